Source: an optimization exercise on an open RTL-to-GDS flow (aim: small area). Production flows keep margins and buffers that such runs may drop. At most, simulation tests tie the RTL to the original design; equivalence was not proved. The runs stand in the order in which they began. Some may have run side by side, so a run need not build on the results above it, and the first need not be the original design. Not every run is shown, and edits may drop behaviour that the tests do not exercise. Only the layout flow was run in run 3; the RTL was not checked for function there. Power figures rest on the tool's default switching activity, not on a simulated workload.

--- flow/design.v ---
`timescale 1ns / 1ps
module controller #(
    parameter ADDR_W = 7,
    parameter BANK_ADDR_W = ADDR_W - 4
) ( 
    input  wire        clk,
    input  wire        rst_n,
    input  wire [ADDR_W-1:0] addr,
    input  wire        ce_n,
    input  wire        we_n,
    input  wire [15:0] bank_active_status,
    output reg  [15:0] bank_sel,
    output reg  [BANK_ADDR_W-1:0] bank_addr,
    output reg         precharge_en,
    output reg         row_decode_en,
    output reg         col_decode_en,
    output reg         sense_amp_en,
    output reg         write_driver_en,
    output reg  [15:0] request_wakeup,
    output reg  [15:0] access_done
);
    parameter IDLE       = 3'b000;
    parameter WAIT_PMU   = 3'b001;
    parameter PRECHARGE  = 3'b010;
    parameter DECODE     = 3'b011;
    parameter ACCESS     = 3'b100;
    parameter FINISH     = 3'b101;
    parameter T_PRECHARGE_CYCLES = 2;
    parameter T_DECODE_CYCLES    = 1;
    parameter T_ACCESS_CYCLES    = 3;
    reg [2:0]  current_state;
    reg [2:0]  next_state;
    reg [ADDR_W-1:0] captured_addr;
    reg        captured_we_n;
    reg [1:0]  timer_counter; 
    wire       timer_done;
    always @* begin
        case (current_state)
            IDLE: begin
                if (!ce_n)
                    next_state = WAIT_PMU;
                else
                    next_state = IDLE;
            end
            WAIT_PMU: begin
                if (bank_active_status[captured_addr[ADDR_W-1:BANK_ADDR_W]])
                    next_state = PRECHARGE;
                else
                    next_state = WAIT_PMU;
            end
            PRECHARGE: begin
                if (timer_done)
                    next_state = DECODE;
                else
                    next_state = PRECHARGE;
            end
            DECODE: begin
                if (timer_done)
                    next_state = ACCESS;
                else
                    next_state = DECODE;
            end
            ACCESS: begin
                if (timer_done)
                    next_state = FINISH;
                else
                    next_state = ACCESS;
            end
            FINISH: begin
                next_state = IDLE;
            end
            default: begin
                next_state = IDLE;
            end
        endcase
    end
    assign timer_done = (current_state == PRECHARGE && timer_counter >= T_PRECHARGE_CYCLES) ||
                        (current_state == DECODE    && timer_counter >= T_DECODE_CYCLES)    ||
                        (current_state == ACCESS    && timer_counter >= T_ACCESS_CYCLES);
    always @(posedge clk or negedge rst_n) begin
        if (!rst_n) begin
            current_state <= IDLE;
            timer_counter <= 0;
            captured_addr <= 0;
            captured_we_n <= 1'b1;
        end else begin
            current_state <= next_state;
            if (current_state == IDLE && next_state == WAIT_PMU) begin
                captured_addr <= addr;
                captured_we_n <= we_n;
            end
            if (next_state != current_state) begin
                timer_counter <= 1; 
            end else if (!timer_done) begin
                timer_counter <= timer_counter + 1;
            end
        end
    end
    always @* begin
        bank_sel        = 16'b0;
        bank_addr       = '0;
        precharge_en    = 1'b0;
        row_decode_en   = 1'b0;
        col_decode_en   = 1'b0;
        sense_amp_en    = 1'b0;
        write_driver_en = 1'b0;
        request_wakeup  = 16'b0;
        access_done     = 16'b0;
        case (current_state)
            WAIT_PMU: begin
                bank_sel       = 1'b1 << captured_addr[ADDR_W-1:BANK_ADDR_W];
                bank_addr      = captured_addr[BANK_ADDR_W-1:0];
                request_wakeup = 1'b1 << captured_addr[ADDR_W-1:BANK_ADDR_W];
            end
            PRECHARGE: begin
                bank_sel     = 1'b1 << captured_addr[ADDR_W-1:BANK_ADDR_W];
                bank_addr    = captured_addr[BANK_ADDR_W-1:0];
                precharge_en = 1'b1;
            end
            DECODE: begin
                bank_sel        = 1'b1 << captured_addr[ADDR_W-1:BANK_ADDR_W];
                bank_addr       = captured_addr[BANK_ADDR_W-1:0];
                row_decode_en   = 1'b1;
                col_decode_en   = 1'b1;
            end
            ACCESS: begin
                bank_sel        = 1'b1 << captured_addr[ADDR_W-1:BANK_ADDR_W];
                bank_addr       = captured_addr[BANK_ADDR_W-1:0];
                row_decode_en   = 1'b1;
                col_decode_en   = 1'b1;
                if (captured_we_n) begin 
                    sense_amp_en = 1'b1;
                end else begin 
                    write_driver_en = 1'b1;
                end
            end
            FINISH: begin
                bank_sel    = 1'b1 << captured_addr[ADDR_W-1:BANK_ADDR_W];
                bank_addr   = captured_addr[BANK_ADDR_W-1:0];
                access_done = 1'b1 << captured_addr[ADDR_W-1:BANK_ADDR_W];
            end
        endcase
    end
endmodule
`timescale 1ns / 1ps
module power_management_unit (    
    input  wire        clk,
    input  wire        rst_n, 
    input  wire [15:0] request_wakeup,
    input  wire [15:0] access_done, 
    output wire [15:0] power_gate_en,
    output wire [15:0] rbb_en,
    output wire [15:0] bank_active_status
);
    parameter DEEP_SLEEP = 2'b00;
    parameter STANDBY    = 2'b01;
    parameter ACTIVE     = 2'b10;
    parameter T_WAKEUP_CYCLES      = 50;
    parameter T_IDLE_CYCLES        = 150;
    parameter T_DEEP_SLEEP_CYCLES  = 1000;
    reg [1:0]  current_state [15:0];
    reg [1:0]  next_state [15:0];
    reg [$clog2(T_WAKEUP_CYCLES)-1:0]      wakeup_timer [15:0];
    reg [$clog2(T_IDLE_CYCLES)-1:0]        idle_timer [15:0];
    reg [$clog2(T_DEEP_SLEEP_CYCLES)-1:0]  deep_sleep_timer [15:0];
    genvar i;
    generate
        for (i = 0; i < 16; i = i + 1) begin : bank_fsm
            wire wakeup_timer_done;
            wire idle_timer_done;
            wire deep_sleep_timer_done;
            always @* begin
                case (current_state[i])
                    DEEP_SLEEP: begin
                        if (request_wakeup[i])
                            next_state[i] = STANDBY;
                        else
                            next_state[i] = DEEP_SLEEP;
                    end
                    STANDBY: begin
                        if (wakeup_timer_done)
                            next_state[i] = ACTIVE;
                        else if (deep_sleep_timer_done)
                            next_state[i] = DEEP_SLEEP;
                        else
                            next_state[i] = STANDBY;
                    end
                    ACTIVE: begin
                        if (idle_timer_done && !request_wakeup[i])
                            next_state[i] = STANDBY;
                        else
                            next_state[i] = ACTIVE;
                    end
                    default: begin
                        next_state[i] = DEEP_SLEEP;
                    end
                endcase
            end
            always @(posedge clk or negedge rst_n) begin
                if (!rst_n) begin
                    current_state[i]    <= DEEP_SLEEP;
                    wakeup_timer[i]     <= 0;
                    idle_timer[i]       <= 0;
                    deep_sleep_timer[i] <= 0;
                end else begin                  
                    current_state[i] <= next_state[i];                  
                    if (current_state[i] == DEEP_SLEEP && next_state[i] == STANDBY) begin
                        wakeup_timer[i] <= 1;
                    end else if (current_state[i] == STANDBY && wakeup_timer[i] > 0 && !wakeup_timer_done) begin
                        wakeup_timer[i] <= wakeup_timer[i] + 1;
                    end else begin
                        wakeup_timer[i] <= 0;
                    end                   
                    if (request_wakeup[i] && current_state[i] == ACTIVE) begin
                        idle_timer[i] <= 0; 
                    end else if (access_done[i] && current_state[i] == ACTIVE) begin
                        idle_timer[i] <= 1; 
                    end else if (current_state[i] == ACTIVE && idle_timer[i] > 0 && !idle_timer_done) begin
                        idle_timer[i] <= idle_timer[i] + 1; 
                    end else begin
                        idle_timer[i] <= 0; 
                    end                    
                    if (current_state[i] == ACTIVE && next_state[i] == STANDBY) begin
                        deep_sleep_timer[i] <= 1;
                    end else if (current_state[i] == STANDBY && deep_sleep_timer[i] > 0 && !deep_sleep_timer_done) begin
                        deep_sleep_timer[i] <= deep_sleep_timer[i] + 1;
                    end else begin
                        deep_sleep_timer[i] <= 0; 
                    end
                end
            end
            assign bank_active_status[i] = (current_state[i] == ACTIVE);
            assign power_gate_en[i]      = (current_state[i] != DEEP_SLEEP);
            assign rbb_en[i]             = (current_state[i] == STANDBY);
            assign wakeup_timer_done     = (wakeup_timer[i] >= T_WAKEUP_CYCLES);
            assign idle_timer_done       = (idle_timer[i]   >= T_IDLE_CYCLES);
            assign deep_sleep_timer_done = (deep_sleep_timer[i] >= T_DEEP_SLEEP_CYCLES);
        end
    endgenerate
endmodule
`timescale 1ns / 1ps
module memory_bank_2 #(
    parameter ROW_BITS = 1,
    parameter COL_BITS = 2
) (
    input  logic       clk,
    input  logic       rst_n,
    input  logic [ROW_BITS+COL_BITS-1:0] bank_addr,
    input  logic [31:0] din,
    input  logic       precharge_en,
    input  logic       row_decode_en,
    input  logic       col_decode_en,
    input  logic       sense_amp_en,
    input  logic       write_driver_en,
    input  logic       power_gate_en,
    input  logic       rbb_en,
    output logic [31:0] bank_dout
);
    localparam WORDS = 1 << (ROW_BITS + COL_BITS);
    wire [ROW_BITS-1:0] row_addr = bank_addr[ROW_BITS+COL_BITS-1:COL_BITS];
    wire [COL_BITS-1:0] col_addr = bank_addr[COL_BITS-1:0];
    logic [31:0] memory_array [WORDS-1:0];
    always @(posedge clk or negedge rst_n) begin
        if (!rst_n) begin
            for (int w = 0; w < WORDS; w++) begin
                memory_array[w] <= 32'b0;
            end
        end else if (write_driver_en) begin
            memory_array[{row_addr, col_addr}] <= din;
        end
    end
    always @* begin
        if (sense_amp_en) begin
            bank_dout = memory_array[{row_addr, col_addr}];
        end else begin
            bank_dout = 32'b0;
        end
    end
endmodule
`timescale 1ns / 1ps
module sram_top #(
    parameter ROW_BITS = 1,
    parameter COL_BITS = 2,
    parameter ADDR_W   = 4 + ROW_BITS + COL_BITS
) (
    input  logic        clk,
    input  logic        rst_n,
    input  logic [ADDR_W-1:0] addr,
    input  logic [31:0] din,
    input  logic        ce_n,
    input  logic        we_n,
    output logic [31:0] dout
);
    wire [ROW_BITS+COL_BITS-1:0] bank_addr;
    wire        precharge_en;
    wire        row_decode_en;
    wire        col_decode_en;
    wire        sense_amp_en;
    wire        write_driver_en;
    wire [15:0] request_wakeup;
    wire [15:0] access_done;
    wire [15:0] bank_active_status;
    wire [15:0] power_gate_en;
    wire [15:0] rbb_en;
    wire [15:0] bank_sel;
    wire [31:0] all_banks_dout [15:0];
    controller #(.ADDR_W(ADDR_W)) u_controller (
        .clk(clk),
        .rst_n(rst_n),
        .addr(addr),
        .ce_n(ce_n),
        .we_n(we_n),
        .bank_active_status(bank_active_status),
        .bank_sel(bank_sel),
        .bank_addr(bank_addr),
        .precharge_en(precharge_en),
        .row_decode_en(row_decode_en),
        .col_decode_en(col_decode_en),
        .sense_amp_en(sense_amp_en),
        .write_driver_en(write_driver_en),
        .request_wakeup(request_wakeup),
        .access_done(access_done)
    );
    power_management_unit u_pmu (
        .clk(clk),
        .rst_n(rst_n),
        .request_wakeup(request_wakeup),
        .access_done(access_done),
        .power_gate_en(power_gate_en),
        .rbb_en(rbb_en),
        .bank_active_status(bank_active_status)
    );
   generate
        for (genvar i = 0; i < 16; i++) begin : BANK_GEN
            wire bank_precharge_en   = precharge_en    & bank_sel[i];
            wire bank_row_decode_en  = row_decode_en   & bank_sel[i];
            wire bank_col_decode_en  = col_decode_en   & bank_sel[i];
            wire bank_sense_amp_en   = sense_amp_en    & bank_sel[i];
            wire bank_write_driver_en= write_driver_en & bank_sel[i];
            memory_bank_2 #(.ROW_BITS(ROW_BITS), .COL_BITS(COL_BITS)) u_bank (
                .clk(clk),
                .rst_n(rst_n),
                .bank_addr(bank_addr), 
                .din(din),
                .precharge_en(bank_precharge_en),
                .row_decode_en(bank_row_decode_en),
                .col_decode_en(bank_col_decode_en),
                .sense_amp_en(bank_sense_amp_en),
                .write_driver_en(bank_write_driver_en),
                .power_gate_en(power_gate_en[i]),
                .rbb_en(rbb_en[i]),
                .bank_dout(all_banks_dout[i])
            );
        end
    endgenerate
    always_comb begin
        dout = 32'b0;
        case (bank_sel)
            16'h0001: dout = all_banks_dout[0];
            16'h0002: dout = all_banks_dout[1];
            16'h0004: dout = all_banks_dout[2];
            16'h0008: dout = all_banks_dout[3];
            16'h0010: dout = all_banks_dout[4];
            16'h0020: dout = all_banks_dout[5];
            16'h0040: dout = all_banks_dout[6];
            16'h0080: dout = all_banks_dout[7];
            16'h0100: dout = all_banks_dout[8];
            16'h0200: dout = all_banks_dout[9];
            16'h0400: dout = all_banks_dout[10];
            16'h0800: dout = all_banks_dout[11];
            16'h1000: dout = all_banks_dout[12];
            16'h2000: dout = all_banks_dout[13];
            16'h4000: dout = all_banks_dout[14];
            16'h8000: dout = all_banks_dout[15];
            default:  dout = 32'b0;
        endcase
    end
endmodule
--- flow/run.sh ---
#!/bin/bash
# synth_recipe.tcl (not shown) runs the flow's synth.tcl, then flattens the netlist and writes it again
# the make line also repeats each setting of config.mk as NAME=value (left out here)
make -C /OpenROAD-flow-scripts/flow DESIGN_CONFIG=/design/flow/config.mk WORK_HOME=/design/flow/orfs CLKGATE_MAP_FILE= SYNTH_SCRIPT=/design/flow/synth_recipe.tcl finish
--- flow/config.mk ---
export PLATFORM = sky130hd
export DESIGN_NAME = sram_top
export DESIGN_NICKNAME = sram_top
export VERILOG_FILES = /design/flow/design.v
export SDC_FILE = /design/flow/constraint.sdc
export NUM_CORES = 4
export LEC_CHECK = 0
export CAP_MARGIN = 20
export CORE_MARGIN = 2
export CORE_UTILIZATION = 45
export PLACE_DENSITY = 0.6
export SETUP_SLACK_MARGIN = 0.3
export SLEW_MARGIN = 20
--- flow/constraint.sdc ---
create_clock -name core_clock -period 10.0 [get_ports {clk}]
set_input_delay 2.0000 -clock core_clock [delete_from_list [all_inputs] [get_ports {clk}]]
set_output_delay 2.0000 -clock core_clock [all_outputs]
set_load 0.01 [all_outputs]
==> summary.md, run 1 <==
### Floorplanning
* 0.452 — Initial Utilization
* 249 — std cell rows
* 684 um — die span in x
* 684 um — Die Ht
* 468000 sq um — area enclosed by the die boundary
* 460000 sq um — core area
* 75 — number of placed I/O pins

### Synthesis
* sky130_fd_sc_hd__dfrtp_1, sky130_fd_sc_hd__mux2_2, sky130_fd_sc_hd__o21ai_0, sky130_fd_sc_hd__clkbuf_1, sky130_fd_sc_hd__nor2_1 — ranking of synthesized cells by instance count
* sky130_fd_sc_hd__dfrtp_1 — most repeated cell in the gate-level netlist after synthesis
* 0.544 — register area share after synthesis
* 4525 — Synth Register Bits
* 12.4 sq um — post-synthesis average cell area
* 1.00 — async set-or-reset flop fraction in the synthesized netlist
* 0 — count of flip-flops with a built-in enable after synthesis
* 0.544 — share of the synthesized area in the top cell type
* sky130_fd_sc_hd__dfrtp_1, sky130_fd_sc_hd__mux2_2, sky130_fd_sc_hd__o21ai_0 — ranking of synthesized cells by area
* sky130_fd_sc_hd__dfrtp_1 — Yosys top cell by area
* 10 — number of warnings issued by yosys
* 208000 sq um — netlist area before placement
* 17000 — nets in the synthesized netlist
* 84 — number of distinct library cell variants in the gate-level netlist after synthesis
* sky130_fd_sc_hd__dfrtp_1 — top flip-flop cell by instance count after synthesis
* 16800 — Post-Syn Instances

### STA
* 0.973 — final clock period utilization by the worst path
* 0.0381 — headroom to the max-slew limit
* 88.8 ps — Clock Skews
* 0 — final number of setup-violating endpoints
* 0 — count of final max-slew check failures
* 1440 ps — Worst Max-Slew Pin Slew
* 0 — Final Hold Violating Endpoints
* 0 ps — setup_tns
* 9730 ps — final critical path time including I/O delays and setup
* 103 MHz — Peak Freq
* no — RSZ-0062 raised after global routing

### Critical path
* or3_1 > nand2_4 > buf_12 > buf_4 > a21oi_1 > a31oi_1 > nor4_1 > nand4_1 > or3_1 > clkdlybuf4s50_1 — crit path cell chain
* 7730 ps — data arrival time of the worst path
* BANK_GEN[13].u_bank.memory_array[2][19] — capturing point of the worst reg2reg path
* 42 — Max Fanout on Critical Path
* 4160 ps — reg-to-reg setup timing slack
* u_controller.captured_addr[1] — critical register-to-register path startpoint
* output port — Worst setup EP type
* reg2out — Crit Path Class
* 8000 ps — critical path required time
* flop — sort of element at the start of the critical path
* sky130_fd_sc_hd__or3_1 — most frequent cell on the critical path
* sky130_fd_sc_hd__nor4_1 — Slowest cell on crit path
* 8 — worst r2r path cells
* 860 ps — delay of the slowest cell on the worst path

### Routing
* 847 mm — WL final
* 0 — number of DRC violations after detailed routing
* 37.0 um — routed wire length per instance
* 19300 — number of DRC violations after detailed-routing iteration 0
* 326 mm — Post-Route M1 WL
* 152000 — total via count in the routed design
* met5 — DR top layer
* 8 — number of search-and-repair iterations in the first detailed-routing pass
* 350 mm — detailed-routed wire length on met2
* 6.63 — via/cell ratio
* 102 mm — wire length on met3
* 0 — remaining antenna violation count after routing

### Worst hold path
* 1 — number of cells on the worst hold path
* BANK_GEN[5].u_bank.memory_array[2][5] — startpoint of the tightest hold check path
* reg2reg — worst min path class
* BANK_GEN[5].u_bank.memory_array[2][5] — end point of the most critical hold path

### Cells and area
* 0.340 — fraction of final layout cells with drive strength greater than 1
* 16500 — Final nets
* 40400 — number of fill cells in the layout
* 11.7% — area added between synthesis and finish
* 113000 sq um — storage element area
* 0.505 — Final Util
* 89200 sq um — total area of multi-input combinational cells

### Power and ir drop
* 0.167 mV — worst IR drop on VDD
* 107 nW — leakage power
* 168 nW/um^2 — pwr dens
* 39.1 mW — Pwr Total

### Placement
* 74 — I/O Buffers
* 0.917 — GPL Wtd Cong
* 502 mm — half-perimeter wire length after placement

### Clock tree
* 60 ps — clock transition time at the flip-flop clock pins of the worst setup and hold paths
* 0 — Gates resized, CTS repair
* 0 — count of hold buffers inserted by post-cts repair
* 480 — cts bufs inserted
* 1100 ps — clock latency at the later pin of the worst-skew pair
* 5 — H-tree Lvls
* 0 — Post-CTS Setup Repair Bufs
* yes — clock tree from TritonCTS
* 4 — buffer depth of the longest clock path
* sky130_fd_sc_hd__clkbuf_16 — clock root buffer master
* 4525 — sink count of the clock tree

### Global route
* 0 — sum of overflow across all layers after global routing
* 172 — pin count of the biggest net entering global routing
* 106 — initial antenna violation count
* 1180 mm — global-route wire length before repair
* 145000 — vias in the first global route
* 0.353 — total global-route track usage

### Outcome
* no timing/DRC/antenna violations — status

### Flow run
* 0 — Max-cap violations

## through the flow
step / hold WS, ps / setup slack [ps] / instance area [sq um] / std cells
CTS: 480 / 710 / 232000 / 22800
global route: 493 / 509 / 232000 / 22900
global placement: 458 / 468 / 216000 / 22000
detailed placement: 466 / 1860 / 217000 / 22000
floorplan: 448 / 5120 / 208000 / 16800
finish: 478 / 267 / 233000 / 22900
## flip-flops by register name (all words and copies together), names as in the netlist
name,cells
u_pmu.current_state,32
BANK_GEN.u_bank.memory_array,4096
u_pmu.idle_timer,128
u_controller.captured_addr,7
u_pmu.wakeup_timer,96
u_controller.current_state,3
u_controller.timer_counter,2
u_pmu.deep_sleep_timer,160
u_controller.captured_we_n,1
## worst max-delay path, delay by kind of cell (launching register included)
| family | cells | cell delay [ps] |
|---|---|---|
| simple gates | 5 | 3870 |
| buf+inv | 3 | 1200 |
| flops | 1 | 740 |
| compound gates | 2 | 700 |
## layer usage
metal	GRT usage	up-vias
li1	-	60100
met1	0.464	80000
met2	0.501	9298
met3	0.111	2673
met4	0.233	84
met5	0.00316	-
## worst max-delay path by stage
stage / slack (ps) / from / endpoint
final: 270 / u_controller.current_state[1] / dout[6]
after global routing: 510 / u_controller.current_state[1] / dout[6]
after CTS: 710 / u_controller.current_state[1] / dout[6]
after detailed placement: 1860 / u_controller.current_state[1] / dout[6]
after global placement: 470 / u_controller.captured_addr[2] / dout[25]
after floorplan: 5120 / u_controller.captured_addr[1] / dout[21]
## cell usage in the layout, fill, tap and decap left out, types with 103 or more instances in the layout
cell type	n
sky130_fd_sc_hd__clkbuf_1	131
sky130_fd_sc_hd__a211oi_1	130
sky130_fd_sc_hd__a221oi_1	304
sky130_fd_sc_hd__mux2_2	4070
sky130_fd_sc_hd__nor2_4	128
sky130_fd_sc_hd__clkbuf_16	483
sky130_fd_sc_hd__ha_1	131
sky130_fd_sc_hd__xor2_1	171
sky130_fd_sc_hd__nand2_1	598
sky130_fd_sc_hd__mux2i_1	411
sky130_fd_sc_hd__nor2_1	577
sky130_fd_sc_hd__a21oi_1	525
sky130_fd_sc_hd__inv_1	215
sky130_fd_sc_hd__o221ai_1	130
sky130_fd_sc_hd__a22oi_1	201
sky130_fd_sc_hd__dfrtp_1	4521
sky130_fd_sc_hd__a31oi_1	112
sky130_fd_sc_hd__o21ai_0	1064
sky130_fd_sc_hd__clkbuf_8	118
sky130_fd_sc_hd__nand2b_1	133
sky130_fd_sc_hd__buf_4	445
sky130_fd_sc_hd__nand3_1	297
sky130_fd_sc_hd__xnor2_1	103
## cell families (layout without fill, tap and decap cells)
family,Yosys count,in the layout,synth area share
multiplexers,4599,4599,0.247
flip-flops,4525,4525,0.544
AO/OA/AOI/OAI,3243,3243,0.103
AND/OR/NAND/NOR,2252,2252,0.0507
buffers and inverters,1780,1669,0.0357
XOR/XNOR,274,274,0.0115
adder cells (fa/ha/maj),131,131,0.00787
other,0,84,0
## power breakdown
| part | switching (mW) | internal, mW |
|---|---|---|
| Sequential | 0.109 | 18.5 |
| Clock | 7.92 | 10.2 |
| Combinational | 1.95 | 0.480 |
## layout make-up
| type | instances | share of cell area |
|---|---|---|
| multi-input combinational | 10500 | 0.383 |
| clock inverter | 130 | 0.00651 |
| tap | 6149 | 0.0331 |
| antenna | 84 | 0.000904 |
| sequential | 4525 | 0.487 |
| inverter | 218 | 0.00362 |
| timing repair buffer | 589 | 0.0244 |
| clock buffer | 732 | 0.0611 |
==> inputs of run 2 (changes only) <==
==> flow/design.v (replaced) <==
`timescale 1ns / 1ps
module controller (
    input  wire        clk,
    input  wire        rst_n,
    input  wire [6:0]  addr,
    input  wire        ce_n,
    input  wire        we_n,
    input  wire [15:0] bank_active_status,
    output wire [6:0]  cap_addr,      
    output wire        seek,          
    output wire        show,          
    output wire        wload,         
    output wire [15:0] request_wakeup,
    output wire [15:0] access_done
);
    localparam IDLE = 4'd0, WAIT = 4'd1, PRE1 = 4'd2, PRE2 = 4'd3, DEC = 4'd4,
               ACC1 = 4'd5, ACC2 = 4'd6, ACC3 = 4'd7, FIN = 4'd8;
    reg [3:0] st;
    reg [6:0] ca;
    reg       cwe_n;
    wire [15:0] bdec = 16'd1 << ca[6:3];
    always @(posedge clk or negedge rst_n) begin
        if (!rst_n)
            st <= IDLE;
        else case (st)
            IDLE:    st <= ce_n ? IDLE : WAIT;
            WAIT:    st <= bank_active_status[ca[6:3]] ? PRE1 : WAIT;
            FIN:     st <= IDLE;
            default: st <= (st > FIN) ? IDLE : st + 4'd1;
        endcase
    end
    always @(posedge clk) begin
        if (st == IDLE && !ce_n) begin
            ca    <= addr;
            cwe_n <= we_n;
        end
    end
    assign cap_addr       = ca;
    assign seek           = (st >= WAIT) && (st <= DEC);
    assign show           = (st >= ACC1) && (st <= ACC3) && cwe_n;
    assign wload          = (st == ACC3) && !cwe_n;
    assign request_wakeup = (st == WAIT) ? bdec : 16'd0;
    assign access_done    = (st == FIN)  ? bdec : 16'd0;
endmodule
`timescale 1ns / 1ps
module power_management_unit (
    input  wire        clk,
    input  wire        rst_n,
    input  wire [15:0] request_wakeup,
    input  wire [15:0] access_done,
    output wire [15:0] bank_active_status
);
    localparam [9:0] TERM = 10'h3ff;
    localparam [9:0] K_WAKE = 10'h12f;   
    localparam [9:0] K_IDLE = 10'h0ca;   
    localparam [9:0] K_DEEP = 10'h3f7;   
    genvar i;
    generate
        for (i = 0; i < 16; i = i + 1) begin : bank_fsm
            reg       act, sb, mode;
            reg [9:0] cnt;
            wire req  = request_wakeup[i];
            wire done = access_done[i];
            wire term = (cnt == TERM);
            wire ld_wake = !act && !sb && req;
            wire ld_deep = act && !req && mode && term;
            wire ld_idle = act && !req && !(mode && term) && done;
            always @(posedge clk or negedge rst_n) begin
                if (!rst_n) begin
                    act  <= 1'b0;
                    sb   <= 1'b0;
                    mode <= 1'b0;
                end else if (act) begin
                    if (req)
                        mode <= 1'b0;
                    else if (mode && term) begin
                        act <= 1'b0;
                        sb  <= 1'b1;
                    end else if (done)
                        mode <= 1'b1;
                end else if (sb) begin
                    if (term) begin
                        sb   <= 1'b0;
                        act  <= !mode;
                        mode <= 1'b0;
                    end
                end else if (req) begin
                    sb   <= 1'b1;
                    mode <= 1'b0;
                end
            end
            always @(posedge clk) begin
                if (ld_wake)
                    cnt <= K_WAKE;
                else if (ld_deep)
                    cnt <= K_DEEP;
                else if (ld_idle)
                    cnt <= K_IDLE;
                else
                    cnt <= {cnt[8:0], cnt[9] ^ cnt[6]};
            end
            assign bank_active_status[i] = act;
        end
    endgenerate
endmodule
`timescale 1ns / 1ps
module memory_bank_2 (
    input  wire        clk,
    input  wire        rst_n,
    input  wire [6:0]  raddr,
    input  wire        seek,
    input  wire        show,
    input  wire [6:0]  waddr,
    input  wire [31:0] din,
    input  wire        wload,
    output wire [31:0] dout
);
    reg  [6:0]  phase;
    reg  [31:0] wbuf;
    reg  [6:0]  wa;
    reg         pend;
    reg  [31:0] rreg;
    reg         rval;
    wire [31:0] d [0:127];
    wire        v [0:127];
    always @(posedge clk)
        phase <= phase + 7'd1;
    wire [6:0] wpos  = wa + phase;
    wire       wfire = pend && (wpos[2:0] == 3'd7);
    always @(posedge clk) begin
        if (wload) begin
            wbuf <= din;
            wa   <= waddr;
        end
    end
    always @(posedge clk or negedge rst_n) begin
        if (!rst_n)
            pend <= 1'b0;
        else
            pend <= wload | (pend & !wfire);
    end
    genvar p;
    generate
        for (p = 0; p < 128; p = p + 1) begin : slot
            reg [31:0] q;
            reg        qv;
            if (p % 8 == 0) begin : wtap
                wire wen = wfire && (wpos[6:3] == ((p / 8 + 15) % 16));
                always @(posedge clk)
                    q <= wen ? wbuf : d[(p + 127) % 128];
                always @(posedge clk or negedge rst_n)
                    if (!rst_n) qv <= 1'b0;
                    else        qv <= wen | v[(p + 127) % 128];
            end else begin : plain
                always @(posedge clk)
                    q <= d[p - 1];
                always @(posedge clk or negedge rst_n)
                    if (!rst_n) qv <= 1'b0;
                    else        qv <= v[p - 1];
            end
            assign d[p] = q;
            assign v[p] = qv;
        end
    endgenerate
    wire [6:0] rpos = raddr + phase;
    wire       fwd  = pend && (wa == raddr);
    wire       rhit = (rpos[1:0] == 2'd0);
    reg [31:0] tap_d;
    reg        tap_v;
    integer k;
    always @* begin
        tap_d = 32'd0;
        tap_v = 1'b0;
        for (k = 0; k < 32; k = k + 1) begin
            tap_d = tap_d | (d[4 * k] & {32{rpos[6:2] == k}});
            tap_v = tap_v | (v[4 * k] & (rpos[6:2] == k));
        end
    end
    always @(posedge clk) begin
        if (seek && (fwd || rhit)) begin
            rreg <= fwd ? wbuf : tap_d;
            rval <= fwd | tap_v;
        end
    end
    assign dout = rreg & {32{show & rval}};
endmodule
`timescale 1ns / 1ps
module sram_top #(
    parameter ROW_BITS = 1,
    parameter COL_BITS = 2,
    parameter ADDR_W   = 4 + ROW_BITS + COL_BITS
) (
    input  logic        clk,
    input  logic        rst_n,
    input  logic [ADDR_W-1:0] addr,
    input  logic [31:0] din,
    input  logic        ce_n,
    input  logic        we_n,
    output logic [31:0] dout
);
    wire [6:0]  cap_addr;
    wire        seek, show, wload;
    wire [15:0] request_wakeup;
    wire [15:0] access_done;
    wire [15:0] bank_active_status;
    controller u_controller (
        .clk(clk),
        .rst_n(rst_n),
        .addr(addr),
        .ce_n(ce_n),
        .we_n(we_n),
        .bank_active_status(bank_active_status),
        .cap_addr(cap_addr),
        .seek(seek),
        .show(show),
        .wload(wload),
        .request_wakeup(request_wakeup),
        .access_done(access_done)
    );
    power_management_unit u_pmu (
        .clk(clk),
        .rst_n(rst_n),
        .request_wakeup(request_wakeup),
        .access_done(access_done),
        .bank_active_status(bank_active_status)
    );
    memory_bank_2 u_mem (
        .clk(clk),
        .rst_n(rst_n),
        .raddr(cap_addr),
        .seek(seek),
        .show(show),
        .waddr(cap_addr),
        .din(din),
        .wload(wload),
        .dout(dout)
    );
endmodule
==> run 2 against run 1 <==
  * First-iteration DRC count shrank 72%
  * Sequential share of layout area rose by 22 points
  * Synthesized area is 47% lower
  * Synthesized cell count decreased by 57%
  * Wire length shrank 65%
  * Clock skew shrank 15 ps
  * Clock-buffer cell count decreased by 133
  * Fmax increased by 68%
  * Sequential cell count shrank 1
  * Non-clock buffer count down 410
  * Global-route usage is 12 points lower
==> summary.md, run 2 <==
### Outcome
* no timing/DRC/antenna violations — status

### STA
* 0.578 — final clock period utilization by the worst path, -0.395
* 0 — final number of setup-violating endpoints, unchanged
* 173 MHz — Peak Freq, +68%
* 5780 ps — final critical path time including I/O delays and setup, -3950 ps
* 0.153 — headroom to the max-slew limit, +0.115
* 0 — count of final max-slew check failures, unchanged
* 1270 ps — Worst Max-Slew Pin Slew, -173 ps
* 0 — Final Hold Violating Endpoints, unchanged
* no — RSZ-0062 raised after global routing
* 73.4 ps — Clock Skews, -15.4 ps
* 4220 ps — Worst Setup Slack, final, +3950 ps
* 266 ps — tightest hold margin, -213 ps
* 0 ps — setup_tns, unchanged

### Synthesis
* sky130_fd_sc_hd__dfxtp_1 — top flip-flop cell by instance count after synthesis
* sky130_fd_sc_hd__dfxtp_1 — most repeated cell in the gate-level netlist after synthesis
* 80 — count of flip-flops with a built-in enable after synthesis, +80
* sky130_fd_sc_hd__dfxtp_1, sky130_fd_sc_hd__mux2_2, sky130_fd_sc_hd__dfrtp_1 — ranking of synthesized cells by area
* 111000 sq um — netlist area before placement, -47%
* 3 — number of warnings issued by yosys, -7
* 4524 — Synth Register Bits, -0.022%
* sky130_fd_sc_hd__dfxtp_1, sky130_fd_sc_hd__mux2_2, sky130_fd_sc_hd__nand2_1, sky130_fd_sc_hd__a22oi_1, sky130_fd_sc_hd__dfrtp_1 — ranking of synthesized cells by instance count
* 0.0400 — async set-or-reset flop fraction in the synthesized netlist, -0.960
* 0.768 — share of the synthesized area in the top cell type, +0.224
* 7206 — nets in the synthesized netlist, -58%
* 7144 — Post-Syn Instances, -57%
* 91 — number of distinct library cell variants in the gate-level netlist after synthesis, +8.3%
* 15.6 sq um — post-synthesis average cell area, +26%
* sky130_fd_sc_hd__dfxtp_1 — Yosys top cell by area
* 0.830 — register area share after synthesis, +0.286

### Routing
* 26.8 um — routed wire length per instance, -27%
* 0 — number of DRC violations after detailed routing, unchanged
* 0 — remaining antenna violation count after routing, unchanged
* 297 mm — WL final, -65%
* 5410 — number of DRC violations after detailed-routing iteration 0, -72%
* 7 — number of search-and-repair iterations in the first detailed-routing pass, -1
* 56900 — total via count in the routed design, -63%
* 5.13 — via/cell ratio, -23%

### Floorplanning
* 75 — number of placed I/O pins, unchanged
* 182 — std cell rows, -27%
* 0.452 — Initial Utilization, about the same
* 501 um — die span in x, -27%
* 251000 sq um — area enclosed by the die boundary, -46%
* 501 um — Die Ht, -27%
* 246000 sq um — core area, -47%

### Clock tree
* yes — clock tree from TritonCTS
* 0 — count of hold buffers inserted by post-cts repair, unchanged
* 1000 ps — clock latency at the later pin of the worst-skew pair, -100 ps
* 4524 — sink count of the clock tree, -0.022%
* 60 ps — clock transition time at the flip-flop clock pins of the worst setup and hold paths, about the same
* sky130_fd_sc_hd__clkbuf_16 — clock root buffer master
* 0 — Post-CTS Setup Repair Bufs, unchanged
* 0 — Gates resized, CTS repair, unchanged
* 420 — cts bufs inserted, -13%
* 4 — buffer depth of the longest clock path, unchanged
* 5 — H-tree Lvls, unchanged

### Critical path
* 4220 ps — reg-to-reg setup timing slack, +60 ps
* 6590 ps — data arrival time of the worst path, -1140 ps
* flop — Worst setup EP type
* flop — sort of element at the start of the critical path
* 14 — worst r2r path cells, +6
* reg2reg — Crit Path Class
* 33 — Max Fanout on Critical Path, -21%
* 10810 ps — critical path required time, +2810 ps

### Cells and area
* sky130_fd_sc_hd__dfxtp_1, sky130_fd_sc_hd__mux2_2, sky130_fd_sc_hd__clkbuf_16, sky130_fd_sc_hd__nand2_1, sky130_fd_sc_hd__a22oi_1 — commonest non-fill, non-tap cells in the layout
* 4096 — number of flip-flops under the largest register name, unchanged
* 0.180 — fraction of final layout cells with drive strength greater than 1, -0.160
* 130000 sq um — final instance area, -44%
* 7573 — Final nets, -54%
* u_mem.slot.q — Top reg by flops
* u_mem.slot.q (4096), u_pmu.bank_fsm.cnt (160), u_mem.slot.qv (128) — largest registers ranked by flip-flop count
* sky130_fd_sc_hd__dfxtp_1 — most common library cell in the layout ignoring fill and taps
* 17.0% — area added between synthesis and finish

### Placement
* 74 — I/O Buffers, unchanged
* 0.865 — GPL Wtd Cong, -5.7%
* 179 mm — half-perimeter wire length after placement, -64%
* 4330 ps — minimum setup slack after placement, +2470 ps
* 116000 sq um — area post-placement, -46%

### Global route
* 0.233 — total global-route track usage, -0.121
* 31 — initial antenna violation count, -71%
* 0 — sum of overflow across all layers after global routing, unchanged
* 55900 — vias in the first global route, -62%
* 121 — pin count of the biggest net entering global routing, -30%
* 413 mm — global-route wire length before repair, -65%

### Worst hold path
* 0 — number of cells on the worst hold path, -1
* reg2reg — worst min path class

### Flow run
* 0 — Max-cap violations, unchanged

==> run 2: worst max-delay path, cell delays in order, from the launching register on <==
cell and delay (ps):
sky130_fd_sc_hd__dfxtp_1 440, sky130_fd_sc_hd__ha_1 280, sky130_fd_sc_hd__inv_1 70, sky130_fd_sc_hd__fa_1 650, sky130_fd_sc_hd__and2b_4 420, sky130_fd_sc_hd__o22ai_4 130, sky130_fd_sc_hd__xnor2_4 150, sky130_fd_sc_hd__buf_4 640
sky130_fd_sc_hd__nand3_2 630, sky130_fd_sc_hd__nor3_4 990, sky130_fd_sc_hd__buf_4 610, sky130_fd_sc_hd__a221oi_1 180, sky130_fd_sc_hd__nand3_1 120, sky130_fd_sc_hd__a2111oi_0 70, sky130_fd_sc_hd__a21oi_1 210
==> run 2: through the flow <==
step                      instances   util
after detailed placement      10300  0.472
after global routing          11100  0.529
after global placement        10300  0.472
final                         11100  0.529
after floorplan                7144      -
after CTS                     11100  0.529
==> run 2: metal layers <==
metal | up-vias | global-route usage | routed length, um
met4 | 8 | 0.0814 | 9490
met1 | 28700 | 0.330 | 134000
li1 | 25200 | - | -
met3 | 591 | 0.0486 | 22200
met2 | 2340 | 0.352 | 131000
met5 | - | 0 | 50
==> run 2: path summary, 6_finish.rpt <==
check	from	endpoint
worst max-delay path	u_mem.phase[0]	u_mem.rreg[0]
worst min-delay path	u_mem.slot[37].q[31]	u_mem.slot[38].q[31]
worst max register to register	u_mem.phase[0]	u_mem.rreg[0]
worst min register to register	u_mem.slot[37].q[31]	u_mem.slot[38].q[31]
max in group asynchronous	rst_n	u_mem.slot[84].qv
min in group asynchronous	rst_n	u_pmu.bank_fsm[8].act
==> run 2: cell type report <==
class	count	area (sq um)
timing repair buffer	179	1570
tap	3220	4030
sequential	4524	92300
antenna	14	35.0
clock inverter	153	1700
inverter	48	180
clock buffer	599	12200
multi-input combinational	2338	18100
fill	19700	116000
==> run 2: cell families (layout without fill, tap and decap cells) <==
family	count (synthesis)	after routing	synth area share
xor+xnor	41	41	0.00364
other cells	0	14	0
mux	543	543	0.0554
compound gates	850	850	0.0566
flops	4524	4524	0.830
simple gates	885	885	0.0409
fa+ha+maj	19	19	0.00227
buf+inv	282	979	0.0112
Power of run 2 is not shown: the default activity estimate is doubtful for this run.
==> inputs of run 3 (changes only) <==
--- a/flow/design.v
+++ b/flow/design.v
@@ -50,47 +50,50 @@
     input  wire [15:0] access_done,
     output wire [15:0] bank_active_status
 );
-    localparam [9:0] TERM = 10'h3ff;
-    localparam [9:0] K_WAKE = 10'h12f;   
-    localparam [9:0] K_IDLE = 10'h0ca;   
-    localparam [9:0] K_DEEP = 10'h3f7;   
+    localparam [9:0] TERM   = 10'h13f;
+    localparam [9:0] K_WAKE = 10'h136;   
+    localparam [9:0] K_IDLE = 10'h334;   
+    localparam [9:0] K_DEEP = 10'h335;   
+    reg         wk;
+    wire [15:0] ld_wake;
+    always @(posedge clk or negedge rst_n) begin
+        if (!rst_n)
+            wk <= 1'b0;
+        else
+            wk <= (|ld_wake) | (wk & (|request_wakeup));
+    end
     genvar i;
     generate
         for (i = 0; i < 16; i = i + 1) begin : bank_fsm
-            reg       act, sb, mode;
+            reg       act, m;
             reg [9:0] cnt;
             wire req  = request_wakeup[i];
             wire done = access_done[i];
             wire term = (cnt == TERM);
-            wire ld_wake = !act && !sb && req;
-            wire ld_deep = act && !req && mode && term;
-            wire ld_idle = act && !req && !(mode && term) && done;
+            assign ld_wake[i] = !act && !m && req;
+            wire ld_deep = act && !req && m && term;
+            wire ld_idle = act && !req && !(m && term) && done;
             always @(posedge clk or negedge rst_n) begin
                 if (!rst_n) begin
-                    act  <= 1'b0;
-                    sb   <= 1'b0;
-                    mode <= 1'b0;
+                    act <= 1'b0;
+                    m   <= 1'b0;
                 end else if (act) begin
                     if (req)
-                        mode <= 1'b0;
-                    else if (mode && term) begin
+                        m <= 1'b0;
+                    else if (m && term)
                         act <= 1'b0;
-                        sb  <= 1'b1;
-                    end else if (done)
-                        mode <= 1'b1;
-                end else if (sb) begin
+                    else if (done)
+                        m <= 1'b1;
+                end else if (m) begin
                     if (term) begin
-                        sb   <= 1'b0;
-                        act  <= !mode;
-                        mode <= 1'b0;
+                        act <= req && wk;
+                        m   <= 1'b0;
                     end
-                end else if (req) begin
-                    sb   <= 1'b1;
-                    mode <= 1'b0;
-                end
+                end else if (req)
+                    m <= 1'b1;
             end
             always @(posedge clk) begin
-                if (ld_wake)
+                if (ld_wake[i])
                     cnt <= K_WAKE;
                 else if (ld_deep)
                     cnt <= K_DEEP;
@@ -120,18 +123,24 @@
     reg  [6:0]  wa;
     reg         pend;
     reg  [31:0] rreg;
-    reg         rval;
+    reg  [3:0]  clrcnt;
     wire [31:0] d [0:127];
-    wire        v [0:127];
     always @(posedge clk)
         phase <= phase + 7'd1;
-    wire [6:0] wpos  = wa + phase;
-    wire       wfire = pend && (wpos[2:0] == 3'd7);
+    wire clr = !(&clrcnt);
+    always @(posedge clk or negedge rst_n) begin
+        if (!rst_n)
+            clrcnt <= 4'd0;
+        else if (clr)
+            clrcnt <= clrcnt + 4'd1;
+    end
+    wire [6:0]  wpos  = wa + phase;
+    wire        wfire = pend && (wpos[2:0] == 3'd7);
     always @(posedge clk) begin
-        if (wload) begin
-            wbuf <= din;
+        if (wload || clr)
+            wbuf <= din & {32{!clr}};
+        if (wload)
             wa   <= waddr;
-        end
     end
     always @(posedge clk or negedge rst_n) begin
         if (!rst_n)
@@ -143,46 +152,32 @@
     generate
         for (p = 0; p < 128; p = p + 1) begin : slot
             reg [31:0] q;
-            reg        qv;
             if (p % 8 == 0) begin : wtap
-                wire wen = wfire && (wpos[6:3] == ((p / 8 + 15) % 16));
+                wire wen = clr || (wfire && (wpos[6:3] == ((p / 8 + 15) % 16)));
                 always @(posedge clk)
                     q <= wen ? wbuf : d[(p + 127) % 128];
-                always @(posedge clk or negedge rst_n)
-                    if (!rst_n) qv <= 1'b0;
-                    else        qv <= wen | v[(p + 127) % 128];
             end else begin : plain
                 always @(posedge clk)
                     q <= d[p - 1];
-                always @(posedge clk or negedge rst_n)
-                    if (!rst_n) qv <= 1'b0;
-                    else        qv <= v[p - 1];
             end
             assign d[p] = q;
-            assign v[p] = qv;
         end
     endgenerate
     wire [6:0] rpos = raddr + phase;
     wire       fwd  = pend && (wa == raddr);
     wire       rhit = (rpos[1:0] == 2'd0);
     reg [31:0] tap_d;
-    reg        tap_v;
     integer k;
     always @* begin
         tap_d = 32'd0;
-        tap_v = 1'b0;
-        for (k = 0; k < 32; k = k + 1) begin
+        for (k = 0; k < 32; k = k + 1)
             tap_d = tap_d | (d[4 * k] & {32{rpos[6:2] == k}});
-            tap_v = tap_v | (v[4 * k] & (rpos[6:2] == k));
-        end
     end
     always @(posedge clk) begin
-        if (seek && (fwd || rhit)) begin
+        if (seek && (fwd || rhit))
             rreg <= fwd ? wbuf : tap_d;
-            rval <= fwd | tap_v;
-        end
-    end
-    assign dout = rreg & {32{show & rval}};
+    end
+    assign dout = rreg & {32{show}};
 endmodule
 `timescale 1ns / 1ps
 module sram_top #(
--- a/flow/config.mk
+++ b/flow/config.mk
@@ -8,6 +8,7 @@
 export CAP_MARGIN = 20
 export CORE_MARGIN = 2
 export CORE_UTILIZATION = 45
+export CTS_BUF_LIST = sky130_fd_sc_hd__clkbuf_4 sky130_fd_sc_hd__clkbuf_8
 export PLACE_DENSITY = 0.6
 export SETUP_SLACK_MARGIN = 0.3
 export SLEW_MARGIN = 20
==> run 3 against run 2 <==
  * Register-to-register slack better by 100 ps
  * Worst setup slack improved by 41 ps
  * Clock-buffer cell count rose by 409
  * Largest cell class unchanged
==> summary.md, run 3 <==
### Cells and area
* 4096 — number of flip-flops under the largest register name, unchanged
* sky130_fd_sc_hd__dfxtp_1 — most common library cell in the layout ignoring fill and taps
* 0.240 — fraction of final layout cells with drive strength greater than 1, +0.0604
* 17.3% — area added between synthesis and finish
* 19500 — number of fill cells in the layout, -1.1%
* 7690 — Final nets, +1.5%
* sky130_fd_sc_hd__dfxtp_1, sky130_fd_sc_hd__clkbuf_8, sky130_fd_sc_hd__mux2_2, sky130_fd_sc_hd__nand2_1, sky130_fd_sc_hd__clkbuf_4 — commonest non-fill, non-tap cells in the layout
* u_mem.slot.q — Top reg by flops
* u_mem.slot.q (4096), u_pmu.bank_fsm.cnt (160) — largest registers ranked by flip-flop count

### Global route
* 0 — sum of overflow across all layers after global routing, unchanged
* 57500 — vias in the first global route, +2.8%
* 80 — pin count of the biggest net entering global routing, -34%
* 0.245 — total global-route track usage, +0.0120
* 422 mm — global-route wire length before repair, +2.3%
* 31 — initial antenna violation count, unchanged

### Floorplanning
* 240000 sq um — core area, -2.4%
* 494 um — Die Ht, -1.3%
* 244000 sq um — area enclosed by the die boundary, -2.6%
* 0.451 — Initial Utilization, -0.00130
* 75 — number of placed I/O pins, unchanged
* 180 — std cell rows, -1.1%
* 494 um — die span in x, -1.3%

### Synthesis
* 0.00958 — async set-or-reset flop fraction in the synthesized netlist, -0.0304
* sky130_fd_sc_hd__dfxtp_1, sky130_fd_sc_hd__mux2_2, sky130_fd_sc_hd__nand2_1, sky130_fd_sc_hd__clkbuf_1, sky130_fd_sc_hd__a22oi_1 — ranking of synthesized cells by instance count
* sky130_fd_sc_hd__dfxtp_1 — most repeated cell in the gate-level netlist after synthesis
* 79 — count of flip-flops with a built-in enable after synthesis, -1.3%
* sky130_fd_sc_hd__dfxtp_1 — Yosys top cell by area
* 7044 — Post-Syn Instances, -1.4%
* 3 — number of warnings issued by yosys, unchanged
* 7107 — nets in the synthesized netlist, -1.4%
* sky130_fd_sc_hd__dfxtp_1, sky130_fd_sc_hd__mux2_2, sky130_fd_sc_hd__edfxtp_1 — ranking of synthesized cells by area
* 0.789 — share of the synthesized area in the top cell type, +0.0210
* 0.820 — register area share after synthesis, -0.00972
* sky130_fd_sc_hd__dfxtp_1 — top flip-flop cell by instance count after synthesis
* 15.4 sq um — post-synthesis average cell area, -1.3%
* 4384 — Synth Register Bits, -3.1%
* 86 — number of distinct library cell variants in the gate-level netlist after synthesis, -5.5%
* 108000 sq um — netlist area before placement, -2.7%

### STA
* 0.574 — final clock period utilization by the worst path, -0.00412
* 174 MHz — Peak Freq, +0.72%
* 0 — count of final max-slew check failures, unchanged
* 5740 ps — final critical path time including I/O delays and setup, -41.2 ps
* 0 — Final Hold Violating Endpoints, unchanged
* 0.106 — headroom to the max-slew limit, -0.0470
* 1340 ps — Worst Max-Slew Pin Slew, +65.6 ps
* 84.3 ps — Clock Skews, +10.9 ps
* 0 — final number of setup-violating endpoints, unchanged
* no — RSZ-0062 raised after global routing
* 0 ps — setup_tns, unchanged

### Routing
* 27.1 um — routed wire length per instance, +0.86%
* 0 — remaining antenna violation count after routing, unchanged
* 0 — number of DRC violations after detailed routing, unchanged
* 305 mm — WL final, +2.8%
* 57800 — total via count in the routed design, +1.7%
* 9 — number of search-and-repair iterations in the first detailed-routing pass, +2
* 6055 — number of DRC violations after detailed-routing iteration 0, +12%
* 5.12 — via/cell ratio, -0.23%

### Placement
* 188 mm — half-perimeter wire length after placement, +4.9%
* 74 — I/O Buffers, unchanged
* 0.880 — GPL Wtd Cong, +1.7%

### Clock tree
* 1120 ps — clock latency at the later pin of the worst-skew pair, +120 ps
* yes — clock tree from TritonCTS
* 6 — H-tree Lvls, +1
* 0 — Post-CTS Setup Repair Bufs, unchanged
* 4384 — sink count of the clock tree, -3.1%
* sky130_fd_sc_hd__clkbuf_8 — clock root buffer master
* 4 — buffer depth of the longest clock path, unchanged
* 60 ps — clock transition time at the flip-flop clock pins of the worst setup and hold paths, about the same
* 0 — count of hold buffers inserted by post-cts repair, unchanged
* 0 — Gates resized, CTS repair, unchanged
* 641 — cts bufs inserted, +53%

### Outcome
* no timing/DRC/antenna violations — status

### Critical path
* output port — Worst setup EP type
* sky130_fd_sc_hd__buf_4 — Slowest cell on crit path
* 28 — Max Fanout on Critical Path, -15%
* inv_1 > ha_1 > nand2b_1 > and3_2 > buf_4 > and2_1 > clkdlybuf4s50_1 — crit path cell chain
* 8000 ps — critical path required time, -2810 ps
* 11 — worst r2r path cells, -3
* 590 ps — delay of the slowest cell on the worst path, -400 ps
* 3740 ps — data arrival time of the worst path, -2850 ps
* reg2out — Crit Path Class
* flop — sort of element at the start of the critical path

### Worst hold path
* reg2reg — worst min path class
* 0 — number of cells on the worst hold path, unchanged

### Flow run
* 0 — Max-cap violations, unchanged

## run 3: cell types whose count changed after synthesis, sizes merged, moves of 22 or more
| cell | delta |
|---|---|
| a22oi | -87 |
| a21o | -23 |
| or2 | +37 |
| dfrtp | -139 |
| clkbuf | +84 |
| o21ai | -54 |
| and2 | +32 |
| mux2i | +46 |
| nand2 | -41 |
| a32o | +22 |
| nand4 | -26 |
| a221oi | +35 |
| buf | -49 |
| nor2 | -23 |
## run 3: layout make-up
cell class / instances / area [sq um] / area share
Antenna cell: 13 / 32.5 / 0.000256
Clock buffer: 1008 / 12500 / 0.0981
Clock inverter: 98 / 888 / 0.00700
Inverter: 31 / 116 / 0.000917
Multi-Input combinational cell: 2360 / 18900 / 0.149
Sequential cell: 4384 / 88800 / 0.699
Tap cell: 3185 / 3990 / 0.0314
Timing Repair Buffer: 209 / 1820 / 0.0143
## run 3: cells by family after synthesis
group | Yosys count | share of synthesized area
XOR/XNOR | 45 | 0.00392
buffers and inverters | 300 | 0.0114
multiplexers | 591 | 0.0617
AND/OR/NAND/NOR | 899 | 0.0429
adder cells (fa/ha/maj) | 20 | 0.00245
flip-flops | 4384 | 0.820
AO/OA/AOI/OAI | 805 | 0.0573
## run 3: final timing paths
| kind | from | endpoint | slack (ps) |
|---|---|---|---|
| setup / recovery | u_controller.st[1] | dout[28] | 4260 |
| hold / removal | u_mem.slot[38].q[12] | u_mem.slot[39].q[12] | 260 |
| setup reg to reg | u_controller.ca[3] | u_mem.rreg[10] | 4320 |
| hold reg to reg | u_mem.slot[38].q[12] | u_mem.slot[39].q[12] | 260 |
| max in group asynchronous | rst_n | u_mem.pend | 8590 |
| min in group asynchronous | rst_n | u_pmu.bank_fsm[3].act | 960 |
## run 3: worst max-delay path, delay by kind of cell, from the launching register on
kind	cells	cell delay (ps)
simple gates	3	730
flops	1	390
fa+ha+maj	1	220
buf+inv	3	1240
## run 3: layer usage
layer / vias to the layer above / GRT usage / wire length (um)
li1: 25600 / - / -
met1: 28900 / 0.336 / 135000
met2: 2660 / 0.366 / 133000
met3: 698 / 0.0628 / 25000
met4: 12 / 0.103 / 12600
met5: - / 0 / 93
## run 3: stage by stage
stage	instances	hold slack, ps	setup WS [ps]	util	instance area, sq um
6_report	11300	262	4260	0.529	127000
5_1_grt	11300	278	4030	0.529	127000
4_1_cts	11300	267	4090	0.529	127000
3_5_place_dp	10200	312	4550	0.474	114000
3_3_place_gp	10200	309	4770	0.473	114000
2_1_floorplan	7044	310	5560	-	108000
Power of run 3 is not shown: the default activity estimate is doubtful for this run.
==> inputs of run 4 (changes only) <==
--- a/flow/design.v
+++ b/flow/design.v
@@ -7,6 +7,7 @@
     input  wire        we_n,
     input  wire [15:0] bank_active_status,
     output wire [6:0]  cap_addr,      
+    output wire [6:0]  req_addr,      
     output wire        seek,          
     output wire        show,          
     output wire        wload,         
@@ -36,7 +37,8 @@
         end
     end
     assign cap_addr       = ca;
-    assign seek           = (st >= WAIT) && (st <= DEC);
+    assign req_addr       = (st == IDLE) ? addr : ca;
+    assign seek           = ((st == IDLE) && !ce_n) || ((st >= WAIT) && (st <= DEC));
     assign show           = (st >= ACC1) && (st <= ACC3) && cwe_n;
     assign wload          = (st == ACC3) && !cwe_n;
     assign request_wakeup = (st == WAIT) ? bdec : 16'd0;
@@ -165,13 +167,16 @@
     endgenerate
     wire [6:0] rpos = raddr + phase;
     wire       fwd  = pend && (wa == raddr);
-    wire       rhit = (rpos[1:0] == 2'd0);
     reg [31:0] tap_d;
+    reg        rhit;
     integer k;
     always @* begin
         tap_d = 32'd0;
-        for (k = 0; k < 32; k = k + 1)
-            tap_d = tap_d | (d[4 * k] & {32{rpos[6:2] == k}});
+        rhit  = 1'b0;
+        for (k = 0; k < 26; k = k + 1) begin
+            tap_d = tap_d | (d[5 * k] & {32{rpos == 5 * k}});
+            rhit  = rhit | (rpos == 5 * k);
+        end
     end
     always @(posedge clk) begin
         if (seek && (fwd || rhit))
@@ -193,7 +198,7 @@
     input  logic        we_n,
     output logic [31:0] dout
 );
-    wire [6:0]  cap_addr;
+    wire [6:0]  cap_addr, req_addr;
     wire        seek, show, wload;
     wire [15:0] request_wakeup;
     wire [15:0] access_done;
@@ -206,6 +211,7 @@
         .we_n(we_n),
         .bank_active_status(bank_active_status),
         .cap_addr(cap_addr),
+        .req_addr(req_addr),
         .seek(seek),
         .show(show),
         .wload(wload),
@@ -222,7 +228,7 @@
     memory_bank_2 u_mem (
         .clk(clk),
         .rst_n(rst_n),
-        .raddr(cap_addr),
+        .raddr(req_addr),
         .seek(seek),
         .show(show),
         .waddr(cap_addr),
==> flow/flow/run.sh (new file) <==
#!/bin/bash
# Layout flow: the standard flow, with the combinational logic mapped by an
# area-oriented ABC script (flow/area.abc) instead of ORFS's speed script.
# Registers, their names and cell types are those of the standard synthesis.
set -euo pipefail
cd "$(dirname "$0")/.."
W=$PWD
sed 's|log_cmd abc {\*}\$abc_args|log_cmd abc {*}[lreplace $abc_args 1 1 '"$W"'/flow/area.abc]|' \
    "$FLOW_HOME/scripts/synth.tcl" > "$W/flow_synth.tcl"
grep -q "flow/area.abc" "$W/flow_synth.tcl"
sed "s|source \$::env(SCRIPTS_DIR)/synth.tcl|source $W/flow_synth.tcl|" \
    "$W/synth_recipe.tcl" > "$W/flow_synth_recipe.tcl"
grep -q "flow_synth.tcl" "$W/flow_synth_recipe.tcl"
bash "$W/standard.sh" SYNTH_SCRIPT="$W/flow_synth_recipe.tcl" finish > "$W/flow_standard.log" 2>&1
==> flow/flow/area.abc (new file) <==
strash
dc2
dch -f
amap -m
topo
==> flow/standard.sh (new file) <==
#!/bin/bash
# synth_recipe.tcl (not shown) runs the flow's synth.tcl, then flattens the netlist and writes it again
# the make line also repeats each setting of config.mk as NAME=value (left out here)
make -C /OpenROAD-flow-scripts/flow DESIGN_CONFIG=/design/flow/config.mk WORK_HOME=/design/flow/orfs CLKGATE_MAP_FILE= SYNTH_SCRIPT=/design/flow/synth_recipe.tcl "${@:-finish}"
--- a/flow/config.mk
+++ b/flow/config.mk
@@ -8,7 +8,6 @@
 export CAP_MARGIN = 20
 export CORE_MARGIN = 2
 export CORE_UTILIZATION = 45
-export CTS_BUF_LIST = sky130_fd_sc_hd__clkbuf_4 sky130_fd_sc_hd__clkbuf_8
 export PLACE_DENSITY = 0.6
 export SETUP_SLACK_MARGIN = 0.3
 export SLEW_MARGIN = 20
removed: flow/run.sh
==> run 4 against run 3 <==
  * Still clean on timing, DRC and antenna
  * Final cell count shrank 4.6%
  * Global-route usage shrank 4.5 points
  * Sequential cell count is the same
  * Worst hold slack lost 2.9 ps
  * Non-clock buffer count shrank 67
  * Design area shrank 4.2%
  * Register-to-register slack lost 1700 ps
  * Clock-buffer cell count shrank 408
  * Synthesized area shrank 5.2%
  * Sequential share of layout area grew 3.1 points
==> summary.md, run 4 <==
### Synthesis
* sky130_fd_sc_hd__dfxtp_1, sky130_fd_sc_hd__edfxtp_1, sky130_fd_sc_hd__a21oi_1 — ranking of synthesized cells by area
* 6960 — nets in the synthesized netlist, -2.1%
* 52 — number of distinct library cell variants in the gate-level netlist after synthesis, -40%
* 14.9 sq um — post-synthesis average cell area, -3.1%
* 0.00958 — async set-or-reset flop fraction in the synthesized netlist, unchanged
* 0 — multiplexer share of the synthesized area, -0.0617
* sky130_fd_sc_hd__dfxtp_1 — most repeated cell in the gate-level netlist after synthesis
* 4384 — Synth Register Bits, unchanged
* 0 — xor and xnor area share after synthesis, -0.00392
* 0.865 — register area share after synthesis, +0.0449
* 6895 — Post-Syn Instances, -2.1%
* 0.00283 — adder-cell area share of the yosys netlist, +0.000378
* sky130_fd_sc_hd__dfxtp_1 — Yosys top cell by area
* compound AO/OA/AOI/OAI gates — dominant combinational cell family by area after synthesis
* 3 — number of warnings issued by yosys, unchanged
* 103000 sq um — netlist area before placement, -5.2%
* 0.0706 — Synth Area in Compound Gates, +0.0133
* 0.0551 — area share of and/or/nand/nor cells after synthesis, +0.0122
* sky130_fd_sc_hd__dfxtp_1, sky130_fd_sc_hd__nor2_1, sky130_fd_sc_hd__a21oi_1, sky130_fd_sc_hd__nand2_1, sky130_fd_sc_hd__clkinv_1 — ranking of synthesized cells by instance count
* sky130_fd_sc_hd__dfxtp_1 — top flip-flop cell by instance count after synthesis
* 0.832 — share of the synthesized area in the top cell type, +0.0432
* 79 — count of flip-flops with a built-in enable after synthesis, unchanged

### Cells and area
* u_mem.slot.q — Top reg by flops
* sky130_fd_sc_hd__dfxtp_1 — most common library cell in the layout ignoring fill and taps
* 4096 — number of flip-flops under the largest register name, unchanged
* 122000 sq um — final instance area, -4.2%
* 7508 — Final nets, -2.4%
* 88800 sq um — storage element area, unchanged
* 0.535 — Final Util, +0.00617
* 13600 sq um — total area of multi-input combinational cells, -28%
* u_mem.slot.q (4096), u_pmu.bank_fsm.cnt (160) — largest registers ranked by flip-flop count
* sky130_fd_sc_hd__dfxtp_1, sky130_fd_sc_hd__nor2_1, sky130_fd_sc_hd__a21oi_1, sky130_fd_sc_hd__clkbuf_16, sky130_fd_sc_hd__nand2_1 — commonest non-fill, non-tap cells in the layout
* 0.0971 — fraction of final layout cells with drive strength greater than 1, -0.143
* 18200 — number of fill cells in the layout, -6.3%
* 10800 — non-filler instance count after layout, -4.6%
* 18.5% — area added between synthesis and finish

### Global route
* 0 — sum of overflow across all layers after global routing, unchanged
* 339 mm — global-route wire length before repair, -20%
* 51800 — vias in the first global route, -10%
* 0.199 — total global-route track usage, -0.0453
* 11 — initial antenna violation count, -65%
* 55 — pin count of the biggest net entering global routing, -31%

### Clock tree
* yes — clock tree from TritonCTS
* sky130_fd_sc_hd__clkbuf_16 — clock root buffer master
* 0 — Post-CTS Setup Repair Bufs, unchanged
* 4384 — sink count of the clock tree, unchanged
* 60 ps — clock transition time at the flip-flop clock pins of the worst setup and hold paths, about the same
* 5 — H-tree Lvls, -1
* 404 — cts bufs inserted, -37%
* 4 — buffer depth of the longest clock path, unchanged
* 980 ps — clock latency at the later pin of the worst-skew pair, -140 ps
* 0 — Gates resized, CTS repair, unchanged
* 0 — count of hold buffers inserted by post-cts repair, unchanged

### Placement
* 135 mm — half-perimeter wire length after placement, -28%
* 2150 ps — minimum setup slack after placement, -2400 ps
* 0.843 — GPL Wtd Cong, -4.1%
* 74 — I/O Buffers, unchanged
* 10000 — number of instances in the placed design, -1.2%
* 108000 sq um — area post-placement, -4.9%

### STA
* 0 — count of final max-slew check failures, unchanged
* 136 MHz — Peak Freq, -22%
* 0 ps — setup_tns, unchanged
* 0 — final number of setup-violating endpoints, unchanged
* 0 — Final Hold Violating Endpoints, unchanged
* 73.4 ps — Clock Skews, -11.0 ps
* 0.735 — final clock period utilization by the worst path, +0.161
* 1050 ps — Worst Max-Slew Pin Slew, -287 ps
* 0.301 — headroom to the max-slew limit, +0.194
* 2650 ps — Worst Setup Slack, final, -1610 ps
* 7350 ps — final critical path time including I/O delays and setup, +1610 ps
* no — RSZ-0062 raised after global routing

### Routing
* 8 — number of search-and-repair iterations in the first detailed-routing pass, -1
* 0 — number of DRC violations after detailed routing, unchanged
* 4.90 — via/cell ratio, -4.4%
* 52800 — total via count in the routed design, -8.8%
* 235 mm — WL final, -23%
* 5072 — number of DRC violations after detailed-routing iteration 0, -16%
* 21.8 um — routed wire length per instance, -19%
* 0 — remaining antenna violation count after routing, unchanged

### Floorplanning
* 481 um — die span in x, -2.6%
* 0.452 — Initial Utilization, +0.000693
* 175 — std cell rows, -2.8%
* 232000 sq um — area enclosed by the die boundary, -5.1%
* 481 um — Die Ht, -2.6%
* 75 — number of placed I/O pins, unchanged
* 227000 sq um — core area, -5.3%

### Critical path
* flop — sort of element at the start of the critical path
* flop — Worst setup EP type
* 7890 ps — data arrival time of the worst path, +4150 ps
* reg2reg — Crit Path Class
* 10540 ps — critical path required time, +2540 ps
* 32 — Max Fanout on Critical Path, +14%

### Worst hold path
* reg2reg — worst min path class

### Flow run
* 0 — Max-cap violations, unchanged

### Power and ir drop
* 47.5 nW — leakage power
* 292 nW/um^2 — pwr dens
* 0.198 mV — worst IR drop on VDD

### Outcome
* no timing/DRC/antenna violations — status

run 4: changes by cell type after synthesis, sizes merged, moves of 100 or more:
cell    delta
nor2b    +102
o21ai    +100
a22oi    -102
clkinv   +170
a21oi    +319
clkbuf   -195
nor2     +514
mux2     -526
run 4: cells by family after synthesis:
kind of cell	after synthesis
buffers and inverters	170
AOI/OAI and AO/OA	1095
and+or+nand+nor	1224
DFF	4384
adders and majority gates	22
run 4: final cells by class:
type                            count  area share
Timing Repair Buffer              142      0.0104
Multi-Input combinational cell   2341       0.112
Sequential cell                  4384       0.730
Clock buffer                      600      0.0996
Antenna cell                        7    0.000144
Inverter                          170     0.00532
Tap cell                         3009      0.0310
Clock inverter                    117      0.0118
run 4: power breakdown:
group	switching [mW]	internal, mW
registers	0.376	18.3
clock network	6.27	9.09
logic	1.07	0.446
total	7.71	27.8
run 4: worst max-delay path, stage by stage, from the launching register on:
cell and delay, ps:
sky130_fd_sc_hd__dfrtp_1 420, sky130_fd_sc_hd__clkinv_1 100, sky130_fd_sc_hd__ha_1 170, sky130_fd_sc_hd__nor2b_1 190, sky130_fd_sc_hd__clkinv_1 120, sky130_fd_sc_hd__nor2_1 370, sky130_fd_sc_hd__clkinv_1 350, sky130_fd_sc_hd__o22ai_1 370
sky130_fd_sc_hd__clkinv_1 180, sky130_fd_sc_hd__ha_1 350, sky130_fd_sc_hd__a21o_1 120, sky130_fd_sc_hd__a31oi_1 50, sky130_fd_sc_hd__nor2_1 140, sky130_fd_sc_hd__nor2_1 60, sky130_fd_sc_hd__nor2_1 90, sky130_fd_sc_hd__nor2_1 60
sky130_fd_sc_hd__o21ai_0 770, sky130_fd_sc_hd__clkinv_1 320, sky130_fd_sc_hd__nand3_1 280, sky130_fd_sc_hd__nor3_2 70, sky130_fd_sc_hd__buf_4 260, sky130_fd_sc_hd__buf_4 370, sky130_fd_sc_hd__nor4_1 340, sky130_fd_sc_hd__nand3_1 120
sky130_fd_sc_hd__nor4b_1 740, sky130_fd_sc_hd__a31oi_4 20, sky130_fd_sc_hd__buf_4 460
run 4: layer usage:
layer	vias to the layer above	routed length [um]	GRT usage
met5	-	14	0
met4	2	7380	0.0696
met3	568	16300	0.0411
met2	1894	98200	0.288
met1	25800	113000	0.295
li1	24500	-	-
run 4: stage by stage:
stage / hold slack (ps) / total power, mW
finish: 259 / 35.5
global placement: 310 / 20.5
floorplan: 310 / 19.7
global route: 275 / 36.7
detailed placement: 312 / 20.5
CTS: 262 / 35.8
run 4: worst paths after layout:
check | cells past startpoint | startpoint | slack, ps | endpoint
min | 0 | u_mem.slot[67].q[23] | 260 | u_mem.slot[68].q[23]
max in group asynchronous | 1 | rst_n | 8420 | u_pmu.bank_fsm[5].m
min reg2reg | 0 | u_mem.slot[67].q[23] | 260 | u_mem.slot[68].q[23]
max | 26 | u_controller.st[0] | 2650 | u_mem.rreg[18]
min in group asynchronous | 1 | rst_n | 1090 | u_pmu.bank_fsm[9].m
max reg2reg | 26 | u_controller.st[0] | 2650 | u_mem.rreg[18]
==> inputs of run 5 (changes only) <==
--- a/flow/flow/run.sh
+++ b/flow/flow/run.sh
@@ -2,6 +2,8 @@
 # Layout flow: the standard flow, with the combinational logic mapped by an
 # area-oriented ABC script (flow/area.abc) instead of ORFS's speed script.
 # Registers, their names and cell types are those of the standard synthesis.
+# Clock tree synthesis runs with the arguments in flow/cts_args.txt (no dummy
+# load cells).
 set -euo pipefail
 cd "$(dirname "$0")/.."
 W=$PWD
@@ -11,4 +13,4 @@
 sed "s|source \$::env(SCRIPTS_DIR)/synth.tcl|source $W/flow_synth.tcl|" \
     "$W/synth_recipe.tcl" > "$W/flow_synth_recipe.tcl"
 grep -q "flow_synth.tcl" "$W/flow_synth_recipe.tcl"
-bash "$W/standard.sh" SYNTH_SCRIPT="$W/flow_synth_recipe.tcl" finish > "$W/flow_standard.log" 2>&1
+bash "$W/standard.sh" SYNTH_SCRIPT="$W/flow_synth_recipe.tcl" CTS_ARGS="$(cat "$W/flow/cts_args.txt")" finish > "$W/flow_standard.log" 2>&1
==> flow/flow/cts_args.txt (new file) <==
-sink_clustering_enable -repair_clock_nets -dont_use_dummy_load
==> run 5 against run 4 <==
  * Critical endpoint unchanged
  * Highest routed layer is now met4
  * Clock-buffer cell count shrank 196
  * Worst setup slack got worse by 13 ps
  * Worst hold slack better by 1.4 ps
  * Still clean on timing, DRC and antenna
  * First-iteration DRC count fell by 5.6%
  * Fmax is 0.17% lower
  * Synthesized cell count did not move
  * Clock power shrank 18%
  * Register-to-register slack about the same
  * Non-clock buffer count unchanged
==> summary.md, run 5 <==
### Outcome
* no timing/DRC/antenna violations — status

### Global route
* 337 mm — global-route wire length before repair, -0.87%
* 0 — sum of overflow across all layers after global routing, unchanged
* 9 — initial antenna violation count, -2
* 51400 — vias in the first global route, -0.63%
* 0.198 — total global-route track usage, -0.00134
* 55 — pin count of the biggest net entering global routing, unchanged

### Cells and area
* 15.2% — area added between synthesis and finish
* 18600 — number of fill cells in the layout, +1.8%
* 7508 — Final nets, unchanged
* 0.0703 — fraction of final layout cells with drive strength greater than 1, -0.0268
* 88800 sq um — storage element area, unchanged
* u_mem.slot.q (4096), u_pmu.bank_fsm.cnt (160) — largest registers ranked by flip-flop count
* 4096 — number of flip-flops under the largest register name, unchanged
* sky130_fd_sc_hd__dfxtp_1, sky130_fd_sc_hd__nor2_1, sky130_fd_sc_hd__a21oi_1, sky130_fd_sc_hd__clkbuf_16, sky130_fd_sc_hd__nand2_1 — commonest non-fill, non-tap cells in the layout
* 13600 sq um — total area of multi-input combinational cells, unchanged
* sky130_fd_sc_hd__dfxtp_1 — most common library cell in the layout ignoring fill and taps
* u_mem.slot.q — Top reg by flops

### Clock tree
* 990 ps — clock latency at the later pin of the worst-skew pair, about the same
* 60 ps — clock transition time at the flip-flop clock pins of the worst setup and hold paths, about the same
* 4 — buffer depth of the longest clock path, unchanged
* yes — clock tree from TritonCTS
* sky130_fd_sc_hd__clkbuf_16 — clock root buffer master
* 404 — cts bufs inserted, unchanged
* 0 — Gates resized, CTS repair, unchanged
* 5 — H-tree Lvls, unchanged
* 4384 — sink count of the clock tree, unchanged
* 0 — count of hold buffers inserted by post-cts repair, unchanged
* 0 — Post-CTS Setup Repair Bufs, unchanged

### Synthesis
* sky130_fd_sc_hd__dfxtp_1 — top flip-flop cell by instance count after synthesis
* sky130_fd_sc_hd__dfxtp_1 — Yosys top cell by area
* 14.9 sq um — post-synthesis average cell area, unchanged
* 0.865 — register area share after synthesis, unchanged
* 52 — number of distinct library cell variants in the gate-level netlist after synthesis, unchanged
* 6960 — nets in the synthesized netlist, unchanged
* 79 — count of flip-flops with a built-in enable after synthesis, unchanged
* sky130_fd_sc_hd__dfxtp_1 — most repeated cell in the gate-level netlist after synthesis
* 103000 sq um — netlist area before placement, unchanged
* 0.00958 — async set-or-reset flop fraction in the synthesized netlist, unchanged
* 3 — number of warnings issued by yosys, unchanged
* 4384 — Synth Register Bits, unchanged
* 6895 — Post-Syn Instances, unchanged
* sky130_fd_sc_hd__dfxtp_1, sky130_fd_sc_hd__edfxtp_1, sky130_fd_sc_hd__a21oi_1 — ranking of synthesized cells by area
* 0.832 — share of the synthesized area in the top cell type, unchanged
* sky130_fd_sc_hd__dfxtp_1, sky130_fd_sc_hd__nor2_1, sky130_fd_sc_hd__a21oi_1, sky130_fd_sc_hd__nand2_1, sky130_fd_sc_hd__clkinv_1 — ranking of synthesized cells by instance count

### Routing
* 0 — number of DRC violations after detailed routing, unchanged
* 233 mm — WL final, -0.83%
* 52100 — total via count in the routed design, -1.2%
* 8 — number of search-and-repair iterations in the first detailed-routing pass, unchanged
* 4788 — number of DRC violations after detailed-routing iteration 0, -5.6%
* 0 — remaining antenna violation count after routing, unchanged
* 22.3 um — routed wire length per instance, +2.2%
* 4.99 — via/cell ratio, +1.8%

### Flow run
* 0 — Max-cap violations, unchanged

### STA
* 136 MHz — Peak Freq, -0.17%
* 0 — count of final max-slew check failures, unchanged
* 0.272 — headroom to the max-slew limit, -0.0283
* 1090 ps — Worst Max-Slew Pin Slew, +42.5 ps
* no — RSZ-0062 raised after global routing
* 7360 ps — final critical path time including I/O delays and setup, +12.6 ps
* 0.736 — final clock period utilization by the worst path, +0.00126
* 0 ps — setup_tns, unchanged
* 0 — Final Hold Violating Endpoints, unchanged
* 105 ps — Clock Skews, +31.6 ps
* 2640 ps — Worst Setup Slack, final, -12.6 ps
* 0 — final number of setup-violating endpoints, unchanged

### Floorplanning
* 481 um — Die Ht, unchanged
* 75 — number of placed I/O pins, unchanged
* 227000 sq um — core area, unchanged
* 0.452 — Initial Utilization, unchanged
* 175 — std cell rows, unchanged
* 481 um — die span in x, unchanged
* 232000 sq um — area enclosed by the die boundary, unchanged

### Placement
* 135 mm — half-perimeter wire length after placement, unchanged
* 0.843 — GPL Wtd Cong, unchanged
* 2150 ps — minimum setup slack after placement, unchanged
* 74 — I/O Buffers, unchanged

### Critical path
* flop — sort of element at the start of the critical path
* 10530 ps — critical path required time, about the same
* reg2reg — Crit Path Class
* 7890 ps — data arrival time of the worst path, about the same
* 32 — Max Fanout on Critical Path, unchanged
* flop — Worst setup EP type

### Power and ir drop
* 279 nW/um^2 — pwr dens, -4.7%
* 45.8 nW — leakage power, -3.6%
* 0.195 mV — worst IR drop on VDD, -1.6%

### Worst hold path
* reg2reg — worst min path class

-- run 5: routing by layer --
layer | track usage | part of all wire | vias up
met4 | 0.0679 | 0.029 | 0
met3 | 0.0413 | 0.071 | 529
met5 | 0 | 0 | -
met1 | 0.292 | 0.48 | 25600
met2 | 0.288 | 0.42 | 1817
li1 | - | - | 24200
-- run 5: path summary, 6_finish.rpt --
path / cells after the start / to / from / slack [ps]
worst max-delay path: 25 / u_mem.rreg[18] / u_controller.st[0] / 2640
worst max register to register: 25 / u_mem.rreg[18] / u_controller.st[0] / 2640
max in group asynchronous: 1 / u_pmu.bank_fsm[5].m / rst_n / 8420
worst min register to register: 0 / u_mem.slot[68].q[23] / u_mem.slot[67].q[23] / 260
worst min-delay path: 0 / u_mem.slot[68].q[23] / u_mem.slot[67].q[23] / 260
min in group asynchronous: 1 / u_pmu.bank_fsm[7].m / rst_n / 1120
-- run 5: final cells by class --
cell class,instances,area share
multi-input cells,2341,0.115
well taps,3009,0.0319
inverters,170,0.00548
flip-flops and latches,4384,0.751
diodes,5,0.000106
repair buffers,142,0.0107
clock buffers,404,0.0856
-- run 5: logic make-up after synthesis --
family / Yosys count / share of synthesized area
DFF: 4384 / 0.865
adders and majority gates: 22 / 0.00283
buffers and inverters: 170 / 0.00622
AOI/OAI and AO/OA: 1095 / 0.0706
and+or+nand+nor: 1224 / 0.0551
-- run 5: worst max-delay path, stage by stage, from the launching register on --
cell and delay [ps]:
sky130_fd_sc_hd__dfrtp_1 420, sky130_fd_sc_hd__clkinv_1 100, sky130_fd_sc_hd__ha_1 170, sky130_fd_sc_hd__nor2b_1 200, sky130_fd_sc_hd__clkinv_1 120, sky130_fd_sc_hd__nor2_1 370
sky130_fd_sc_hd__clkinv_1 360, sky130_fd_sc_hd__o22ai_1 470, sky130_fd_sc_hd__clkinv_1 140, sky130_fd_sc_hd__ha_1 290, sky130_fd_sc_hd__nand2_1 40, sky130_fd_sc_hd__o21ai_0 290
sky130_fd_sc_hd__a21oi_1 140, sky130_fd_sc_hd__o21bai_1 190, sky130_fd_sc_hd__nor2_1 70, sky130_fd_sc_hd__a21oi_1 580, sky130_fd_sc_hd__clkinv_1 330, sky130_fd_sc_hd__nand3_1 300
sky130_fd_sc_hd__nor3_2 70, sky130_fd_sc_hd__buf_4 250, sky130_fd_sc_hd__buf_4 370, sky130_fd_sc_hd__nor4_1 320, sky130_fd_sc_hd__nand3_1 130, sky130_fd_sc_hd__nor4b_1 720
sky130_fd_sc_hd__a31oi_4 20, sky130_fd_sc_hd__buf_4 440
-- run 5: power by group --
part	total, mW	switching, mW	internal [mW]
registers	18.7	0.374	18.3
clock network	12.7	5.67	7.06
logic	1.51	1.07	0.446
total	32.9	7.11	25.8
-- run 5: stage by stage --
stage / util / instance area (sq um) / cells / total power, mW / hold WS (ps)
finish: 0.520 / 118000 / 10500 / 32.9 / 261
global route: 0.520 / 118000 / 10500 / 34.0 / 267
CTS: 0.520 / 118000 / 10400 / 33.2 / 256
detailed placement: 0.476 / 108000 / 10000 / 20.5 / 312
global placement: 0.476 / 108000 / 10000 / 20.5 / 310
floorplan: - / 103000 / 6895 / 19.7 / 310
==> inputs of run 6 (changes only) <==
==> flow/flow/cts_args.txt (replaced) <==
-sink_clustering_enable -repair_clock_nets -dont_use_dummy_load -sink_clustering_size 24 -sink_clustering_max_diameter 80
==> run 6 against run 5 <==
  * Still clean
  * First-iteration DRC count rose by 9.7%
  * Clock power shrank 33%
  * Sequential share of layout area is 3.3 points higher
  * Synthesized area did not move
  * Global-route usage fell by 0.49 points
  * Fmax down 0.41%
  * Register-to-register slack worse by 30 ps
  * Design area is 4.2% lower
  * Total power fell by 13%
  * Die area unchanged
  * Via count is 2.6% lower
  * Clock skew fell by 29 ps
  * Largest power group unchanged
==> summary.md, run 6 <==
### Outcome
* no timing/DRC/antenna violations — status

### Power and ir drop
* 0.191 mV — worst IR drop on VDD, -2.1%
* 0.053 — logic gate share of total power, +0.007
* 0.298 — clock network fraction of design power, -0.089
* 0.222 — switching power as a share of total power, +0.00626
* 6.38 mW — power dissipated by switching net loads, -10%
* 0.649 — Reg power frac, +0.082
* 254 nW/um^2 — pwr dens, -8.9%
* 43.3 nW — leakage power, -5.4%
* 22.3 mW — internal power, -13%

### Synthesis
* 3 — number of warnings issued by yosys, unchanged
* sky130_fd_sc_hd__dfxtp_1, sky130_fd_sc_hd__edfxtp_1, sky130_fd_sc_hd__a21oi_1 — ranking of synthesized cells by area
* sky130_fd_sc_hd__dfxtp_1 — Yosys top cell by area
* 79 — count of flip-flops with a built-in enable after synthesis, unchanged
* 6895 — Post-Syn Instances, unchanged
* 52 — number of distinct library cell variants in the gate-level netlist after synthesis, unchanged
* 0.00958 — async set-or-reset flop fraction in the synthesized netlist, unchanged
* 103000 sq um — netlist area before placement, unchanged
* 0.832 — share of the synthesized area in the top cell type, unchanged
* sky130_fd_sc_hd__dfxtp_1 — most repeated cell in the gate-level netlist after synthesis
* 6960 — nets in the synthesized netlist, unchanged
* sky130_fd_sc_hd__dfxtp_1 — top flip-flop cell by instance count after synthesis
* 14.9 sq um — post-synthesis average cell area, unchanged
* 0.865 — register area share after synthesis, unchanged
* 4384 — Synth Register Bits, unchanged
* sky130_fd_sc_hd__dfxtp_1, sky130_fd_sc_hd__nor2_1, sky130_fd_sc_hd__a21oi_1, sky130_fd_sc_hd__nand2_1, sky130_fd_sc_hd__clkinv_1 — ranking of synthesized cells by instance count

### Routing
* 0 — remaining antenna violation count after routing, unchanged
* 22.2 um — routed wire length per instance, -0.18%
* 50800 — total via count in the routed design, -2.6%
* 228 mm — WL final, -2.1%
* 4.95 — via/cell ratio, -0.72%
* 0 — number of DRC violations after detailed routing, unchanged
* 5252 — number of DRC violations after detailed-routing iteration 0, +9.7%
* 9 — number of search-and-repair iterations in the first detailed-routing pass, +1

### Clock tree
* 0 — Post-CTS Setup Repair Bufs, unchanged
* 203 — cts bufs inserted, -50%
* 0 — count of hold buffers inserted by post-cts repair, unchanged
* sky130_fd_sc_hd__clkbuf_16 — clock root buffer master
* 3 — buffer depth of the longest clock path, -1
* 90 ps — clock transition time at the flip-flop clock pins of the worst setup and hold paths, +30 ps
* 4384 — sink count of the clock tree, unchanged
* yes — clock tree from TritonCTS
* 4 — H-tree Lvls, -1
* 0 — Gates resized, CTS repair, unchanged
* 870 ps — clock latency at the later pin of the worst-skew pair, -120 ps

### Floorplanning
* 232000 sq um — area enclosed by the die boundary, unchanged
* 75 — number of placed I/O pins, unchanged
* 175 — std cell rows, unchanged
* 481 um — Die Ht, unchanged
* 0.452 — Initial Utilization, unchanged
* 227000 sq um — core area, unchanged
* 481 um — die span in x, unchanged

### Placement
* 0.843 — GPL Wtd Cong, unchanged
* 108000 sq um — area post-placement, unchanged
* 135 mm — half-perimeter wire length after placement, unchanged
* 10000 — number of instances in the placed design, unchanged
* 74 — I/O Buffers, unchanged

### Critical path
* u_controller.st[0] — critical register-to-register path startpoint
* 2610 ps — reg-to-reg setup timing slack, -30 ps
* 26 — worst r2r path cells, +4.0%
* 7820 ps — data arrival time of the worst path, -70 ps
* 32 — Max Fanout on Critical Path, unchanged
* reg2reg — Crit Path Class
* flop — sort of element at the start of the critical path
* 10420 ps — critical path required time, -110 ps
* u_mem.rreg[15] — capturing point of the worst reg2reg path
* flop — Worst setup EP type

### STA
* 0 — final number of setup-violating endpoints, unchanged
* 75.8 ps — Clock Skews, -29.2 ps
* 0 — Final Hold Violating Endpoints, unchanged
* 0 — count of final max-slew check failures, unchanged
* 258 ps — tightest hold margin, -3.02 ps
* 1060 ps — Worst Max-Slew Pin Slew, -28.9 ps
* 0 ps — setup_tns, unchanged
* no — RSZ-0062 raised after global routing
* 135 MHz — Peak Freq, -0.41%
* 0.739 — final clock period utilization by the worst path, +0.00304
* 0.284 — headroom to the max-slew limit, +0.0118
* 7390 ps — final critical path time including I/O delays and setup, +30.4 ps

### Cells and area
* 10.3% — area added between synthesis and finish
* 10300 — non-filler instance count after layout, -1.9%
* 113000 sq um — final instance area, -4.2%
* 0.0445 — fraction of final layout cells with drive strength greater than 1, -0.0258
* 7307 — Final nets, -2.7%
* sky130_fd_sc_hd__dfxtp_1 — most common library cell in the layout ignoring fill and taps
* sky130_fd_sc_hd__dfxtp_1, sky130_fd_sc_hd__nor2_1, sky130_fd_sc_hd__a21oi_1, sky130_fd_sc_hd__clkbuf_16, sky130_fd_sc_hd__nand2_1 — commonest non-fill, non-tap cells in the layout
* 4096 — number of flip-flops under the largest register name, unchanged
* u_mem.slot.q (4096), u_pmu.bank_fsm.cnt (160) — largest registers ranked by flip-flop count
* 0.498 — Final Util, -0.0221
* u_mem.slot.q — Top reg by flops

### Worst hold path
* reg2reg — worst min path class
* 0 — number of cells on the worst hold path, unchanged
* u_mem.slot[38].q[23] — startpoint of the tightest hold check path
* u_mem.slot[39].q[23] — end point of the most critical hold path

### Flow run
* 0 — Max-cap violations, unchanged

### Global route
* 8 — initial antenna violation count, -1
* 327 mm — global-route wire length before repair, -2.8%
* 48800 — vias in the first global route, -5.0%
* 55 — pin count of the biggest net entering global routing, unchanged
* 0 — sum of overflow across all layers after global routing, unchanged
* 0.193 — total global-route track usage, -0.00494

run 6: cell counts after synthesis:
Identical to the previous run, type by type.
run 6: worst max-delay path by stage:
| stage | from | end | cells after the start |
|---|---|---|---|
| floorplan | addr[0] | u_mem.rreg[0] | 16 |
| global placement | addr[0] | u_mem.rreg[15] | 22 |
| detailed placement | addr[0] | u_mem.rreg[15] | 22 |
| CTS | u_controller.st[0] | u_mem.rreg[15] | 21 |
| global route | u_controller.st[0] | u_mem.rreg[15] | 25 |
| finish | u_controller.st[0] | u_mem.rreg[15] | 26 |
run 6: power by group through the flow:
stage / clock [mW] / sequential (mW) / combinational, mW
6_report: 8.55 / 18.6 / 1.51
5_1_grt: 9.36 / 18.7 / 1.62
4_1_cts: 8.74 / 18.6 / 1.49
3_5_place_dp: 0 / 19.0 / 1.49
3_3_place_gp: 0 / 19.0 / 1.42
2_1_floorplan: 0 / 18.9 / 0.813
run 6: kinds of logic (layout without fill, tap and decap cells):
family / count (synthesis) / in the layout / synth area share
buf+inv: 170 / 515 / 0.00622
compound gates: 1095 / 1095 / 0.0706
other cells: 0 / 10 / 0
fa+ha+maj: 22 / 22 / 0.00283
flops: 4384 / 4384 / 0.865
simple gates: 1224 / 1224 / 0.0551
run 6: worst max-delay path, stage by stage, from the launching register on:
cell	delay (ps)
sky130_fd_sc_hd__dfrtp_1	430
sky130_fd_sc_hd__clkinv_1	100
sky130_fd_sc_hd__ha_1	160
sky130_fd_sc_hd__nor2b_1	190
sky130_fd_sc_hd__clkinv_1	120
sky130_fd_sc_hd__nor2_1	380
sky130_fd_sc_hd__clkinv_1	360
sky130_fd_sc_hd__o22ai_1	370
sky130_fd_sc_hd__clkinv_1	180
sky130_fd_sc_hd__ha_1	350
sky130_fd_sc_hd__a21o_1	120
sky130_fd_sc_hd__a31oi_1	50
sky130_fd_sc_hd__nor2_1	130
sky130_fd_sc_hd__nor2_1	60
sky130_fd_sc_hd__nor2_1	90
sky130_fd_sc_hd__nor2_1	60
sky130_fd_sc_hd__o21ai_0	830
sky130_fd_sc_hd__clkinv_1	330
sky130_fd_sc_hd__nand3_1	290
sky130_fd_sc_hd__nor3_2	70
sky130_fd_sc_hd__buf_4	260
sky130_fd_sc_hd__buf_4	370
sky130_fd_sc_hd__nor4_1	310
sky130_fd_sc_hd__nand3_1	120
sky130_fd_sc_hd__nor4b_1	700
sky130_fd_sc_hd__a31oi_4	20
sky130_fd_sc_hd__buf_4	460
run 6: area by class of cell:
type | instances | area [sq um]
fill | 19100 | 114000
sequential | 4384 | 88800
multi-input combinational | 2341 | 13600
clock buffer | 203 | 5080
tap | 3009 | 3760
timing repair buffer | 142 | 1270
inverter | 170 | 647
antenna | 10 | 25.0
run 6: metrics by stage:
step / setup slack [ps] / total power [mW]
after floorplan: 1380 / 19.7
after global placement: 2260 / 20.5
after detailed placement: 2150 / 20.5
after CTS: 2840 / 28.9
after global routing: 2330 / 29.7
final: 2610 / 28.7
run 6: metal layers:
metal	vias up	routed length (um)	track usage
li1	23700	-	-
met1	25000	112000	0.293
met2	1628	95700	0.281
met3	415	14600	0.0352
met4	0	5840	0.0538
met5	-	0	0
==> inputs of run 7 (changes only) <==
--- a/flow/flow/run.sh
+++ b/flow/flow/run.sh
@@ -3,7 +3,7 @@
 # area-oriented ABC script (flow/area.abc) instead of ORFS's speed script.
 # Registers, their names and cell types are those of the standard synthesis.
 # Clock tree synthesis runs with the arguments in flow/cts_args.txt (no dummy
-# load cells).
+# load cells). Ports are buffered with sky130_fd_sc_hd__buf_1.
 set -euo pipefail
 cd "$(dirname "$0")/.."
 W=$PWD
@@ -13,4 +13,5 @@
 sed "s|source \$::env(SCRIPTS_DIR)/synth.tcl|source $W/flow_synth.tcl|" \
     "$W/synth_recipe.tcl" > "$W/flow_synth_recipe.tcl"
 grep -q "flow_synth.tcl" "$W/flow_synth_recipe.tcl"
-bash "$W/standard.sh" SYNTH_SCRIPT="$W/flow_synth_recipe.tcl" CTS_ARGS="$(cat "$W/flow/cts_args.txt")" finish > "$W/flow_standard.log" 2>&1
+bash "$W/standard.sh" SYNTH_SCRIPT="$W/flow_synth_recipe.tcl" CTS_ARGS="$(cat "$W/flow/cts_args.txt")" \
+    BUFFER_PORTS_ARGS="-buffer_cell sky130_fd_sc_hd__buf_1" finish > "$W/flow_standard.log" 2>&1
==> flow/flow/cts_args.txt (replaced) <==
-sink_clustering_enable -repair_clock_nets -dont_use_dummy_load -buf_list sky130_fd_sc_hd__clkbuf_4 -sink_clustering_size 10 -sink_clustering_max_diameter 40
==> run 7 against run 6 <==
  * Final cell count grew 3.4%
  * Synthesized area did not move
  * Still clean
  * Worst setup slack got worse by 17 ps
  * First-iteration DRC count is 11% lower
  * Critical path type unchanged
  * Highest routed layer is now met5
  * Clock power down about 10%
  * Non-clock buffer count decreased by 1
  * Sequential power about the same
  * Global-route usage increased by 0.61 points
==> summary.md, run 7 <==
### Outcome
* no timing/DRC/antenna violations — status

### Cells and area
* 10600 — non-filler instance count after layout, +3.4%
* 0.492 — Final Util, -0.00633
* 8.87% — area added between synthesis and finish
* u_mem.slot.q — Top reg by flops
* sky130_fd_sc_hd__dfxtp_1 — most common library cell in the layout ignoring fill and taps
* 7651 — Final nets, +4.7%
* 19400 — number of fill cells in the layout, +1.5%
* u_mem.slot.q (4096), u_pmu.bank_fsm.cnt (160) — largest registers ranked by flip-flop count
* sky130_fd_sc_hd__dfxtp_1, sky130_fd_sc_hd__nor2_1, sky130_fd_sc_hd__clkbuf_4, sky130_fd_sc_hd__a21oi_1, sky130_fd_sc_hd__nand2_1 — commonest non-fill, non-tap cells in the layout
* 0.0878 — fraction of final layout cells with drive strength greater than 1, +0.0433
* 88800 sq um — storage element area, unchanged
* 13600 sq um — total area of multi-input combinational cells, about the same
* 4096 — number of flip-flops under the largest register name, unchanged

### Global route
* 0.291 — global-route met2 utilization, +0.0101
* 0.199 — total global-route track usage, +0.00606
* 52200 — vias in the first global route, +6.8%
* 0.0433 — global routing met3 resource utilization, +0.00807
* 51 — pin count of the biggest net entering global routing, -7.3%
* 12 — initial antenna violation count, +4
* met2 — most congested layer reported by global routing
* 0 — sum of overflow across all layers after global routing, unchanged
* 338 mm — global-route wire length before repair, +3.3%
* 0.289 — GRT met1 Usage, -0.00380

### Synthesis
* 6960 — nets in the synthesized netlist, unchanged
* 79 — count of flip-flops with a built-in enable after synthesis, unchanged
* 4384 — Synth Register Bits, unchanged
* 52 — number of distinct library cell variants in the gate-level netlist after synthesis, unchanged
* 0.865 — register area share after synthesis, unchanged
* 3 — number of warnings issued by yosys, unchanged
* 0.832 — share of the synthesized area in the top cell type, unchanged
* sky130_fd_sc_hd__dfxtp_1 — Yosys top cell by area
* sky130_fd_sc_hd__dfxtp_1 — top flip-flop cell by instance count after synthesis
* 0.00958 — async set-or-reset flop fraction in the synthesized netlist, unchanged
* sky130_fd_sc_hd__dfxtp_1, sky130_fd_sc_hd__edfxtp_1, sky130_fd_sc_hd__a21oi_1 — ranking of synthesized cells by area
* 14.9 sq um — post-synthesis average cell area, unchanged
* 6895 — Post-Syn Instances, unchanged
* 103000 sq um — netlist area before placement, unchanged
* sky130_fd_sc_hd__dfxtp_1 — most repeated cell in the gate-level netlist after synthesis
* sky130_fd_sc_hd__dfxtp_1, sky130_fd_sc_hd__nor2_1, sky130_fd_sc_hd__a21oi_1, sky130_fd_sc_hd__nand2_1, sky130_fd_sc_hd__clkinv_1 — ranking of synthesized cells by instance count

### STA
* 1080 ps — Worst Max-Slew Pin Slew, +15.2 ps
* no — RSZ-0062 raised after global routing
* 0 — final number of setup-violating endpoints, unchanged
* 135 MHz — Peak Freq, -0.23%
* 0 ps — setup_tns, unchanged
* 0 — count of final max-slew check failures, unchanged
* 130 ps — Clock Skews, +54.2 ps
* 7410 ps — final critical path time including I/O delays and setup, +17.2 ps
* 0.741 — final clock period utilization by the worst path, +0.00172
* 0.277 — headroom to the max-slew limit, -0.00711
* 0 — Final Hold Violating Endpoints, unchanged
* 2590 ps — Worst Setup Slack, final, -17.2 ps

### Power and ir drop
* 43.1 nW — leakage power, -0.41%
* 0.181 mV — worst IR drop on VDD, -5.1%
* 27.8 mW — Pwr Total, -3.3%
* 249 nW/um^2 — pwr dens, -2.0%

### Flow run
* 0 — Max-cap violations, unchanged

### Critical path
* reg2reg — Crit Path Class
* 32 — Max Fanout on Critical Path, unchanged
* 10910 ps — critical path required time, +490 ps
* flop — sort of element at the start of the critical path
* flop — Worst setup EP type
* 8320 ps — data arrival time of the worst path, +500 ps

### Routing
* 0 — remaining antenna violation count after routing, unchanged
* 7 — number of search-and-repair iterations in the first detailed-routing pass, -2
* 4681 — number of DRC violations after detailed-routing iteration 0, -11%
* 4.96 — via/cell ratio, +0.26%
* 0 — number of DRC violations after detailed routing, unchanged
* 52700 — total via count in the routed design, +3.7%
* 233 mm — WL final, +2.3%
* 22.0 um — routed wire length per instance, -1.1%

### Placement
* 134 mm — half-perimeter wire length after placement, -0.66%
* 74 — I/O Buffers, unchanged
* 2300 ps — minimum setup slack after placement, +148 ps
* 0.817 — GPL Wtd Cong, -3.1%
* 10000 — number of instances in the placed design, unchanged

### Floorplanning
* 175 — std cell rows, unchanged
* 0.452 — Initial Utilization, unchanged
* 227000 sq um — core area, unchanged
* 481 um — Die Ht, unchanged
* 75 — number of placed I/O pins, unchanged
* 232000 sq um — area enclosed by the die boundary, unchanged
* 481 um — die span in x, unchanged

### Clock tree
* sky130_fd_sc_hd__clkbuf_4 — clock root buffer master
* yes — clock tree from TritonCTS
* 548 — cts bufs inserted, +170%
* 1350 ps — clock latency at the later pin of the worst-skew pair, +480 ps
* 4 — buffer depth of the longest clock path, +1
* 0 — count of hold buffers inserted by post-cts repair, unchanged
* 0 — Gates resized, CTS repair, unchanged
* 6 — H-tree Lvls, +2
* 100 ps — clock transition time at the flip-flop clock pins of the worst setup and hold paths, about the same
* 4384 — sink count of the clock tree, unchanged
* 0 — Post-CTS Setup Repair Bufs, unchanged

### Worst hold path
* reg2reg — worst min path class

run 7: cell counts after synthesis:
No cell type changed its count.
run 7: routing by layer:
layer  share of wire  wire (um)  vias to the layer above
met1            0.47     110000                    25600
met4           0.034       7820                        2
li1                -          -                    24600
met2            0.42      99000                     1901
met3           0.070      16200                      532
met5        0.000051         12                        -
run 7: final cells by class:
| class | instances | share of cell area |
|---|---|---|
| repair buffers | 141 | 0.00700 |
| clock buffers | 548 | 0.0368 |
| well taps | 3009 | 0.0337 |
| flip-flops and latches | 4384 | 0.795 |
| multi-input cells | 2341 | 0.122 |
| diodes | 17 | 0.000381 |
| inverters | 170 | 0.00579 |
run 7: path summary, 6_finish.rpt:
kind	startpoint	to	slack (ps)	cells past startpoint
worst max-delay path	u_controller.st[0]	u_mem.rreg[10]	2590	24
worst min-delay path	u_mem.slot[67].q[1]	u_mem.slot[68].q[1]	210	0
worst max register to register	u_controller.st[0]	u_mem.rreg[10]	2590	24
worst min register to register	u_mem.slot[67].q[1]	u_mem.slot[68].q[1]	210	0
max in group asynchronous	rst_n	u_controller.st[0]	8770	2
min in group asynchronous	rst_n	u_pmu.bank_fsm[12].m	740	2
run 7: through the flow:
step	area, sq um	hold slack (ps)
final	112000	206
after floorplan	103000	310
after CTS	112000	207
after global placement	108000	310
after detailed placement	108000	312
after global routing	112000	201
run 7: power breakdown:
| group | total (mW) | internal (mW) | switching (mW) |
|---|---|---|---|
| clock network | 7.66 | 2.54 | 5.12 |
| registers | 18.6 | 18.3 | 0.367 |
| logic | 1.47 | 0.413 | 1.06 |
run 7: cell families after synthesis:
family | Yosys count | share of synthesized area
buffers and inverters | 170 | 0.00622
adders and majority gates | 22 | 0.00283
and+or+nand+nor | 1224 | 0.0551
DFF | 4384 | 0.865
AOI/OAI and AO/OA | 1095 | 0.0706
run 7: worst max-delay path, cell delays in order, from the launching register on:
cell and delay [ps]:
sky130_fd_sc_hd__dfrtp_1 420, sky130_fd_sc_hd__clkinv_1 90, sky130_fd_sc_hd__ha_1 170, sky130_fd_sc_hd__nor2b_1 200, sky130_fd_sc_hd__clkinv_1 130, sky130_fd_sc_hd__nor2_1 350, sky130_fd_sc_hd__clkinv_1 320, sky130_fd_sc_hd__o22ai_1 450
sky130_fd_sc_hd__clkinv_1 130, sky130_fd_sc_hd__ha_1 300, sky130_fd_sc_hd__nand2_1 50, sky130_fd_sc_hd__o21ai_0 300, sky130_fd_sc_hd__a21oi_1 130, sky130_fd_sc_hd__o21bai_1 190, sky130_fd_sc_hd__nor2_1 60, sky130_fd_sc_hd__a21oi_1 410
sky130_fd_sc_hd__nand3_1 380, sky130_fd_sc_hd__nor2_4 720, sky130_fd_sc_hd__buf_4 670, sky130_fd_sc_hd__nor3_1 90, sky130_fd_sc_hd__nand2_1 110, sky130_fd_sc_hd__nor3_1 40, sky130_fd_sc_hd__nor4b_1 220, sky130_fd_sc_hd__a31oi_4 190
sky130_fd_sc_hd__buf_4 800
==> inputs of run 8 (changes only) <==
--- a/flow/config.mk
+++ b/flow/config.mk
@@ -5,9 +5,9 @@
 export SDC_FILE = /design/flow/constraint.sdc
 export NUM_CORES = 4
 export LEC_CHECK = 0
-export CAP_MARGIN = 20
+export CAP_MARGIN = 0
 export CORE_MARGIN = 2
 export CORE_UTILIZATION = 45
 export PLACE_DENSITY = 0.6
 export SETUP_SLACK_MARGIN = 0.3
-export SLEW_MARGIN = 20
+export SLEW_MARGIN = 0
==> run 8 against run 7 <==
  * Global-route usage is essentially flat
  * Register-to-register slack got worse by 150 ps
  * Design area barely moved
  * Combinational power about the same
  * Sequential share of layout area about the same
==> summary.md, run 8 <==
### Outcome
* no timing/DRC/antenna violations — status

### Synthesis
* 0.0706 — Synth Area in Compound Gates, unchanged
* sky130_fd_sc_hd__dfxtp_1, sky130_fd_sc_hd__nor2_1, sky130_fd_sc_hd__a21oi_1, sky130_fd_sc_hd__nand2_1, sky130_fd_sc_hd__clkinv_1 — ranking of synthesized cells by instance count
* 0.832 — share of the synthesized area in the top cell type, unchanged
* sky130_fd_sc_hd__dfxtp_1 — most repeated cell in the gate-level netlist after synthesis
* 0 — multiplexer share of the synthesized area, unchanged
* 79 — count of flip-flops with a built-in enable after synthesis, unchanged
* 0 — xor and xnor area share after synthesis, unchanged
* 0.865 — register area share after synthesis, unchanged
* 0.00283 — adder-cell area share of the yosys netlist, unchanged
* 0.0551 — area share of and/or/nand/nor cells after synthesis, unchanged
* 3 — number of warnings issued by yosys, unchanged
* sky130_fd_sc_hd__dfxtp_1 — Yosys top cell by area
* 52 — number of distinct library cell variants in the gate-level netlist after synthesis, unchanged
* sky130_fd_sc_hd__dfxtp_1, sky130_fd_sc_hd__edfxtp_1, sky130_fd_sc_hd__a21oi_1 — ranking of synthesized cells by area
* 14.9 sq um — post-synthesis average cell area, unchanged
* 4384 — Synth Register Bits, unchanged
* 6960 — nets in the synthesized netlist, unchanged
* 0.00958 — async set-or-reset flop fraction in the synthesized netlist, unchanged
* 103000 sq um — netlist area before placement, unchanged
* compound AO/OA/AOI/OAI gates — dominant combinational cell family by area after synthesis
* sky130_fd_sc_hd__dfxtp_1 — top flip-flop cell by instance count after synthesis
* 6895 — Post-Syn Instances, unchanged

### Floorplanning
* 227000 sq um — core area, unchanged
* 481 um — die span in x, unchanged
* 481 um — Die Ht, unchanged
* 175 — std cell rows, unchanged
* 0.452 — Initial Utilization, unchanged
* 232000 sq um — area enclosed by the die boundary, unchanged
* 75 — number of placed I/O pins, unchanged

### Cells and area
* 0.0872 — fraction of final layout cells with drive strength greater than 1, -0.000613
* 7647 — Final nets, -0.052%
* 19400 — number of fill cells in the layout, +0.22%
* sky130_fd_sc_hd__dfxtp_1 — most common library cell in the layout ignoring fill and taps
* 88800 sq um — storage element area, unchanged
* u_mem.slot.q (4096), u_pmu.bank_fsm.cnt (160) — largest registers ranked by flip-flop count
* 0.492 — Final Util, about the same
* sky130_fd_sc_hd__dfxtp_1, sky130_fd_sc_hd__nor2_1, sky130_fd_sc_hd__clkbuf_4, sky130_fd_sc_hd__a21oi_1, sky130_fd_sc_hd__nand2_1 — commonest non-fill, non-tap cells in the layout
* 8.83% — area added between synthesis and finish, about the same
* 4096 — number of flip-flops under the largest register name, unchanged
* u_mem.slot.q — Top reg by flops
* 112000 sq um — final instance area, about the same
* 13600 sq um — total area of multi-input combinational cells, about the same

### Critical path
* u_mem.rreg[28] — capturing point of the worst reg2reg path
* 960 ps — delay of the slowest cell on the worst path, +160 ps
* 21 — worst r2r path cells, -13%
* u_controller.st[0] — Worst Setup SP
* 8460 ps — data arrival time of the worst path, +140 ps
* 2440 ps — reg-to-reg setup timing slack, -150 ps
* 32 — Max Fanout on Critical Path, unchanged
* flop — sort of element at the start of the critical path
* u_controller.st[0] — critical register-to-register path startpoint
* sky130_fd_sc_hd__o21ai_0 — Slowest cell on crit path
* flop — Worst setup EP type
* clkinv_1 > ha_1 > nor2b_1 > clkinv_1 > nor2_1 > clkinv_1 > o22ai_1 > clkinv_1 > ha_1 > nand2_1 > o21ai_0 > o21ai_0 > nand4_1 > nor2_4 > buf_4 > nor3_1 > nand2_1 > nor3_1 > nor4b_1 > a31oi_4 > buf_4 — crit path cell chain
* sky130_fd_sc_hd__clkinv_1 — most frequent cell on the critical path
* simple AND/OR/NAND/NOR gates — cell class contributing the biggest share of worst-path delay
* 6 — buffer and inverter count on the worst path, unchanged
* reg2reg — Crit Path Class
* 10900 ps — critical path required time, about the same

### Power and ir drop
* 6.54 mW — power dissipated by switching net loads, -0.18%
* 43.1 nW — leakage power, about the same
* 21.2 mW — internal power, about the same
* 0.236 — switching power as a share of total power, about the same
* 0.179 mV — worst IR drop on VDD, -1.2%
* 249 nW/um^2 — pwr dens, about the same
* 0.672 — Reg power frac, about the same
* 0.275 — clock network fraction of design power, about the same
* 27.8 mW — Pwr Total, -0.11%
* 0.053 — logic gate share of total power, about the same

### Clock tree
* 0 — count of hold buffers inserted by post-cts repair, unchanged
* 6 — H-tree Lvls, unchanged
* 544 — cts bufs inserted, -0.73%
* yes — clock tree from TritonCTS
* sky130_fd_sc_hd__clkbuf_4 — clock root buffer master
* 4 — buffer depth of the longest clock path, unchanged
* 0 — Gates resized, CTS repair, unchanged
* 0 — Post-CTS Setup Repair Bufs, unchanged
* 100 ps — clock transition time at the flip-flop clock pins of the worst setup and hold paths, about the same
* 1360 ps — clock latency at the later pin of the worst-skew pair, about the same
* 4384 — sink count of the clock tree, unchanged

### Global route
* 0.288 — GRT met1 Usage, -0.00104
* 0 — sum of overflow across all layers after global routing, unchanged
* 51 — pin count of the biggest net entering global routing, unchanged
* 52300 — vias in the first global route, +0.35%
* 339 mm — global-route wire length before repair, +0.23%
* met2 — most congested layer reported by global routing
* 0.291 — global-route met2 utilization, -0.000675
* 12 — initial antenna violation count, unchanged
* 0.0447 — global routing met3 resource utilization, +0.00136
* 0.199 — total global-route track usage, about the same

### STA
* 120 ps — Clock Skews, -10.2 ps
* 0 — count of final max-slew check failures, unchanged
* 7560 ps — final critical path time including I/O delays and setup, +149 ps
* 242 ps — tightest hold margin, +35.9 ps
* 0 — Final Hold Violating Endpoints, unchanged
* 132 MHz — Peak Freq, -2.0%
* 0.756 — final clock period utilization by the worst path, +0.0149
* 0.157 — headroom to the max-slew limit, -0.120
* 1260 ps — Worst Max-Slew Pin Slew, +178 ps
* 0 — final number of setup-violating endpoints, unchanged
* 0 ps — setup_tns, unchanged
* no — RSZ-0062 raised after global routing

### Routing
* 0 — remaining antenna violation count after routing, unchanged
* 52700 — total via count in the routed design, -0.021%
* 233 mm — WL final, -0.17%
* 4.97 — via/cell ratio, about the same
* 9 — number of search-and-repair iterations in the first detailed-routing pass, +2
* 0 — number of DRC violations after detailed routing, unchanged
* 4693 — number of DRC violations after detailed-routing iteration 0, +0.26%
* 21.9 um — routed wire length per instance, -0.11%

### Worst hold path
* reg2reg — worst min path class
* u_mem.slot[74].q[0] — end point of the most critical hold path
* 0 — number of cells on the worst hold path, unchanged
* u_mem.slot[73].q[0] — startpoint of the tightest hold check path

### Flow run
* 0 — Max-cap violations, unchanged

### Placement
* 0.817 — GPL Wtd Cong, unchanged
* 108000 sq um — area post-placement, about the same
* 74 — I/O Buffers, unchanged
* 134 mm — half-perimeter wire length after placement, about the same

[run 8: cell counts after synthesis]
Identical to the previous run, type by type.
[run 8: cell families after synthesis]
kind of cell,Yosys count
buffers and inverters,170
and+or+nand+nor,1224
AOI/OAI and AO/OA,1095
DFF,4384
adders and majority gates,22
[run 8: worst max-delay path by stage]
stage                                 to  cells past startpoint
final                     u_mem.rreg[28]                     21
after global routing      u_mem.rreg[12]                     21
after CTS                 u_mem.rreg[12]                     21
after detailed placement  u_mem.rreg[15]                     16
after global placement    u_mem.rreg[23]                     19
after floorplan            u_mem.rreg[0]                     16
[run 8: area by class of cell]
type,instances,share of cell area
multi-input combinational,2341,0.122
antenna,14,0.000314
timing repair buffer,141,0.00700
tap,3009,0.0337
inverter,170,0.00579
clock buffer,544,0.0366
sequential,4384,0.795
[run 8: power groups by stage]
stage	Combinational, mW	Clock, mW	Sequential [mW]
floorplan	0.813	0	18.9
global placement	1.39	0	19.0
detailed placement	1.44	0	19.0
CTS	1.45	7.91	18.6
global route	1.58	8.61	18.7
finish	1.46	7.64	18.6
[run 8: through the flow]
step           setup slack, ps  std cells
3_3_place_gp              2480      10000
3_5_place_dp              2300      10000
5_1_grt                   2140      10600
2_1_floorplan             1380       6895
6_report                  2440      10600
4_1_cts                   2720      10600
[run 8: layer usage]
layer / vias to the layer above / wire length [um]
met5: - / 0
met4: 0 / 8010
met3: 538 / 16300
met2: 1886 / 98600
met1: 25600 / 110000
li1: 24600 / -
==> inputs of run 9 (changes only) <==
--- a/flow/design.v
+++ b/flow/design.v
@@ -157,7 +157,7 @@
             if (p % 8 == 0) begin : wtap
                 wire wen = clr || (wfire && (wpos[6:3] == ((p / 8 + 15) % 16)));
                 always @(posedge clk)
-                    q <= wen ? wbuf : d[(p + 127) % 128];
+                    q <= wen ? ((p / 8) % 2 ? ~wbuf : wbuf) : ~d[(p + 127) % 128];
             end else begin : plain
                 always @(posedge clk)
                     q <= d[p - 1];
@@ -174,7 +174,7 @@
         tap_d = 32'd0;
         rhit  = 1'b0;
         for (k = 0; k < 26; k = k + 1) begin
-            tap_d = tap_d | (d[5 * k] & {32{rpos == 5 * k}});
+            tap_d = tap_d | ((((5 * k) / 8) % 2 ? ~d[5 * k] : d[5 * k]) & {32{rpos == 5 * k}});
             rhit  = rhit | (rpos == 5 * k);
         end
     end
--- a/flow/config.mk
+++ b/flow/config.mk
@@ -5,9 +5,10 @@
 export SDC_FILE = /design/flow/constraint.sdc
 export NUM_CORES = 4
 export LEC_CHECK = 0
-export CAP_MARGIN = 0
+export CAP_MARGIN = 20
 export CORE_MARGIN = 2
 export CORE_UTILIZATION = 45
+export GPL_TIMING_DRIVEN = 0
 export PLACE_DENSITY = 0.6
 export SETUP_SLACK_MARGIN = 0.3
-export SLEW_MARGIN = 0
+export SLEW_MARGIN = 20
==> run 9 against run 8 <==
  * Still clean on timing, DRC and antenna
  * Fmax is 16% higher
  * Sequential share of layout area is 1.4 points lower
  * Sequential cell count stayed put
  * Total power is 0.40% higher
  * Die area is 0.84% lower
  * Register-to-register slack better by 1000 ps
  * Global-route usage is 2.7 points higher
  * Critical path type unchanged
  * Critical endpoint is now u_mem.rreg[8]
  * Largest cell class unchanged
==> summary.md, run 9 <==
### Synthesis
* 6721 — nets in the synthesized netlist, -3.4%
* 102000 sq um — netlist area before placement, -0.84%
* sky130_fd_sc_hd__dfxtp_1 — most repeated cell in the gate-level netlist after synthesis
* sky130_fd_sc_hd__dfxtp_1, sky130_fd_sc_hd__o22ai_1, sky130_fd_sc_hd__edfxtp_1 — ranking of synthesized cells by area
* compound AO/OA/AOI/OAI gates — dominant combinational cell family by area after synthesis
* 0 — xor and xnor area share after synthesis, unchanged
* 0.0465 — area share of and/or/nand/nor cells after synthesis, -0.00861
* 49 — number of distinct library cell variants in the gate-level netlist after synthesis, -5.8%
* sky130_fd_sc_hd__dfxtp_1 — Yosys top cell by area
* 15.3 sq um — post-synthesis average cell area, +2.7%
* 0.839 — share of the synthesized area in the top cell type, +0.00707
* 6656 — Post-Syn Instances, -3.5%
* sky130_fd_sc_hd__dfxtp_1 — top flip-flop cell by instance count after synthesis
* 3 — number of warnings issued by yosys, unchanged
* 0.873 — register area share after synthesis, +0.00735
* 79 — count of flip-flops with a built-in enable after synthesis, unchanged
* 0 — multiplexer share of the synthesized area, unchanged
* 0.0714 — Synth Area in Compound Gates, +0.000809
* 0.00285 — adder-cell area share of the yosys netlist, +0.0000240
* 4384 — Synth Register Bits, unchanged
* sky130_fd_sc_hd__dfxtp_1, sky130_fd_sc_hd__o22ai_1, sky130_fd_sc_hd__nor2_1, sky130_fd_sc_hd__clkinv_1, sky130_fd_sc_hd__nand2_1 — ranking of synthesized cells by instance count
* 0.00958 — async set-or-reset flop fraction in the synthesized netlist, unchanged

### STA
* 0.653 — final clock period utilization by the worst path, -0.103
* 0 — final number of setup-violating endpoints, unchanged
* 0 — count of final max-slew check failures, unchanged
* 153 MHz — Peak Freq, +16%
* 0 — Final Hold Violating Endpoints, unchanged
* 1090 ps — Worst Max-Slew Pin Slew, -170 ps
* 3470 ps — Worst Setup Slack, final, +1030 ps
* 142 ps — Clock Skews, +21.9 ps
* 236 ps — tightest hold margin, -5.76 ps
* no — RSZ-0062 raised after global routing
* 0.268 — headroom to the max-slew limit, +0.111
* 6530 ps — final critical path time including I/O delays and setup, -1030 ps

### Routing
* 5.15 — via/cell ratio, +3.7%
* 0 — remaining antenna violation count after routing, unchanged
* 263 mm — WL final, +13%
* 6 — number of search-and-repair iterations in the first detailed-routing pass, -3
* 0 — number of DRC violations after detailed routing, unchanged
* 4373 — number of DRC violations after detailed-routing iteration 0, -6.8%
* 25.2 um — routed wire length per instance, +15%
* 53700 — total via count in the routed design, +2.0%

### Placement
* 9881 — number of instances in the placed design, -1.6%
* 164 mm — half-perimeter wire length after placement, +22%
* 2970 ps — minimum setup slack after placement, +666 ps
* 74 — I/O Buffers, unchanged
* 0.781 — GPL Wtd Cong, -4.5%

### Critical path
* sky130_fd_sc_hd__o21ai_0 — Slowest cell on crit path
* 22 — worst r2r path cells, +4.8%
* 7580 ps — data arrival time of the worst path, -880 ps
* clkinv_1 > ha_1 > clkinv_1 > nor2_1 > nand2_1 > clkinv_1 > o22ai_1 > clkinv_1 > ha_1 > nand3_1 > nand3b_1 > o21ai_0 > or2_0 > or3_4 > buf_16 > o22ai_1 > a211oi_1 > o211ai_1 > a211oi_1 > o2111ai_1 > a2111oi_0 > a22oi_1 — crit path cell chain
* 3470 ps — reg-to-reg setup timing slack, +1030 ps
* 5 — buffer and inverter count on the worst path, -1
* sky130_fd_sc_hd__clkinv_1 — most frequent cell on the critical path
* reg2reg — Crit Path Class
* flop — Worst setup EP type
* flop — sort of element at the start of the critical path
* compound AO/OA/AOI/OAI gates — cell class contributing the biggest share of worst-path delay
* 18 — Max Fanout on Critical Path, -44%
* u_controller.st[0] — critical register-to-register path startpoint
* 860 ps — delay of the slowest cell on the worst path, -100 ps
* 11040 ps — critical path required time, +140 ps
* u_mem.rreg[8] — capturing point of the worst reg2reg path

### Floorplanning
* 75 — number of placed I/O pins, unchanged
* 479 um — Die Ht, -0.42%
* 479 um — die span in x, -0.42%
* 225000 sq um — core area, -1.1%
* 230000 sq um — area enclosed by the die boundary, -0.84%
* 174 — std cell rows, -0.57%
* 0.453 — Initial Utilization, +0.000950

### Power and ir drop
* 43.4 nW — leakage power, +0.59%
* 0.142 mV — worst IR drop on VDD, -21%
* 245 nW/um^2 — pwr dens, -1.4%
* 27.9 mW — Pwr Total, +0.40%

### Cells and area
* u_mem.slot.q — Top reg by flops
* 11.7% — area added between synthesis and finish
* u_mem.slot.q (4096), u_pmu.bank_fsm.cnt (160) — largest registers ranked by flip-flop count
* sky130_fd_sc_hd__dfxtp_1, sky130_fd_sc_hd__o22ai_1, sky130_fd_sc_hd__clkbuf_4, sky130_fd_sc_hd__nor2_1, sky130_fd_sc_hd__nand2_1 — commonest non-fill, non-tap cells in the layout
* sky130_fd_sc_hd__dfxtp_1 — most common library cell in the layout ignoring fill and taps
* 18900 — number of fill cells in the layout, -2.7%
* 0.506 — Final Util, +0.0141
* 7498 — Final nets, -1.9%
* 4096 — number of flip-flops under the largest register name, unchanged
* 10400 — non-filler instance count after layout, -1.6%
* 0.104 — fraction of final layout cells with drive strength greater than 1, +0.0164

### Clock tree
* 0 — Post-CTS Setup Repair Bufs, unchanged
* 541 — cts bufs inserted, -0.55%
* 0 — count of hold buffers inserted by post-cts repair, unchanged
* yes — clock tree from TritonCTS
* 4 — buffer depth of the longest clock path, unchanged
* 0 — Gates resized, CTS repair, unchanged
* 100 ps — clock transition time at the flip-flop clock pins of the worst setup and hold paths, about the same
* 4384 — sink count of the clock tree, unchanged
* sky130_fd_sc_hd__clkbuf_4 — clock root buffer master
* 1380 ps — clock latency at the later pin of the worst-skew pair, +20 ps
* 6 — H-tree Lvls, unchanged

### Global route
* 54200 — vias in the first global route, +3.6%
* 372 mm — global-route wire length before repair, +10%
* 45 — pin count of the biggest net entering global routing, -12%
* 0.226 — total global-route track usage, +0.0269
* 14 — initial antenna violation count, +2
* 0 — sum of overflow across all layers after global routing, unchanged

### Outcome
* no timing/DRC/antenna violations — status

### Worst hold path
* u_mem.slot[28].q[9] — end point of the most critical hold path
* reg2reg — worst min path class
* 0 — number of cells on the worst hold path, unchanged
* u_mem.slot[27].q[9] — startpoint of the tightest hold check path

### Flow run
* 0 — Max-cap violations, unchanged

[run 9: cell count changes in the layout (fill, tap and decap cells not counted), sizes merged, moves of 20 or more]
cell and change:
o2111ai +24, o21ai -20, nand2 -22, buf +94
o22ai +564, nand3 -24, a222oi -94, a22o -95
nor2 -231, or3 +20, a21oi -379
[run 9: cells by family (layout without fill, tap and decap cells)]
logic type      after synthesis  count (layout)
flops                      4384            4384
compound gates             1100            1100
simple gates                970             970
buf+inv                     180             955
fa+ha+maj                    22              22
other cells                   0              12
[run 9: worst register-to-register path, delay by kind of cell, from the launching register on]
kind | cells | cell delay, ps
AOI/OAI and AO/OA | 9 | 2870
and+or+nand+nor | 6 | 1450
buffers and inverters | 5 | 960
adders and majority gates | 2 | 520
DFF | 1 | 400
[run 9: cell type report]
| type | count | area [sq um] | share of cell area |
|---|---|---|---|
| Inverter | 180 | 802 | 0.00706 |
| Antenna cell | 12 | 30.0 | 0.000264 |
| Tap cell | 2992 | 3740 | 0.0329 |
| Timing Repair Buffer | 234 | 3610 | 0.0318 |
| Clock buffer | 541 | 4060 | 0.0357 |
| Multi-Input combinational cell | 2092 | 12600 | 0.111 |
| Sequential cell | 4384 | 88800 | 0.781 |
[run 9: power by group]
group,leakage [nW],switching (mW),total [mW],internal [mW]
registers,35.7,0.308,18.5,18.2
logic,5.15,1.16,1.72,0.564
clock network,2.49,5.15,7.66,2.51
total,43.4,6.62,27.9,21.2
[run 9: metrics by stage]
stage                     cell area (sq um)  TNS [ps]
after floorplan                      102000         0
after global placement               106000  -4801670
after detailed placement             110000         0
after CTS                            114000         0
after global routing                 114000         0
final                                114000         0
[run 9: worst max path at each step]
stage                                end  cells after the start          startpoint
after floorplan            u_mem.rreg[0]                     18             addr[0]
after global placement    u_mem.rreg[28]                     13             addr[6]
after detailed placement   u_mem.rreg[8]                     23             addr[0]
after CTS                  u_mem.rreg[8]                     27  u_controller.st[0]
after global routing       u_mem.rreg[8]                     22  u_controller.st[0]
final                      u_mem.rreg[8]                     22  u_controller.st[0]
[run 9: per-layer routing]
layer  routed length, um  part of all wire  track usage  up-vias
met4                9210             0.035       0.0869        2
li1                    -                 -            -    24300
met2              112000              0.43        0.331     2011
met5                  13          0.000049            0        -
met3               18100             0.069       0.0459      543
met1              124000              0.47        0.329    26800
==> inputs of run 10 (changes only) <==
--- a/flow/config.mk
+++ b/flow/config.mk
@@ -8,7 +8,6 @@
 export CAP_MARGIN = 20
 export CORE_MARGIN = 2
 export CORE_UTILIZATION = 45
-export GPL_TIMING_DRIVEN = 0
 export PLACE_DENSITY = 0.6
 export SETUP_SLACK_MARGIN = 0.3
 export SLEW_MARGIN = 20
==> run 10 against run 9 <==
  * Still clean
  * Design area down 2.5%
  * Combinational power down 12%
  * Sequential share of layout area up 2.0 points
  * Final cell count down 0.67%
  * Wire length up 0.31%
  * Global-route usage about the same
==> summary.md, run 10 <==
### Routing
* 0 — number of DRC violations after detailed routing, unchanged
* 5.22 — via/cell ratio, +1.5%
* 0 — remaining antenna violation count after routing, unchanged
* 4853 — number of DRC violations after detailed-routing iteration 0, +11%
* 54100 — total via count in the routed design, +0.80%
* 264 mm — WL final, +0.31%
* 25.5 um — routed wire length per instance, +0.98%
* 6 — number of search-and-repair iterations in the first detailed-routing pass, unchanged

### Worst hold path
* u_mem.slot[93].q[22] — startpoint of the tightest hold check path
* 0 — number of cells on the worst hold path, unchanged
* reg2reg — worst min path class

### Critical path
* 3000 ps — reg-to-reg setup timing slack, -460 ps
* u_controller.st[0] — Worst Setup SP
* 19 — Max Fanout on Critical Path, +1
* 11000 ps — critical path required time, -40 ps
* 940 ps — delay of the slowest cell on the worst path, +80 ps
* flop — sort of element at the start of the critical path
* reg2reg — Crit Path Class
* clkinv_1 > ha_1 > clkinv_1 > nor2_1 > nand2_1 > clkinv_1 > o22ai_1 > clkinv_1 > ha_1 > nand3_1 > nand3b_1 > a21oi_1 > o21bai_1 > nor2_1 > a21oi_1 > clkinv_1 > or3_1 > nor2_4 > nor4b_1 > nand4_1 > nor4_1 > nand3_1 > o32a_2 > buf_4 — crit path cell chain
* compound AO/OA/AOI/OAI gates — cell class contributing the biggest share of worst-path delay
* 24 — worst r2r path cells, +9.1%
* 24 — Crit path depth, +9.1%
* u_controller.st[0] — critical register-to-register path startpoint
* 6 — buffer and inverter count on the worst path, +1
* flop — Worst setup EP type
* sky130_fd_sc_hd__clkinv_1 — most frequent cell on the critical path
* 7990 ps — data arrival time of the worst path, +410 ps
* sky130_fd_sc_hd__o32a_2 — Slowest cell on crit path

### Clock tree
* 90 ps — clock transition time at the flip-flop clock pins of the worst setup and hold paths, about the same
* 4 — buffer depth of the longest clock path, unchanged
* 1410 ps — clock latency at the later pin of the worst-skew pair, +30 ps
* 4384 — sink count of the clock tree, unchanged
* 541 — cts bufs inserted, unchanged
* yes — clock tree from TritonCTS
* 0 — Gates resized, CTS repair, unchanged
* 6 — H-tree Lvls, unchanged
* 0 — count of hold buffers inserted by post-cts repair, unchanged
* 0 — Post-CTS Setup Repair Bufs, unchanged
* sky130_fd_sc_hd__clkbuf_4 — clock root buffer master

### Global route
* 45 — pin count of the biggest net entering global routing, unchanged
* 372 mm — global-route wire length before repair, about the same
* 26 — initial antenna violation count, +12
* 0 — sum of overflow across all layers after global routing, unchanged
* 0.226 — total global-route track usage, +0.000407
* 53200 — vias in the first global route, -1.8%

### Cells and area
* 8.94% — area added between synthesis and finish
* u_mem.slot.q (4096), u_pmu.bank_fsm.cnt (160) — largest registers ranked by flip-flop count
* 4096 — number of flip-flops under the largest register name, unchanged
* sky130_fd_sc_hd__dfxtp_1, sky130_fd_sc_hd__o22ai_1, sky130_fd_sc_hd__clkbuf_4, sky130_fd_sc_hd__nor2_1, sky130_fd_sc_hd__nand2_1 — commonest non-fill, non-tap cells in the layout
* 7424 — Final nets, -0.99%
* 111000 sq um — final instance area, -2.5%
* sky130_fd_sc_hd__dfxtp_1 — most common library cell in the layout ignoring fill and taps
* u_mem.slot.q — Top reg by flops
* 0.0943 — fraction of final layout cells with drive strength greater than 1, -0.00929

### Floorplanning
* 225000 sq um — core area, unchanged
* 174 — std cell rows, unchanged
* 75 — number of placed I/O pins, unchanged
* 230000 sq um — area enclosed by the die boundary, unchanged
* 479 um — Die Ht, unchanged
* 0.453 — Initial Utilization, unchanged
* 479 um — die span in x, unchanged

### STA
* no — RSZ-0062 raised after global routing
* 0 — count of final max-slew check failures, unchanged
* 0.170 — headroom to the max-slew limit, -0.0988
* 0.700 — final clock period utilization by the worst path, +0.0461
* 1250 ps — Worst Max-Slew Pin Slew, +160 ps
* 7000 ps — final critical path time including I/O delays and setup, +461 ps
* 0 ps — setup_tns, unchanged
* 0 — final number of setup-violating endpoints, unchanged
* 0 — Final Hold Violating Endpoints, unchanged
* 258 ps — tightest hold margin, +21.7 ps
* 151 ps — Clock Skews, +9.38 ps
* 143 MHz — Peak Freq, -6.6%

### Power and ir drop
* 27.7 mW — Pwr Total, -0.53%
* 21.1 mW — internal power, -0.61%
* 42.2 nW — leakage power, -2.7%
* 6.60 mW — power dissipated by switching net loads, -0.27%
* 0.238 — switching power as a share of total power, +0.000614
* 0.190 mV — worst IR drop on VDD, +34%
* 0.276 — clock network fraction of design power, about the same
* 0.669 — Reg power frac, +0.006
* 0.055 — logic gate share of total power, -0.007
* 250 nW/um^2 — pwr dens, +2.0%

### Synthesis
* 102000 sq um — netlist area before placement, unchanged
* 3 — number of warnings issued by yosys, unchanged
* sky130_fd_sc_hd__dfxtp_1 — top flip-flop cell by instance count after synthesis
* 0.839 — share of the synthesized area in the top cell type, unchanged
* 49 — number of distinct library cell variants in the gate-level netlist after synthesis, unchanged
* 0.00958 — async set-or-reset flop fraction in the synthesized netlist, unchanged
* sky130_fd_sc_hd__dfxtp_1 — Yosys top cell by area
* 79 — count of flip-flops with a built-in enable after synthesis, unchanged
* 0.873 — register area share after synthesis, unchanged
* 4384 — Synth Register Bits, unchanged
* sky130_fd_sc_hd__dfxtp_1 — most repeated cell in the gate-level netlist after synthesis
* 6656 — Post-Syn Instances, unchanged
* 6721 — nets in the synthesized netlist, unchanged
* sky130_fd_sc_hd__dfxtp_1, sky130_fd_sc_hd__o22ai_1, sky130_fd_sc_hd__nor2_1, sky130_fd_sc_hd__clkinv_1, sky130_fd_sc_hd__nand2_1 — ranking of synthesized cells by instance count
* 15.3 sq um — post-synthesis average cell area, unchanged
* sky130_fd_sc_hd__dfxtp_1, sky130_fd_sc_hd__o22ai_1, sky130_fd_sc_hd__edfxtp_1 — ranking of synthesized cells by area

### Placement
* 0.824 — GPL Wtd Cong, +5.6%
* 107000 sq um — area post-placement, -2.6%
* 74 — I/O Buffers, unchanged
* 144 mm — half-perimeter wire length after placement, -12%

### Outcome
* no timing/DRC/antenna violations — status

### Flow run
* 0 — Max-cap violations, unchanged

-- run 10: final timing paths --
check | end
setup / recovery | u_mem.rreg[25]
hold / removal | u_mem.slot[94].q[22]
setup reg to reg | u_mem.rreg[25]
hold reg to reg | u_mem.slot[94].q[22]
max in group asynchronous | u_pmu.bank_fsm[6].m
min in group asynchronous | u_controller.st[1]
-- run 10: layout make-up --
cell class,instances,area [sq um]
clock buffers,541,4060
inverters,180,677
well taps,2992,3740
repair buffers,160,925
diodes,16,40.0
multi-input cells,2092,12600
flip-flops and latches,4384,88800
fillers,19300,114000
-- run 10: power groups by stage --
| stage | Clock, mW | Combinational [mW] | Sequential (mW) |
|---|---|---|---|
| floorplan | 0 | 0.822 | 18.7 |
| CTS | 7.87 | 1.50 | 18.5 |
| detailed placement | 0 | 1.50 | 18.9 |
| global route | 8.60 | 1.62 | 18.6 |
| finish | 7.65 | 1.52 | 18.5 |
| global placement | 0 | 1.44 | 18.9 |
-- run 10: cell families (layout without fill, tap and decap cells) --
kind of cell	Yosys count	count (layout)	share of synthesized area
buffers and inverters	180	881	0.00664
adders and majority gates	22	22	0.00285
AOI/OAI and AO/OA	1100	1100	0.0714
and+or+nand+nor	970	970	0.0465
DFF	4384	4384	0.873
other	0	16	0
-- run 10: per-layer routing --
| metal | vias up | global-route usage | wire (um) |
|---|---|---|---|
| met1 | 26800 | 0.325 | 120000 |
| met2 | 2597 | 0.330 | 112000 |
| met3 | 612 | 0.0549 | 22300 |
| met5 | - | 0.00311 | 142 |
| li1 | 24200 | - | - |
| met4 | 9 | 0.0877 | 9150 |
-- run 10: metrics by stage --
| step | worst slack (ps) | util | instances |
|---|---|---|---|
| 6_report | 3000 | 0.493 | 10400 |
| 5_1_grt | 2820 | 0.493 | 10400 |
| 4_1_cts | 3210 | 0.493 | 10300 |
| 3_5_place_dp | 2640 | 0.475 | 9808 |
| 3_3_place_gp | 2650 | 0.475 | 9808 |
| 2_1_floorplan | 2740 | - | 6656 |
==> inputs of run 11 (changes only) <==
--- a/flow/config.mk
+++ b/flow/config.mk
@@ -7,7 +7,7 @@
 export LEC_CHECK = 0
 export CAP_MARGIN = 20
 export CORE_MARGIN = 2
-export CORE_UTILIZATION = 45
-export PLACE_DENSITY = 0.6
+export CORE_UTILIZATION = 65
+export PLACE_DENSITY = 0.75
 export SETUP_SLACK_MARGIN = 0.3
 export SLEW_MARGIN = 20
==> run 11 against run 10 <==
  * Synthesized cell count did not move
  * Wire length fell by 6.9%
  * Clock power fell by 2%
  * Utilization rose by 21 points
  * Sequential share of layout area rose by 0.97 points
  * Highest routed layer is now met4
  * Non-clock buffer count fell by 14
  * Combinational power fell by 3%
  * Register-to-register slack got worse by 120 ps
  * Via count rose by 0.13%
  * Worst setup slack got worse by 120 ps
  * Still clean on timing, DRC and antenna
  * Clock skew rose by 11 ps
  * Synthesized area did not move
==> summary.md, run 11 <==
### Outcome
* no timing/DRC/antenna violations — status

### Power and ir drop
* 0.250 mV — worst IR drop on VDD, +31%
* 42.1 nW — leakage power, -0.23%
* 251 nW/um^2 — pwr dens, +0.38%

### Synthesis
* 0.0465 — area share of and/or/nand/nor cells after synthesis, unchanged
* sky130_fd_sc_hd__dfxtp_1 — most repeated cell in the gate-level netlist after synthesis
* 102000 sq um — netlist area before placement, unchanged
* 0.00958 — async set-or-reset flop fraction in the synthesized netlist, unchanged
* 0.00285 — adder-cell area share of the yosys netlist, unchanged
* sky130_fd_sc_hd__dfxtp_1 — top flip-flop cell by instance count after synthesis
* 3 — number of warnings issued by yosys, unchanged
* sky130_fd_sc_hd__dfxtp_1 — Yosys top cell by area
* 0.839 — share of the synthesized area in the top cell type, unchanged
* 4384 — Synth Register Bits, unchanged
* 49 — number of distinct library cell variants in the gate-level netlist after synthesis, unchanged
* 0 — xor and xnor area share after synthesis, unchanged
* compound AO/OA/AOI/OAI gates — dominant combinational cell family by area after synthesis
* sky130_fd_sc_hd__dfxtp_1, sky130_fd_sc_hd__o22ai_1, sky130_fd_sc_hd__edfxtp_1 — ranking of synthesized cells by area
* 6656 — Post-Syn Instances, unchanged
* 0 — multiplexer share of the synthesized area, unchanged
* 15.3 sq um — post-synthesis average cell area, unchanged
* 0.0714 — Synth Area in Compound Gates, unchanged
* 6721 — nets in the synthesized netlist, unchanged
* 0.873 — register area share after synthesis, unchanged
* sky130_fd_sc_hd__dfxtp_1, sky130_fd_sc_hd__o22ai_1, sky130_fd_sc_hd__nor2_1, sky130_fd_sc_hd__clkinv_1, sky130_fd_sc_hd__nand2_1 — ranking of synthesized cells by instance count
* 79 — count of flip-flops with a built-in enable after synthesis, unchanged

### STA
* 0 — Final Hold Violating Endpoints, unchanged
* 0 — final number of setup-violating endpoints, unchanged
* 0 — count of final max-slew check failures, unchanged
* 162 ps — Clock Skews, +10.7 ps
* 2880 ps — Worst Setup Slack, final, -121 ps
* 0.712 — final clock period utilization by the worst path, +0.0121
* 0 ps — setup_tns, unchanged
* no — RSZ-0062 raised after global routing
* 7120 ps — final critical path time including I/O delays and setup, +121 ps
* 0.139 — headroom to the max-slew limit, -0.0307
* 241 ps — tightest hold margin, -17.1 ps
* 1290 ps — Worst Max-Slew Pin Slew, +46.1 ps
* 141 MHz — Peak Freq, -1.7%

### Routing
* 246 mm — WL final, -6.9%
* 0 — number of DRC violations after detailed routing, unchanged
* 0 — remaining antenna violation count after routing, unchanged
* 54200 — total via count in the routed design, +0.13%
* 26.1 um — routed wire length per instance, +2.6%
* 5.77 — via/cell ratio, +10%
* 7 — number of search-and-repair iterations in the first detailed-routing pass, +1
* 5968 — number of DRC violations after detailed-routing iteration 0, +23%

### Clock tree
* 100 ps — clock transition time at the flip-flop clock pins of the worst setup and hold paths, about the same
* 4 — buffer depth of the longest clock path, unchanged
* 0 — count of hold buffers inserted by post-cts repair, unchanged
* 531 — cts bufs inserted, -1.8%
* 6 — H-tree Lvls, unchanged
* 1400 ps — clock latency at the later pin of the worst-skew pair, about the same
* sky130_fd_sc_hd__clkbuf_4 — clock root buffer master
* 4384 — sink count of the clock tree, unchanged
* 0 — Post-CTS Setup Repair Bufs, unchanged
* 0 — Gates resized, CTS repair, unchanged
* yes — clock tree from TritonCTS

### Floorplanning
* 400 um — Die Ht, -17%
* 0.653 — Initial Utilization, +0.200
* 400 um — die span in x, -17%
* 160000 sq um — area enclosed by the die boundary, -31%
* 145 — std cell rows, -17%
* 156000 sq um — core area, -31%
* 75 — number of placed I/O pins, unchanged

### Cells and area
* u_mem.slot.q — Top reg by flops
* sky130_fd_sc_hd__dfxtp_1, sky130_fd_sc_hd__o22ai_1, sky130_fd_sc_hd__clkbuf_4, sky130_fd_sc_hd__nor2_1, sky130_fd_sc_hd__nand2_1 — commonest non-fill, non-tap cells in the layout
* 4096 — number of flip-flops under the largest register name, unchanged
* 109000 sq um — final instance area, -1.2%
* 7.63% — area added between synthesis and finish
* 0.0915 — fraction of final layout cells with drive strength greater than 1, -0.00283
* 7400 — Final nets, -0.32%
* 0.703 — Final Util, +0.209
* u_mem.slot.q (4096), u_pmu.bank_fsm.cnt (160) — largest registers ranked by flip-flop count
* sky130_fd_sc_hd__dfxtp_1 — most common library cell in the layout ignoring fill and taps

### Global route
* 349 mm — global-route wire length before repair, -6.2%
* 0 — sum of overflow across all layers after global routing, unchanged
* 45 — pin count of the biggest net entering global routing, unchanged
* 53300 — vias in the first global route, +0.073%
* 0.306 — total global-route track usage, +0.0799
* 9 — initial antenna violation count, -65%

### Critical path
* flop — sort of element at the start of the critical path
* flop — Worst setup EP type
* 10970 ps — critical path required time, -30 ps
* reg2reg — Crit Path Class
* 22 — worst r2r path cells, -8.3%
* u_controller.st[0] — critical register-to-register path startpoint
* u_mem.rreg[1] — capturing point of the worst reg2reg path
* 20 — Max Fanout on Critical Path, +1
* 2880 ps — reg-to-reg setup timing slack, -120 ps
* 8080 ps — data arrival time of the worst path, +90 ps
* u_controller.st[0] — Worst Setup SP

### Worst hold path
* reg2reg — worst min path class
* u_mem.slot[37].q[1] — end point of the most critical hold path
* 0 — number of cells on the worst hold path, unchanged
* u_mem.slot[36].q[1] — startpoint of the tightest hold check path

### Placement
* 136 mm — half-perimeter wire length after placement, -5.5%
* 2710 ps — minimum setup slack after placement, +65.3 ps
* 105000 sq um — area post-placement, -1.2%
* 0.861 — GPL Wtd Cong, +4.5%
* 74 — I/O Buffers, unchanged

### Flow run
* 0 — Max-cap violations, unchanged

run 11: cell counts after synthesis:
No cell type changed its count.
run 11: where the power goes:
group          switching [mW]  internal [mW]
Combinational            1.05          0.430
Clock                    5.01           2.47
Sequential              0.353           18.2
Total                    6.42           21.1
run 11: worst max path at each step:
| stage | to | slack (ps) | cells past startpoint |
|---|---|---|---|
| after detailed placement | u_mem.rreg[18] | 2710 | 17 |
| after CTS | u_mem.rreg[1] | 3290 | 22 |
| after floorplan | u_mem.rreg[0] | 2740 | 18 |
| final | u_mem.rreg[1] | 2880 | 22 |
| after global routing | u_mem.rreg[1] | 2710 | 22 |
| after global placement | u_mem.rreg[11] | 2740 | 17 |
run 11: critical path, cell delays in order (launching register included):
cell	delay, ps
sky130_fd_sc_hd__dfrtp_1	390
sky130_fd_sc_hd__clkinv_1	140
sky130_fd_sc_hd__ha_1	220
sky130_fd_sc_hd__clkinv_1	50
sky130_fd_sc_hd__nor2_1	60
sky130_fd_sc_hd__nand2_1	320
sky130_fd_sc_hd__clkinv_1	260
sky130_fd_sc_hd__o22ai_1	400
sky130_fd_sc_hd__clkinv_1	130
sky130_fd_sc_hd__ha_1	300
sky130_fd_sc_hd__nand3_1	70
sky130_fd_sc_hd__nand3b_1	130
sky130_fd_sc_hd__a21oi_1	80
sky130_fd_sc_hd__o21bai_1	180
sky130_fd_sc_hd__nor2_1	60
sky130_fd_sc_hd__a21oi_1	440
sky130_fd_sc_hd__clkinv_1	240
sky130_fd_sc_hd__or3_1	530
sky130_fd_sc_hd__nor2_4	910
sky130_fd_sc_hd__nor4_1	120
sky130_fd_sc_hd__nand3_1	150
sky130_fd_sc_hd__o32a_2	990
sky130_fd_sc_hd__buf_4	510
run 11: metal layers:
| metal | GRT usage | up-vias | wire length, um |
|---|---|---|---|
| li1 | - | 24100 | - |
| met1 | 0.435 | 26400 | 106000 |
| met2 | 0.449 | 2991 | 106000 |
| met3 | 0.0777 | 695 | 23800 |
| met4 | 0.131 | 0 | 9960 |
| met5 | 0 | - | 0 |
run 11: cell type report:
class	count	area, sq um
antenna	13	32.5
clock buffer	531	3990
fill	9944	46400
inverter	180	676
multi-input combinational	2092	12600
sequential	4384	88800
tap	2058	2570
timing repair buffer	146	852
run 11: kinds of logic (layout without fill, tap and decap cells):
group,after synthesis,count (layout)
other,0,13
buffers and inverters,180,857
adder cells (fa/ha/maj),22,22
AO/OA/AOI/OAI,1100,1100
flip-flops,4384,4384
AND/OR/NAND/NOR,970,970
run 11: metrics by stage:
step | cells | total power [mW]
final | 9404 | 27.5
after global routing | 9402 | 28.4
after detailed placement | 8860 | 20.3
after floorplan | 6656 | 19.6
after global placement | 8858 | 20.3
after CTS | 9391 | 27.5
==> inputs of run 12 (changes only) <==
==> flow/flow/cts_args.txt (replaced) <==
-sink_clustering_enable -repair_clock_nets -dont_use_dummy_load -buf_list sky130_fd_sc_hd__clkbuf_4 -sink_clustering_size 11 -sink_clustering_max_diameter 40
==> run 12 against run 11 <==
  * Via count is 0.51% lower
  * Critical endpoint is now u_mem.rreg[28]
  * Wire length down 0.26%
  * Clock skew rose by 45 ps
  * Final cell count fell by 0.80%
  * Highest routed layer is now met5
  * Sequential cell count stayed put
  * Still clean on timing, DRC and antenna
==> summary.md, run 12 <==
### Synthesis
* 79 — count of flip-flops with a built-in enable after synthesis, unchanged
* 6656 — Post-Syn Instances, unchanged
* 49 — number of distinct library cell variants in the gate-level netlist after synthesis, unchanged
* sky130_fd_sc_hd__dfxtp_1, sky130_fd_sc_hd__o22ai_1, sky130_fd_sc_hd__nor2_1, sky130_fd_sc_hd__clkinv_1, sky130_fd_sc_hd__nand2_1 — ranking of synthesized cells by instance count
* 0.873 — register area share after synthesis, unchanged
* 0.839 — share of the synthesized area in the top cell type, unchanged
* 4384 — Synth Register Bits, unchanged
* 3 — number of warnings issued by yosys, unchanged
* sky130_fd_sc_hd__dfxtp_1 — most repeated cell in the gate-level netlist after synthesis
* 102000 sq um — netlist area before placement, unchanged
* sky130_fd_sc_hd__dfxtp_1 — Yosys top cell by area
* sky130_fd_sc_hd__dfxtp_1, sky130_fd_sc_hd__o22ai_1, sky130_fd_sc_hd__edfxtp_1 — ranking of synthesized cells by area
* sky130_fd_sc_hd__dfxtp_1 — top flip-flop cell by instance count after synthesis
* 6721 — nets in the synthesized netlist, unchanged
* 15.3 sq um — post-synthesis average cell area, unchanged
* 0.00958 — async set-or-reset flop fraction in the synthesized netlist, unchanged

### Critical path
* 20 — Max Fanout on Critical Path, unchanged
* reg2reg — Crit Path Class
* 880 ps — delay of the slowest cell on the worst path, -110 ps
* u_controller.st[0] — Worst Setup SP
* 3200 ps — reg-to-reg setup timing slack, +320 ps
* sky130_fd_sc_hd__clkinv_1 — most frequent cell on the critical path
* u_controller.st[0] — critical register-to-register path startpoint
* 7930 ps — data arrival time of the worst path, -150 ps
* 28 — worst r2r path cells, +27%
* flop — Worst setup EP type
* flop — sort of element at the start of the critical path
* u_mem.rreg[28] — end point of the critical path
* sky130_fd_sc_hd__or3_2 — Slowest cell on crit path
* 11130 ps — critical path required time, +160 ps
* u_mem.rreg[28] — capturing point of the worst reg2reg path

### Floorplanning
* 145 — std cell rows, unchanged
* 0.653 — Initial Utilization, unchanged
* 400 um — Die Ht, unchanged
* 160000 sq um — area enclosed by the die boundary, unchanged
* 75 — number of placed I/O pins, unchanged
* 400 um — die span in x, unchanged
* 156000 sq um — core area, unchanged

### Routing
* 11 — number of search-and-repair iterations in the first detailed-routing pass, +4
* 26.3 um — routed wire length per instance, +0.54%
* 53900 — total via count in the routed design, -0.51%
* 245 mm — WL final, -0.26%
* 0 — remaining antenna violation count after routing, unchanged
* 0 — number of DRC violations after detailed routing, unchanged
* 5539 — number of DRC violations after detailed-routing iteration 0, -7.2%
* 5.78 — via/cell ratio, +0.29%

### Power and ir drop
* 0.260 — clock network fraction of design power, -0.012
* 0.055 — logic gate share of total power, about the same
* 0.685 — Reg power frac, +0.011
* 6.33 mW — power dissipated by switching net loads, -1.3%
* 248 nW/um^2 — pwr dens, -1.1%
* 20.7 mW — internal power, -1.6%
* 0.234 — switching power as a share of total power, +0.000521
* 41.8 nW — leakage power, -0.76%
* 0.245 mV — worst IR drop on VDD, -2.1%

### STA
* 0 — Final Hold Violating Endpoints, unchanged
* 1270 ps — Worst Max-Slew Pin Slew, -20.4 ps
* 3200 ps — Worst Setup Slack, final, +318 ps
* 0.680 — final clock period utilization by the worst path, -0.0318
* 0 — count of final max-slew check failures, unchanged
* 6800 ps — final critical path time including I/O delays and setup, -318 ps
* 0 — final number of setup-violating endpoints, unchanged
* 206 ps — Clock Skews, +44.8 ps
* 0.152 — headroom to the max-slew limit, +0.0136
* 147 MHz — Peak Freq, +4.7%
* 0 ps — setup_tns, unchanged
* no — RSZ-0062 raised after global routing

### Clock tree
* 4384 — sink count of the clock tree, unchanged
* 4 — buffer depth of the longest clock path, unchanged
* 460 — cts bufs inserted, -13%
* 0 — Gates resized, CTS repair, unchanged
* 1480 ps — clock latency at the later pin of the worst-skew pair, +80 ps
* 5 — H-tree Lvls, -1
* 0 — count of hold buffers inserted by post-cts repair, unchanged
* yes — clock tree from TritonCTS
* 120 ps — clock transition time at the flip-flop clock pins of the worst setup and hold paths, +20 ps
* 0 — Post-CTS Setup Repair Bufs, unchanged
* sky130_fd_sc_hd__clkbuf_4 — clock root buffer master

### Cells and area
* 0.699 — Final Util, -0.00341
* u_mem.slot.q — Top reg by flops
* 7329 — Final nets, -0.96%
* u_mem.slot.q (4096), u_pmu.bank_fsm.cnt (160) — largest registers ranked by flip-flop count
* sky130_fd_sc_hd__dfxtp_1 — most common library cell in the layout ignoring fill and taps
* 7.11% — area added between synthesis and finish
* 4096 — number of flip-flops under the largest register name, unchanged
* sky130_fd_sc_hd__dfxtp_1, sky130_fd_sc_hd__o22ai_1, sky130_fd_sc_hd__clkbuf_4, sky130_fd_sc_hd__nor2_1, sky130_fd_sc_hd__nand2_1 — commonest non-fill, non-tap cells in the layout
* 0.0826 — fraction of final layout cells with drive strength greater than 1, -0.00888

### Placement
* 136 mm — half-perimeter wire length after placement, unchanged
* 0.861 — GPL Wtd Cong, unchanged
* 74 — I/O Buffers, unchanged
* 2710 ps — minimum setup slack after placement, unchanged

### Flow run
* 0 — Max-cap violations, unchanged

### Global route
* 0 — sum of overflow across all layers after global routing, unchanged
* 348 mm — global-route wire length before repair, -0.41%
* 6 — initial antenna violation count, -3
* 45 — pin count of the biggest net entering global routing, unchanged
* 0.305 — total global-route track usage, -0.000877
* 52800 — vias in the first global route, -0.98%

### Worst hold path
* reg2reg — worst min path class
* u_mem.slot[1].q[12] — startpoint of the tightest hold check path

### Outcome
* no timing/DRC/antenna violations — status

-- run 12: cells by family (layout without fill, tap and decap cells) --
group                    Yosys count  after routing  synth area share
adder cells (fa/ha/maj)           22             22           0.00285
other                              0              9                 0
AO/OA/AOI/OAI                   1100           1100            0.0714
AND/OR/NAND/NOR                  970            970            0.0465
flip-flops                      4384           4384             0.873
buffers and inverters            180            786           0.00664
-- run 12: area by class of cell --
type,instances,area (sq um)
inverter,180,676
multi-input combinational,2092,12600
tap,2058,2570
fill,10000,46900
antenna,9,22.5
clock buffer,460,3450
sequential,4384,88800
timing repair buffer,146,852
-- run 12: worst min path at each step --
stage / endpoint / slack, ps / cells after the start
2_1_floorplan: u_mem.slot[100].q[0] / 310 / 0
3_3_place_gp: u_mem.slot[57].q[1] / 310 / 0
3_5_place_dp: u_mem.slot[119].q[16] / 310 / 0
4_1_cts: u_mem.slot[75].q[30] / 220 / 0
5_1_grt: u_mem.slot[103].q[22] / 250 / 0
6_report: u_mem.slot[2].q[12] / 240 / 0
-- run 12: critical path, delay by kind of cell, from the launching register on --
kind / cells / cell delay (ps)
and+or+nand+nor: 10 / 2230
DFF: 1 / 410
AOI/OAI and AO/OA: 7 / 1780
buffers and inverters: 8 / 1410
adders and majority gates: 3 / 720
-- run 12: power by group through the flow --
stage | combinational (mW) | sequential [mW] | clock [mW]
floorplan | 0.822 | 18.7 | 0
global placement | 1.36 | 18.9 | 0
detailed placement | 1.42 | 18.9 | 0
CTS | 1.43 | 18.5 | 7.10
global route | 1.57 | 18.6 | 7.82
finish | 1.49 | 18.5 | 7.04
-- run 12: through the flow --
stage	instances	power, mW	instance area (sq um)	hold slack [ps]
3_3_place_gp	8858	20.3	105000	310
4_1_cts	9320	27.1	109000	221
2_1_floorplan	6656	19.6	102000	310
6_report	9329	27.1	109000	237
3_5_place_dp	8860	20.3	105000	312
5_1_grt	9323	28.0	109000	251
-- run 12: metal layers --
| metal | wire length, um | global-route usage | vias up |
|---|---|---|---|
| met5 | 12 | 0.00121 | - |
| met4 | 11000 | 0.134 | 2 |
| met3 | 23900 | 0.0802 | 778 |
| met2 | 105000 | 0.446 | 2910 |
| met1 | 106000 | 0.433 | 26300 |
| li1 | - | - | 23900 |
==> inputs of run 13 (changes only) <==
--- a/flow/design.v
+++ b/flow/design.v
@@ -10,6 +10,7 @@
     output wire [6:0]  req_addr,      
     output wire        seek,          
     output wire        show,          
+    output wire        first,         
     output wire        wload,         
     output wire [15:0] request_wakeup,
     output wire [15:0] access_done
@@ -38,7 +39,8 @@
     end
     assign cap_addr       = ca;
     assign req_addr       = (st == IDLE) ? addr : ca;
-    assign seek           = ((st == IDLE) && !ce_n) || ((st >= WAIT) && (st <= DEC));
+    assign seek           = ((st == IDLE) && !ce_n) || ((st >= WAIT) && (st <= ACC1));
+    assign first          = (st == ACC1);
     assign show           = (st >= ACC1) && (st <= ACC3) && cwe_n;
     assign wload          = (st == ACC3) && !cwe_n;
     assign request_wakeup = (st == WAIT) ? bdec : 16'd0;
@@ -115,9 +117,11 @@
     input  wire [6:0]  raddr,
     input  wire        seek,
     input  wire        show,
+    input  wire        first,
     input  wire [6:0]  waddr,
     input  wire [31:0] din,
     input  wire        wload,
+    input  wire        any_active,
     output wire [31:0] dout
 );
     reg  [6:0]  phase;
@@ -125,16 +129,16 @@
     reg  [6:0]  wa;
     reg         pend;
     reg  [31:0] rreg;
-    reg  [3:0]  clrcnt;
+    reg         woke;
     wire [31:0] d [0:127];
     always @(posedge clk)
         phase <= phase + 7'd1;
-    wire clr = !(&clrcnt);
-    always @(posedge clk or negedge rst_n) begin
-        if (!rst_n)
-            clrcnt <= 4'd0;
-        else if (clr)
-            clrcnt <= clrcnt + 4'd1;
+    wire clr = !woke;
+    always @(posedge clk or negedge rst_n) begin
+        if (!rst_n)
+            woke <= 1'b0;
+        else if (any_active)
+            woke <= 1'b1;
     end
     wire [6:0]  wpos  = wa + phase;
     wire        wfire = pend && (wpos[2:0] == 3'd7);
@@ -173,16 +177,18 @@
     always @* begin
         tap_d = 32'd0;
         rhit  = 1'b0;
-        for (k = 0; k < 26; k = k + 1) begin
-            tap_d = tap_d | ((((5 * k) / 8) % 2 ? ~d[5 * k] : d[5 * k]) & {32{rpos == 5 * k}});
-            rhit  = rhit | (rpos == 5 * k);
-        end
-    end
+        for (k = 0; k < 22; k = k + 1) begin
+            tap_d = tap_d | ((((6 * k) / 8) % 2 ? ~d[6 * k] : d[6 * k]) & {32{rpos == 6 * k}});
+            rhit  = rhit | (rpos == 6 * k);
+        end
+    end
+    wire [31:0] live = fwd ? wbuf : tap_d;
+    wire        lhit = fwd || rhit;
     always @(posedge clk) begin
-        if (seek && (fwd || rhit))
-            rreg <= fwd ? wbuf : tap_d;
-    end
-    assign dout = rreg & {32{show}};
+        if (seek && lhit)
+            rreg <= live;
+    end
+    assign dout = ((first && lhit) ? live : rreg) & {32{show}};
 endmodule
 `timescale 1ns / 1ps
 module sram_top #(
@@ -199,7 +205,7 @@
     output logic [31:0] dout
 );
     wire [6:0]  cap_addr, req_addr;
-    wire        seek, show, wload;
+    wire        seek, show, first, wload;
     wire [15:0] request_wakeup;
     wire [15:0] access_done;
     wire [15:0] bank_active_status;
@@ -214,6 +220,7 @@
         .req_addr(req_addr),
         .seek(seek),
         .show(show),
+        .first(first),
         .wload(wload),
         .request_wakeup(request_wakeup),
         .access_done(access_done)
@@ -231,9 +238,11 @@
         .raddr(req_addr),
         .seek(seek),
         .show(show),
+        .first(first),
         .waddr(cap_addr),
         .din(din),
         .wload(wload),
+        .any_active(|bank_active_status),
         .dout(dout)
     );
 endmodule
==> flow/flow/cts_args.txt (replaced) <==
-sink_clustering_enable -repair_clock_nets -dont_use_dummy_load -buf_list sky130_fd_sc_hd__clkbuf_4 -sink_clustering_size 10 -sink_clustering_max_diameter 40
--- a/flow/config.mk
+++ b/flow/config.mk
@@ -9,5 +9,5 @@
 export CORE_MARGIN = 2
 export CORE_UTILIZATION = 65
 export PLACE_DENSITY = 0.75
-export SETUP_SLACK_MARGIN = 0.3
+export SETUP_SLACK_MARGIN = 0.1
 export SLEW_MARGIN = 20
==> run 13 against run 12 <==
  * Non-clock buffer count rose by 25
  * Die area decreased by 0.70%
  * Worst setup slack worse by 2800 ps
  * Sequential share of layout area fell by 0.17 points
  * Clock skew decreased by 100 ps
  * Synthesized cell count is 2.5% lower
  * Clock-buffer cell count grew 72
  * Global-route usage down 0.11 points
  * Critical path depth shrank 1
  * Sequential power increased by 29%
  * Largest power group unchanged
==> summary.md, run 13 <==
### Outcome
* no timing/DRC/antenna violations — status

### Global route
* 52700 — vias in the first global route, -0.072%
* 345 mm — global-route wire length before repair, -0.73%
* 0 — sum of overflow across all layers after global routing, unchanged
* 41 — pin count of the biggest net entering global routing, -8.9%
* 5 — initial antenna violation count, -1
* 0.304 — total global-route track usage, -0.00111

### Synthesis
* sky130_fd_sc_hd__dfxtp_1, sky130_fd_sc_hd__o22ai_1, sky130_fd_sc_hd__edfxtp_1 — ranking of synthesized cells by area
* 51 — number of distinct library cell variants in the gate-level netlist after synthesis, +4.1%
* 0.845 — share of the synthesized area in the top cell type, +0.00600
* 3 — number of warnings issued by yosys, unchanged
* 4381 — Synth Register Bits, -0.068%
* 0.00890 — async set-or-reset flop fraction in the synthesized netlist, -0.000678
* sky130_fd_sc_hd__dfxtp_1 — Yosys top cell by area
* 6491 — Post-Syn Instances, -2.5%
* 79 — count of flip-flops with a built-in enable after synthesis, unchanged
* 6554 — nets in the synthesized netlist, -2.5%
* sky130_fd_sc_hd__dfxtp_1 — top flip-flop cell by instance count after synthesis
* 101000 sq um — netlist area before placement, -0.71%
* 15.6 sq um — post-synthesis average cell area, +1.8%
* 0.878 — register area share after synthesis, +0.00549
* sky130_fd_sc_hd__dfxtp_1 — most repeated cell in the gate-level netlist after synthesis
* sky130_fd_sc_hd__dfxtp_1, sky130_fd_sc_hd__o22ai_1, sky130_fd_sc_hd__nor2_1, sky130_fd_sc_hd__clkinv_1, sky130_fd_sc_hd__nand2_1 — ranking of synthesized cells by instance count

### STA
* yes — RSZ-0062 raised after global routing
* 410 ps — Worst Setup Slack, final, -2790 ps
* 104 MHz — Peak Freq, -29%
* 0.262 — headroom to the max-slew limit, +0.110
* 0 — final number of setup-violating endpoints, unchanged
* 0 ps — setup_tns, unchanged
* 104 ps — Clock Skews, -103 ps
* 9590 ps — final critical path time including I/O delays and setup, +2790 ps
* 1110 ps — Worst Max-Slew Pin Slew, -164 ps
* 0.959 — final clock period utilization by the worst path, +0.279
* 0 — Final Hold Violating Endpoints, unchanged
* 0 — count of final max-slew check failures, unchanged

### Critical path
* u_controller.st[0] — critical register-to-register path startpoint
* reg2out — Crit Path Class
* flop — sort of element at the start of the critical path
* 7590 ps — data arrival time of the worst path, -340 ps
* sky130_fd_sc_hd__a2111oi_0 — Slowest cell on crit path
* 12 — Max Fanout on Critical Path, -40%
* 660 ps — delay of the slowest cell on the worst path, -220 ps
* 26 — worst r2r path cells, -7.1%
* 3800 ps — reg-to-reg setup timing slack, +600 ps
* 8000 ps — critical path required time, -3130 ps
* output port — Worst setup EP type
* sky130_fd_sc_hd__clkinv_1 — most frequent cell on the critical path
* u_mem.rreg[13] — capturing point of the worst reg2reg path

### Routing
* 0 — remaining antenna violation count after routing, unchanged
* 5.73 — via/cell ratio, -0.99%
* 243 mm — WL final, -0.97%
* 26.3 um — routed wire length per instance, about the same
* 52900 — total via count in the routed design, -1.9%
* 5493 — number of DRC violations after detailed-routing iteration 0, -0.83%
* 0 — number of DRC violations after detailed routing, unchanged
* 7 — number of search-and-repair iterations in the first detailed-routing pass, -4

### Clock tree
* yes — clock tree from TritonCTS
* 4 — buffer depth of the longest clock path, unchanged
* 100 ps — clock transition time at the flip-flop clock pins of the worst setup and hold paths, -20 ps
* 0 — count of hold buffers inserted by post-cts repair, unchanged
* 1320 ps — clock latency at the later pin of the worst-skew pair, -160 ps
* 6 — H-tree Lvls, +1
* 532 — cts bufs inserted, +16%
* sky130_fd_sc_hd__clkbuf_4 — clock root buffer master
* 4381 — sink count of the clock tree, -0.068%

### Power and ir drop
* 316 nW/um^2 — pwr dens, +27%
* 0.206 mV — worst IR drop on VDD, -16%
* 34.4 mW — Pwr Total, +27%
* 42.6 nW — leakage power, +2.0%

### Flow run
* 0 — Max-cap violations, unchanged

### Cells and area
* 8.01% — area added between synthesis and finish
* 4096 — number of flip-flops under the largest register name, unchanged
* u_mem.slot.q (4096), u_pmu.bank_fsm.cnt (160) — largest registers ranked by flip-flop count
* 7259 — Final nets, -0.96%
* sky130_fd_sc_hd__dfxtp_1 — most common library cell in the layout ignoring fill and taps
* u_mem.slot.q — Top reg by flops
* 0.0976 — fraction of final layout cells with drive strength greater than 1, +0.0150
* sky130_fd_sc_hd__dfxtp_1, sky130_fd_sc_hd__o22ai_1, sky130_fd_sc_hd__clkbuf_4, sky130_fd_sc_hd__nor2_1, sky130_fd_sc_hd__clkinv_1 — commonest non-fill, non-tap cells in the layout
* 9998 — number of fill cells in the layout, -0.24%
* 109000 sq um — final instance area, +0.13%
* 0.707 — Final Util, +0.00821

### Floorplanning
* 154000 sq um — core area, -1.0%
* 398 um — Die Ht, -0.35%
* 398 um — die span in x, -0.35%
* 159000 sq um — area enclosed by the die boundary, -0.70%
* 144 — std cell rows, -0.69%
* 75 — number of placed I/O pins, unchanged
* 0.655 — Initial Utilization, +0.00216

### Worst hold path
* reg2reg — worst min path class
* u_mem.slot[64].q[22] — startpoint of the tightest hold check path
* u_mem.slot[65].q[22] — end point of the most critical hold path
* 0 — number of cells on the worst hold path, unchanged

### Placement
* 105000 sq um — area post-placement, -0.51%
* 74 — I/O Buffers, unchanged
* 135 mm — half-perimeter wire length after placement, -0.64%
* 0.842 — GPL Wtd Cong, -2.2%
* 321 ps — minimum setup slack after placement, -2390 ps

==> run 13: layer usage <==
| layer | track usage | vias up | share of wire |
|---|---|---|---|
| li1 | - | 23600 | - |
| met1 | 0.429 | 26000 | 0.43 |
| met2 | 0.457 | 2697 | 0.44 |
| met3 | 0.0726 | 654 | 0.088 |
| met4 | 0.124 | 0 | 0.042 |
| met5 | 0 | - | 0 |
==> run 13: critical path: cells and delay by family, from the launching register on <==
kind / cells / cell delay [ps]
AOI/OAI and AO/OA: 10 / 2790
adders and majority gates: 2 / 470
buffers and inverters: 8 / 1550
DFF: 1 / 430
and+or+nand+nor: 7 / 1010
==> run 13: repair_timing <==
item,in CTS,in global routing
pin swaps,1,2
resized for setup,11,21
buffers inserted,0,5
endpoints found under the setup margin,32,32
==> run 13: cell families after synthesis <==
group | after synthesis | share of synthesized area
flops | 4381 | 0.878
buf+inv | 176 | 0.00654
compound gates | 1052 | 0.0709
fa+ha+maj | 20 | 0.00263
simple gates | 862 | 0.0419
==> run 13: power breakdown <==
group          switching [mW]  internal (mW)  leakage [nW]
sequential               1.79           22.0          36.2
combinational            2.22          0.957          3.94
clock                    5.03           2.47          2.45
==> run 13: how the worst max path moves through the flow <==
stage / start / to / slack (ps) / cells past startpoint
after floorplan: addr[2] / dout[0] / 200 / 15
after global placement: addr[0] / dout[31] / 550 / 24
after detailed placement: addr[0] / dout[31] / 320 / 24
after CTS: u_controller.st[0] / dout[30] / 100 / 24
after global routing: u_controller.st[0] / dout[24] / 40 / 31
final: u_controller.st[0] / dout[30] / 410 / 27
==> run 13: layout make-up <==
type	count	area (sq um)	area share
Inverter	176	674	0.00618
Sequential cell	4381	88700	0.813
Tap cell	2044	2560	0.0234
Timing Repair Buffer	171	1140	0.0104
Clock buffer	532	3990	0.0366
Multi-Input combinational cell	1934	12000	0.110
Antenna cell	4	10.0	0.0000917
==> run 13: per-stage QoR <==
stage,instances,hold slack [ps]
final,9242,281
after detailed placement,8701,312
after global placement,8700,309
after CTS,9233,276
after global routing,9242,271
after floorplan,6491,310
==> inputs of run 14 (changes only) <==
--- a/flow/config.mk
+++ b/flow/config.mk
@@ -9,5 +9,5 @@
 export CORE_MARGIN = 2
 export CORE_UTILIZATION = 65
 export PLACE_DENSITY = 0.75
-export SETUP_SLACK_MARGIN = 0.1
+export SETUP_SLACK_MARGIN = 0.3
 export SLEW_MARGIN = 20
==> run 14 against run 13 <==
  * Critical endpoint unchanged
  * First-iteration DRC count is 17% higher
  * Highest routed layer is now met5
  * Critical path type unchanged
  * Clock power hardly changed
  * Wire length is 0.88% higher
  * Clock skew is 18 ps lower
==> summary.md, run 14 <==
### Floorplanning
* 75 — number of placed I/O pins, unchanged
* 0.655 — Initial Utilization, unchanged
* 144 — std cell rows, unchanged
* 398 um — die span in x, unchanged
* 398 um — Die Ht, unchanged
* 159000 sq um — area enclosed by the die boundary, unchanged
* 154000 sq um — core area, unchanged

### Worst hold path
* reg2reg — worst min path class

### Routing
* 26.4 um — routed wire length per instance, +0.58%
* 0 — remaining antenna violation count after routing, unchanged
* 5.73 — via/cell ratio, about the same
* 6402 — number of DRC violations after detailed-routing iteration 0, +17%
* 8 — number of search-and-repair iterations in the first detailed-routing pass, +1
* 53100 — total via count in the routed design, +0.37%
* 0 — number of DRC violations after detailed routing, unchanged
* 245 mm — WL final, +0.88%

### Cells and area
* sky130_fd_sc_hd__dfxtp_1, sky130_fd_sc_hd__o22ai_1, sky130_fd_sc_hd__clkbuf_4, sky130_fd_sc_hd__nor2_1, sky130_fd_sc_hd__clkinv_1 — commonest non-fill, non-tap cells in the layout
* 0.101 — fraction of final layout cells with drive strength greater than 1, +0.00336
* u_mem.slot.q (4096), u_pmu.bank_fsm.cnt (160) — largest registers ranked by flip-flop count
* 4096 — number of flip-flops under the largest register name, unchanged
* sky130_fd_sc_hd__dfxtp_1 — most common library cell in the layout ignoring fill and taps
* 109000 sq um — final instance area, +0.15%
* 9269 — non-filler instance count after layout, +0.29%
* 7277 — Final nets, +0.25%
* 0.708 — Final Util, +0.00104
* u_mem.slot.q — Top reg by flops
* 9840 — number of fill cells in the layout, -1.6%
* 8.17% — area added between synthesis and finish

### Clock tree
* 0 — count of hold buffers inserted by post-cts repair, unchanged
* 6 — H-tree Lvls, unchanged
* 4381 — sink count of the clock tree, unchanged
* yes — clock tree from TritonCTS
* sky130_fd_sc_hd__clkbuf_4 — clock root buffer master
* 4 — buffer depth of the longest clock path, unchanged
* 100 ps — clock transition time at the flip-flop clock pins of the worst setup and hold paths, about the same
* 1330 ps — clock latency at the later pin of the worst-skew pair, about the same
* 532 — cts bufs inserted, unchanged

### STA
* 106 MHz — Peak Freq, +1.4%
* 0.252 — headroom to the max-slew limit, -0.0103
* 1120 ps — Worst Max-Slew Pin Slew, +15.5 ps
* 9460 ps — final critical path time including I/O delays and setup, -128 ps
* 0 — count of final max-slew check failures, unchanged
* 0 ps — setup_tns, unchanged
* 86.1 ps — Clock Skews, -17.5 ps
* no — RSZ-0062 raised after global routing
* 0.946 — final clock period utilization by the worst path, -0.0128
* 0 — Final Hold Violating Endpoints, unchanged
* 0 — final number of setup-violating endpoints, unchanged

### Critical path
* sky130_fd_sc_hd__clkinv_1 — most frequent cell on the critical path
* 580 ps — delay of the slowest cell on the worst path, -80 ps
* reg2out — Crit Path Class
* 8000 ps — critical path required time, about the same
* output port — Worst setup EP type
* 7460 ps — data arrival time of the worst path, -130 ps
* flop — sort of element at the start of the critical path
* 14 — Max Fanout on Critical Path, +2
* sky130_fd_sc_hd__a22oi_1 — Slowest cell on crit path

### Synthesis
* 51 — number of distinct library cell variants in the gate-level netlist after synthesis, unchanged
* sky130_fd_sc_hd__dfxtp_1 — Yosys top cell by area
* 79 — count of flip-flops with a built-in enable after synthesis, unchanged
* 6554 — nets in the synthesized netlist, unchanged
* 0.00890 — async set-or-reset flop fraction in the synthesized netlist, unchanged
* 15.6 sq um — post-synthesis average cell area, unchanged
* sky130_fd_sc_hd__dfxtp_1, sky130_fd_sc_hd__o22ai_1, sky130_fd_sc_hd__nor2_1, sky130_fd_sc_hd__clkinv_1, sky130_fd_sc_hd__nand2_1 — ranking of synthesized cells by instance count
* 0.878 — register area share after synthesis, unchanged
* sky130_fd_sc_hd__dfxtp_1 — most repeated cell in the gate-level netlist after synthesis
* 6491 — Post-Syn Instances, unchanged
* 0.845 — share of the synthesized area in the top cell type, unchanged
* 4381 — Synth Register Bits, unchanged
* sky130_fd_sc_hd__dfxtp_1 — top flip-flop cell by instance count after synthesis
* 101000 sq um — netlist area before placement, unchanged
* 3 — number of warnings issued by yosys, unchanged
* sky130_fd_sc_hd__dfxtp_1, sky130_fd_sc_hd__o22ai_1, sky130_fd_sc_hd__edfxtp_1 — ranking of synthesized cells by area

### Placement
* 8711 — number of instances in the placed design, +0.11%
* 0.856 — GPL Wtd Cong, +1.6%
* 74 — I/O Buffers, unchanged
* 139 mm — half-perimeter wire length after placement, +3.1%
* 105000 sq um — area post-placement, about the same

### Global route
* 40 — pin count of the biggest net entering global routing, -2.4%
* 13 — initial antenna violation count, +8
* 0.306 — total global-route track usage, +0.00127
* 52300 — vias in the first global route, -0.83%
* 0 — sum of overflow across all layers after global routing, unchanged
* 345 mm — global-route wire length before repair, -0.17%

### Power and ir drop
* 316 nW/um^2 — pwr dens, about the same
* 42.7 nW — leakage power, +0.19%
* 34.5 mW — Pwr Total, +0.17%
* 0.180 mV — worst IR drop on VDD, -13%

### Flow run
* 0 — Max-cap violations, unchanged

### Outcome
* no timing/DRC/antenna violations — status

==> run 14: cell count changes in the layout (fill, tap and decap cells not counted), moves of 3 or more <==
cell,change
sky130_fd_sc_hd__buf_4,+22
sky130_fd_sc_hd__diode_2,+9
sky130_fd_sc_hd__a2111oi_0,-4
sky130_fd_sc_hd__a2111oi_1,+3
sky130_fd_sc_hd__buf_12,-3
sky130_fd_sc_hd__buf_6,-3
==> run 14: repair_timing <==
item | in CTS | in global routing
pin swaps | 2 | 2
gates resized for setup | 13 | 24
gates cloned | 0 | 1
endpoints found under the setup margin | 32 | 28
buffers inserted | 5 | 6
==> run 14: final timing paths <==
path,from,end,slack [ps],depth (start not counted)
min,u_mem.slot[51].q[13],u_mem.slot[52].q[13],270,0
min reg2reg,u_mem.slot[51].q[13],u_mem.slot[52].q[13],270,0
max,u_controller.st[0],dout[30],540,25
max reg2reg,u_controller.st[0],u_mem.rreg[5],3990,26
min in group asynchronous,rst_n,u_pmu.bank_fsm[5].act,790,1
max in group asynchronous,rst_n,u_pmu.bank_fsm[7].act,8570,1
==> run 14: final cells by class <==
| cell class | instances | area (sq um) | area share |
|---|---|---|---|
| Timing Repair Buffer | 188 | 1240 | 0.0113 |
| Antenna cell | 13 | 32.5 | 0.000298 |
| Sequential cell | 4381 | 88700 | 0.812 |
| Inverter | 176 | 686 | 0.00628 |
| Clock buffer | 532 | 3990 | 0.0366 |
| Tap cell | 2044 | 2560 | 0.0234 |
| Multi-Input combinational cell | 1935 | 12100 | 0.110 |
==> run 14: routing by layer <==
metal  share of wire  vias up  track usage
li1                -    23700            -
met1            0.42    25700        0.433
met2            0.43     2948        0.447
met3            0.11      721       0.0837
met4           0.043       10        0.129
met5         0.00031        -            0
==> run 14: report_power, final <==
part / leakage, nW / switching, mW / internal [mW]
registers: 36.2 / 1.80 / 22.0
clock network: 2.45 / 5.03 / 2.47
logic: 4.02 / 2.25 / 0.971
==> run 14: worst max-delay path: cells and delay by family, from the launching register on <==
kind | cells | cell delay (ps)
AOI/OAI and AO/OA | 9 | 2170
DFF | 1 | 410
buffers and inverters | 9 | 1600
adders and majority gates | 2 | 500
and+or+nand+nor | 5 | 1410
==> run 14: metrics by stage <==
step / setup slack, ps / hold slack, ps
6_report: 538 / 268
2_1_floorplan: 693 / 310
4_1_cts: 381 / 267
3_3_place_gp: 873 / 310
3_5_place_dp: 738 / 312
5_1_grt: 216 / 271
==> run 14: cells by family (layout without fill, tap and decap cells) <==
| kind of cell | Yosys count | after routing | synth area share |
|---|---|---|---|
| AND/OR/NAND/NOR | 862 | 863 | 0.0419 |
| adder cells (fa/ha/maj) | 20 | 20 | 0.00263 |
| AO/OA/AOI/OAI | 1052 | 1052 | 0.0709 |
| flip-flops | 4381 | 4381 | 0.878 |
| buffers and inverters | 176 | 896 | 0.00654 |
| other | 0 | 13 | 0 |
==> inputs of run 15 (changes only) <==
--- a/flow/config.mk
+++ b/flow/config.mk
@@ -9,5 +9,5 @@
 export CORE_MARGIN = 2
 export CORE_UTILIZATION = 65
 export PLACE_DENSITY = 0.75
-export SETUP_SLACK_MARGIN = 0.3
+export SETUP_SLACK_MARGIN = 0.0
 export SLEW_MARGIN = 20
==> run 15 against run 14 <==
  * Critical path depth down 1
  * Register-to-register slack worse by 220 ps
  * Clock skew up 18 ps
  * Highest routed layer is now met4
  * Worst hold slack worse by 0.76 ps
  * Utilization down 0.13 points
  * Worst setup slack worse by 180 ps
  * First-iteration DRC count down 16%
==> summary.md, run 15 <==
### Outcome
* no timing/DRC/antenna violations — status

### Cells and area
* sky130_fd_sc_hd__dfxtp_1 — most common library cell in the layout ignoring fill and taps
* 7.98% — area added between synthesis and finish
* 4096 — number of flip-flops under the largest register name, unchanged
* 7257 — Final nets, -0.27%
* sky130_fd_sc_hd__dfxtp_1, sky130_fd_sc_hd__o22ai_1, sky130_fd_sc_hd__clkbuf_4, sky130_fd_sc_hd__nor2_1, sky130_fd_sc_hd__clkinv_1 — commonest non-fill, non-tap cells in the layout
* u_mem.slot.q (4096), u_pmu.bank_fsm.cnt (160) — largest registers ranked by flip-flop count
* 109000 sq um — final instance area, -0.18%
* u_mem.slot.q — Top reg by flops
* 0.0972 — fraction of final layout cells with drive strength greater than 1, -0.00375

### Synthesis
* sky130_fd_sc_hd__dfxtp_1, sky130_fd_sc_hd__o22ai_1, sky130_fd_sc_hd__edfxtp_1 — ranking of synthesized cells by area
* 4381 — Synth Register Bits, unchanged
* 51 — number of distinct library cell variants in the gate-level netlist after synthesis, unchanged
* sky130_fd_sc_hd__dfxtp_1 — top flip-flop cell by instance count after synthesis
* sky130_fd_sc_hd__dfxtp_1, sky130_fd_sc_hd__o22ai_1, sky130_fd_sc_hd__nor2_1, sky130_fd_sc_hd__clkinv_1, sky130_fd_sc_hd__nand2_1 — ranking of synthesized cells by instance count
* 0.878 — register area share after synthesis, unchanged
* 15.6 sq um — post-synthesis average cell area, unchanged
* 101000 sq um — netlist area before placement, unchanged
* 6491 — Post-Syn Instances, unchanged
* sky130_fd_sc_hd__dfxtp_1 — Yosys top cell by area
* 3 — number of warnings issued by yosys, unchanged
* sky130_fd_sc_hd__dfxtp_1 — most repeated cell in the gate-level netlist after synthesis
* 79 — count of flip-flops with a built-in enable after synthesis, unchanged
* 6554 — nets in the synthesized netlist, unchanged
* 0.845 — share of the synthesized area in the top cell type, unchanged
* 0.00890 — async set-or-reset flop fraction in the synthesized netlist, unchanged

### Global route
* 5 — initial antenna violation count, -8
* 52700 — vias in the first global route, +0.85%
* 345 mm — global-route wire length before repair, +0.17%
* 0.304 — total global-route track usage, -0.00127
* 41 — pin count of the biggest net entering global routing, +2.5%
* 0 — sum of overflow across all layers after global routing, unchanged

### Placement
* 0.842 — GPL Wtd Cong, -1.6%
* 135 mm — half-perimeter wire length after placement, -3.0%
* 105000 sq um — area post-placement, about the same
* 74 — I/O Buffers, unchanged

### Floorplanning
* 154000 sq um — core area, unchanged
* 144 — std cell rows, unchanged
* 398 um — Die Ht, unchanged
* 75 — number of placed I/O pins, unchanged
* 0.655 — Initial Utilization, unchanged
* 398 um — die span in x, unchanged
* 159000 sq um — area enclosed by the die boundary, unchanged

### Critical path
* 7640 ps — data arrival time of the worst path, +180 ps
* 8 — buffer and inverter count on the worst path, -1
* reg2out — Crit Path Class
* clkinv_1 > ha_1 > clkinv_1 > nor2_1 > clkinv_1 > nor2_4 > inv_2 > o22ai_1 > clkinv_1 > ha_1 > a21o_1 > a31oi_1 > nor2_1 > a21oi_2 > clkinv_1 > nand3_1 > nor2_1 > inv_2 > o221a_1 > o2111ai_1 > a2111oi_0 > a22oi_1 > o221a_1 > buf_1 — crit path cell chain
* output port — Worst setup EP type
* 8000 ps — critical path required time, about the same
* sky130_fd_sc_hd__inv_2 — Slowest cell on crit path
* compound AO/OA/AOI/OAI gates — cell class contributing the biggest share of worst-path delay
* 23 — Max Fanout on Critical Path, +9
* sky130_fd_sc_hd__clkinv_1 — most frequent cell on the critical path
* flop — sort of element at the start of the critical path
* 870 ps — delay of the slowest cell on the worst path, +290 ps

### Routing
* 5348 — number of DRC violations after detailed-routing iteration 0, -16%
* 0 — number of DRC violations after detailed routing, unchanged
* 5.73 — via/cell ratio, about the same
* 6 — number of search-and-repair iterations in the first detailed-routing pass, -2
* 0 — remaining antenna violation count after routing, unchanged
* 26.3 um — routed wire length per instance, -0.50%
* 52900 — total via count in the routed design, -0.36%
* 243 mm — WL final, -0.79%

### Clock tree
* sky130_fd_sc_hd__clkbuf_4 — clock root buffer master
* 6 — H-tree Lvls, unchanged
* 532 — cts bufs inserted, unchanged
* 4 — buffer depth of the longest clock path, unchanged
* 1320 ps — clock latency at the later pin of the worst-skew pair, about the same
* 4381 — sink count of the clock tree, unchanged
* 100 ps — clock transition time at the flip-flop clock pins of the worst setup and hold paths, about the same
* yes — clock tree from TritonCTS

### Power and ir drop
* 0.205 mV — worst IR drop on VDD, +14%
* 34.4 mW — Pwr Total, -0.16%
* 0.092 — logic gate share of total power, about the same
* 9.04 mW — power dissipated by switching net loads, -0.44%
* 316 nW/um^2 — pwr dens, about the same
* 0.690 — Reg power frac, about the same
* 0.218 — clock network fraction of design power, about the same
* 0.263 — switching power as a share of total power, -0.000741
* 42.6 nW — leakage power, -0.23%
* 25.4 mW — internal power, about the same

### STA
* 104 MHz — Peak Freq, -1.8%
* 9640 ps — final critical path time including I/O delays and setup, +176 ps
* 0 — count of final max-slew check failures, unchanged
* 0 — Final Hold Violating Endpoints, unchanged
* 1190 ps — Worst Max-Slew Pin Slew, +63.7 ps
* 0 — final number of setup-violating endpoints, unchanged
* 104 ps — Clock Skews, +18.1 ps
* 0 ps — setup_tns, unchanged
* 0.208 — headroom to the max-slew limit, -0.0437
* 0.964 — final clock period utilization by the worst path, +0.0176

### Worst hold path
* reg2reg — worst min path class

### Flow run
* 0 — Max-cap violations, unchanged

[run 15: changes by cell type in the layout (fill, tap and decap cells not counted), moves of 2 or more]
| cell | change |
|---|---|
| sky130_fd_sc_hd__o22ai_1 | +2 |
| sky130_fd_sc_hd__a2111oi_1 | -3 |
| sky130_fd_sc_hd__buf_12 | +3 |
| sky130_fd_sc_hd__diode_2 | -7 |
| sky130_fd_sc_hd__buf_4 | -21 |
| sky130_fd_sc_hd__clkinv_1 | +2 |
| sky130_fd_sc_hd__inv_2 | +2 |
| sky130_fd_sc_hd__a2111oi_0 | +4 |
| sky130_fd_sc_hd__inv_4 | -3 |
| sky130_fd_sc_hd__o22ai_2 | -2 |
[run 15: cells by family after synthesis]
family / synth area share
and+or+nand+nor: 0.0419
DFF: 0.878
adders and majority gates: 0.00263
buffers and inverters: 0.00654
AOI/OAI and AO/OA: 0.0709
[run 15: final cells by class]
type / instances / area (sq um)
flip-flops and latches: 4381 / 88700
fillers: 9999 / 45200
inverters: 176 / 664
multi-input cells: 1934 / 12000
well taps: 2044 / 2560
repair buffers: 169 / 1110
clock buffers: 532 / 3990
diodes: 6 / 15.0
[run 15: per-stage QoR]
step | hold slack (ps) | instances | util | setup slack, ps
floorplan | 310 | 6491 | - | 201
global placement | 309 | 8700 | 0.680 | 545
detailed placement | 312 | 8701 | 0.680 | 321
CTS | 276 | 9233 | 0.706 | 78.7
global route | 271 | 9240 | 0.707 | -46.1
finish | 267 | 9242 | 0.707 | 363
[run 15: what timing repair did]
action                                  4_1_cts  5_1_grt
endpoints found under the setup margin       32       32
hold buffers                                  0        0
gates cloned                                  0        0
resized for setup                            10       13
pin swaps                                     1        1
setup buffers                                 0        3
[run 15: worst reg2reg max path, cell delays in order, from the launching register on]
cell and delay (ps):
sky130_fd_sc_hd__dfrtp_1 430, sky130_fd_sc_hd__clkinv_1 80, sky130_fd_sc_hd__ha_1 140, sky130_fd_sc_hd__clkinv_1 80
sky130_fd_sc_hd__nor2_1 160, sky130_fd_sc_hd__clkinv_1 170, sky130_fd_sc_hd__nor2_4 230, sky130_fd_sc_hd__inv_2 130
sky130_fd_sc_hd__o22ai_1 210, sky130_fd_sc_hd__clkinv_1 180, sky130_fd_sc_hd__ha_1 360, sky130_fd_sc_hd__a21o_1 180
sky130_fd_sc_hd__a31oi_1 260, sky130_fd_sc_hd__nor2_1 120, sky130_fd_sc_hd__a21oi_2 320, sky130_fd_sc_hd__clkinv_1 230
sky130_fd_sc_hd__nand3_1 250, sky130_fd_sc_hd__nor2_1 130, sky130_fd_sc_hd__inv_2 870, sky130_fd_sc_hd__o221a_1 370
sky130_fd_sc_hd__o2111ai_1 100, sky130_fd_sc_hd__a2111oi_0 590, sky130_fd_sc_hd__a22oi_1 340
[run 15: path summary, 6_finish.rpt]
check / endpoint / start / slack (ps) / cells past startpoint
worst max-delay path: dout[30] / u_controller.st[0] / 360 / 24
worst min-delay path: u_mem.slot[106].q[5] / u_mem.slot[105].q[5] / 270 / 0
worst max register to register: u_mem.rreg[30] / u_controller.st[0] / 3770 / 22
worst min register to register: u_mem.slot[106].q[5] / u_mem.slot[105].q[5] / 270 / 0
max in group asynchronous: u_pmu.bank_fsm[13].m / rst_n / 8460 / 1
min in group asynchronous: u_mem.pend / rst_n / 840 / 1
[run 15: layer usage]
layer	global-route usage	wire length, um
met1	0.428	106000
met2	0.457	107000
met3	0.0732	20900
met4	0.124	9450
met5	0	0
[run 15: power groups by stage]
stage	Clock [mW]	Sequential, mW	Combinational (mW)
final	7.51	23.8	3.17
after global routing	8.30	24.1	3.29
after CTS	7.59	23.7	3.08
after detailed placement	0	24.1	3.06
after global placement	0	23.9	2.93
after floorplan	0	23.2	1.58
==> inputs of run 16 (changes only) <==
--- a/flow/design.v
+++ b/flow/design.v
@@ -58,6 +58,7 @@
     localparam [9:0] K_WAKE = 10'h136;   
     localparam [9:0] K_IDLE = 10'h334;   
     localparam [9:0] K_DEEP = 10'h335;   
+    localparam [9:0] POL    = 10'b0101010101;
     reg         wk;
     wire [15:0] ld_wake;
     always @(posedge clk or negedge rst_n) begin
@@ -70,7 +71,8 @@
     generate
         for (i = 0; i < 16; i = i + 1) begin : bank_fsm
             reg       act, m;
-            reg [9:0] cnt;
+            reg  [9:0] cnt_q;
+            wire [9:0] cnt = cnt_q ^ POL;
             wire req  = request_wakeup[i];
             wire done = access_done[i];
             wire term = (cnt == TERM);
@@ -98,13 +100,13 @@
             end
             always @(posedge clk) begin
                 if (ld_wake[i])
-                    cnt <= K_WAKE;
+                    cnt_q <= K_WAKE ^ POL;
                 else if (ld_deep)
-                    cnt <= K_DEEP;
+                    cnt_q <= K_DEEP ^ POL;
                 else if (ld_idle)
-                    cnt <= K_IDLE;
+                    cnt_q <= K_IDLE ^ POL;
                 else
-                    cnt <= {cnt[8:0], cnt[9] ^ cnt[6]};
+                    cnt_q <= {cnt[8:0], cnt[9] ^ cnt[6]} ^ POL;
             end
             assign bank_active_status[i] = act;
         end
==> run 16 against run 15 <==
  * Still clean on timing, DRC and antenna
  * Combinational power fell by 3%
  * Register-to-register slack gained 30 ps
  * Total power shrank 0.17%
  * Non-clock buffer count rose by 5
  * Design area decreased by 0.45%
  * Critical path depth grew 1
  * Clock skew grew 53 ps
  * Clock power shrank 3.9%
  * Sequential cell count unchanged
  * Clock-buffer cell count is 35 lower
  * Die area is 0.26% lower
  * Largest cell class unchanged
==> summary.md, run 16 <==
### STA
* 0.968 — final clock period utilization by the worst path, +0.00412
* 0 — final number of setup-violating endpoints, unchanged
* 1040 ps — Worst Max-Slew Pin Slew, -142 ps
* 321 ps — Worst Setup Slack, final, -41.2 ps
* 9680 ps — final critical path time including I/O delays and setup, +41.2 ps
* 0 — count of final max-slew check failures, unchanged
* 237 ps — tightest hold margin, -30.4 ps
* 103 MHz — Peak Freq, -0.43%
* 0.304 — headroom to the max-slew limit, +0.0960
* 0 — Final Hold Violating Endpoints, unchanged
* 157 ps — Clock Skews, +53.1 ps

### Routing
* 25.6 um — routed wire length per instance, -2.5%
* 52700 — total via count in the routed design, -0.48%
* 0 — number of DRC violations after detailed routing, unchanged
* 0 — remaining antenna violation count after routing, unchanged
* 5081 — number of DRC violations after detailed-routing iteration 0, -5.0%
* 237 mm — WL final, -2.7%
* 5.71 — via/cell ratio, -0.30%
* 7 — number of search-and-repair iterations in the first detailed-routing pass, +1

### Placement
* 8716 — number of instances in the placed design, +0.17%
* 781 ps — minimum setup slack after placement, +460 ps
* 136 mm — half-perimeter wire length after placement, +0.53%
* 0.875 — GPL Wtd Cong, +3.8%
* 74 — I/O Buffers, unchanged

### Floorplanning
* 0.654 — Initial Utilization, -0.000932
* 144 — std cell rows, unchanged
* 154000 sq um — core area, -0.12%
* 398 um — die span in x, -0.13%
* 398 um — Die Ht, -0.13%
* 158000 sq um — area enclosed by the die boundary, -0.26%
* 75 — number of placed I/O pins, unchanged

### Critical path
* u_controller.st[0] — Worst Setup SP
* 8000 ps — critical path required time, about the same
* reg2out — Crit Path Class
* u_mem.rreg[5] — capturing point of the worst reg2reg path
* 26 — worst r2r path cells, +18%
* 8 — buffer and inverter count on the worst path, unchanged
* sky130_fd_sc_hd__a21oi_1 — Slowest cell on crit path
* 580 ps — delay of the slowest cell on the worst path, -290 ps
* 7680 ps — data arrival time of the worst path, +40 ps
* sky130_fd_sc_hd__clkinv_1 — most frequent cell on the critical path
* output port — Worst setup EP type
* flop — sort of element at the start of the critical path
* compound AO/OA/AOI/OAI gates — cell class contributing the biggest share of worst-path delay
* 3800 ps — reg-to-reg setup timing slack, +30 ps
* 25 — Crit path depth, +4.2%
* 20 — Max Fanout on Critical Path, -13%
* dout[12] — end point of the critical path
* u_controller.st[0] — critical register-to-register path startpoint

### Global route
* 51400 — vias in the first global route, -2.6%
* 12 — initial antenna violation count, +7
* 0.296 — total global-route track usage, -0.00838
* 0 — sum of overflow across all layers after global routing, unchanged
* 48 — pin count of the biggest net entering global routing, +17%
* 336 mm — global-route wire length before repair, -2.6%

### Synthesis
* 0.880 — register area share after synthesis, +0.00228
* sky130_fd_sc_hd__dfxtp_1, sky130_fd_sc_hd__o22ai_1, sky130_fd_sc_hd__edfxtp_1 — ranking of synthesized cells by area
* sky130_fd_sc_hd__dfxtp_1 — top flip-flop cell by instance count after synthesis
* 0.00890 — async set-or-reset flop fraction in the synthesized netlist, unchanged
* 3 — number of warnings issued by yosys, unchanged
* 49 — number of distinct library cell variants in the gate-level netlist after synthesis, -3.9%
* sky130_fd_sc_hd__dfxtp_1, sky130_fd_sc_hd__o22ai_1, sky130_fd_sc_hd__nor2_1, sky130_fd_sc_hd__clkinv_1, sky130_fd_sc_hd__nand2_1 — ranking of synthesized cells by instance count
* sky130_fd_sc_hd__dfxtp_1 — most repeated cell in the gate-level netlist after synthesis
* 79 — count of flip-flops with a built-in enable after synthesis, unchanged
* 101000 sq um — netlist area before placement, -0.26%
* 4381 — Synth Register Bits, unchanged
* 6498 — Post-Syn Instances, +0.11%
* 15.5 sq um — post-synthesis average cell area, -0.37%
* sky130_fd_sc_hd__dfxtp_1 — Yosys top cell by area
* 0.847 — share of the synthesized area in the top cell type, +0.00219
* 6561 — nets in the synthesized netlist, +0.11%

### Cells and area
* 7234 — Final nets, -0.32%
* sky130_fd_sc_hd__dfxtp_1, sky130_fd_sc_hd__o22ai_1, sky130_fd_sc_hd__clkbuf_4, sky130_fd_sc_hd__nor2_1, sky130_fd_sc_hd__clkinv_1 — commonest non-fill, non-tap cells in the layout
* 7.77% — area added between synthesis and finish
* 9829 — number of fill cells in the layout, -1.7%
* u_mem.slot.q — Top reg by flops
* 11700 sq um — total area of multi-input combinational cells, -2.7%
* sky130_fd_sc_hd__dfxtp_1 — most common library cell in the layout ignoring fill and taps
* 4096 — number of flip-flops under the largest register name, unchanged
* 88700 sq um — storage element area, unchanged
* 0.0935 — fraction of final layout cells with drive strength greater than 1, -0.00373
* u_mem.slot.q (4096), u_pmu.bank_fsm.cnt_q (160) — largest registers ranked by flip-flop count
* 9225 — non-filler instance count after layout, -0.18%

### Clock tree
* 1440 ps — clock latency at the later pin of the worst-skew pair, +120 ps
* 0 — count of hold buffers inserted by post-cts repair, unchanged
* 497 — cts bufs inserted, -6.6%
* 4 — buffer depth of the longest clock path, unchanged
* 100 ps — clock transition time at the flip-flop clock pins of the worst setup and hold paths, about the same
* 4381 — sink count of the clock tree, unchanged
* yes — clock tree from TritonCTS
* 5 — H-tree Lvls, -1
* sky130_fd_sc_hd__clkbuf_4 — clock root buffer master

### Power and ir drop
* 0.245 mV — worst IR drop on VDD, +19%
* 317 nW/um^2 — pwr dens, +0.28%
* 42.4 nW — leakage power, -0.36%

### Worst hold path
* reg2reg — worst min path class

### Outcome
* no timing/DRC/antenna violations — status

### Flow run
* 0 — Max-cap violations, unchanged

## run 16: worst min path at each step
stage                     cells past startpoint                   end            startpoint  slack, ps
after floorplan                               0  u_mem.slot[100].q[0]   u_mem.slot[99].q[0]        310
after global placement                        0  u_mem.slot[33].q[13]  u_mem.slot[32].q[13]        310
after detailed placement                      0  u_mem.slot[105].q[8]  u_mem.slot[104].q[8]        310
after CTS                                     0  u_mem.slot[71].q[18]  u_mem.slot[70].q[18]        230
after global routing                          0  u_mem.slot[78].q[13]  u_mem.slot[77].q[13]        220
final                                         0  u_mem.slot[22].q[13]  u_mem.slot[21].q[13]        240
## run 16: logic make-up after synthesis
kind of cell             count (synthesis)  synth area share
AND/OR/NAND/NOR                        831            0.0382
buffers and inverters                  186           0.00693
flip-flops                            4381             0.880
adder cells (fa/ha/maj)                 20           0.00263
AO/OA/AOI/OAI                         1080            0.0719
## run 16: per-layer routing
metal | GRT usage | vias to the layer above | wire length (um)
li1 | - | 23600 | -
met1 | 0.429 | 25700 | 103000
met2 | 0.434 | 2711 | 101000
met3 | 0.0707 | 624 | 23700
met4 | 0.116 | 4 | 8970
met5 | 0 | - | 34
## run 16: layout make-up
| class | count | area share |
|---|---|---|
| clock buffers | 497 | 0.0344 |
| diodes | 12 | 0.000277 |
| multi-input cells | 1931 | 0.108 |
| repair buffers | 174 | 0.0104 |
| flip-flops and latches | 4381 | 0.817 |
| well taps | 2044 | 0.0236 |
| inverters | 186 | 0.00667 |
## run 16: per-stage QoR
step	cell area (sq um)	TNS, ps	util	power [mW]
global route	109000	-140	0.705	35.6
floorplan	101000	0	-	25.1
detailed placement	105000	0	0.680	27.4
CTS	108000	0	0.704	34.4
global placement	105000	0	0.680	27.1
finish	109000	0	0.705	34.4
## run 16: report_power, final
part           total, mW  switching (mW)  internal, mW
clock network       7.22            4.94          2.28
logic               3.07            2.15         0.916
registers           24.1            1.87          22.2
total               34.4            8.96          25.4
## run 16: timing repair
action                     4_1_cts  5_1_grt
setup endpoints to repair       32       32
setup buffers                    0        0
pin swaps                        0        0
resized for setup               10       26

-- re-timing with driven ports --
In the flow no input, the clock included, has a driving cell. The finished layouts below were timed again as built, in two steps.
Step 1 sets driving cells, clkbuf_16 on the clock port and buf_2 on the other inputs (assumed; they add their load-dependent delay and slew).
Step 2 also shifts input and output timing later by t, the mid clock arrival at the registers, as if the neighbouring blocks saw the same clock.
Slacks: ideal / step 1 / step 2; pairs: ideal / step 1.
| run | shift t [ns] | setup WS [ns] | worst setup path after step 2 | clock arrival spread, ns | slew at the worst register clock pin (ns) |
|---|---|---|---|---|---|
| run 1 | 1.193 | 0.267 / 0.136 / 1.329 | register to output | 0.097 / 0.098 | 0.07 / 0.07 |
| run 2 | 1.041 | 4.217 / 4.217 / 4.217 | register to register | 0.104 / 0.104 | 0.07 / 0.07 |
| run 3 | 1.154 | 4.258 / 4.170 / 4.318 | register to register | 0.103 / 0.103 | 0.08 / 0.08 |
| run 4 | 1.031 | 2.649 / 2.649 / 1.819 | input to register | 0.078 / 0.078 | 0.07 / 0.07 |
| run 5 | 1.020 | 2.637 / 2.637 / 1.799 | input to register | 0.105 / 0.105 | 0.07 / 0.07 |
| run 6 | 0.909 | 2.606 / 2.606 / 1.821 | input to register | 0.100 / 0.100 | 0.09 / 0.09 |
| run 7 | 1.395 | 2.589 / 2.589 / 2.182 | input to register | 0.176 / 0.176 | 0.11 / 0.11 |
| run 8 | 1.357 | 2.440 / 2.440 / 2.069 | input to register | 0.166 / 0.165 | 0.11 / 0.11 |
| run 9 | 1.409 | 3.466 / 3.466 / 2.856 | input to register | 0.178 / 0.177 | 0.11 / 0.11 |
| run 10 | 1.421 | 3.004 / 3.004 / 2.427 | input to register | 0.151 / 0.151 | 0.11 / 0.11 |
| run 11 | 1.395 | 2.883 / 2.883 / 2.291 | input to register | 0.162 / 0.162 | 0.11 / 0.11 |
| run 12 | 1.463 | 3.201 / 3.201 / 2.485 | input to register | 0.207 / 0.206 | 0.12 / 0.12 |
| run 13 | 1.370 | 0.410 / 0.325 / 1.016 | input to output | 0.128 / 0.128 | 0.12 / 0.12 |
| run 14 | 1.374 | 0.538 / 0.466 / 1.202 | input to output | 0.138 / 0.138 | 0.11 / 0.11 |
| run 15 | 1.373 | 0.363 / 0.278 / 0.952 | input to output | 0.143 / 0.143 | 0.12 / 0.12 |
| run 16 | 1.428 | 0.321 / 0.240 / 0.942 | input to output | 0.184 / 0.184 | 0.11 / 0.11 |
After both steps every run listed still meets setup and hold. The setup slack of run 5, which loses most, moves by 0.000 ns with the drivers and by -0.838 ns with both steps.
